From an optimization exercise on the open Yosys and OpenROAD flow, aimed at small area and a short achievable clock period; shortcuts taken in it are not production practice.
Only simulation tests tie the RTL to the original design; equivalence was not proved.
Order is by start time. A run may have started before the one above it ended, and the first run may already hold edits.
The series may have gaps, and a smaller design here may also do less where the tests do not look.
Power figures rest on the tool's default switching activity, not on a simulated workload.

File: flow/run.sh
#!/bin/bash
# synth_recipe.tcl (not shown) runs the flow's synth.tcl, then flattens the netlist and writes it again
# the make line also repeats each setting of config.mk as NAME=value (left out here)
make -C /OpenROAD-flow-scripts/flow DESIGN_CONFIG=/design/flow/config.mk WORK_HOME=/design/flow/orfs CLKGATE_MAP_FILE= SYNTH_SCRIPT=/design/flow/synth_recipe.tcl finish
File: flow/config.mk
export PLATFORM = sky130hd
export DESIGN_NAME = Project
export DESIGN_NICKNAME = Project
export VERILOG_FILES = /design/flow/design.v
export SDC_FILE = /design/flow/constraint.sdc
export NUM_CORES = 4
export LEC_CHECK = 0
export CAP_MARGIN = 20
export CORE_MARGIN = 2
export CORE_UTILIZATION = 40
export SLEW_MARGIN = 20
File: flow/constraint.sdc
create_clock -name core_clock -period 8.0 [get_ports {clock}]
set_input_delay 1.6000 -clock core_clock [delete_from_list [all_inputs] [get_ports {clock}]]
set_output_delay 1.6000 -clock core_clock [all_outputs]
set_load 0.01 [all_outputs]
File: flow/design.v
module MUX2#(parameter SIZE = 4)(input SLCT,input[SIZE - 1:0] IN1, IN0, output[SIZE - 1:0] OT);
  assign OT = (SLCT)?IN1:IN0;  
endmodule
module MUX4#(parameter SIZE = 8)(input[1:0] SLCT, input [SIZE - 1:0] IN3, IN2, IN1, IN0, output [SIZE - 1 : 0] OT);
  assign OT = (SLCT[1] == 1'b1)? { (SLCT[0] == 1'b1)?IN3 : IN2 } :  {(SLCT[0] == 1'b1)?IN1 : IN0} ;
endmodule
module Add(input [7 : 0] a, b, output[7 : 0] out);
  assign out = a + b;
endmodule
module SixToEightExtend(input [5:0] In, output [7:0] Out);
  assign Out = { In[5], In[5], In};
endmodule
module SixToSixteen(input [5:0] In, output [15:0] Out);
  assign Out = { 10'b0, In};
endmodule
module PC(
  input clock,
  input reset,
  input PCEn,
  input [7:0] in, 
  output [7:0] out
);
  reg [7:0] Data;
  always@(posedge clock) begin
    if(reset)
      Data <= 8'b0;
    else if(PCEn)
      Data <= in;
  end
  assign out = Data;
endmodule  
module IF_STAGE(
  input         clk,
  input         rst,
  input         instr_fetch_enable,
  input [5:0]   imm_branch_offset,
  input         branch_enable,
  input         jump,
  input [15:0]  imem_data,
  output [7:0]  pc,
  output [15:0] instr
);
  wire[7:0] PCI;
  wire[7:0] PCO;
  wire[7:0] PCAdd1O;
  wire[7:0] PC1AddBr8;
  wire[7:0] Br8;
  wire[1:0] Mux4Select;
  assign Mux4Select = {jump, branch_enable};
  SixToEightExtend mySixToEight(
      .In(imm_branch_offset),
      .Out(Br8)
  );
  PC myPC(
      .clock(clk), 
      .reset(rst), 
      .PCEn(instr_fetch_enable),
      .in(PCI), 
      .out(PCO)
  );
  Add myPCByOne( 
    .a(PCO),
    .b(8'b00000001),
    .out(PCAdd1O)
  );
  Add myPC1ByBz( 
    .a(Br8),
    .b(PCAdd1O),
    .out(PC1AddBr8)
  );
  MUX4#(8) myIfMux4(
  .SLCT(Mux4Select), 
  .IN3(8'b0), 
  .IN2(Br8), 
  .IN1(PC1AddBr8), 
  .IN0(PCAdd1O), 
  .OT(PCI)
  );
  assign instr = imem_data;
  assign pc = PCO;
endmodule
module IF_ID(
  input clock,
  input reset,
  input [15:0] In,
  input InEnable,
  output [15:0] Out
);
  reg [15:0]myRegIFToID;
  always@(posedge clock) begin
    if(reset)
      myRegIFToID <= 0;
    else if(InEnable) myRegIFToID <= In; 
  end
  assign Out = myRegIFToID;
  endmodule
module  RegisterFile  (
  input         clk,
  input         rst,
  input         rg_wrt_enable,
  input [2:0]   rg_wrt_dest,
  input[15:0]   rg_wrt_data,
  input [2:0]   rg_rd_addr1,
  output [15:0] rg_rd_data1,
  input [2:0]   rg_rd_addr2,
  output [15:0] rg_rd_data2
);
reg [15:0] DataRegister [7:1];
  always@(posedge clk)begin
    if(rst)begin
       DataRegister[7][15:0] <= 16'b0;
       DataRegister[6][15:0] <= 16'b0;
       DataRegister[5][15:0] <= 16'b0;
       DataRegister[4][15:0] <= 16'b0;
       DataRegister[3][15:0] <= 16'b0;
       DataRegister[2][15:0] <= 16'b0;
       DataRegister[1][15:0] <= 16'b0;
    end
    else if(rg_wrt_enable && rg_wrt_dest != 0)
      DataRegister[rg_wrt_dest] <= rg_wrt_data;
    end
  assign rg_rd_data1 = (rg_rd_addr1 == 0) ? 16'b0 : DataRegister[rg_rd_addr1];
  assign rg_rd_data2 = (rg_rd_addr2 == 0) ? 16'b0 : DataRegister[rg_rd_addr2];
endmodule
module CONTROLLER(
  input             clock,
  input             reset,
  input             enable,
  input [15:0]      In,
  input             Zero,
  output reg [3:0]  alu_cmd,
  output reg        rf_write_back_en,
  output reg        write_back_result_mux,
  output reg        mem_write_en,
  output reg        rf_write_dest_mux,
  output reg        add_2_mux,
  output reg        data_2_mux,
  output reg        mem_write_mux,
  output reg        branchEn,
  output reg        jump
);
  wire [3:0] OP;
  assign OP = In[15:12];
  always@(posedge clock) begin
    if(reset) begin
    alu_cmd <= 0; rf_write_back_en <= 0; write_back_result_mux <= 0; mem_write_en <= 0; rf_write_dest_mux <= 0; add_2_mux <= 0; data_2_mux <= 0; mem_write_mux <= 0; branchEn <= 0; jump <= 0;
    end
    else if(enable) begin
    alu_cmd <= 0; rf_write_back_en <= 0; write_back_result_mux <= 0; mem_write_en <= 0; rf_write_dest_mux <= 0; add_2_mux <= 0; data_2_mux <= 0; mem_write_mux <= 0; branchEn <= 0; jump <= 0;
    case(OP) 
      0: begin if(OP == 0) begin alu_cmd <= 0; end end
      1: begin if(OP == 1) begin alu_cmd <= 1;  rf_write_back_en <= 1; rf_write_dest_mux <= 1; end end
      2: begin if(OP == 2) begin alu_cmd <= 2; rf_write_back_en <= 1; rf_write_dest_mux <= 1; end end
      3: begin if(OP == 3) begin alu_cmd <= 3; rf_write_back_en <= 1; rf_write_dest_mux <= 1; end end
      4: begin if(OP == 4) begin alu_cmd <= 4; rf_write_back_en <= 1; rf_write_dest_mux <= 1; end end
      5: begin if(OP == 5) begin alu_cmd <= 5; rf_write_back_en <= 1; rf_write_dest_mux <= 1; end end
      6: begin if(OP == 6) begin alu_cmd <= 6; rf_write_back_en <= 1; rf_write_dest_mux <= 1; end end
      7: begin if(OP == 7) begin alu_cmd <= 7; rf_write_back_en <= 1; rf_write_dest_mux <= 1; end end
      8: begin if(OP == 8) begin alu_cmd <= 8; rf_write_back_en <= 1; rf_write_dest_mux <= 1; end end
      9: begin if(OP == 9) begin alu_cmd <= 9; rf_write_back_en <= 1; rf_write_dest_mux <= 1; end end
      10: begin if(OP == 10) begin alu_cmd <= 1; rf_write_back_en <= 1;  data_2_mux <= 1; rf_write_dest_mux <= 1; end end
      11: begin if(OP == 11) begin alu_cmd <= 1; rf_write_back_en <= 1;  data_2_mux <= 1; rf_write_dest_mux <= 1; write_back_result_mux <= 1; end end
      12: begin if(OP == 12) begin alu_cmd <= 1; data_2_mux <= 1; add_2_mux <= 1; mem_write_mux <= 1; mem_write_en <= 1; end end
      13: begin if(OP == 13) begin branchEn <=(Zero)?1:0; end end
      14: begin if(OP == 14) begin jump <= 1; end end
    endcase
    end
  end
endmodule
module ID_STAGE (
input         clk,
input         rst,
input         ID_Enable,
input         ID_Zero,
input         ID_RegWriteEn,
input [2:0]   ID_RegWriteDest,
input [15:0]  ID_RegWriteData,
input [15:0]  ID_In,
input [15:0]  ID_Controller,
output [15:0] ID_AluSrc1,
output [15:0] ID_AluSrc2,
output [15:0] ID_MemWriteData,
output [2:0]  ID_RFWriteBackDest,
output        ID_MemWriteEn,
output        ID_WriteBackResultMux,
output        ID_RFWriteBackEn,
output [3:0]  ID_ALUCmd,
output        ID_jump,
output        ID_branch,
output  [2:0] ID_op1,
output  [2:0] ID_op2
);
wire [15:0] sixteenExtended;
wire RFWriteDestMux;
wire Add2Mux;
wire Data2Mux;
wire MemWriteDataMux;
wire [2:0] Add2MuxAddress;
wire [15:0] RegisterFileData2;
SixToSixteen mySixToSixteen(
 .In(ID_In[5:0]),
 .Out(sixteenExtended)
);
MUX2 #(16) myData2Mux2( 
  .SLCT(Data2Mux),
  .IN1(sixteenExtended),
  .IN0(RegisterFileData2), 
  .OT(ID_AluSrc2)
);
MUX2 #(3) myAdd2Mux2( 
  .SLCT(Add2Mux),
  .IN1(ID_In[11:9]),
  .IN0(ID_In[5:3]), 
  .OT(Add2MuxAddress)
);
assign ID_op1 = ID_In[8:6];
assign ID_op2 = Add2MuxAddress;
RegisterFile myRegisterFile(
  .clk(clk),
  .rst(rst),
  .rg_wrt_enable(ID_RegWriteEn),
  .rg_wrt_dest(ID_RegWriteDest),
  .rg_wrt_data(ID_RegWriteData),
  .rg_rd_addr1(ID_In[8:6]),
  .rg_rd_data1(ID_AluSrc1),
  .rg_rd_addr2(Add2MuxAddress),
  .rg_rd_data2(RegisterFileData2)
);
MUX2 #(16) myMemWriteDataMux2( 
  .SLCT(MemWriteDataMux),
  .IN1(RegisterFileData2),
  .IN0(16'b0), 
  .OT(ID_MemWriteData)
);
MUX2 #(3) myWriteDestMux2( 
  .SLCT(RFWriteDestMux),
  .IN1(ID_In[11:9]), 
  .IN0(3'b0),
  .OT(ID_RFWriteBackDest)
);
CONTROLLER  myController(
  .clock(clk),
  .reset(rst),
  .enable(ID_Enable),
  .In(ID_Controller),
  .Zero(ID_Zero),
  .alu_cmd(ID_ALUCmd),
  .rf_write_back_en(ID_RFWriteBackEn),
  .write_back_result_mux(ID_WriteBackResultMux),
  .mem_write_en(ID_MemWriteEn),
  .rf_write_dest_mux(RFWriteDestMux),
  .add_2_mux(Add2Mux),
  .data_2_mux(Data2Mux),
  .mem_write_mux(MemWriteDataMux),
  .branchEn(ID_branch),
  .jump(ID_jump)
);
endmodule
module ID_EX(
  input clock,
  input reset,
  input[3:0] ex_alu_cmd,
  input [15:0] ex_alu_src1,
  input[15:0] ex_alu_src2,
  input mem_write_en,
  input [15:0] mem_write_data,
  input write_back_en,
  input [2:0] write_back_dest,
  input write_back_result_mux,
  input stall,
  output [57:0] RegIDToExOut
);
  reg [57:0]myRegIDToEx;
  always@(posedge clock) begin
    if(reset)
      myRegIDToEx <= 0;
    else if(stall) begin 
      myRegIDToEx[57:54] <= ex_alu_cmd; 
      myRegIDToEx[53:38] <= ex_alu_src1;
      myRegIDToEx[37:22] <= ex_alu_src2;
      myRegIDToEx[21:21] <= mem_write_en;
      myRegIDToEx[20:5] <= mem_write_data;
      myRegIDToEx[4:4] <= write_back_en;
      myRegIDToEx[3:1] <= write_back_dest;
      myRegIDToEx[0:0] <= write_back_result_mux;
    end
    else
      myRegIDToEx <= 0;
   end
  assign RegIDToExOut = myRegIDToEx;
endmodule
module ALU (
  input      [15:0] a,
  input      [15:0] b,
  input      [3:0]  cmd,
  output reg [15:0] rLeft,
  output reg [15:0] rRight,
  output zero
);
  always@(a, b, cmd) begin
    rRight = 0;
    rLeft = 0;
    case(cmd) 
      1: rRight = a + b;
      2: rRight = a - b;
      3: rRight = a & b;
      4: rRight = a | b;
      5: rRight = a ^ b;
      6: begin rRight[15:1] = a[14:0]; rRight[0]=  a[0]; end
      7: begin rRight[14:0] = a[15:1]; rRight[15] = a[15]; end
      8: rRight = {1'b0, a[15:1] };
      9: begin {rLeft, rRight} = a * b; end
    endcase    
  end   
  assign zero = (rLeft == 0 && rRight == 0)?1:0;
endmodule
module EX_STAGE(
  input [3:0]       EX_AluCmd,
  input [15:0]      EX_AluSrc1,
  input [15:0]      EX_AluSrc2,
  output            zeroFlag,
  output  [15:0]    EX_LowResult
);
  ALU myAlu(
   .a(EX_AluSrc1),
   .b(EX_AluSrc2),
   .cmd(EX_AluCmd),
   .rLeft(),
   .rRight(EX_LowResult),
   .zero(zeroFlag)
  );
endmodule                
module EX_MEM(
  input clock,
  input reset,
  input [15:0] ex_alu_result,
  input mem_write_en,
  input[15:0] mem_write_data,
  input write_back_en,
  input [2:0] write_back_dest,
  input write_back_result_mux,
  output [37:0] RegExToMemOut
);
  reg [37:0]myRegExToMem;
  always@(posedge clock) begin
    if(reset) begin
      myRegExToMem <= 0;
    end
    else begin
      myRegExToMem[37:22] <= ex_alu_result; 
      myRegExToMem[21:21] <= mem_write_en;
      myRegExToMem[20:5] <= mem_write_data;
      myRegExToMem[4:4] <= write_back_en;
      myRegExToMem[3:1] <= write_back_dest;
      myRegExToMem[0:0] <= write_back_result_mux;
    end
  end
  assign RegExToMemOut = myRegExToMem;
endmodule
module MEM_WB(
  input clock,
  input reset,
  input [15:0] ex_alu_result,
  input [15:0] mem_read_data,
  input write_back_en,
  input [2:0] write_back_dest,
  input write_back_result_mux,
  output [36:0] RegMemToWBOut
);
  reg [36:0] RegMemToWB;
  always@(posedge clock) begin
    if(reset) begin
      RegMemToWB <= 0;
    end
    else begin
      RegMemToWB[36:21] <= ex_alu_result; 
      RegMemToWB[20:5] <= mem_read_data;
      RegMemToWB[4:4] <= write_back_en;
      RegMemToWB[3:1] <= write_back_dest;
      RegMemToWB[0:0] <= write_back_result_mux;
    end
  end
  assign RegMemToWBOut = RegMemToWB;
endmodule
module WB_STAGE(
  input [36:0]  pipeline_reg_in,
  output        Reg_write_en,
  output [2:0]  Reg_write_dest,
  output [15:0] Reg_write_data
);    
  MUX2 #(16) myWBRstMux2( 
    .SLCT(pipeline_reg_in[0:0]),
    .IN1(pipeline_reg_in[20:5]),
    .IN0(pipeline_reg_in[36:21]),
    .OT(Reg_write_data)
  );
  assign Reg_write_dest = pipeline_reg_in[3:1];
  assign Reg_write_en = pipeline_reg_in[4];
endmodule
module HAZARD
(
  input       clk,
  input       rst,
  input      [2:0] decoding_op_src1,
  input      [2:0] decoding_op_src2,
  input      [2:0] decoding_op_dest,
  input      [2:0] ex_op_dest,
  input      [2:0] mem_op_dest,
  input      [2:0] wb_op_dest,
  output reg   pipeline_stall_n
);
  always@(*) begin
      pipeline_stall_n = 1;
    if(rst) begin
      pipeline_stall_n = 0;
    end
    else if((decoding_op_src1 == wb_op_dest || decoding_op_src1 == mem_op_dest || decoding_op_src1 == ex_op_dest) && (decoding_op_src1 != 0) )
      pipeline_stall_n = 0;
    else if((decoding_op_src2 == wb_op_dest || decoding_op_src2 == mem_op_dest || decoding_op_src2 == ex_op_dest) && (decoding_op_src2 != 0) )
      pipeline_stall_n = 0;
    else if((decoding_op_dest == wb_op_dest || decoding_op_dest == mem_op_dest || decoding_op_dest == ex_op_dest) && (decoding_op_dest != 0) )
      pipeline_stall_n = 0;
  end
endmodule 
module Project(
      input clock,
      input reset,
      output [7:0]  imem_addr,
      input  [15:0] imem_data,
      output [15:0] dmem_addr,
      output [15:0] dmem_wdata,
      output        dmem_we,
      input  [15:0] dmem_rdata,
      output        wb_en,
      output [2:0]  wb_dest,
      output [15:0] wb_data
  );
  wire  [15:0] IF_Output;
  wire  [7:0]   PC_Out;
  wire  [15:0] ID_Input;
  wire  [15:0] ID_Alusrc1;
  wire  [15:0] ID_Alusrc2;
  wire  [15:0] ID_Memwritedata;
  wire  [3:0] ID_Alucmd;
  wire  [2:0] ID_Rfwritebackdest;
  wire IDJump;
  wire IDBranch;
  wire IDMemwriteenable;   
  wire IDWritebackenable;
  wire IDWritebackresultmux;  
  wire  [57:0]  EX_Input;
  wire  [37:0]  MEM_Input;  
  wire  [15:0]  EX_Lowresult;
  wire  [36:0]  WB_Input;
  wire  [15:0]  MEM_Memoryout;  
  wire  WBWriteenable;
  wire  [2:0] WBWritedest;
  wire  [15:0] WBWritedata;
  wire  stall;
  wire  [2:0] IDop1;
  wire  [2:0] IDop2;
  wire  zero;
  IF_STAGE Inst_Fetch(
    .clk(clock),
    .rst(reset),
    .instr_fetch_enable(stall),
    .imm_branch_offset(ID_Input[5:0]),
    .branch_enable(IDBranch),
    .jump(IDJump),
    .imem_data(imem_data),
    .pc(PC_Out),
    .instr(IF_Output)
    );
  IF_ID IF_ID_Register(
    .clock(clock),
    .reset(reset),
    .In(IF_Output),
    .InEnable(stall),
    .Out(ID_Input)
      );
  ID_STAGE Inst_Decode(
    .clk(clock),
    .rst(reset),
    .ID_Enable(stall),
    .ID_Zero(zero),
    .ID_RegWriteEn(WBWriteenable),
    .ID_RegWriteDest(WBWritedest),
    .ID_RegWriteData(WBWritedata),
    .ID_In(ID_Input),
    .ID_Controller(IF_Output),
    .ID_AluSrc1(ID_Alusrc1),
    .ID_AluSrc2(ID_Alusrc2),
    .ID_MemWriteData(ID_Memwritedata),
    .ID_RFWriteBackDest(ID_Rfwritebackdest),
    .ID_MemWriteEn(IDMemwriteenable),
    .ID_WriteBackResultMux(IDWritebackresultmux),
    .ID_RFWriteBackEn(IDWritebackenable),
    .ID_ALUCmd(ID_Alucmd),
    .ID_jump(IDJump),
    .ID_branch(IDBranch),
    .ID_op1(IDop1),
    .ID_op2(IDop2)
  );
  ID_EX   ID_EX_Register(
    .clock(clock),
    .reset(reset),
    .ex_alu_cmd(ID_Alucmd),
    .ex_alu_src1(ID_Alusrc1),
    .ex_alu_src2(ID_Alusrc2),
    .mem_write_en(IDMemwriteenable),
    .mem_write_data(ID_Memwritedata),
    .write_back_en(IDWritebackenable),
    .write_back_dest(ID_Rfwritebackdest),
    .write_back_result_mux(IDWritebackresultmux),
    .stall(stall),
    .RegIDToExOut(EX_Input)
  );
  EX_STAGE  Inst_Execute(
    .EX_AluCmd(EX_Input[57:54]),
    .EX_AluSrc1(EX_Input[53:38]),
    .EX_AluSrc2(EX_Input[37:22]),
    .zeroFlag(zero),
    .EX_LowResult(EX_Lowresult)
  );
  EX_MEM  EX_MEM_Register(
    .clock(clock),
    .reset(reset),
    .ex_alu_result(EX_Lowresult),
    .mem_write_en(EX_Input[21:21]),
    .mem_write_data(EX_Input[20:5]),
    .write_back_en(EX_Input[4:4]),
    .write_back_dest(EX_Input[3:1]),
    .write_back_result_mux(EX_Input[0:0]),
    .RegExToMemOut(MEM_Input)
  );
  assign dmem_addr = MEM_Input[37:22];
  assign dmem_wdata = MEM_Input[20:5];
  assign dmem_we = MEM_Input[21];
  assign MEM_Memoryout = dmem_rdata;
  MEM_WB MEM_WB_Register(
    .clock(clock),
    .reset(reset),
    .ex_alu_result(MEM_Input[37:22]),
    .mem_read_data(MEM_Memoryout),
    .write_back_en(MEM_Input[4:4]),
    .write_back_dest(MEM_Input[3:1]),
    .write_back_result_mux(MEM_Input[0:0]),
    .RegMemToWBOut(WB_Input)
  );
  WB_STAGE Inst_WriteBack(
    .pipeline_reg_in(WB_Input),
    .Reg_write_en(WBWriteenable),
    .Reg_write_dest(WBWritedest),
    .Reg_write_data(WBWritedata)
  );
  HAZARD myHazard(
  .clk(clock),
  .rst(reset),
  .decoding_op_src1(IDop1),
  .decoding_op_src2(IDop2),
  .decoding_op_dest(ID_Input[11:9]),
  .ex_op_dest(EX_Input[3:1]),
  .mem_op_dest(MEM_Input[3:1]),
  .wb_op_dest(WBWritedest),
  .pipeline_stall_n(stall)
);
  assign imem_addr = PC_Out;
  assign wb_en = WBWriteenable;
  assign wb_dest = WBWritedest;
  assign wb_data = WBWritedata;
endmodule
==> key figures, run 1 <==
Timing
  – Max Fclk: 130 MHz
  – Slew Viols, Final: 0
  – Post-layout min period: 7.71 ns
  – Max-slew headroom: 0.222
  – Clock Skew: 0.0295 ns
  – Endpoints failing setup: 0
  – Final hold vios: 0
  – Worst-margin pin slew: 1.17 ns
  – Period utilization: 0.964
  – RSZ-0062 raised after global routing: no

CTS
  – Clk latency of the worst-skew pair: 0.59 ns
  – Clock Tree Root: clkbuf_16
  – Hold_buf cts: 0
  – Worst-path clk slew: 0.08 ns
  – CTS tree: yes
  – Clock buffer depth: 3
  – Number of CTS-inserted buffers: 31
  – Clock sinks: 291
  – Postcts setup bufs: 0
  – H-tree depth: 1
  – # resized after CTS: 1

Logic synthesis
  – Sequential element share of the synthesized area: 0.295
  – Synth area leaders: fa_1 (17%), dfxtp_1 (15%), edfxtp_1 (14%)
  – Seq cells post-synth: 291
  – Post-synth cell types: 86
  – Post-synthesis cell area: 23500 µm²
  – Post-Syn Instances: 2586
  – Avg Cell Area, Syn: 9.09 µm²
  – Asr flop ratio synth: 0
  – Ys flop type: dfxtp_1
  – Top cell type's share of synthesized area: 0.168
  – Yosys top cell by area: fa_1
  – Syn. warnings: 9
  – EDFF count, synth: 112

Detailed routing
  – Per-cell routed wire length: 21.5 µm
  – Residual DRC: 0
  – Vias/cell: 5.48
  – Routed Antenna Nets: 0
  – Via count: 18600
  – Final WL: 72800 µm
  – DR iter-0 viols: 1577
  – First drt pass iteration count: 5

Worst setup path
  – Worst EP required: 8.53 ns
  – Startpoint types: flip-flop
  – Worst Path Max Fanout: 10
  – CP Class: flip-flop to flip-flop
  – CP arrival: 8.24 ns
  – Crit end category: flip-flop

Power and ir drop
  – Leakage: 10.0 nW
  – Peak supply drop: 171 µV
  – Power per Cell Area: 171 nW/µm²

Layout
  – Area growth syn-to-layout: 11.1%
  – Fin util: 0.451
  – Final instance area: 26100 µm²
  – Fin nets: 2983
  – Antenna diodes: 0
  – Layout cells sized above 1: 0.0596

Flow run
  – Max Cap Violations: 0

Global route
  – Vias in the first global route: 19000
  – Most Used Layer, Global Route: met2
  – Grt met2 use: 0.398
  – GRT Total Usage: 0.240
  – Initial antenna violation count: 1
  – Routing usage on met1: 0.328
  – First-pass GRT wire length: 113000 µm
  – M3 GR Usage: 0.0292
  – Largest net degree at the start of global routing: 68
  – Total gr overflow: 0

Floorplan
  – IO Pins: 95
  – Die H: 246 µm
  – Initial core utilization: 0.406
  – Core Area: 57900 µm²
  – Placement Rows: 88
  – Die X: 246 µm
  – Die ar.: 60800 µm²

Status
  – Outcome: finished clean

Place
  – Half-perimeter wire length after placement: 54500 µm
  – Cell area after placement: 25000 µm²
  – GPL Wtd Cong: 0.963
  – Port Buf Inserts: 94

Min path
  – Worst min path class: flip-flop to flip-flop
layer usage:
| layer | vias up | part of all wire |
|---|---|---|
| met1 | 9163 | 0.44 |
| met2 | 700 | 0.46 |
| li1 | 8564 | - |
| met5 | - | 0 |
| met3 | 127 | 0.067 |
| met4 | 0 | 0.028 |
metrics by stage:
stage / TNS [ns] / hold WS [ns] / std cells / worst slack, ns / power, mW
2_1_floorplan: 0 / 0.409 / 2601 / 1.94 / 2.55
3_3_place_gp: -0.439 / 0.420 / 3324 / -0.439 / 2.91
3_5_place_dp: -0.0178 / 0.425 / 3324 / -0.0178 / 2.93
4_1_cts: 0 / 0.436 / 3382 / 0.130 / 4.47
5_1_grt: 0 / 0.450 / 3383 / 0.116 / 4.64
6_report: 0 / 0.431 / 3383 / 0.290 / 4.46
cell type report:
| cell class | count | area [µm²] |
|---|---|---|
| clock buffers | 38 | 843 |
| clock inverters | 20 | 253 |
| fillers | 5749 | 31800 |
| inverters | 304 | 1140 |
| multi-input cells | 1830 | 14700 |
| flip-flops and latches | 291 | 6950 |
| well taps | 765 | 957 |
| repair buffers | 135 | 1250 |
registers in the layout, indices dropped and copies added, names as in the netlist:
register and cells:
Inst_Decode.myController.branchEn 1, MEM_WB_Register.RegMemToWB 37, Inst_Decode.myController.mem_write_en 1, Inst_Decode.myController.rf_write_dest_mux 1
Inst_Decode.myController.alu_cmd 4, Inst_Decode.myRegisterFile.DataRegister 128, ID_EX_Register.myRegIDToEx 58, Inst_Fetch.myPC.Data 8
IF_ID_Register.myRegIFToID 12, Inst_Decode.myController.write_back_result_mux 1, EX_MEM_Register.myRegExToMem 38, Inst_Decode.myController.data_2_mux 1
Inst_Decode.myController.jump 1
report_power, final:
group          total, mW  switching, mW  internal [mW]
registers           1.73          0.117           1.61
clock network       1.55          0.633          0.917
logic               1.18          0.738          0.440
placed cells by master, fill, tap and decap left out, types with 10 or more instances in the layout:
master / n
o21bai_1: 10
edfxtp_1: 112
o21ai_0: 67
and2_1: 27
a22oi_1: 14
conb_1: 16
clkinv_1: 21
inv_1: 286
ha_1: 159
a21o_1: 11
clkdlybuf4s50_1: 93
a311oi_1: 17
fa_1: 197
nor2b_1: 81
nor4_1: 11
a211oi_1: 51
buf_4: 41
mux2i_1: 58
nand3_1: 29
nand2b_1: 21
nor2_1: 355
nand2_1: 288
clkbuf_16: 32
nand3b_1: 17
nand4_1: 14
mux4_2: 33
nor3_1: 29
dfxtp_1: 177
xnor2_1: 39
a31oi_1: 17
xor2_1: 24
a21oi_1: 96
path summary, 6_finish.rpt:
kind,start,to,slack [ns],cells after the start
max reg2reg,ID_EX_Register.myRegIDToEx[26]$_SDFF_PP0_,Inst_Decode.myController.branchEn$_SDFFE_PP0P_,0.29,22
min reg2reg,Inst_Decode.myController.alu_cmd[0]$_SDFFE_PP0P_,ID_EX_Register.myRegIDToEx[54]$_SDFF_PP0_,0.43,2
max,ID_EX_Register.myRegIDToEx[26]$_SDFF_PP0_,Inst_Decode.myController.branchEn$_SDFFE_PP0P_,0.29,22
min,Inst_Decode.myController.alu_cmd[0]$_SDFFE_PP0P_,ID_EX_Register.myRegIDToEx[54]$_SDFF_PP0_,0.43,2
critical path: stages, from the launching register on:
cell and delay [ns]:
dfxtp_1 0.74, clkinvlp_4 0.53, nor2_1 0.27, fa_1 0.43, inv_1 0.08, fa_1 0.43
fa_1 0.51, inv_1 0.04, ha_1 0.29, fa_1 0.48, inv_1 0.05, fa_1 0.47
inv_1 0.04, ha_1 0.37, a21oi_1 0.24, nand2_1 0.13, o21ai_0 0.33, xor2_1 0.21
nor2_1 0.14, a2111oi_1 0.74, nor4bb_4 0.67, a31oi_1 0.23, a21bo_1 0.22
cell usage after synthesis, types with 33 or more instances:
master,number
nor2_1,355
nand2_1,288
inv_1,286
fa_1,197
dfxtp_1,179
ha_1,159
clkbuf_1,117
edfxtp_1,112
a21oi_1,96
nor2b_1,81
o21ai_0,67
mux2i_1,59
a211oi_1,51
xnor2_1,39
buf_4,34
mux4_2,33
cells by family (layout without fill, tap and decap cells):
| kind of cell | after synthesis | in the layout | share of synthesized area |
|---|---|---|---|
| and+or+nand+nor | 920 | 920 | 0.178 |
| buffers and inverters | 480 | 497 | 0.0832 |
| AOI/OAI and AO/OA | 375 | 375 | 0.107 |
| adders and majority gates | 356 | 356 | 0.252 |
| DFF | 291 | 291 | 0.295 |
| muxes | 100 | 100 | 0.0608 |
| xor gates and xnor gates | 63 | 63 | 0.0235 |
| other | 1 | 16 | 0.000159 |
==> inputs of run 2 (changes only) <==
==> flow/design.v (replaced) <==
module MULROWS(input [15:0] a, input [15:0] b, output [15:0] r0, output [15:0] r1, output [15:0] r2);
  wire one0 = b[0] ^ 1'b0;
  wire two0 = (b[1] & ~b[0] & ~1'b0) | (~b[1] & b[0] & 1'b0);
  wire neg0 = b[1];
  wire pp0_0 = (one0 & a[0]) ^ neg0;
  wire pp0_1 = ((one0 & a[1]) | (two0 & a[0])) ^ neg0;
  wire pp0_2 = ((one0 & a[2]) | (two0 & a[1])) ^ neg0;
  wire pp0_3 = ((one0 & a[3]) | (two0 & a[2])) ^ neg0;
  wire pp0_4 = ((one0 & a[4]) | (two0 & a[3])) ^ neg0;
  wire pp0_5 = ((one0 & a[5]) | (two0 & a[4])) ^ neg0;
  wire pp0_6 = ((one0 & a[6]) | (two0 & a[5])) ^ neg0;
  wire pp0_7 = ((one0 & a[7]) | (two0 & a[6])) ^ neg0;
  wire pp0_8 = ((one0 & a[8]) | (two0 & a[7])) ^ neg0;
  wire pp0_9 = ((one0 & a[9]) | (two0 & a[8])) ^ neg0;
  wire pp0_10 = ((one0 & a[10]) | (two0 & a[9])) ^ neg0;
  wire pp0_11 = ((one0 & a[11]) | (two0 & a[10])) ^ neg0;
  wire pp0_12 = ((one0 & a[12]) | (two0 & a[11])) ^ neg0;
  wire pp0_13 = ((one0 & a[13]) | (two0 & a[12])) ^ neg0;
  wire pp0_14 = ((one0 & a[14]) | (two0 & a[13])) ^ neg0;
  wire pp0_15 = ((one0 & a[15]) | (two0 & a[14])) ^ neg0;
  wire one1 = b[2] ^ b[1];
  wire two1 = (b[3] & ~b[2] & ~b[1]) | (~b[3] & b[2] & b[1]);
  wire neg1 = b[3];
  wire pp1_0 = (one1 & a[0]) ^ neg1;
  wire pp1_1 = ((one1 & a[1]) | (two1 & a[0])) ^ neg1;
  wire pp1_2 = ((one1 & a[2]) | (two1 & a[1])) ^ neg1;
  wire pp1_3 = ((one1 & a[3]) | (two1 & a[2])) ^ neg1;
  wire pp1_4 = ((one1 & a[4]) | (two1 & a[3])) ^ neg1;
  wire pp1_5 = ((one1 & a[5]) | (two1 & a[4])) ^ neg1;
  wire pp1_6 = ((one1 & a[6]) | (two1 & a[5])) ^ neg1;
  wire pp1_7 = ((one1 & a[7]) | (two1 & a[6])) ^ neg1;
  wire pp1_8 = ((one1 & a[8]) | (two1 & a[7])) ^ neg1;
  wire pp1_9 = ((one1 & a[9]) | (two1 & a[8])) ^ neg1;
  wire pp1_10 = ((one1 & a[10]) | (two1 & a[9])) ^ neg1;
  wire pp1_11 = ((one1 & a[11]) | (two1 & a[10])) ^ neg1;
  wire pp1_12 = ((one1 & a[12]) | (two1 & a[11])) ^ neg1;
  wire pp1_13 = ((one1 & a[13]) | (two1 & a[12])) ^ neg1;
  wire one2 = b[4] ^ b[3];
  wire two2 = (b[5] & ~b[4] & ~b[3]) | (~b[5] & b[4] & b[3]);
  wire neg2 = b[5];
  wire pp2_0 = (one2 & a[0]) ^ neg2;
  wire pp2_1 = ((one2 & a[1]) | (two2 & a[0])) ^ neg2;
  wire pp2_2 = ((one2 & a[2]) | (two2 & a[1])) ^ neg2;
  wire pp2_3 = ((one2 & a[3]) | (two2 & a[2])) ^ neg2;
  wire pp2_4 = ((one2 & a[4]) | (two2 & a[3])) ^ neg2;
  wire pp2_5 = ((one2 & a[5]) | (two2 & a[4])) ^ neg2;
  wire pp2_6 = ((one2 & a[6]) | (two2 & a[5])) ^ neg2;
  wire pp2_7 = ((one2 & a[7]) | (two2 & a[6])) ^ neg2;
  wire pp2_8 = ((one2 & a[8]) | (two2 & a[7])) ^ neg2;
  wire pp2_9 = ((one2 & a[9]) | (two2 & a[8])) ^ neg2;
  wire pp2_10 = ((one2 & a[10]) | (two2 & a[9])) ^ neg2;
  wire pp2_11 = ((one2 & a[11]) | (two2 & a[10])) ^ neg2;
  wire one3 = b[6] ^ b[5];
  wire two3 = (b[7] & ~b[6] & ~b[5]) | (~b[7] & b[6] & b[5]);
  wire neg3 = b[7];
  wire pp3_0 = (one3 & a[0]) ^ neg3;
  wire pp3_1 = ((one3 & a[1]) | (two3 & a[0])) ^ neg3;
  wire pp3_2 = ((one3 & a[2]) | (two3 & a[1])) ^ neg3;
  wire pp3_3 = ((one3 & a[3]) | (two3 & a[2])) ^ neg3;
  wire pp3_4 = ((one3 & a[4]) | (two3 & a[3])) ^ neg3;
  wire pp3_5 = ((one3 & a[5]) | (two3 & a[4])) ^ neg3;
  wire pp3_6 = ((one3 & a[6]) | (two3 & a[5])) ^ neg3;
  wire pp3_7 = ((one3 & a[7]) | (two3 & a[6])) ^ neg3;
  wire pp3_8 = ((one3 & a[8]) | (two3 & a[7])) ^ neg3;
  wire pp3_9 = ((one3 & a[9]) | (two3 & a[8])) ^ neg3;
  wire one4 = b[8] ^ b[7];
  wire two4 = (b[9] & ~b[8] & ~b[7]) | (~b[9] & b[8] & b[7]);
  wire neg4 = b[9];
  wire pp4_0 = (one4 & a[0]) ^ neg4;
  wire pp4_1 = ((one4 & a[1]) | (two4 & a[0])) ^ neg4;
  wire pp4_2 = ((one4 & a[2]) | (two4 & a[1])) ^ neg4;
  wire pp4_3 = ((one4 & a[3]) | (two4 & a[2])) ^ neg4;
  wire pp4_4 = ((one4 & a[4]) | (two4 & a[3])) ^ neg4;
  wire pp4_5 = ((one4 & a[5]) | (two4 & a[4])) ^ neg4;
  wire pp4_6 = ((one4 & a[6]) | (two4 & a[5])) ^ neg4;
  wire pp4_7 = ((one4 & a[7]) | (two4 & a[6])) ^ neg4;
  wire one5 = b[10] ^ b[9];
  wire two5 = (b[11] & ~b[10] & ~b[9]) | (~b[11] & b[10] & b[9]);
  wire neg5 = b[11];
  wire pp5_0 = (one5 & a[0]) ^ neg5;
  wire pp5_1 = ((one5 & a[1]) | (two5 & a[0])) ^ neg5;
  wire pp5_2 = ((one5 & a[2]) | (two5 & a[1])) ^ neg5;
  wire pp5_3 = ((one5 & a[3]) | (two5 & a[2])) ^ neg5;
  wire pp5_4 = ((one5 & a[4]) | (two5 & a[3])) ^ neg5;
  wire pp5_5 = ((one5 & a[5]) | (two5 & a[4])) ^ neg5;
  wire one6 = b[12] ^ b[11];
  wire two6 = (b[13] & ~b[12] & ~b[11]) | (~b[13] & b[12] & b[11]);
  wire neg6 = b[13];
  wire pp6_0 = (one6 & a[0]) ^ neg6;
  wire pp6_1 = ((one6 & a[1]) | (two6 & a[0])) ^ neg6;
  wire pp6_2 = ((one6 & a[2]) | (two6 & a[1])) ^ neg6;
  wire pp6_3 = ((one6 & a[3]) | (two6 & a[2])) ^ neg6;
  wire one7 = b[14] ^ b[13];
  wire two7 = (b[15] & ~b[14] & ~b[13]) | (~b[15] & b[14] & b[13]);
  wire neg7 = b[15];
  wire pp7_0 = (one7 & a[0]) ^ neg7;
  wire pp7_1 = ((one7 & a[1]) | (two7 & a[0])) ^ neg7;
  wire hs1 = neg2 ^ pp0_4;
  wire hc1 = neg2 & pp0_4;
  wire hs2 = pp0_5 ^ pp1_3;
  wire hc2 = pp0_5 & pp1_3;
  wire fs3 = neg3 ^ pp0_6 ^ pp1_4;
  wire fc3 = (neg3 & pp0_6) | (neg3 & pp1_4) | (pp0_6 & pp1_4);
  wire hs4 = pp2_2 ^ pp3_0;
  wire hc4 = pp2_2 & pp3_0;
  wire fs5 = pp0_7 ^ pp1_5 ^ pp2_3;
  wire fc5 = (pp0_7 & pp1_5) | (pp0_7 & pp2_3) | (pp1_5 & pp2_3);
  wire hs6 = pp3_1 ^ hc4;
  wire hc6 = pp3_1 & hc4;
  wire fs7 = neg4 ^ pp0_8 ^ pp1_6;
  wire fc7 = (neg4 & pp0_8) | (neg4 & pp1_6) | (pp0_8 & pp1_6);
  wire fs8 = pp2_4 ^ pp3_2 ^ pp4_0;
  wire fc8 = (pp2_4 & pp3_2) | (pp2_4 & pp4_0) | (pp3_2 & pp4_0);
  wire hs9 = fc5 ^ fs7;
  wire hc9 = fc5 & fs7;
  wire fs10 = pp0_9 ^ pp1_7 ^ pp2_5;
  wire fc10 = (pp0_9 & pp1_7) | (pp0_9 & pp2_5) | (pp1_7 & pp2_5);
  wire fs11 = pp3_3 ^ pp4_1 ^ fc7;
  wire fc11 = (pp3_3 & pp4_1) | (pp3_3 & fc7) | (pp4_1 & fc7);
  wire hs12 = fc8 ^ fs10;
  wire hc12 = fc8 & fs10;
  wire fs13 = neg5 ^ pp0_10 ^ pp1_8;
  wire fc13 = (neg5 & pp0_10) | (neg5 & pp1_8) | (pp0_10 & pp1_8);
  wire fs14 = pp2_6 ^ pp3_4 ^ pp4_2;
  wire fc14 = (pp2_6 & pp3_4) | (pp2_6 & pp4_2) | (pp3_4 & pp4_2);
  wire fs15 = pp5_0 ^ fc10 ^ fs13;
  wire fc15 = (pp5_0 & fc10) | (pp5_0 & fs13) | (fc10 & fs13);
  wire hs16 = fs14 ^ hc12;
  wire hc16 = fs14 & hc12;
  wire fs17 = pp0_11 ^ pp1_9 ^ pp2_7;
  wire fc17 = (pp0_11 & pp1_9) | (pp0_11 & pp2_7) | (pp1_9 & pp2_7);
  wire fs18 = pp3_5 ^ pp4_3 ^ pp5_1;
  wire fc18 = (pp3_5 & pp4_3) | (pp3_5 & pp5_1) | (pp4_3 & pp5_1);
  wire fs19 = fc13 ^ fc14 ^ fs17;
  wire fc19 = (fc13 & fc14) | (fc13 & fs17) | (fc14 & fs17);
  wire hs20 = fs18 ^ fc15;
  wire hc20 = fs18 & fc15;
  wire fs21 = neg6 ^ pp0_12 ^ pp1_10;
  wire fc21 = (neg6 & pp0_12) | (neg6 & pp1_10) | (pp0_12 & pp1_10);
  wire fs22 = pp2_8 ^ pp3_6 ^ pp4_4;
  wire fc22 = (pp2_8 & pp3_6) | (pp2_8 & pp4_4) | (pp3_6 & pp4_4);
  wire fs23 = pp5_2 ^ pp6_0 ^ fc17;
  wire fc23 = (pp5_2 & pp6_0) | (pp5_2 & fc17) | (pp6_0 & fc17);
  wire fs24 = fc18 ^ fs21 ^ fs22;
  wire fc24 = (fc18 & fs21) | (fc18 & fs22) | (fs21 & fs22);
  wire hs25 = fc19 ^ fs23;
  wire hc25 = fc19 & fs23;
  wire fs26 = pp0_13 ^ pp1_11 ^ pp2_9;
  wire fc26 = (pp0_13 & pp1_11) | (pp0_13 & pp2_9) | (pp1_11 & pp2_9);
  wire fs27 = pp3_7 ^ pp4_5 ^ pp5_3;
  wire fc27 = (pp3_7 & pp4_5) | (pp3_7 & pp5_3) | (pp4_5 & pp5_3);
  wire fs28 = pp6_1 ^ fc21 ^ fc22;
  wire fc28 = (pp6_1 & fc21) | (pp6_1 & fc22) | (fc21 & fc22);
  wire fs29 = fs26 ^ fs27 ^ fc23;
  wire fc29 = (fs26 & fs27) | (fs26 & fc23) | (fs27 & fc23);
  wire hs30 = fc24 ^ fs28;
  wire hc30 = fc24 & fs28;
  wire fs31 = neg7 ^ pp0_14 ^ pp1_12;
  wire fc31 = (neg7 & pp0_14) | (neg7 & pp1_12) | (pp0_14 & pp1_12);
  wire fs32 = pp2_10 ^ pp3_8 ^ pp4_6;
  wire fc32 = (pp2_10 & pp3_8) | (pp2_10 & pp4_6) | (pp3_8 & pp4_6);
  wire fs33 = pp5_4 ^ pp6_2 ^ pp7_0;
  wire fc33 = (pp5_4 & pp6_2) | (pp5_4 & pp7_0) | (pp6_2 & pp7_0);
  wire fs34 = fc26 ^ fc27 ^ fs31;
  wire fc34 = (fc26 & fc27) | (fc26 & fs31) | (fc27 & fs31);
  wire fs35 = fs32 ^ fs33 ^ fc28;
  wire fc35 = (fs32 & fs33) | (fs32 & fc28) | (fs33 & fc28);
  wire hs36 = fs34 ^ hc30;
  wire hc36 = fs34 & hc30;
  wire fs37 = pp0_15 ^ pp1_13 ^ pp2_11;
  wire fs38 = pp3_9 ^ pp4_7 ^ pp5_5;
  wire fs39 = pp6_3 ^ pp7_1 ^ fc31;
  wire fs40 = fc32 ^ fc33 ^ fs37;
  wire fs41 = fs38 ^ fc34 ^ fs39;
  wire hs42 = fs40 ^ fc35;
  assign r0 = {fs41, fc29, hc25, fs24, fs19, fc11, hc9, fs8, fc3, hc2, pp2_1, pp1_2, pp0_3, pp0_2, pp0_1, pp0_0};
  assign r1 = {hc36, fs35, fs29, hc20, hc16, fs15, fs11, hc6, fs5, fs3, hc1, pp2_0, pp1_1, pp1_0, 1'b0, neg0};
  assign r2 = {hs42, hs36, hs30, hs25, hs20, hs16, hs12, hs9, hs6, hs4, hs2, hs1, 1'b0, neg1, 1'b0, 1'b0};
endmodule
module Project(
      input clock,
      input reset,
      output [7:0]  imem_addr,
      input  [15:0] imem_data,
      output [15:0] dmem_addr,
      output [15:0] dmem_wdata,
      output        dmem_we,
      input  [15:0] dmem_rdata,
      output        wb_en,
      output [2:0]  wb_dest,
      output [15:0] wb_data
  );
  wire stall_n;
  wire zero;
  reg  [7:0]  pc;
  reg  [15:0] ir;         
  reg         id_jmp;     
  reg         id_st;      
  reg         id_br;      
  wire [3:0]  if_op = imem_data[15:12];
  wire [7:0]  br8 = {{2{ir[5]}}, ir[5:0]};
  wire [7:0]  pc_inc = pc + 8'd1;
  wire [7:0]  pc_next = id_jmp ? br8 : id_br ? pc_inc + br8 : pc_inc;
  always @(posedge clock) begin
    if (reset) begin
      pc <= 8'd0;
      ir[15:3] <= 13'd0;
      id_jmp <= 1'b0;
      id_st <= 1'b0;
      id_br <= 1'b0;
    end else if (stall_n) begin
      pc <= pc_next;
      ir[15:3] <= imem_data[15:3];
      id_jmp <= if_op == 4'd14;
      id_st <= if_op == 4'd12;
      id_br <= (if_op == 4'd13) & zero;
    end
  end
  always @(posedge clock)
    if (stall_n) ir[2:0] <= imem_data[2:0];
  wire [3:0] op = ir[15:12];
  wire [2:0] rd = ir[11:9];
  wire [2:0] rs = ir[8:6];
  wire [2:0] src2 = id_st ? rd : ir[5:3];
  reg        ex_wb, mem_wb, wb_wb;
  reg [2:0]  ex_rd, mem_rd, wb_rd;
  function hit(input [2:0] r, input e1, input [2:0] d1, input e2, input [2:0] d2, input e3, input [2:0] d3);
    hit = (r != 3'd0) & ((e1 & (r == d1)) | (e2 & (r == d2)) | (e3 & (r == d3)));
  endfunction
  assign stall_n = ~(hit(rs, ex_wb, ex_rd, mem_wb, mem_rd, wb_wb, wb_rd) |
                     hit(src2, ex_wb, ex_rd, mem_wb, mem_rd, wb_wb, wb_rd) |
                     hit(rd, ex_wb, ex_rd, mem_wb, mem_rd, wb_wb, wb_rd));
  reg [15:0] regs [1:7];
  reg [7:1]  valid;
  reg [15:0] wb_val;
  always @(posedge clock) begin
    if (reset)
      valid <= 7'd0;
    else if (wb_wb && wb_rd != 3'd0)
      valid[wb_rd] <= 1'b1;
  end
  always @(posedge clock)
    if (wb_wb && wb_rd != 3'd0)
      regs[wb_rd] <= wb_val;
  function [15:0] rdreg(input [2:0] r);
    integer k;
    begin
      rdreg = 16'd0;
      for (k = 1; k < 8; k = k + 1)
        rdreg = rdreg | ({16{r == k && valid[k]}} & regs[k]);
    end
  endfunction
  wire [15:0] rdata1 = rdreg(rs);
  wire [15:0] rdata2 = rdreg(src2);
  wire d_wb   = (op != 4'd0) & (op <= 4'd11);
  wire d_imm  = (op == 4'd10) | (op == 4'd11) | (op == 4'd12);
  wire d_ld   = op == 4'd11;
  wire d_st   = op == 4'd12;
  wire [3:0] d_cmd = (op <= 4'd9) ? op : (op <= 4'd12) ? 4'd1 : 4'd0;
  reg  [15:0] ex_a, ex_b;
  reg  [5:0]  ex_imm;
  reg         ex_useimm, ex_ld, ex_st;
  reg  [3:0]  ex_cmd;
  always @(posedge clock) begin
    ex_a <= rdata1;
    ex_b <= rdata2;
    ex_imm <= ir[5:0];
    ex_useimm <= d_imm;
    ex_ld <= d_ld;
    ex_rd <= rd;
    if (reset || !stall_n) begin
      ex_cmd <= 4'd0;
      ex_wb <= 1'b0;
      ex_st <= 1'b0;
    end else begin
      ex_cmd <= d_cmd;
      ex_wb <= d_wb;
      ex_st <= d_st;
    end
  end
  wire is_add = ex_cmd == 4'd1;
  wire is_sub = ex_cmd == 4'd2;
  wire is_mul = ex_cmd == 4'd9;
  wire [15:0] a = ex_a;
  wire [15:0] b = ex_b;
  wire [15:0] bsel = ex_useimm ? {10'd0, ex_imm} : b;
  wire [15:0] badd = bsel ^ {16{is_sub}};
  wire [16:0] sum17 = {a, 1'b1} + {badd, is_sub};
  wire [15:0] sum = sum17[16:1];
  wire [15:0] m0, m1, m2;
  MULROWS mul_rows(.a(a), .b(b), .r0(m0), .r1(m1), .r2(m2));
  reg [15:0] res;
  always @(*) begin
    case (ex_cmd)
      4'd3: res = a & b;
      4'd4: res = a | b;
      4'd5: res = a ^ b;
      4'd6: res = {a[14:0], a[0]};
      4'd7: res = {a[15], a[15:1]};
      4'd8: res = {1'b0, a[15:1]};
      4'd9: res = m0;
      default: res = sum;
    endcase
  end
  wire [15:0] ax = a ^ badd;
  wire [15:0] ao = a | badd;
  wire z_addsub = ~|(ax ^ {ao[14:0], is_sub});    
  wire z_a = ~|a;
  wire z_b = ~|b;
  reg zf;
  always @(*) begin
    case (ex_cmd)
      4'd1, 4'd2: zf = z_addsub;
      4'd3: zf = ~|(a & b);
      4'd4: zf = z_a & z_b;
      4'd5: zf = a == b;
      4'd6: zf = ~|a[14:0];
      4'd7: zf = z_a;
      4'd8: zf = ~|a[15:1];
      4'd9: zf = z_a | z_b;
      default: zf = 1'b1;
    endcase
  end
  assign zero = zf;
  reg  [15:0] mem_s, mem_c, mem_t;
  reg         mem_we, mem_ld, mem_mul;
  always @(posedge clock) begin
    mem_s <= res;
    mem_c <= is_mul ? m1 : b;
    mem_t <= m2;
    mem_ld <= ex_ld;
    mem_mul <= is_mul;
    mem_rd <= ex_rd;
    if (reset) begin
      mem_we <= 1'b0;
      mem_wb <= 1'b0;
    end else begin
      mem_we <= ex_st;
      mem_wb <= ex_wb;
    end
  end
  assign dmem_addr = mem_s;
  assign dmem_wdata = mem_c;
  assign dmem_we = mem_we;
  wire [15:0] fa_s = mem_s ^ mem_c ^ mem_t;
  wire [15:0] fa_c = (mem_s & mem_c) | (mem_s & mem_t) | (mem_c & mem_t);
  wire [15:0] product = fa_s + {fa_c[14:0], 1'b0};
  wire [15:0] mem_val = mem_ld ? dmem_rdata : mem_mul ? product : mem_s;
  always @(posedge clock) begin
    wb_val <= mem_val;
    wb_rd <= mem_rd;
    if (reset) wb_wb <= 1'b0;
    else wb_wb <= mem_wb;
  end
  assign imem_addr = pc;
  assign wb_en = wb_wb;
  assign wb_dest = wb_rd;
  assign wb_data = wb_val;
endmodule
==> run 2 against run 1 <==
Effect of this change:
- still clean
- clock skew down 0.017 ns
- sequential power up 9.8%
- power down 0.57%
- clock-buffer cell count unchanged
- wire length down 19%
- global-route usage up 2.3 points
- largest power group unchanged
==> key figures, run 2 <==
Status
  – Outcome: finished clean

Timing
  – Fin Setup TNS: 0 ns
  – Worst-margin pin slew: 0.974 ns
  – Setup WS post-layout: 3.55 ns
  – Slew Viols, Final: 0
  – Max Fclk: 225 MHz
  – Max-slew headroom: 0.351
  – Endpoints failing setup: 0
  – Post-layout min period: 4.45 ns
  – Final hold vios: 0
  – Period utilization: 0.557
  – RSZ-0062 raised after global routing: no
  – Clock Skew: 0.0121 ns

Place
  – Half-perimeter wire length after placement: 40100 µm
  – Cell area after placement: 18500 µm²
  – GPL Wtd Cong: 0.956
  – Pre-CTS WS: 3.67 ns
  – Port Buf Inserts: 94

Logic synthesis
  – Seq cells post-synth: 267
  – Top cell type's share of synthesized area: 0.203
  – EDFF count, synth: 115
  – Asr flop ratio synth: 0
  – Post-Syn Instances: 1823
  – Sequential element share of the synthesized area: 0.383
  – Post-synth cell types: 77
  – Most frequent cells after synthesis: a21oi_1 (158), dfxtp_1 (152), nand2_1 (127), nor2_1 (124), edfxtp_1 (115)
  – Yosys top cell by area: edfxtp_1
  – Syn. warnings: 1
  – Most frequent cell after synthesis: a21oi_1
  – Ys flop type: dfxtp_1
  – Avg Cell Area, Syn: 9.31 µm²
  – Post-synthesis cell area: 17000 µm²
  – Synth area leaders: edfxtp_1 (20%), dfxtp_1 (18%), ha_1 (7.7%)

Floorplan
  – Initial core utilization: 0.405
  – Core Area: 41900 µm²
  – Die H: 210 µm
  – Die ar.: 44100 µm²
  – Placement Rows: 75
  – Die X: 210 µm
  – IO Pins: 95

Detailed routing
  – First drt pass iteration count: 7
  – Per-cell routed wire length: 24.5 µm
  – Via count: 14900
  – Residual DRC: 0
  – Vias/cell: 6.19
  – Final WL: 59100 µm
  – DR iter-0 viols: 1700
  – Routed Antenna Nets: 0

CTS
  – Number of CTS-inserted buffers: 29
  – Clock buffer depth: 3
  – Worst-path clk slew: 0.07 ns
  – CTS tree: yes
  – Hold_buf cts: 0
  – # resized after CTS: 0
  – Clock sinks: 267
  – Postcts setup bufs: 0
  – Clk latency of the worst-skew pair: 0.58 ns
  – Clock Tree Root: clkbuf_16
  – H-tree depth: 1

Worst setup path
  – Critical Path, Cell by Cell: inv_1 > nor2_1 > a22oi_1 > o22ai_1 > a21oi_1 > fa_1 > inv_1 > fa_1 > inv_1 > fa_1 > xnor2_1 > xnor2_1 > xnor2_1 > xnor2_1 > xnor2_1
  – CP Class: flip-flop to flip-flop
  – Logic depth of the worst path, buffers included: 15
  – CP most frequent cell: xnor2_1
  – Worst Path Max Fanout: 21
  – Crit-path max cell delay: 0.85 ns
  – CP arrival: 4.91 ns
  – Buffer and inverter count on the worst path: 3
  – Register-to-Register Path Depth: 15
  – CP top delay family: adder cells
  – Crit end category: flip-flop
  – Worst EP required: 8.46 ns
  – Slowest CP cell: dfxtp_1
  – Startpoint types: flip-flop

Layout
  – Area growth syn-to-layout: 14.4%
  – Layout cells sized above 1: 0.0656
  – Fin nets: 2029
  – Number of flip-flops in the largest register: 112
  – Fin util: 0.463
  – Final instance area: 19400 µm²
  – Reg with most FFs: regs
  – Commonest cells after routing, fill and taps aside: a21oi_1 (158), dfxtp_1 (151), nand2_1 (127)
  – Commonest non-fill, non-tap cell in the layout: a21oi_1
  – Filler cells: 4011
  – Antenna diodes: 0

Global route
  – Largest net degree at the start of global routing: 64
  – Initial antenna violation count: 1
  – First-pass GRT wire length: 88400 µm
  – GRT Total Usage: 0.263
  – Vias in the first global route: 14300
  – Total gr overflow: 0

Min path
  – WHS Path Cells: 0
  – Worst min path class: flip-flop to flip-flop

Flow run
  – Max Cap Violations: 0

Power and ir drop
  – Peak supply drop: 144 µV
  – Leakage: 7.07 nW
  – Power per Cell Area: 228 nW/µm²
==> run 2: cell types whose count changed after synthesis, moves of 54 or more <==
cell,before,now
nor2_1,355,124
inv_1,286,84
nand2_1,288,127
fa_1,197,39
a22oi_1,14,90
nor2b_1,81,18
a21oi_1,96,158
xnor2_1,39,100
ha_1,159,105
==> run 2: metrics by stage <==
| stage | hold slack (ns) | total power, mW | cells |
|---|---|---|---|
| finish | 0.327 | 4.43 | 2413 |
| global route | 0.334 | 4.65 | 2413 |
| CTS | 0.329 | 4.44 | 2413 |
| detailed placement | 0.314 | 3.11 | 2359 |
| global placement | 0.311 | 3.09 | 2359 |
| floorplan | 0.310 | 2.62 | 1823 |
==> run 2: logic make-up after synthesis <==
family / after synthesis / share of synthesized area
buffers and inverters: 233 / 0.0528
DFF: 267 / 0.383
xor gates and xnor gates: 139 / 0.0717
and+or+nand+nor: 439 / 0.124
muxes: 32 / 0.0197
AOI/OAI and AO/OA: 569 / 0.226
adders and majority gates: 144 / 0.123
==> run 2: layer usage <==
metal	wire, µm	vias to the layer above	track usage
li1	-	6807	-
met4	2640	0	0.117
met2	26600	852	0.419
met1	24500	7112	0.352
met3	5310	155	0.0454
met5	0	-	0
==> run 2: report_power, final <==
part / total [mW] / leakage [nW] / switching [mW] / internal, mW
clock: 1.33 / 0.467 / 0.575 / 0.756
sequential: 1.90 / 2.28 / 0.286 / 1.61
combinational: 1.21 / 4.33 / 0.682 / 0.527
total: 4.43 / 7.07 / 1.54 / 2.89
==> run 2: layout make-up <==
| class | count | area (µm²) | share of cell area |
|---|---|---|---|
| inverters | 90 | 338 | 0.0174 |
| clock buffers | 38 | 811 | 0.0417 |
| clock inverters | 16 | 149 | 0.00766 |
| repair buffers | 140 | 1290 | 0.0662 |
| flip-flops and latches | 267 | 6500 | 0.334 |
| well taps | 539 | 674 | 0.0347 |
| multi-input cells | 1323 | 9670 | 0.498 |
==> run 2: path summary, 6_finish.rpt <==
path         slack [ns]             from                end
min                0.33    ex_ld$_DFF_P_     mem_ld$_DFF_P_
min reg2reg        0.33    ex_ld$_DFF_P_     mem_ld$_DFF_P_
max reg2reg        3.55  ex_b[2]$_DFF_P_  mem_t[15]$_DFF_P_
max                3.55  ex_b[2]$_DFF_P_  mem_t[15]$_DFF_P_
==> inputs of run 3 (changes only) <==
--- a/flow/design.v
+++ b/flow/design.v
@@ -1,99 +1,119 @@
-module MULROWS(input [15:0] a, input [15:0] b, output [15:0] r0, output [15:0] r1, output [15:0] r2);
-  wire one0 = b[0] ^ 1'b0;
-  wire two0 = (b[1] & ~b[0] & ~1'b0) | (~b[1] & b[0] & 1'b0);
+module KSADD16(input [15:0] x, input [15:0] y, input cin, output [15:0] s);
+  wire [15:0] p = x ^ y;
+  wire [15:0] g0 = (x & y) | {15'd0, p[0] & cin};
+  wire [15:0] g1, p1, g2, p2, g3, p3, g4;
+  genvar i;
+  generate
+    for (i = 0; i < 16; i = i + 1) begin : lvl
+      if (i >= 1) begin
+        assign g1[i] = g0[i] | (p[i] & g0[i-1]);
+        assign p1[i] = p[i] & p[i-1];
+      end else begin
+        assign g1[i] = g0[i];
+        assign p1[i] = p[i];
+      end
+      if (i >= 2) begin
+        assign g2[i] = g1[i] | (p1[i] & g1[i-2]);
+        assign p2[i] = p1[i] & p1[i-2];
+      end else begin
+        assign g2[i] = g1[i];
+        assign p2[i] = p1[i];
+      end
+      if (i >= 4) begin
+        assign g3[i] = g2[i] | (p2[i] & g2[i-4]);
+        assign p3[i] = p2[i] & p2[i-4];
+      end else begin
+        assign g3[i] = g2[i];
+        assign p3[i] = p2[i];
+      end
+      if (i >= 8)
+        assign g4[i] = g3[i] | (p3[i] & g3[i-8]);
+      else
+        assign g4[i] = g3[i];
+    end
+  endgenerate
+  assign s = p ^ {g4[14:0], cin};
+endmodule
+module MULROWS(input [15:0] a, input [15:0] b, input [7:0] one, input [7:0] two, output [15:0] r0, output [15:0] r1, output [15:0] r2);
   wire neg0 = b[1];
-  wire pp0_0 = (one0 & a[0]) ^ neg0;
-  wire pp0_1 = ((one0 & a[1]) | (two0 & a[0])) ^ neg0;
-  wire pp0_2 = ((one0 & a[2]) | (two0 & a[1])) ^ neg0;
-  wire pp0_3 = ((one0 & a[3]) | (two0 & a[2])) ^ neg0;
-  wire pp0_4 = ((one0 & a[4]) | (two0 & a[3])) ^ neg0;
-  wire pp0_5 = ((one0 & a[5]) | (two0 & a[4])) ^ neg0;
-  wire pp0_6 = ((one0 & a[6]) | (two0 & a[5])) ^ neg0;
-  wire pp0_7 = ((one0 & a[7]) | (two0 & a[6])) ^ neg0;
-  wire pp0_8 = ((one0 & a[8]) | (two0 & a[7])) ^ neg0;
-  wire pp0_9 = ((one0 & a[9]) | (two0 & a[8])) ^ neg0;
-  wire pp0_10 = ((one0 & a[10]) | (two0 & a[9])) ^ neg0;
-  wire pp0_11 = ((one0 & a[11]) | (two0 & a[10])) ^ neg0;
-  wire pp0_12 = ((one0 & a[12]) | (two0 & a[11])) ^ neg0;
-  wire pp0_13 = ((one0 & a[13]) | (two0 & a[12])) ^ neg0;
-  wire pp0_14 = ((one0 & a[14]) | (two0 & a[13])) ^ neg0;
-  wire pp0_15 = ((one0 & a[15]) | (two0 & a[14])) ^ neg0;
-  wire one1 = b[2] ^ b[1];
-  wire two1 = (b[3] & ~b[2] & ~b[1]) | (~b[3] & b[2] & b[1]);
+  wire pp0_0 = (one[0] & a[0]) ^ neg0;
+  wire pp0_1 = ((one[0] & a[1]) | (two[0] & a[0])) ^ neg0;
+  wire pp0_2 = ((one[0] & a[2]) | (two[0] & a[1])) ^ neg0;
+  wire pp0_3 = ((one[0] & a[3]) | (two[0] & a[2])) ^ neg0;
+  wire pp0_4 = ((one[0] & a[4]) | (two[0] & a[3])) ^ neg0;
+  wire pp0_5 = ((one[0] & a[5]) | (two[0] & a[4])) ^ neg0;
+  wire pp0_6 = ((one[0] & a[6]) | (two[0] & a[5])) ^ neg0;
+  wire pp0_7 = ((one[0] & a[7]) | (two[0] & a[6])) ^ neg0;
+  wire pp0_8 = ((one[0] & a[8]) | (two[0] & a[7])) ^ neg0;
+  wire pp0_9 = ((one[0] & a[9]) | (two[0] & a[8])) ^ neg0;
+  wire pp0_10 = ((one[0] & a[10]) | (two[0] & a[9])) ^ neg0;
+  wire pp0_11 = ((one[0] & a[11]) | (two[0] & a[10])) ^ neg0;
+  wire pp0_12 = ((one[0] & a[12]) | (two[0] & a[11])) ^ neg0;
+  wire pp0_13 = ((one[0] & a[13]) | (two[0] & a[12])) ^ neg0;
+  wire pp0_14 = ((one[0] & a[14]) | (two[0] & a[13])) ^ neg0;
+  wire pp0_15 = ((one[0] & a[15]) | (two[0] & a[14])) ^ neg0;
   wire neg1 = b[3];
-  wire pp1_0 = (one1 & a[0]) ^ neg1;
-  wire pp1_1 = ((one1 & a[1]) | (two1 & a[0])) ^ neg1;
-  wire pp1_2 = ((one1 & a[2]) | (two1 & a[1])) ^ neg1;
-  wire pp1_3 = ((one1 & a[3]) | (two1 & a[2])) ^ neg1;
-  wire pp1_4 = ((one1 & a[4]) | (two1 & a[3])) ^ neg1;
-  wire pp1_5 = ((one1 & a[5]) | (two1 & a[4])) ^ neg1;
-  wire pp1_6 = ((one1 & a[6]) | (two1 & a[5])) ^ neg1;
-  wire pp1_7 = ((one1 & a[7]) | (two1 & a[6])) ^ neg1;
-  wire pp1_8 = ((one1 & a[8]) | (two1 & a[7])) ^ neg1;
-  wire pp1_9 = ((one1 & a[9]) | (two1 & a[8])) ^ neg1;
-  wire pp1_10 = ((one1 & a[10]) | (two1 & a[9])) ^ neg1;
-  wire pp1_11 = ((one1 & a[11]) | (two1 & a[10])) ^ neg1;
-  wire pp1_12 = ((one1 & a[12]) | (two1 & a[11])) ^ neg1;
-  wire pp1_13 = ((one1 & a[13]) | (two1 & a[12])) ^ neg1;
-  wire one2 = b[4] ^ b[3];
-  wire two2 = (b[5] & ~b[4] & ~b[3]) | (~b[5] & b[4] & b[3]);
+  wire pp1_0 = (one[1] & a[0]) ^ neg1;
+  wire pp1_1 = ((one[1] & a[1]) | (two[1] & a[0])) ^ neg1;
+  wire pp1_2 = ((one[1] & a[2]) | (two[1] & a[1])) ^ neg1;
+  wire pp1_3 = ((one[1] & a[3]) | (two[1] & a[2])) ^ neg1;
+  wire pp1_4 = ((one[1] & a[4]) | (two[1] & a[3])) ^ neg1;
+  wire pp1_5 = ((one[1] & a[5]) | (two[1] & a[4])) ^ neg1;
+  wire pp1_6 = ((one[1] & a[6]) | (two[1] & a[5])) ^ neg1;
+  wire pp1_7 = ((one[1] & a[7]) | (two[1] & a[6])) ^ neg1;
+  wire pp1_8 = ((one[1] & a[8]) | (two[1] & a[7])) ^ neg1;
+  wire pp1_9 = ((one[1] & a[9]) | (two[1] & a[8])) ^ neg1;
+  wire pp1_10 = ((one[1] & a[10]) | (two[1] & a[9])) ^ neg1;
+  wire pp1_11 = ((one[1] & a[11]) | (two[1] & a[10])) ^ neg1;
+  wire pp1_12 = ((one[1] & a[12]) | (two[1] & a[11])) ^ neg1;
+  wire pp1_13 = ((one[1] & a[13]) | (two[1] & a[12])) ^ neg1;
   wire neg2 = b[5];
-  wire pp2_0 = (one2 & a[0]) ^ neg2;
-  wire pp2_1 = ((one2 & a[1]) | (two2 & a[0])) ^ neg2;
-  wire pp2_2 = ((one2 & a[2]) | (two2 & a[1])) ^ neg2;
-  wire pp2_3 = ((one2 & a[3]) | (two2 & a[2])) ^ neg2;
-  wire pp2_4 = ((one2 & a[4]) | (two2 & a[3])) ^ neg2;
-  wire pp2_5 = ((one2 & a[5]) | (two2 & a[4])) ^ neg2;
-  wire pp2_6 = ((one2 & a[6]) | (two2 & a[5])) ^ neg2;
-  wire pp2_7 = ((one2 & a[7]) | (two2 & a[6])) ^ neg2;
-  wire pp2_8 = ((one2 & a[8]) | (two2 & a[7])) ^ neg2;
-  wire pp2_9 = ((one2 & a[9]) | (two2 & a[8])) ^ neg2;
-  wire pp2_10 = ((one2 & a[10]) | (two2 & a[9])) ^ neg2;
-  wire pp2_11 = ((one2 & a[11]) | (two2 & a[10])) ^ neg2;
-  wire one3 = b[6] ^ b[5];
-  wire two3 = (b[7] & ~b[6] & ~b[5]) | (~b[7] & b[6] & b[5]);
+  wire pp2_0 = (one[2] & a[0]) ^ neg2;
+  wire pp2_1 = ((one[2] & a[1]) | (two[2] & a[0])) ^ neg2;
+  wire pp2_2 = ((one[2] & a[2]) | (two[2] & a[1])) ^ neg2;
+  wire pp2_3 = ((one[2] & a[3]) | (two[2] & a[2])) ^ neg2;
+  wire pp2_4 = ((one[2] & a[4]) | (two[2] & a[3])) ^ neg2;
+  wire pp2_5 = ((one[2] & a[5]) | (two[2] & a[4])) ^ neg2;
+  wire pp2_6 = ((one[2] & a[6]) | (two[2] & a[5])) ^ neg2;
+  wire pp2_7 = ((one[2] & a[7]) | (two[2] & a[6])) ^ neg2;
+  wire pp2_8 = ((one[2] & a[8]) | (two[2] & a[7])) ^ neg2;
+  wire pp2_9 = ((one[2] & a[9]) | (two[2] & a[8])) ^ neg2;
+  wire pp2_10 = ((one[2] & a[10]) | (two[2] & a[9])) ^ neg2;
+  wire pp2_11 = ((one[2] & a[11]) | (two[2] & a[10])) ^ neg2;
   wire neg3 = b[7];
-  wire pp3_0 = (one3 & a[0]) ^ neg3;
-  wire pp3_1 = ((one3 & a[1]) | (two3 & a[0])) ^ neg3;
-  wire pp3_2 = ((one3 & a[2]) | (two3 & a[1])) ^ neg3;
-  wire pp3_3 = ((one3 & a[3]) | (two3 & a[2])) ^ neg3;
-  wire pp3_4 = ((one3 & a[4]) | (two3 & a[3])) ^ neg3;
-  wire pp3_5 = ((one3 & a[5]) | (two3 & a[4])) ^ neg3;
-  wire pp3_6 = ((one3 & a[6]) | (two3 & a[5])) ^ neg3;
-  wire pp3_7 = ((one3 & a[7]) | (two3 & a[6])) ^ neg3;
-  wire pp3_8 = ((one3 & a[8]) | (two3 & a[7])) ^ neg3;
-  wire pp3_9 = ((one3 & a[9]) | (two3 & a[8])) ^ neg3;
-  wire one4 = b[8] ^ b[7];
-  wire two4 = (b[9] & ~b[8] & ~b[7]) | (~b[9] & b[8] & b[7]);
+  wire pp3_0 = (one[3] & a[0]) ^ neg3;
+  wire pp3_1 = ((one[3] & a[1]) | (two[3] & a[0])) ^ neg3;
+  wire pp3_2 = ((one[3] & a[2]) | (two[3] & a[1])) ^ neg3;
+  wire pp3_3 = ((one[3] & a[3]) | (two[3] & a[2])) ^ neg3;
+  wire pp3_4 = ((one[3] & a[4]) | (two[3] & a[3])) ^ neg3;
+  wire pp3_5 = ((one[3] & a[5]) | (two[3] & a[4])) ^ neg3;
+  wire pp3_6 = ((one[3] & a[6]) | (two[3] & a[5])) ^ neg3;
+  wire pp3_7 = ((one[3] & a[7]) | (two[3] & a[6])) ^ neg3;
+  wire pp3_8 = ((one[3] & a[8]) | (two[3] & a[7])) ^ neg3;
+  wire pp3_9 = ((one[3] & a[9]) | (two[3] & a[8])) ^ neg3;
   wire neg4 = b[9];
-  wire pp4_0 = (one4 & a[0]) ^ neg4;
-  wire pp4_1 = ((one4 & a[1]) | (two4 & a[0])) ^ neg4;
-  wire pp4_2 = ((one4 & a[2]) | (two4 & a[1])) ^ neg4;
-  wire pp4_3 = ((one4 & a[3]) | (two4 & a[2])) ^ neg4;
-  wire pp4_4 = ((one4 & a[4]) | (two4 & a[3])) ^ neg4;
-  wire pp4_5 = ((one4 & a[5]) | (two4 & a[4])) ^ neg4;
-  wire pp4_6 = ((one4 & a[6]) | (two4 & a[5])) ^ neg4;
-  wire pp4_7 = ((one4 & a[7]) | (two4 & a[6])) ^ neg4;
-  wire one5 = b[10] ^ b[9];
-  wire two5 = (b[11] & ~b[10] & ~b[9]) | (~b[11] & b[10] & b[9]);
+  wire pp4_0 = (one[4] & a[0]) ^ neg4;
+  wire pp4_1 = ((one[4] & a[1]) | (two[4] & a[0])) ^ neg4;
+  wire pp4_2 = ((one[4] & a[2]) | (two[4] & a[1])) ^ neg4;
+  wire pp4_3 = ((one[4] & a[3]) | (two[4] & a[2])) ^ neg4;
+  wire pp4_4 = ((one[4] & a[4]) | (two[4] & a[3])) ^ neg4;
+  wire pp4_5 = ((one[4] & a[5]) | (two[4] & a[4])) ^ neg4;
+  wire pp4_6 = ((one[4] & a[6]) | (two[4] & a[5])) ^ neg4;
+  wire pp4_7 = ((one[4] & a[7]) | (two[4] & a[6])) ^ neg4;
   wire neg5 = b[11];
-  wire pp5_0 = (one5 & a[0]) ^ neg5;
-  wire pp5_1 = ((one5 & a[1]) | (two5 & a[0])) ^ neg5;
-  wire pp5_2 = ((one5 & a[2]) | (two5 & a[1])) ^ neg5;
-  wire pp5_3 = ((one5 & a[3]) | (two5 & a[2])) ^ neg5;
-  wire pp5_4 = ((one5 & a[4]) | (two5 & a[3])) ^ neg5;
-  wire pp5_5 = ((one5 & a[5]) | (two5 & a[4])) ^ neg5;
-  wire one6 = b[12] ^ b[11];
-  wire two6 = (b[13] & ~b[12] & ~b[11]) | (~b[13] & b[12] & b[11]);
+  wire pp5_0 = (one[5] & a[0]) ^ neg5;
+  wire pp5_1 = ((one[5] & a[1]) | (two[5] & a[0])) ^ neg5;
+  wire pp5_2 = ((one[5] & a[2]) | (two[5] & a[1])) ^ neg5;
+  wire pp5_3 = ((one[5] & a[3]) | (two[5] & a[2])) ^ neg5;
+  wire pp5_4 = ((one[5] & a[4]) | (two[5] & a[3])) ^ neg5;
+  wire pp5_5 = ((one[5] & a[5]) | (two[5] & a[4])) ^ neg5;
   wire neg6 = b[13];
-  wire pp6_0 = (one6 & a[0]) ^ neg6;
-  wire pp6_1 = ((one6 & a[1]) | (two6 & a[0])) ^ neg6;
-  wire pp6_2 = ((one6 & a[2]) | (two6 & a[1])) ^ neg6;
-  wire pp6_3 = ((one6 & a[3]) | (two6 & a[2])) ^ neg6;
-  wire one7 = b[14] ^ b[13];
-  wire two7 = (b[15] & ~b[14] & ~b[13]) | (~b[15] & b[14] & b[13]);
+  wire pp6_0 = (one[6] & a[0]) ^ neg6;
+  wire pp6_1 = ((one[6] & a[1]) | (two[6] & a[0])) ^ neg6;
+  wire pp6_2 = ((one[6] & a[2]) | (two[6] & a[1])) ^ neg6;
+  wire pp6_3 = ((one[6] & a[3]) | (two[6] & a[2])) ^ neg6;
   wire neg7 = b[15];
-  wire pp7_0 = (one7 & a[0]) ^ neg7;
-  wire pp7_1 = ((one7 & a[1]) | (two7 & a[0])) ^ neg7;
+  wire pp7_0 = (one[7] & a[0]) ^ neg7;
+  wire pp7_1 = ((one[7] & a[1]) | (two[7] & a[0])) ^ neg7;
   wire hs1 = neg2 ^ pp0_4;
   wire hc1 = neg2 & pp0_4;
@@ -257,14 +277,28 @@
   wire d_ld   = op == 4'd11;
   wire d_st   = op == 4'd12;
+  wire d_sub  = op == 4'd2;
+  wire d_mul  = op == 4'd9;
   wire [3:0] d_cmd = (op <= 4'd9) ? op : (op <= 4'd12) ? 4'd1 : 4'd0;
-  reg  [15:0] ex_a, ex_b;
-  reg  [5:0]  ex_imm;
-  reg         ex_useimm, ex_ld, ex_st;
+  wire [15:0] d_bb = d_imm ? {10'd0, ir[5:0]} : d_sub ? ~rdata2 : rdata2;
+  wire [7:0] b_one, b_two;
+  genvar j;
+  generate
+    for (j = 0; j < 8; j = j + 1) begin : booth
+      wire hi = rdata2[2*j+1];
+      wire md = rdata2[2*j];
+      wire lo = (j == 0) ? 1'b0 : rdata2[(j == 0 ? 0 : 2*j-1)];
+      assign b_one[j] = md ^ lo;
+      assign b_two[j] = (hi & ~md & ~lo) | (~hi & md & lo);
+    end
+  endgenerate
+  wire [15:0] d_x = d_mul ? {b_two, b_one} : rdata2;
+  reg  [15:0] ex_a, ex_bb, ex_x;
+  reg         ex_cin, ex_ld, ex_st;
   reg  [3:0]  ex_cmd;
   always @(posedge clock) begin
     ex_a <= rdata1;
-    ex_b <= rdata2;
-    ex_imm <= ir[5:0];
-    ex_useimm <= d_imm;
+    ex_bb <= d_bb;
+    ex_x <= d_x;
+    ex_cin <= d_sub;
     ex_ld <= d_ld;
     ex_rd <= rd;
@@ -279,40 +313,37 @@
     end
   end
-  wire is_add = ex_cmd == 4'd1;
-  wire is_sub = ex_cmd == 4'd2;
   wire is_mul = ex_cmd == 4'd9;
   wire [15:0] a = ex_a;
-  wire [15:0] b = ex_b;
-  wire [15:0] bsel = ex_useimm ? {10'd0, ex_imm} : b;
-  wire [15:0] badd = bsel ^ {16{is_sub}};
-  wire [16:0] sum17 = {a, 1'b1} + {badd, is_sub};
-  wire [15:0] sum = sum17[16:1];
+  wire [15:0] bb = ex_bb;
+  wire [15:0] sum;
+  KSADD16 alu_add(.x(a), .y(bb), .cin(ex_cin), .s(sum));
   wire [15:0] m0, m1, m2;
-  MULROWS mul_rows(.a(a), .b(b), .r0(m0), .r1(m1), .r2(m2));
-  reg [15:0] res;
+  MULROWS mul_rows(.a(a), .b(bb), .one(ex_x[7:0]), .two(ex_x[15:8]), .r0(m0), .r1(m1), .r2(m2));
+  reg [15:0] res_o;
   always @(*) begin
     case (ex_cmd)
-      4'd3: res = a & b;
-      4'd4: res = a | b;
-      4'd5: res = a ^ b;
-      4'd6: res = {a[14:0], a[0]};
-      4'd7: res = {a[15], a[15:1]};
-      4'd8: res = {1'b0, a[15:1]};
-      4'd9: res = m0;
-      default: res = sum;
+      4'd3: res_o = a & bb;
+      4'd4: res_o = a | bb;
+      4'd5: res_o = a ^ bb;
+      4'd6: res_o = {a[14:0], a[0]};
+      4'd7: res_o = {a[15], a[15:1]};
+      4'd8: res_o = {1'b0, a[15:1]};
+      default: res_o = m0;
     endcase
   end
-  wire [15:0] ax = a ^ badd;
-  wire [15:0] ao = a | badd;
-  wire z_addsub = ~|(ax ^ {ao[14:0], is_sub});    
+  wire use_sum = (ex_cmd < 4'd3) | (ex_cmd > 4'd9);
+  wire [15:0] res = use_sum ? sum : res_o;
+  wire [15:0] ax = a ^ bb;
+  wire [15:0] ao = a | bb;
+  wire z_addsub = ~|(ax ^ {ao[14:0], ex_cin});    
   wire z_a = ~|a;
-  wire z_b = ~|b;
+  wire z_b = ~|bb;
   reg zf;
   always @(*) begin
     case (ex_cmd)
       4'd1, 4'd2: zf = z_addsub;
-      4'd3: zf = ~|(a & b);
+      4'd3: zf = ~|(a & bb);
       4'd4: zf = z_a & z_b;
-      4'd5: zf = a == b;
+      4'd5: zf = ~|ax;
       4'd6: zf = ~|a[14:0];
       4'd7: zf = z_a;
@@ -327,5 +358,5 @@
   always @(posedge clock) begin
     mem_s <= res;
-    mem_c <= is_mul ? m1 : b;
+    mem_c <= is_mul ? m1 : ex_x;
     mem_t <= m2;
     mem_ld <= ex_ld;
@@ -345,6 +376,7 @@
   wire [15:0] fa_s = mem_s ^ mem_c ^ mem_t;
   wire [15:0] fa_c = (mem_s & mem_c) | (mem_s & mem_t) | (mem_c & mem_t);
-  wire [15:0] product = fa_s + {fa_c[14:0], 1'b0};
-  wire [15:0] mem_val = mem_ld ? dmem_rdata : mem_mul ? product : mem_s;
+  wire [15:0] product;
+  KSADD16 mul_add(.x(fa_s), .y({fa_c[14:0], 1'b0}), .cin(1'b0), .s(product));
+  wire [15:0] mem_val = mem_mul ? product : mem_ld ? dmem_rdata : mem_s;
   always @(posedge clock) begin
     wb_val <= mem_val;
--- a/flow/config.mk
+++ b/flow/config.mk
@@ -8,4 +8,5 @@
 export CAP_MARGIN = 20
 export CORE_MARGIN = 2
-export CORE_UTILIZATION = 40
+export CORE_UTILIZATION = 50
+export SETUP_SLACK_MARGIN = 5
 export SLEW_MARGIN = 20
==> run 3 against run 2 <==
Effect of this change:
- power is 32% higher
- setup slack better by 1.5 ns
- synthesized cell count down 8.1%
- utilization up 12 points
- synthesized area is 1.3% lower
- global-route usage up 4.0 points
- sequential power rose by 14%
- highest routed layer unchanged
==> key figures, run 3 <==
Power and ir drop
  – Power per Cell Area: 302 nW/µm²
  – Peak supply drop: 204 µV
  – Leakage: 7.23 nW

Logic synthesis
  – Synth area leaders: edfxtp_1 (21%), dfxtp_1 (19%), xnor2_1 (7.2%)
  – EDFF count, synth: 115
  – Most frequent cells after synthesis: dfxtp_1 (162), xnor2_1 (137), edfxtp_1 (115), clkbuf_1 (109), a22oi_1 (106)
  – Avg Cell Area, Syn: 10.0 µm²
  – Top cell type's share of synthesized area: 0.206
  – Asr flop ratio synth: 0
  – Ys flop type: dfxtp_1
  – Syn. warnings: 1
  – Post-synth cell types: 80
  – Seq cells post-synth: 277
  – Yosys top cell by area: edfxtp_1
  – Post-Syn Instances: 1676
  – Sequential element share of the synthesized area: 0.400
  – Most frequent cell after synthesis: dfxtp_1
  – Post-synthesis cell area: 16800 µm²

Place
  – GPL Wtd Cong: 0.962
  – Cell area after placement: 18000 µm²
  – Half-perimeter wire length after placement: 37500 µm
  – Port Buf Inserts: 94
  – Dpl cells: 2114

Layout
  – Commonest non-fill, non-tap cell in the layout: xnor2_1
  – Commonest cells after routing, fill and taps aside: xnor2_1 (137), edfxtp_1 (115), a22oi_1 (106)
  – Fin nets: 1874
  – Final instance area: 19400 µm²
  – Area growth syn-to-layout: 15.8%
  – Layout cells sized above 1: 0.126
  – Antenna diodes: 0
  – Reg with most FFs: regs
  – Number of flip-flops in the largest register: 112
  – Final std cells w/o fill: 2194
  – Fin util: 0.583

CTS
  – Clk latency of the worst-skew pair: 0.60 ns
  – Clock buffer depth: 3
  – CTS tree: yes
  – H-tree depth: 1
  – Clock Tree Root: clkbuf_16
  – Worst-path clk slew: 0.06 ns
  – Number of CTS-inserted buffers: 30
  – Hold_buf cts: 0
  – Clock sinks: 277

Floorplan
  – Die X: 187 µm
  – IO Pins: 95
  – Core Area: 33300 µm²
  – Die ar.: 35000 µm²
  – Initial core utilization: 0.503
  – Die H: 187 µm
  – Placement Rows: 67

Worst setup path
  – Slowest CP cell: dfxtp_4
  – CP arrival: 1.39 ns
  – CP top delay family: buffers and inverters
  – FF-to-FF Start: ir[4]$_SDFFE_PP0N_
  – CP Class: flip-flop to primary output
  – Flop2flop setup slack: 5.09 ns
  – Critical Path, Cell by Cell: buf_4 > dlygate4sd2_1
  – Critical Path End: wb_dest[0]
  – Buffer and inverter count on the worst path: 2
  – Startpoint types: flip-flop
  – Crit-path max cell delay: 0.37 ns
  – Register-to-Register Path Depth: 8
  – Crit path from: wb_rd[0]$_DFF_P_
  – Worst EP required: 6.40 ns
  – Crit end category: primary output
  – RR Endpoint: ex_x[10]$_DFF_P_
  – Logic depth of the worst path, buffers included: 2
  – Worst Path Max Fanout: 6

Global route
  – GRT Total Usage: 0.303
  – First-pass GRT wire length: 81900 µm
  – Vias in the first global route: 13500
  – Total gr overflow: 0
  – Initial antenna violation count: 1
  – Largest net degree at the start of global routing: 41

Detailed routing
  – Routed Antenna Nets: 0
  – First drt pass iteration count: 6
  – DR iter-0 viols: 1463
  – Final WL: 54100 µm
  – Via count: 13800
  – Per-cell routed wire length: 24.7 µm
  – Vias/cell: 6.27
  – Residual DRC: 0

Timing
  – Hold_ws: 0.335 ns
  – Max Fclk: 334 MHz
  – Final hold vios: 0
  – RSZ-0062 raised after global routing: yes
  – Clock Skew: 0.0342 ns
  – Endpoints failing setup: 0
  – Post-layout min period: 2.99 ns
  – Fin Setup TNS: 0 ns
  – Slew Viols, Final: 0
  – Period utilization: 0.374
  – Max-slew headroom: 0.263
  – Worst-margin pin slew: 1.08 ns

Min path
  – Worst min path class: flip-flop to flip-flop

Flow run
  – Max Cap Violations: 0

Status
  – Outcome: finished clean
run 3: worst min path at each step:
| stage | start | endpoint | slack (ns) | depth (start not counted) |
|---|---|---|---|---|
| after floorplan | ex_ld$_DFF_P_ | mem_ld$_DFF_P_ | 0.31 | 0 |
| after global placement | ex_ld$_DFF_P_ | mem_ld$_DFF_P_ | 0.31 | 0 |
| after detailed placement | ex_ld$_DFF_P_ | mem_ld$_DFF_P_ | 0.32 | 0 |
| after CTS | ex_ld$_DFF_P_ | mem_ld$_DFF_P_ | 0.33 | 0 |
| after global routing | ex_ld$_DFF_P_ | mem_ld$_DFF_P_ | 0.36 | 0 |
| final | ex_ld$_DFF_P_ | mem_ld$_DFF_P_ | 0.34 | 0 |
run 3: where the power goes:
part           leakage (nW)  switching [mW]  total (mW)  internal [mW]
Sequential             2.41           0.404        2.17           1.77
Clock                 0.545           0.613        1.49          0.873
Combinational          4.27            1.23        2.21          0.983
run 3: routing by layer:
layer  up-vias  GRT usage  wire length (µm)
met2       688      0.494             25300
met5         -          0                 0
met1      6684      0.403             22300
li1       6253          -                 -
met3       136     0.0497              4240
met4         0      0.125              2340
run 3: cell type report:
type	count	area, µm²
clock buffers	39	902
flip-flops and latches	277	6820
inverters	75	289
well taps	448	561
clock inverters	17	188
multi-input cells	1191	9350
fillers	2958	13900
repair buffers	147	1290
run 3: timing repair:
action,CTS,global route
gates resized for setup,124,33
endpoints found under the setup margin,125,46
buffers inserted,1,22
pin swaps,1,5
cloned,1,0
run 3: cell families after synthesis:
| family | share of synthesized area |
|---|---|
| compound gates | 0.182 |
| buf+inv | 0.0503 |
| fa+ha+maj | 0.106 |
| mux | 0.0386 |
| simple gates | 0.128 |
| xor+xnor | 0.0946 |
| flops | 0.400 |
run 3: per-stage QoR:
step | setup WS, ns | total power [mW]
3_3_place_gp | 4.29 | 4.26
4_1_cts | 4.84 | 5.78
3_5_place_dp | 4.54 | 4.30
6_report | 5.01 | 5.87
2_1_floorplan | 5.06 | 3.49
5_1_grt | 4.87 | 6.20
run 3: worst register-to-register path, stage by stage (launching register included):
cell and delay (ns):
dfxtp_1 0.55, mux2i_2 0.12, buf_4 0.26, and2_1 0.36, a32o_1 0.35, a2111oi_4 0.68, and3b_1 0.26, nor3_1 0.13
a21oi_1 0.06
==> inputs of run 4 (changes only) <==
==> flow/flow/run.sh (new file) <==
#!/bin/bash
set -euo pipefail
export SETUP_SLACK_MARGIN=5.6
export BUFFER_PORTS_ARGS="-buffer_cell sky130_fd_sc_hd__buf_2"
bash standard.sh > standard.log 2>&1
==> flow/standard.sh (new file) <==
#!/bin/bash
# synth_recipe.tcl (not shown) runs the flow's synth.tcl, then flattens the netlist and writes it again
# the make line also repeats each setting of config.mk as NAME=value (left out here)
make -C /OpenROAD-flow-scripts/flow DESIGN_CONFIG=/design/flow/config.mk WORK_HOME=/design/flow/orfs CLKGATE_MAP_FILE= SYNTH_SCRIPT=/design/flow/synth_recipe.tcl "${@:-finish}"
--- a/flow/config.mk
+++ b/flow/config.mk
@@ -9,4 +9,3 @@
 export CORE_MARGIN = 2
 export CORE_UTILIZATION = 50
-export SETUP_SLACK_MARGIN = 5
 export SLEW_MARGIN = 20
removed: flow/run.sh
==> run 4 against run 3 <==
Effect of this change:
- synthesized area unchanged
- sequential share of layout area down 3.4 points
- setup slack better by 0.29 ns
- wire length up 9.1%
- clock-buffer cell count up 1
- global-route usage up 2.2 points
- synthesized cell count unchanged
- final area up 14%
- clock skew down 0.012 ns
- largest cell class unchanged
- highest routed layer is now met5
==> key figures, run 4 <==
Status
  – Outcome: finished clean

Global route
  – Total gr overflow: 0
  – Initial antenna violation count: 4
  – Vias in the first global route: 14400
  – First-pass GRT wire length: 88100 µm
  – GRT Total Usage: 0.326
  – Largest net degree at the start of global routing: 41

Detailed routing
  – DR iter-0 viols: 1638
  – Routed Antenna Nets: 0
  – Per-cell routed wire length: 25.0 µm
  – Final WL: 59100 µm
  – Vias/cell: 6.31
  – First drt pass iteration count: 10
  – Via count: 14900
  – Residual DRC: 0

Logic synthesis
  – Post-synth cell types: 80
  – Most frequent cell after synthesis: dfxtp_1
  – Synth area leaders: edfxtp_1 (21%), dfxtp_1 (19%), xnor2_1 (7.2%)
  – Asr flop ratio synth: 0
  – Post-synthesis cell area: 16800 µm²
  – Post-Syn Instances: 1676
  – Ys flop type: dfxtp_1
  – Most frequent cells after synthesis: dfxtp_1 (162), xnor2_1 (137), edfxtp_1 (115), clkbuf_1 (109), a22oi_1 (106)
  – Syn. warnings: 1
  – Sequential element share of the synthesized area: 0.400
  – Top cell type's share of synthesized area: 0.206
  – EDFF count, synth: 115
  – Yosys top cell by area: edfxtp_1
  – Seq cells post-synth: 277
  – Avg Cell Area, Syn: 10.0 µm²

Min path
  – Worst min path class: flip-flop to flip-flop

Floorplan
  – Die ar.: 35000 µm²
  – Die H: 187 µm
  – Core Area: 33300 µm²
  – Initial core utilization: 0.503
  – Placement Rows: 67
  – Die X: 187 µm
  – IO Pins: 95

Layout
  – Reg with most FFs: regs
  – Layout cells sized above 1: 0.359
  – Number of flip-flops in the largest register: 112
  – Fin nets: 2044
  – Filler cells: 2563
  – Fin util: 0.663
  – FF/Latch Area: 7000 µm²
  – Commonest cells after routing, fill and taps aside: buf_4 (181), xnor2_1 (120), edfxtp_1 (115)
  – Multi-input logic area: 10400 µm²
  – Area growth syn-to-layout: 31.7%
  – Final std cells w/o fill: 2364
  – Commonest non-fill, non-tap cell in the layout: buf_4

Place
  – Half-perimeter wire length after placement: 37100 µm
  – GPL Wtd Cong: 0.970
  – Dpl cells: 2111
  – Port Buf Inserts: 94

Worst setup path
  – Worst Path Max Fanout: 2
  – Crit-path max cell delay: 0.42 ns
  – Critical Path, Cell by Cell: buf_6
  – CP top delay family: flip-flops
  – CP arrival: 1.11 ns
  – Worst EP required: 6.40 ns
  – Slowest CP cell: dfxtp_4
  – Crit end category: primary output
  – Startpoint types: flip-flop
  – CP Class: flip-flop to primary output
  – Buffer and inverter count on the worst path: 1

Power and ir drop
  – Power per Cell Area: 292 nW/µm²
  – Peak supply drop: 191 µV
  – Leakage: 8.18 nW
  – Power Total: 6.43 mW

CTS
  – Number of CTS-inserted buffers: 29
  – Hold_buf cts: 0
  – CTS tree: yes
  – Clk latency of the worst-skew pair: 0.58 ns
  – Worst-path clk slew: 0.06 ns
  – Clock sinks: 277
  – Clock Tree Root: clkbuf_16
  – Clock buffer depth: 3
  – H-tree depth: 1

Timing
  – Slew Viols, Final: 0
  – Final hold vios: 0
  – Max Fclk: 369 MHz
  – Post-layout min period: 2.71 ns
  – RSZ-0062 raised after global routing: yes
  – Period utilization: 0.338
  – Fin Setup TNS: 0 ns
  – Max-slew headroom: 0.395
  – Clock Skew: 0.0218 ns
  – Worst-margin pin slew: 0.907 ns
  – Endpoints failing setup: 0

Flow run
  – Max Cap Violations: 0
## run 4: changes by cell type in the layout (fill, tap and decap cells not counted), sizes merged, moves of 2 or more
cell           previous run  this run
clkinvlp                  2         7
dlygate4sd2              60         0
inv                      77        73
clkdlybuf4s50            33         0
clkinv                   11         8
buf                      53       313
mux2                     13        15
clkbuf                   39        41
## run 4: path summary, 6_finish.rpt
check	startpoint	endpoint	slack [ns]	cells past startpoint
max	wb_val[10]$_DFF_P_	wb_data[10]	5.29	1
min	ex_ld$_DFF_P_	mem_ld$_DFF_P_	0.33	0
max reg2reg	mem_c[5]$_DFF_P_	wb_val[13]$_DFF_P_	5.36	10
min reg2reg	ex_ld$_DFF_P_	mem_ld$_DFF_P_	0.33	0
## run 4: where the power goes
| part | internal (mW) | switching (mW) | leakage, nW | total [mW] |
|---|---|---|---|---|
| registers | 1.78 | 0.315 | 2.45 | 2.09 |
| clock network | 0.762 | 0.578 | 0.461 | 1.34 |
| logic | 1.40 | 1.60 | 5.27 | 3.00 |
| total | 3.94 | 2.49 | 8.18 | 6.43 |
## run 4: area by class of cell
cell class | count | share of cell area
Clock inverter | 14 | 0.00595
Inverter | 75 | 0.0146
Antenna cell | 1 | 0.000113
Tap cell | 448 | 0.0254
Sequential cell | 277 | 0.317
Clock buffer | 40 | 0.0375
Multi-Input combinational cell | 1194 | 0.473
Timing Repair Buffer | 315 | 0.126
## run 4: routing by layer
layer	vias to the layer above	routed length (µm)	track usage
met5	-	13	0
li1	6611	-	-
met4	2	3350	0.147
met2	886	27100	0.531
met1	7193	23300	0.425
met3	226	5330	0.0578
## run 4: per-stage QoR
| stage | area [µm²] | setup WS [ns] | hold slack (ns) |
|---|---|---|---|
| floorplan | 17100 | 5.50 | 0.310 |
| global placement | 17600 | 4.34 | 0.310 |
| detailed placement | 17600 | 4.26 | 0.318 |
| CTS | 21000 | 5.27 | 0.331 |
| global route | 22100 | 5.26 | 0.340 |
| finish | 22100 | 5.29 | 0.329 |
## run 4: cell families (layout without fill, tap and decap cells)
| family | count (synthesis) | in the layout | synth area share |
|---|---|---|---|
| adders and majority gates | 118 | 118 | 0.106 |
| and+or+nand+nor | 413 | 413 | 0.128 |
| other | 0 | 1 | 0 |
| xor gates and xnor gates | 181 | 181 | 0.0946 |
| AOI/OAI and AO/OA | 417 | 418 | 0.182 |
| DFF | 277 | 277 | 0.400 |
| buffers and inverters | 209 | 444 | 0.0503 |
| muxes | 61 | 64 | 0.0386 |
## run 4: repair_timing
action                                  CTS  global route
pin swaps                                72            87
setup buffers                           137            55
gates resized for setup                 338           140
gates cloned                              5             1
endpoints found under the setup margin  219           135
==> inputs of run 5 (changes only) <==
==> flow/flow/run.sh (replaced) <==
#!/bin/bash
set -euo pipefail
export SETUP_SLACK_MARGIN=5.0
export BUFFER_PORTS_ARGS="-buffer_cell sky130_fd_sc_hd__buf_1"
bash standard.sh > standard.log 2>&1
--- a/flow/config.mk
+++ b/flow/config.mk
@@ -8,4 +8,4 @@
 export CAP_MARGIN = 20
 export CORE_MARGIN = 2
-export CORE_UTILIZATION = 50
+export CORE_UTILIZATION = 60
 export SLEW_MARGIN = 20
==> run 5 against run 4 <==
Effect of this change:
- wire length fell by 11%
- cell count fell by 11%
- die area fell by 16%
- hold slack improved by 0.091 ns
- register-to-register slack got worse by 0.33 ns
- still clean
- clock power rose by about 10%
- final area fell by 15%
- clock skew rose by 0.0068 ns
- synthesized area did not move
- largest cell class unchanged
- largest power group is now registers
==> key figures, run 5 <==
Status
  – Outcome: finished clean

Place
  – Dpl cells: 2037
  – GPL Wtd Cong: 0.931
  – Pre-CTS WS: 4.28 ns
  – Cell area after placement: 17200 µm²
  – Port Buf Inserts: 94
  – Half-perimeter wire length after placement: 35800 µm

Power and ir drop
  – Power Total: 5.76 mW
  – Power per Cell Area: 309 nW/µm²
  – Leakage: 6.65 nW
  – Peak supply drop: 250 µV

Layout
  – Area growth syn-to-layout: 11.3%
  – FF/Latch Area: 6750 µm²
  – Number of flip-flops in the largest register: 112
  – Filler cells: 2250
  – Commonest cells after routing, fill and taps aside: xnor2_1 (137), dfxtp_1 (130), edfxtp_1 (115)
  – Final std cells w/o fill: 2108
  – Commonest non-fill, non-tap cell in the layout: xnor2_1
  – Multi-input logic area: 9420 µm²
  – Final instance area: 18600 µm²
  – Reg with most FFs: regs
  – Fin nets: 1858
  – Layout cells sized above 1: 0.105
  – Antenna diodes: 0

Timing
  – Clock Skew: 0.0286 ns
  – Max Fclk: 337 MHz
  – Endpoints failing setup: 0
  – Worst-margin pin slew: 1.06 ns
  – Post-layout min period: 2.97 ns
  – Slew Viols, Final: 0
  – Period utilization: 0.371
  – Max-slew headroom: 0.282
  – RSZ-0062 raised after global routing: no
  – Setup WS post-layout: 5.03 ns
  – Fin Setup TNS: 0 ns
  – Final hold vios: 0

Worst setup path
  – FF-to-FF Start: ex_bb[11]$_SDFF_PP0_
  – CP arrival: 3.45 ns
  – Crit path from: ex_bb[11]$_SDFF_PP0_
  – Crit end category: flip-flop
  – Worst Path Max Fanout: 8
  – Worst EP required: 8.48 ns
  – Startpoint types: flip-flop
  – CP Class: flip-flop to flip-flop

Global route
  – Vias in the first global route: 12900
  – Initial antenna violation count: 0
  – Largest net degree at the start of global routing: 41
  – Total gr overflow: 0
  – First-pass GRT wire length: 78000 µm
  – GRT Total Usage: 0.354

Logic synthesis
  – Post-synth cell types: 80
  – Yosys top cell by area: edfxtp_1
  – EDFF count, synth: 115
  – Most frequent cell after synthesis: dfxtp_1
  – Most frequent cells after synthesis: dfxtp_1 (162), xnor2_1 (137), edfxtp_1 (115), clkbuf_1 (109), a22oi_1 (106)
  – Ys flop type: dfxtp_1
  – Asr flop ratio synth: 0
  – Post-synthesis cell area: 16800 µm²
  – Synth area leaders: edfxtp_1 (21%), dfxtp_1 (19%), xnor2_1 (7.2%)
  – Sequential element share of the synthesized area: 0.400
  – Avg Cell Area, Syn: 10.0 µm²
  – Seq cells post-synth: 277
  – Syn. warnings: 1
  – Top cell type's share of synthesized area: 0.206
  – Post-Syn Instances: 1676

CTS
  – Hold_buf cts: 0
  – Worst-path clk slew: 0.06 ns
  – Clock sinks: 277
  – Number of CTS-inserted buffers: 30
  – CTS tree: yes
  – Clock Tree Root: clkbuf_16
  – Clk latency of the worst-skew pair: 0.59 ns
  – H-tree depth: 1
  – Clock buffer depth: 3

Detailed routing
  – DR iter-0 viols: 1531
  – First drt pass iteration count: 6
  – Vias/cell: 6.59
  – Residual DRC: 0
  – Final WL: 52700 µm
  – Via count: 13900
  – Routed Antenna Nets: 0
  – Per-cell routed wire length: 25.0 µm

Min path
  – Min-delay src: ex_ld$_DFF_P_
  – Worst min path class: flip-flop to flip-flop

Floorplan
  – Die ar.: 29300 µm²
  – Initial core utilization: 0.606
  – IO Pins: 95
  – Die X: 171 µm
  – Placement Rows: 61
  – Die H: 171 µm
  – Core Area: 27600 µm²

Flow run
  – Max Cap Violations: 0
[run 5: critical path: stages, from the launching register on]
cell	delay (ns)
dfxtp_1	0.59
inv_1	0.27
ha_1	0.46
xnor2_1	0.19
nor4_1	0.38
nand3_1	0.13
nor4_1	0.38
a211oi_1	0.15
o41ai_1	0.34
[run 5: cells by family (layout without fill, tap and decap cells)]
kind of cell               count (synthesis)  in the layout  share of synthesized area
AOI/OAI and AO/OA                        417            418                      0.182
xor gates and xnor gates                 181            181                     0.0946
adders and majority gates                118            118                      0.106
buffers and inverters                    209            261                     0.0503
DFF                                      277            277                      0.400
muxes                                     61             62                     0.0386
and+or+nand+nor                          413            413                      0.128
[run 5: repair_timing]
| action | CTS | global route |
|---|---|---|
| resized for setup | 24 | 38 |
| setup endpoints to repair | 63 | 33 |
| cloned | 2 | 0 |
| pin swaps | 2 | 3 |
| buffers inserted | 2 | 11 |
[run 5: power by group]
part,switching [mW],internal (mW)
sequential,0.407,1.74
clock,0.592,0.887
combinational,1.24,0.891
total,2.23,3.52
[run 5: final cells by class]
| class | count | share of cell area |
|---|---|---|
| Multi-Input combinational cell | 1192 | 0.505 |
| Inverter | 75 | 0.0155 |
| Clock inverter | 19 | 0.0144 |
| Sequential cell | 277 | 0.362 |
| Timing Repair Buffer | 130 | 0.0342 |
| Tap cell | 378 | 0.0254 |
| Clock buffer | 37 | 0.0433 |
[run 5: final timing paths]
check / slack, ns / end / cells past startpoint
worst min register to register: 0.42 / mem_ld$_DFF_P_ / 0
worst max-delay path: 5.03 / id_br$_SDFFE_PP0N_ / 8
worst min-delay path: 0.42 / mem_ld$_DFF_P_ / 0
worst max register to register: 5.03 / id_br$_SDFFE_PP0N_ / 8
[run 5: per-stage QoR]
| stage | util | hold WS, ns |
|---|---|---|
| 3_5_place_dp | 0.624 | 0.411 |
| 6_report | 0.675 | 0.420 |
| 3_3_place_gp | 0.624 | 0.412 |
| 4_1_cts | 0.667 | 0.425 |
| 2_1_floorplan | - | 0.310 |
| 5_1_grt | 0.675 | 0.433 |
[run 5: per-layer routing]
metal,up-vias,part of all wire,track usage,wire (µm)
met2,845,0.45,0.561,23700
met3,187,0.097,0.0622,5120
met4,0,0.060,0.185,3180
met1,6627,0.39,0.465,20700
met5,-,0,0,0
li1,6223,-,-,-
==> inputs of run 6 (changes only) <==
==> flow/flow/run.sh (replaced) <==
#!/bin/bash
set -euo pipefail
export SETUP_SLACK_MARGIN=5.3
export BUFFER_PORTS_ARGS="-buffer_cell sky130_fd_sc_hd__buf_1"
bash standard.sh > standard.log 2>&1
==> run 6 against run 5 <==
Effect of this change:
- cell count rose by 3.3%
- sequential share of layout area fell by 1.1 points
- final area rose by 6.4%
- combinational power rose by about 20%
- wire length rose by 5.8%
- flip-flop and latch count did not move
- synthesized cell count did not move
- register-to-register slack improved by 0.27 ns
==> key figures, run 6 <==
Place
  – Dpl cells: 2045
  – Port Buf Inserts: 94
  – Pre-CTS WS: 4.30 ns
  – GPL Wtd Cong: 0.961
  – Half-perimeter wire length after placement: 36600 µm
  – Cell area after placement: 17300 µm²

Layout
  – Commonest non-fill, non-tap cell in the layout: xnor2_1
  – Number of flip-flops in the largest register: 112
  – Layout cells sized above 1: 0.233
  – Final std cells w/o fill: 2177
  – Fin nets: 1926
  – Fin util: 0.718
  – Area growth syn-to-layout: 18.4%
  – Commonest cells after routing, fill and taps aside: xnor2_1 (133), edfxtp_1 (115), a22oi_1 (100)
  – Reg with most FFs: regs
  – Final instance area: 19800 µm²

Logic synthesis
  – Sequential element share of the synthesized area: 0.400
  – Post-Syn Instances: 1676
  – Post-synth cell types: 80
  – Seq cells post-synth: 277
  – Most frequent cells after synthesis: dfxtp_1 (162), xnor2_1 (137), edfxtp_1 (115), clkbuf_1 (109), a22oi_1 (106)
  – Most frequent cell after synthesis: dfxtp_1
  – Yosys top cell by area: edfxtp_1
  – Avg Cell Area, Syn: 10.0 µm²
  – Top cell type's share of synthesized area: 0.206
  – Syn. warnings: 1
  – EDFF count, synth: 115
  – Ys flop type: dfxtp_1
  – Asr flop ratio synth: 0
  – Synth area leaders: edfxtp_1 (21%), dfxtp_1 (19%), xnor2_1 (7.2%)
  – Post-synthesis cell area: 16800 µm²

Worst setup path
  – Worst Path Max Fanout: 3
  – FF-to-FF Start: wb_rd[0]$_DFF_P_
  – RR Endpoint: valid[5]$_SDFFE_PP0P_
  – Register-to-Register Path Depth: 12
  – Crit end category: primary output
  – Startpoint types: flip-flop
  – CP Class: flip-flop to primary output
  – Worst EP required: 6.40 ns
  – Flop2flop setup slack: 5.30 ns
  – CP arrival: 1.16 ns

CTS
  – CTS tree: yes
  – Worst-path clk slew: 0.06 ns
  – Clock Tree Root: clkbuf_16
  – Clock sinks: 277
  – Clk latency of the worst-skew pair: 0.58 ns
  – Number of CTS-inserted buffers: 29
  – Clock buffer depth: 3
  – H-tree depth: 1

Timing
  – Fin Setup TNS: 0 ns
  – Post-layout min period: 2.76 ns
  – Final hold vios: 0
  – Setup WS post-layout: 5.24 ns
  – Max-slew headroom: 0.342
  – Clock Skew: 0.0305 ns
  – Slew Viols, Final: 0
  – Hold_ws: 0.395 ns
  – RSZ-0062 raised after global routing: yes
  – Endpoints failing setup: 0
  – Period utilization: 0.345
  – Max Fclk: 362 MHz
  – Worst-margin pin slew: 0.987 ns

Detailed routing
  – Final WL: 55800 µm
  – Via count: 14500
  – DR iter-0 viols: 1803
  – Routed Antenna Nets: 0
  – Per-cell routed wire length: 25.6 µm
  – First drt pass iteration count: 9
  – Residual DRC: 0
  – Vias/cell: 6.68

Global route
  – Initial antenna violation count: 0
  – First-pass GRT wire length: 82500 µm
  – Total gr overflow: 0
  – Vias in the first global route: 13800
  – Largest net degree at the start of global routing: 41
  – GRT Total Usage: 0.373

Power and ir drop
  – Peak supply drop: 266 µV
  – Power Total: 6.04 mW
  – Leakage: 7.28 nW
  – Power per Cell Area: 304 nW/µm²

Status
  – Outcome: finished clean

Floorplan
  – Placement Rows: 61
  – Die H: 171 µm
  – Core Area: 27600 µm²
  – IO Pins: 95
  – Initial core utilization: 0.606
  – Die ar.: 29300 µm²
  – Die X: 171 µm

Min path
  – Worst min path class: flip-flop to flip-flop
  – WHS Path Cells: 0
  – Hold EP: mem_ld$_DFF_P_
  – Min-delay src: ex_ld$_DFF_P_

Flow run
  – Max Cap Violations: 0
## run 6: where the power goes
group / total, mW / leakage, nW / internal (mW) / switching (mW)
Sequential: 2.11 / 2.44 / 1.78 / 0.335
Clock: 1.38 / 0.482 / 0.782 / 0.593
Combinational: 2.55 / 4.36 / 1.12 / 1.43
## run 6: logic make-up after synthesis
kind of cell,count (synthesis),share of synthesized area
AO/OA/AOI/OAI,417,0.182
XOR/XNOR,181,0.0946
flip-flops,277,0.400
buffers and inverters,209,0.0503
AND/OR/NAND/NOR,413,0.128
multiplexers,61,0.0386
adder cells (fa/ha/maj),118,0.106
## run 6: worst max-delay path by stage
stage,start,end,slack (ns),depth (start not counted)
after floorplan,ex_bb[7]$_SDFF_PP0_,mem_c[15]$_DFF_P_,5.32,9
after global placement,id_st$_SDFFE_PP0N_,ir[0]$_DFFE_PN_,4.35,5
after detailed placement,id_st$_SDFFE_PP0N_,ir[1]$_DFFE_PN_,4.30,5
after CTS,wb_rd[0]$_DFF_P_,valid[5]$_SDFFE_PP0P_,5.30,12
after global routing,wb_rd[0]$_DFF_P_,wb_dest[0],5.21,2
final,wb_rd[0]$_DFF_P_,wb_dest[0],5.24,2
## run 6: repair_timing
action,CTS,global route
pin swaps,16,36
hold buffers,0,0
hold endpoints to repair,0,0
setup buffers,35,37
gates resized for setup,197,127
gates cloned,3,1
setup endpoints to repair,157,108
## run 6: cell type report
cell class | instances | area, µm²
flip-flops and latches | 277 | 6950
diodes | 2 | 5.00
clock inverters | 15 | 131
multi-input cells | 1194 | 9800
repair buffers | 197 | 1340
well taps | 378 | 473
fillers | 2039 | 7790
clock buffers | 39 | 846
inverters | 75 | 293
## run 6: worst max-delay path: stages (launching register included)
cell and delay [ns]:
dfxtp_4 0.37, buf_6 0.13, buf_6 0.11
## run 6: metal layers
| layer | global-route usage | part of all wire |
|---|---|---|
| met5 | 0 | 0 |
| met4 | 0.194 | 0.057 |
| met3 | 0.0703 | 0.10 |
| met2 | 0.597 | 0.46 |
| met1 | 0.484 | 0.38 |
==> inputs of run 7 (changes only) <==
--- a/flow/config.mk
+++ b/flow/config.mk
@@ -9,3 +9,5 @@
 export CORE_MARGIN = 2
 export CORE_UTILIZATION = 60
+export CTS_BUF_LIST = sky130_fd_sc_hd__clkbuf_8
+export CTS_CLUSTER_SIZE = 20
 export SLEW_MARGIN = 20
==> run 7 against run 6 <==
Effect of this change:
- largest power group unchanged
- setup slack better by 0.070 ns
- cell count up 1.6%
- global-route usage about the same
- clock power down 9%
- largest cell class unchanged
- final area down 0.25%
==> key figures, run 7 <==
Status
  – Outcome: finished clean

Logic synthesis
  – Synth area leaders: edfxtp_1 (21%), dfxtp_1 (19%), xnor2_1 (7.2%)
  – Asr flop ratio synth: 0
  – Post-synth cell types: 80
  – Ys flop type: dfxtp_1
  – Most frequent cell after synthesis: dfxtp_1
  – Syn. warnings: 1
  – Avg Cell Area, Syn: 10.0 µm²
  – EDFF count, synth: 115
  – Post-synthesis cell area: 16800 µm²
  – Most frequent cells after synthesis: dfxtp_1 (162), xnor2_1 (137), edfxtp_1 (115), clkbuf_1 (109), a22oi_1 (106)
  – Top cell type's share of synthesized area: 0.206
  – Sequential element share of the synthesized area: 0.400
  – Post-Syn Instances: 1676
  – Seq cells post-synth: 277
  – Yosys top cell by area: edfxtp_1

Power and ir drop
  – Peak supply drop: 250 µV
  – Power Total: 5.89 mW
  – Leakage: 7.34 nW
  – Power per Cell Area: 298 nW/µm²

Global route
  – First-pass GRT wire length: 82400 µm
  – Initial antenna violation count: 3
  – Total gr overflow: 0
  – Largest net degree at the start of global routing: 41
  – GRT Total Usage: 0.374
  – Vias in the first global route: 13900

Floorplan
  – Placement Rows: 61
  – Die H: 171 µm
  – Die X: 171 µm
  – Initial core utilization: 0.606
  – Core Area: 27600 µm²
  – IO Pins: 95
  – Die ar.: 29300 µm²

Timing
  – Slew Viols, Final: 0
  – RSZ-0062 raised after global routing: yes
  – Clock Skew: 0.0444 ns
  – Period utilization: 0.336
  – Max-slew headroom: 0.339
  – Worst-margin pin slew: 0.990 ns
  – Max Fclk: 372 MHz
  – Fin Setup TNS: 0 ns
  – Endpoints failing setup: 0
  – Final hold vios: 0
  – Post-layout min period: 2.69 ns

Worst setup path
  – Startpoint types: flip-flop
  – CP top delay family: flip-flops
  – Buffer and inverter count on the worst path: 1
  – Critical Path, Cell by Cell: buf_6
  – Worst Path Max Fanout: 5
  – Worst EP required: 6.40 ns
  – Crit-path max cell delay: 0.40 ns
  – CP arrival: 1.09 ns
  – Crit end category: primary output
  – Slowest CP cell: dfxtp_4
  – CP Class: flip-flop to primary output

CTS
  – H-tree depth: 2
  – Clk latency of the worst-skew pair: 0.59 ns
  – CTS tree: yes
  – Clock Tree Root: clkbuf_8
  – Clock sinks: 277
  – Number of CTS-inserted buffers: 44
  – Worst-path clk slew: 0.06 ns
  – Hold_buf cts: 0
  – Clock buffer depth: 3

Detailed routing
  – Final WL: 55500 µm
  – Via count: 14500
  – DR iter-0 viols: 1677
  – First drt pass iteration count: 10
  – Per-cell routed wire length: 25.1 µm
  – Vias/cell: 6.57
  – Residual DRC: 0
  – Routed Antenna Nets: 0

Layout
  – Number of flip-flops in the largest register: 112
  – Fin nets: 1948
  – Layout cells sized above 1: 0.236
  – Commonest non-fill, non-tap cell in the layout: xnor2_1
  – Commonest cells after routing, fill and taps aside: xnor2_1 (135), edfxtp_1 (115), buf_4 (102)
  – Area growth syn-to-layout: 18.1%
  – Reg with most FFs: regs

Flow run
  – Max Cap Violations: 0

Min path
  – Worst min path class: flip-flop to flip-flop

Place
  – Half-perimeter wire length after placement: 36600 µm
  – GPL Wtd Cong: 0.961
  – Port Buf Inserts: 94
[run 7: final cells by class]
cell class                 count  area, µm²
fill                        2079       7840
timing repair buffer         204       1420
antenna                        1       2.50
multi-input combinational   1194       9730
tap                          378        473
clock inverter                30        205
sequential                   277       6950
inverter                      75        295
clock buffer                  52        716
[run 7: logic make-up (layout without fill, tap and decap cells)]
logic type / after synthesis / count (layout) / share of synthesized area
compound gates: 417 / 418 / 0.182
mux: 61 / 64 / 0.0386
fa+ha+maj: 118 / 118 / 0.106
other cells: 0 / 1 / 0
xor+xnor: 181 / 181 / 0.0946
buf+inv: 209 / 361 / 0.0503
flops: 277 / 277 / 0.400
simple gates: 413 / 413 / 0.128
[run 7: through the flow]
stage               area, µm²  hold WS [ns]  std cells   util  worst slack [ns]
floorplan               16800         0.310       1676      -              5.32
global placement        17300         0.412       2045  0.626              4.35
detailed placement      17300         0.410       2045  0.626              4.30
CTS                     19100         0.422       2173  0.691              5.29
global route            19800         0.429       2210  0.716              5.21
finish                  19800         0.421       2211  0.716              5.31
[run 7: path summary, 6_finish.rpt]
kind | start | endpoint | slack (ns) | cells past startpoint
max | wb_rd[0]$_DFF_P_ | wb_dest[0] | 5.31 | 1
min | mem_rd[0]$_DFF_P_ | wb_rd[0]$_DFF_P_ | 0.42 | 0
max reg2reg | ir[9]$_SDFFE_PP0N_ | ex_x[15]$_DFF_P_ | 5.32 | 7
min reg2reg | mem_rd[0]$_DFF_P_ | wb_rd[0]$_DFF_P_ | 0.42 | 0
[run 7: routing by layer]
metal	wire length, µm	GRT usage
met5	16	0
met2	25300	0.597
met4	3130	0.190
met3	5530	0.0756
met1	21500	0.482
[run 7: worst register-to-register path: stages, from the launching register on]
cell and delay, ns:
dfxtp_2 0.57, mux2_4 0.39, o2111a_4 0.54, a32o_1 0.28, a2111oi_4 0.06, buf_4 0.19
or3_1 0.40, a21oi_1 0.17
[run 7: what timing repair did]
action	4_1_cts	5_1_grt
pin swaps	18	32
cloned	3	2
endpoints found under the setup margin	158	98
setup buffers	43	35
resized for setup	205	109
[run 7: where the power goes]
part | internal (mW) | total, mW | switching [mW]
registers | 1.78 | 2.11 | 0.330
clock network | 0.668 | 1.26 | 0.591
logic | 1.12 | 2.53 | 1.41
total | 3.56 | 5.89 | 2.33
==> inputs of run 8 (changes only) <==
--- a/flow/config.mk
+++ b/flow/config.mk
@@ -8,6 +8,7 @@
 export CAP_MARGIN = 20
 export CORE_MARGIN = 2
-export CORE_UTILIZATION = 60
+export CORE_UTILIZATION = 70
 export CTS_BUF_LIST = sky130_fd_sc_hd__clkbuf_8
 export CTS_CLUSTER_SIZE = 20
+export PLACE_DENSITY = 0.75
 export SLEW_MARGIN = 20
==> run 8 against run 7 <==
Effect of this change:
- hold slack got worse by 0.032 ns
- sequential power barely moved
- combinational power grew 2%
- final area decreased by 1.2%
- flip-flop and latch count stayed put
- fmax shrank 4.2%
- die area decreased by 14%
- non-clock buffer count decreased by 12
- setup slack got worse by 0.12 ns
- cell count decreased by 3.4%
- critical endpoint is now valid[5]$_SDFFE_PP0P_
- highest routed layer is now met4
==> key figures, run 8 <==
Status
  – Outcome: finished clean

Logic synthesis
  – Top cell type's share of synthesized area: 0.206
  – Avg Cell Area, Syn: 10.0 µm²
  – Yosys top cell by area: edfxtp_1
  – Ys flop type: dfxtp_1
  – Asr flop ratio synth: 0
  – Synth area leaders: edfxtp_1 (21%), dfxtp_1 (19%), xnor2_1 (7.2%)
  – Sequential element share of the synthesized area: 0.400
  – Syn. warnings: 1
  – Most frequent cell after synthesis: dfxtp_1
  – Post-synth cell types: 80
  – Post-synthesis cell area: 16800 µm²
  – Most frequent cells after synthesis: dfxtp_1 (162), xnor2_1 (137), edfxtp_1 (115), clkbuf_1 (109), a22oi_1 (106)
  – EDFF count, synth: 115
  – Post-Syn Instances: 1676
  – Seq cells post-synth: 277

Detailed routing
  – Via count: 15000
  – Per-cell routed wire length: 26.3 µm
  – Final WL: 56100 µm
  – First drt pass iteration count: 10
  – DR iter-0 viols: 2693
  – Residual DRC: 0
  – Vias/cell: 7.04
  – Routed Antenna Nets: 0

Global route
  – Vias in the first global route: 14500
  – Total gr overflow: 0
  – First-pass GRT wire length: 83100 µm
  – Initial antenna violation count: 0
  – Largest net degree at the start of global routing: 41
  – GRT Total Usage: 0.422

Timing
  – Period utilization: 0.351
  – Hold_ws: 0.389 ns
  – Max-slew headroom: 0.344
  – Endpoints failing setup: 0
  – Worst-margin pin slew: 0.984 ns
  – Clock Skew: 0.0499 ns
  – Slew Viols, Final: 0
  – Final hold vios: 0
  – RSZ-0062 raised after global routing: yes
  – Max Fclk: 356 MHz
  – Fin Setup TNS: 0 ns
  – Post-layout min period: 2.81 ns
  – Setup WS post-layout: 5.19 ns

Layout
  – Reg with most FFs: regs
  – Commonest cells after routing, fill and taps aside: xnor2_1 (135), edfxtp_1 (115), a22oi_1 (101)
  – Antenna diodes: 0
  – Area growth syn-to-layout: 16.7%
  – Layout cells sized above 1: 0.231
  – Commonest non-fill, non-tap cell in the layout: xnor2_1
  – Fin util: 0.833
  – Fin nets: 1935
  – Number of flip-flops in the largest register: 112

Place
  – GPL Wtd Cong: 0.991
  – Pre-CTS WS: 4.57 ns
  – Half-perimeter wire length after placement: 35600 µm
  – Port Buf Inserts: 94

Floorplan
  – Die ar.: 25200 µm²
  – Core Area: 23500 µm²
  – Die X: 159 µm
  – Initial core utilization: 0.714
  – Placement Rows: 56
  – Die H: 159 µm
  – IO Pins: 95

Flow run
  – Max Cap Violations: 0

Worst setup path
  – FF-to-FF Start: wb_rd[1]$_DFF_P_
  – Worst EP required: 8.52 ns
  – CP Class: flip-flop to flip-flop
  – Worst Path Max Fanout: 5
  – Crit path from: wb_rd[1]$_DFF_P_
  – CP arrival: 3.32 ns
  – Startpoint types: flip-flop
  – Crit end category: flip-flop

CTS
  – Worst-path clk slew: 0.07 ns
  – Number of CTS-inserted buffers: 45
  – Clk latency of the worst-skew pair: 0.60 ns
  – H-tree depth: 2
  – CTS tree: yes
  – Clock buffer depth: 3
  – Hold_buf cts: 0
  – Clock Tree Root: clkbuf_8
  – Clock sinks: 277

Min path
  – Min-delay src: ex_ld$_DFF_P_
  – Worst min path class: flip-flop to flip-flop

Power and ir drop
  – Power Total: 5.93 mW
  – Leakage: 7.32 nW
  – Peak supply drop: 230 µV
  – Power per Cell Area: 303 nW/µm²
[run 8: through the flow]
step                      cells  instance area [µm²]
after floorplan            1676                16800
after global placement     1985                17200
after detailed placement   1985                17200
after CTS                  2108                19000
after global routing       2136                19600
final                      2136                19600
[run 8: final timing paths]
check	to	slack (ns)	depth (start not counted)
max	valid[5]$_SDFFE_PP0P_	5.19	12
max reg2reg	valid[5]$_SDFFE_PP0P_	5.19	12
min	mem_ld$_DFF_P_	0.39	0
min reg2reg	mem_ld$_DFF_P_	0.39	0
[run 8: report_power, final]
part | internal (mW) | switching [mW]
clock network | 0.674 | 0.588
logic | 1.10 | 1.48
registers | 1.77 | 0.317
total | 3.54 | 2.39
[run 8: layout make-up]
cell class / instances / area (µm²)
multi-input combinational: 1192 / 9710
inverter: 75 / 293
sequential: 277 / 6920
clock buffer: 53 / 729
clock inverter: 28 / 191
timing repair buffer: 192 / 1310
fill: 1334 / 3910
tap: 319 / 399
[run 8: logic make-up (layout without fill, tap and decap cells)]
logic type | Yosys count | after routing | synth area share
fa+ha+maj | 118 | 118 | 0.106
xor+xnor | 181 | 181 | 0.0946
simple gates | 413 | 413 | 0.128
flops | 277 | 277 | 0.400
compound gates | 417 | 418 | 0.182
mux | 61 | 62 | 0.0386
buf+inv | 209 | 348 | 0.0503
[run 8: routing by layer]
layer / track usage / up-vias / wire length, µm
met1: 0.527 / 7118 / 19400
met2: 0.656 / 1210 / 25100
li1: - / 6374 / -
met3: 0.112 / 338 / 7190
met4: 0.259 / 0 / 4430
met5: 0 / - / 0
[run 8: critical path, cell delays in order, from the launching register on]
cell        delay, ns
dfxtp_4          0.37
clkinvlp_4       0.16
ha_4             0.22
ha_4             0.28
and3_4           0.20
inv_1            0.08
ha_4             0.18
nor4b_4          0.26
a31oi_1          0.12
or3_4            0.41
nor3b_4          0.23
a21oi_1          0.11
nor2_1           0.12
[run 8: what timing repair did]
item / 4_1_cts / 5_1_grt
gates resized for setup: 198 / 104
setup buffers: 40 / 27
pin swaps: 10 / 25
setup endpoints to repair: 149 / 83
gates cloned: 2 / 1
==> inputs of run 9 (changes only) <==
--- a/flow/design.v
+++ b/flow/design.v
@@ -251,16 +251,22 @@
                      hit(src2, ex_wb, ex_rd, mem_wb, mem_rd, wb_wb, wb_rd) |
                      hit(rd, ex_wb, ex_rd, mem_wb, mem_rd, wb_wb, wb_rd));
-  reg [15:0] regs [1:7];
+  reg [127:16] regs;    
   reg [7:1]  valid;
   reg [15:0] wb_val;
-  always @(posedge clock) begin
-    if (reset)
-      valid <= 7'd0;
-    else if (wb_wb && wb_rd != 3'd0)
-      valid[wb_rd] <= 1'b1;
-  end
-  always @(posedge clock)
-    if (wb_wb && wb_rd != 3'd0)
-      regs[wb_rd] <= wb_val;
+  wire [7:1] wen;
+  genvar k;
+  generate
+    for (k = 1; k < 8; k = k + 1) begin : rf
+      assign wen[k] = wb_wb & (wb_rd == k);
+      always @(posedge clock) begin
+        if (reset)
+          valid[k] <= 1'b0;
+        else if (wen[k])
+          valid[k] <= 1'b1;
+        if (wen[k])
+          regs[16*k +: 16] <= wb_val;
+      end
+    end
+  endgenerate
   function [15:0] rdreg(input [2:0] r);
     integer k;
@@ -268,5 +274,5 @@
       rdreg = 16'd0;
       for (k = 1; k < 8; k = k + 1)
-        rdreg = rdreg | ({16{r == k && valid[k]}} & regs[k]);
+        rdreg = rdreg | ({16{r == k && valid[k]}} & regs[16*k +: 16]);
     end
   endfunction
--- a/flow/config.mk
+++ b/flow/config.mk
@@ -8,7 +8,6 @@
 export CAP_MARGIN = 20
 export CORE_MARGIN = 2
-export CORE_UTILIZATION = 70
+export CORE_UTILIZATION = 60
 export CTS_BUF_LIST = sky130_fd_sc_hd__clkbuf_8
 export CTS_CLUSTER_SIZE = 20
-export PLACE_DENSITY = 0.75
 export SLEW_MARGIN = 20
==> run 9 against run 8 <==
Effect of this change:
- still clean on timing, DRC and antenna
- synthesized area grew 0.37%
- sequential share of layout area shrank 1.5 points
- power up 4.5%
- utilization down 9.0 points
- clock-buffer cell count unchanged
==> key figures, run 9 <==
Status
  – Outcome: finished clean

Global route
  – Largest net degree at the start of global routing: 31
  – GRT Total Usage: 0.398
  – Vias in the first global route: 14100
  – Initial antenna violation count: 1
  – Total gr overflow: 0
  – First-pass GRT wire length: 86700 µm

Worst setup path
  – RR Endpoint: mem_s[15]$_DFF_P_
  – Worst EP required: 8.47 ns
  – CP most frequent cell: xnor2_1
  – Crit-path max cell delay: 0.47 ns
  – Flop2flop setup slack: 5.24 ns
  – Slowest CP cell: dfxtp_2
  – Worst Path Max Fanout: 8
  – Startpoint types: flip-flop
  – Register-to-Register Path Depth: 9
  – CP Class: flip-flop to flip-flop
  – CP arrival: 3.23 ns
  – Critical Path, Cell by Cell: a22oi_2 > xnor2_1 > fa_1 > fa_1 > xnor2_2 > xnor2_1 > xnor2_1 > o21a_1 > a21oi_4
  – Crit end category: flip-flop
  – FF-to-FF Start: ex_a[13]$_DFF_P_

Timing
  – Fin Setup TNS: 0 ns
  – RSZ-0062 raised after global routing: yes
  – Clock Skew: 0.0400 ns
  – Max Fclk: 363 MHz
  – Period utilization: 0.345
  – Slew Viols, Final: 0
  – Endpoints failing setup: 0
  – Max-slew headroom: 0.397
  – Worst-margin pin slew: 0.904 ns
  – Post-layout min period: 2.76 ns
  – Final hold vios: 0

Layout
  – Reg with most FFs: regs
  – Fin nets: 1988
  – Layout cells sized above 1: 0.278
  – Final instance area: 20600 µm²
  – Commonest cells after routing, fill and taps aside: buf_4 (132), xnor2_1 (125), edfxtp_1 (115)
  – Fin util: 0.743
  – Number of flip-flops in the largest register: 112
  – Area growth syn-to-layout: 22.4%
  – Final std cells w/o fill: 2262
  – Commonest non-fill, non-tap cell in the layout: buf_4

Place
  – GPL Wtd Cong: 0.999
  – Half-perimeter wire length after placement: 37700 µm
  – Cell area after placement: 17300 µm²
  – Port Buf Inserts: 94
  – Dpl cells: 2058

Power and ir drop
  – Leakage: 7.59 nW
  – Power Total: 6.19 mW
  – Peak supply drop: 281 µV
  – Power per Cell Area: 301 nW/µm²

Detailed routing
  – Vias/cell: 6.69
  – Via count: 15100
  – First drt pass iteration count: 6
  – Per-cell routed wire length: 26.5 µm
  – Final WL: 60000 µm
  – Routed Antenna Nets: 0
  – Residual DRC: 0
  – DR iter-0 viols: 2154

CTS
  – Worst-path clk slew: 0.07 ns
  – Clock sinks: 277
  – CTS tree: yes
  – Number of CTS-inserted buffers: 46
  – Clk latency of the worst-skew pair: 0.61 ns
  – H-tree depth: 2
  – Clock Tree Root: clkbuf_8
  – Clock buffer depth: 3
  – Hold_buf cts: 0

Floorplan
  – Die X: 171 µm
  – Core Area: 27700 µm²
  – Die H: 171 µm
  – IO Pins: 95
  – Initial core utilization: 0.607
  – Placement Rows: 61
  – Die ar.: 29400 µm²

Min path
  – WHS Path Cells: 0
  – Hold EP: mem_ld$_DFF_P_
  – Min-delay src: ex_ld$_DFF_P_
  – Worst min path class: flip-flop to flip-flop

Logic synthesis
  – Yosys top cell by area: edfxtp_1
  – Ys flop type: dfxtp_1
  – Synth area leaders: edfxtp_1 (21%), dfxtp_1 (19%), xnor2_1 (6.8%)
  – Asr flop ratio synth: 0
  – Avg Cell Area, Syn: 9.94 µm²
  – Most frequent cell after synthesis: dfxtp_1
  – Seq cells post-synth: 277
  – Post-Syn Instances: 1692
  – Syn. warnings: 1
  – EDFF count, synth: 115
  – Sequential element share of the synthesized area: 0.398
  – Most frequent cells after synthesis: dfxtp_1 (162), xnor2_1 (131), a21oi_1 (116), clkbuf_1 (115), edfxtp_1 (115)
  – Post-synth cell types: 84
  – Top cell type's share of synthesized area: 0.205
  – Post-synthesis cell area: 16800 µm²

Flow run
  – Max Cap Violations: 0
## run 9: changes by cell type after synthesis, moves of 11 or more
cell / previous run / this run
a21oi_1: 97 / 116
and3_1: 15 / 4
mux2_2: 11 / 22
mux2i_1: 47 / 27
nand3_1: 88 / 64
nor2_1: 88 / 108
o211ai_1: 12 / 58
## run 9: critical path, delay by kind of cell, from the launching register on
kind | cells | cell delay (ns)
xor gates and xnor gates | 4 | 0.67
DFF | 1 | 0.47
adders and majority gates | 2 | 0.94
AOI/OAI and AO/OA | 3 | 0.55
## run 9: logic make-up (layout without fill, tap and decap cells)
group,Yosys count,after routing,synth area share
AOI/OAI and AO/OA,464,465,0.202
xor gates and xnor gates,179,179,0.0932
adders and majority gates,109,109,0.0994
buffers and inverters,221,409,0.0530
DFF,277,277,0.398
muxes,51,53,0.0330
other,0,1,0
and+or+nand+nor,391,391,0.121
## run 9: final cells by class
type	instances	area (µm²)
diodes	1	2.50
clock buffers	53	729
clock inverters	33	358
fillers	2036	7120
inverters	81	322
multi-input cells	1197	9810
flip-flops and latches	277	6980
well taps	378	473
repair buffers	242	1910
## run 9: layer usage
metal	vias to the layer above	routed length, µm	GRT usage
met5	-	17	0
met4	2	4500	0.245
met3	267	6550	0.0867
met2	1090	27400	0.631
met1	7241	21500	0.497
li1	6529	-	-
## run 9: worst max path at each step
| stage | endpoint | start | cells after the start |
|---|---|---|---|
| 2_1_floorplan | mem_c[15]$_DFF_P_ | ex_bb[7]$_SDFF_PP0_ | 9 |
| 3_3_place_gp | ex_cmd[3]$_SDFF_PP0_ | id_st$_SDFFE_PP0N_ | 7 |
| 3_5_place_dp | ex_cmd[3]$_SDFF_PP0_ | id_st$_SDFFE_PP0N_ | 7 |
| 4_1_cts | wb_data[1] | wb_val[1]$_DFF_P_ | 1 |
| 5_1_grt | wb_val[13]$_DFF_P_ | mem_c[2]$_DFF_P_ | 11 |
| 6_report | mem_s[15]$_DFF_P_ | ex_a[13]$_DFF_P_ | 9 |
## run 9: where the power goes
part / switching [mW] / internal, mW / total, mW
logic: 1.47 / 1.12 / 2.59
clock network: 0.630 / 0.845 / 1.47
registers: 0.356 / 1.77 / 2.13
## run 9: metrics by stage
stage                     hold WS, ns  worst slack (ns)
after detailed placement        0.322              4.04
after global routing            0.353              5.17
final                           0.336              5.24
after floorplan                 0.310              5.30
after global placement          0.312              4.17
after CTS                       0.337              5.25
## run 9: what timing repair did
item,CTS,global route
gates cloned,3,2
endpoints found under the hold margin,0,0
endpoints found under the setup margin,144,92
gates resized for setup,259,124
setup buffers,55,57
pin swaps,19,50
==> inputs of run 10 (changes only) <==
--- a/flow/config.mk
+++ b/flow/config.mk
@@ -12,2 +12,3 @@
 export CTS_CLUSTER_SIZE = 20
 export SLEW_MARGIN = 20
+export TNS_END_PERCENT = 0
==> run 10 against run 9 <==
Effect of this change:
- first-iteration DRC count down 5.8%
- sequential power about the same
- critical path type is now flip-flop to primary output
- power down 5.9%
- setup slack better by 0.018 ns
- critical endpoint is now dmem_wdata[12]
- highest routed layer is now met4
- clock power down 9%
- hold slack worse by 0.011 ns
- combinational power down 9.3%
==> key figures, run 10 <==
Worst setup path
  – CP arrival: 1.14 ns
  – CP top delay family: flip-flops
  – Worst Path Max Fanout: 2
  – Critical Path, Cell by Cell: buf_2
  – Slowest CP cell: dfxtp_4
  – Crit-path max cell delay: 0.41 ns
  – Startpoint types: flip-flop
  – Crit end category: primary output
  – Buffer and inverter count on the worst path: 1
  – Worst EP required: 6.40 ns
  – CP Class: flip-flop to primary output

Timing
  – Period utilization: 0.343
  – Final hold vios: 0
  – Post-layout min period: 2.74 ns
  – Endpoints failing setup: 0
  – Slew Viols, Final: 0
  – Fin Setup TNS: 0 ns
  – Worst-margin pin slew: 1.12 ns
  – Max Fclk: 365 MHz
  – Clock Skew: 0.0215 ns
  – RSZ-0062 raised after global routing: yes
  – Setup WS post-layout: 5.26 ns
  – Max-slew headroom: 0.252

Power and ir drop
  – Power per Cell Area: 301 nW/µm²
  – Power Total: 5.83 mW
  – Leakage: 6.96 nW
  – Peak supply drop: 291 µV

Detailed routing
  – Vias/cell: 6.64
  – Final WL: 57000 µm
  – First drt pass iteration count: 9
  – DR iter-0 viols: 2029
  – Via count: 14600
  – Residual DRC: 0
  – Per-cell routed wire length: 26.0 µm
  – Routed Antenna Nets: 0

Global route
  – Initial antenna violation count: 2
  – GRT Total Usage: 0.386
  – First-pass GRT wire length: 84100 µm
  – Total gr overflow: 0
  – Vias in the first global route: 13700
  – Largest net degree at the start of global routing: 31

Floorplan
  – Die ar.: 29400 µm²
  – IO Pins: 95
  – Die H: 171 µm
  – Die X: 171 µm
  – Initial core utilization: 0.607
  – Core Area: 27700 µm²
  – Placement Rows: 61

Layout
  – Layout cells sized above 1: 0.203
  – FF/Latch Area: 6880 µm²
  – Reg with most FFs: regs
  – Antenna diodes: 0
  – Number of flip-flops in the largest register: 112
  – Commonest non-fill, non-tap cell in the layout: xnor2_1
  – Filler cells: 2165
  – Commonest cells after routing, fill and taps aside: xnor2_1 (127), edfxtp_1 (115), nor2_1 (108), a21oi_1 (108), a22oi_1 (107)
  – Multi-input logic area: 9620 µm²
  – Fin nets: 1922
  – Area growth syn-to-layout: 15.3%

Logic synthesis
  – Most frequent cell after synthesis: dfxtp_1
  – Ys flop type: dfxtp_1
  – Syn. warnings: 1
  – Post-Syn Instances: 1692
  – Seq cells post-synth: 277
  – Most frequent cells after synthesis: dfxtp_1 (162), xnor2_1 (131), a21oi_1 (116), clkbuf_1 (115), edfxtp_1 (115)
  – EDFF count, synth: 115
  – Sequential element share of the synthesized area: 0.398
  – Post-synth cell types: 84
  – Asr flop ratio synth: 0
  – Top cell type's share of synthesized area: 0.205
  – Synth area leaders: edfxtp_1 (21%), dfxtp_1 (19%), xnor2_1 (6.8%)
  – Yosys top cell by area: edfxtp_1
  – Avg Cell Area, Syn: 9.94 µm²
  – Post-synthesis cell area: 16800 µm²

CTS
  – CTS tree: yes
  – Clk latency of the worst-skew pair: 0.58 ns
  – H-tree depth: 2
  – Hold_buf cts: 0
  – Clock sinks: 277
  – Clock buffer depth: 3
  – Number of CTS-inserted buffers: 48
  – Worst-path clk slew: 0.06 ns
  – Clock Tree Root: clkbuf_8

Min path
  – Worst min path class: flip-flop to flip-flop

Flow run
  – Max Cap Violations: 0

Place
  – Port Buf Inserts: 94
  – GPL Wtd Cong: 0.960
  – Half-perimeter wire length after placement: 37400 µm
  – Pre-CTS WS: 4.55 ns

Status
  – Outcome: finished clean
==> run 10: metrics by stage <==
stage	util	hold slack (ns)	instances	instance area (µm²)
detailed placement	0.626	0.312	2058	17300
CTS	0.680	0.329	2172	18800
global route	0.700	0.354	2196	19400
floorplan	-	0.310	1692	16800
finish	0.700	0.325	2196	19400
global placement	0.626	0.311	2058	17300
==> run 10: logic make-up after synthesis <==
family                   share of synthesized area
XOR/XNOR                                    0.0932
AND/OR/NAND/NOR                              0.121
flip-flops                                   0.398
buffers and inverters                       0.0530
multiplexers                                0.0330
AO/OA/AOI/OAI                                0.202
adder cells (fa/ha/maj)                     0.0994
==> run 10: worst paths after layout <==
path,depth (start not counted),slack [ns],from,to
min,0,0.33,ex_ld$_DFF_P_,mem_ld$_DFF_P_
max reg2reg,9,5.27,ex_bb[15]$_SDFF_PP0_,id_br$_SDFFE_PP0N_
max,1,5.26,mem_c[12]$_DFF_P_,dmem_wdata[12]
min reg2reg,0,0.33,ex_ld$_DFF_P_,mem_ld$_DFF_P_
==> run 10: worst reg2reg max path: stages (launching register included) <==
cell and delay, ns:
dfxtp_1 0.48, inv_1 0.17, ha_1 0.38, xnor2_1 0.16, nor4_1 0.40, nand3_1 0.16, nor4_2 0.34, a21oi_1 0.14
a211oi_1 0.31, a31o_1 0.12
==> run 10: timing repair <==
item	4_1_cts	5_1_grt
setup buffers	23	23
pin swaps	4	23
setup endpoints to repair	130	127
cloned	2	1
gates resized for setup	121	102
==> run 10: layer usage <==
layer / global-route usage / vias up / share of wire
li1: - / 6410 / -
met1: 0.491 / 6966 / 0.37
met2: 0.602 / 955 / 0.45
met3: 0.0778 / 240 / 0.10
met4: 0.246 / 0 / 0.071
met5: 0 / - / 0
==> run 10: final cells by class <==
type | instances | share of cell area
Timing Repair Buffer | 174 | 0.0565
Clock buffer | 58 | 0.0412
Clock inverter | 31 | 0.0108
Inverter | 81 | 0.0162
Sequential cell | 277 | 0.355
Tap cell | 378 | 0.0244
Multi-Input combinational cell | 1197 | 0.496
==> run 10: where the power goes <==
part / total, mW / leakage [nW] / switching [mW] / internal, mW
Sequential: 2.14 / 2.43 / 0.375 / 1.76
Clock: 1.34 / 0.548 / 0.610 / 0.729
Combinational: 2.35 / 3.99 / 1.37 / 0.981
==> inputs of run 11 (changes only) <==
==> flow/flow/run.sh (replaced) <==
#!/bin/bash
set -euo pipefail
export SETUP_SLACK_MARGIN=5.2
export BUFFER_PORTS_ARGS="-buffer_cell sky130_fd_sc_hd__buf_1"
bash standard.sh > standard.log 2>&1
==> run 11 against run 10 <==
Effect of this change:
- flip-flop and latch count stayed put
- critical path depth stayed put
- highest routed layer is now met5
- die area stayed put
- largest power group unchanged
- sequential share of layout area is 0.79 points higher
- register-to-register slack worse by 0.19 ns
- first-iteration DRC count is 12% lower
- hold slack better by 0.0033 ns
- sequential power hardly changed
- synthesized area stayed put
- power is 3.4% lower
- still clean on timing, DRC and antenna
==> key figures, run 11 <==
Power and ir drop
  – Power Internal: 3.36 mW
  – Comb power frac: 0.383
  – Switching share of power: 0.403
  – Peak supply drop: 266 µV
  – Sequential Power Share: 0.380
  – Clk pwr share: 0.236
  – Sw Pwr: 2.27 mW
  – Leakage: 6.57 nW
  – Power per Cell Area: 303 nW/µm²

Logic synthesis
  – Sequential element share of the synthesized area: 0.398
  – Most frequent cell after synthesis: dfxtp_1
  – Post-synthesis cell area: 16800 µm²
  – Most frequent cells after synthesis: dfxtp_1 (162), xnor2_1 (131), a21oi_1 (116), clkbuf_1 (115), edfxtp_1 (115)
  – EDFF count, synth: 115
  – Post-synth cell types: 84
  – Post-Syn Instances: 1692
  – Avg Cell Area, Syn: 9.94 µm²
  – Asr flop ratio synth: 0
  – Syn. warnings: 1
  – Post-synthesis mux area share: 0.0330
  – Area share of and/or/nand/nor cells after synthesis: 0.121
  – Synth Area in Compound Gates: 0.202
  – Post-Synth Adder-Cell Area: 0.0994
  – Xor and xnor area share after synthesis: 0.0932
  – Synth area leaders: edfxtp_1 (21%), dfxtp_1 (19%), xnor2_1 (6.8%)
  – Yosys top cell by area: edfxtp_1
  – Top cell type's share of synthesized area: 0.205
  – Ys flop type: dfxtp_1
  – Largest family of logic cells by synthesized area: compound AO/OA/AOI/OAI gates
  – Seq cells post-synth: 277

CTS
  – CTS tree: yes
  – Number of CTS-inserted buffers: 47
  – Clock sinks: 277
  – Clock buffer depth: 3
  – Hold_buf cts: 0
  – Clk latency of the worst-skew pair: 0.58 ns
  – Clock Tree Root: clkbuf_8
  – Worst-path clk slew: 0.06 ns
  – H-tree depth: 2

Global route
  – Total gr overflow: 0
  – Initial antenna violation count: 1
  – Largest net degree at the start of global routing: 31
  – Vias in the first global route: 13700
  – GRT Total Usage: 0.380
  – First-pass GRT wire length: 82900 µm

Flow run
  – Max Cap Violations: 0

Detailed routing
  – Vias/cell: 6.58
  – Final WL: 55800 µm
  – Residual DRC: 0
  – Via count: 14200
  – DR iter-0 viols: 1777
  – First drt pass iteration count: 10
  – Per-cell routed wire length: 25.9 µm
  – Routed Antenna Nets: 0

Timing
  – Max Fclk: 341 MHz
  – Endpoints failing setup: 0
  – Slew Viols, Final: 0
  – RSZ-0062 raised after global routing: yes
  – Hold_ws: 0.329 ns
  – Max-slew headroom: 0.304
  – Post-layout min period: 2.94 ns
  – Period utilization: 0.367
  – Final hold vios: 0
  – Clock Skew: 0.0330 ns
  – Worst-margin pin slew: 1.04 ns
  – Fin Setup TNS: 0 ns

Floorplan
  – Die ar.: 29400 µm²
  – Initial core utilization: 0.607
  – Placement Rows: 61
  – Die X: 171 µm
  – Core Area: 27700 µm²
  – Die H: 171 µm
  – IO Pins: 95

Layout
  – Filler cells: 2268
  – Commonest cells after routing, fill and taps aside: xnor2_1 (131), dfxtp_1 (126), edfxtp_1 (115)
  – Number of flip-flops in the largest register: 112
  – Layout cells sized above 1: 0.132
  – Commonest non-fill, non-tap cell in the layout: xnor2_1
  – Area growth syn-to-layout: 10.6%
  – Fin nets: 1881
  – Reg with most FFs: regs

Worst setup path
  – Startpoint types: flip-flop
  – RR Endpoint: mem_s[15]$_DFF_P_
  – Crit path from: mem_c[12]$_DFF_P_
  – Flop2flop setup slack: 5.08 ns
  – CP top delay family: flip-flops
  – Critical Path End: dmem_wdata[12]
  – FF-to-FF Start: ex_x[5]$_DFF_P_
  – Crit-path max cell delay: 0.59 ns
  – Register-to-Register Path Depth: 9
  – Critical Path, Cell by Cell: buf_1
  – Worst Path Max Fanout: 2
  – Crit end category: primary output
  – Buffer and inverter count on the worst path: 1
  – Worst EP required: 6.40 ns
  – CP arrival: 1.34 ns
  – Slowest CP cell: dfxtp_1
  – Logic depth of the worst path, buffers included: 1
  – CP Class: flip-flop to primary output

Place
  – GPL Wtd Cong: 0.983
  – Half-perimeter wire length after placement: 37800 µm
  – Port Buf Inserts: 94

Status
  – Outcome: finished clean

Min path
  – Worst min path class: flip-flop to flip-flop
[run 11: cell count changes in the layout (fill, tap and decap cells not counted), sizes merged, moves of 2 or more]
| cell | delta |
|---|---|
| bufinv | +2 |
| clkinvlp | -2 |
| clkbuf | -21 |
| buf | -21 |
[run 11: final cells by class]
type	count	area (µm²)	area share
multi-input combinational	1195	9390	0.505
sequential	277	6740	0.363
clock buffer	54	743	0.0400
timing repair buffer	136	684	0.0368
tap	378	473	0.0254
inverter	81	307	0.0165
clock inverter	32	253	0.0136
antenna	1	2.50	0.000135
[run 11: per-stage QoR]
step | power, mW | cell area [µm²] | utilization | setup WS, ns | std cells
3_5_place_dp | 4.19 | 17300 | 0.626 | 4.38 | 2056
5_1_grt | 5.90 | 18600 | 0.671 | 5.02 | 2153
2_1_floorplan | 3.48 | 16800 | - | 5.19 | 1692
6_report | 5.63 | 18600 | 0.671 | 5.06 | 2154
3_3_place_gp | 4.16 | 17300 | 0.626 | 4.50 | 2056
4_1_cts | 5.57 | 18500 | 0.667 | 5.09 | 2146
[run 11: what timing repair did]
item                                    CTS  global route
gates resized for setup                  49            19
gates cloned                              1             0
pin swaps                                 4             4
buffers inserted                          3             7
endpoints found under the setup margin  112           100
[run 11: routing by layer]
metal | GRT usage | routed length, µm | vias up
met3 | 0.0874 | 5590 | 187
li1 | - | - | 6305
met2 | 0.605 | 25600 | 885
met1 | 0.469 | 21000 | 6793
met5 | 0 | 10 | -
met4 | 0.230 | 3530 | 2
[run 11: worst min-delay path by stage]
stage | start | slack, ns | cells past startpoint | to
floorplan | ex_ld$_DFF_P_ | 0.31 | 0 | mem_ld$_DFF_P_
global placement | ex_ld$_DFF_P_ | 0.31 | 0 | mem_ld$_DFF_P_
detailed placement | ex_ld$_DFF_P_ | 0.31 | 0 | mem_ld$_DFF_P_
CTS | ex_ld$_DFF_P_ | 0.33 | 0 | mem_ld$_DFF_P_
global route | ex_ld$_DFF_P_ | 0.35 | 0 | mem_ld$_DFF_P_
finish | ex_ld$_DFF_P_ | 0.33 | 0 | mem_ld$_DFF_P_
[run 11: kinds of logic (layout without fill, tap and decap cells)]
family	Yosys count	in the layout
other cells	0	1
simple gates	391	391
compound gates	464	465
xor+xnor	179	179
flops	277	277
mux	51	51
buf+inv	221	303
fa+ha+maj	109	109
[run 11: power by group through the flow]
| stage | combinational, mW | clock (mW) | sequential (mW) |
|---|---|---|---|
| 2_1_floorplan | 1.54 | 0 | 1.95 |
| 3_3_place_gp | 2.02 | 0 | 2.14 |
| 3_5_place_dp | 2.05 | 0 | 2.14 |
| 4_1_cts | 2.10 | 1.35 | 2.12 |
| 5_1_grt | 2.33 | 1.41 | 2.16 |
| 6_report | 2.16 | 1.33 | 2.14 |
==> inputs of run 12 (changes only) <==
--- a/flow/design.v
+++ b/flow/design.v
@@ -216,5 +216,5 @@
   reg  [15:0] ir;         
   reg         id_jmp;     
-  reg         id_st;      
+  reg  [2:0]  id_src2;    
   reg         id_br;      
   wire [3:0]  if_op = imem_data[15:12];
@@ -227,5 +227,5 @@
       ir[15:3] <= 13'd0;
       id_jmp <= 1'b0;
-      id_st <= 1'b0;
+      id_src2 <= 3'd0;
       id_br <= 1'b0;
     end else if (stall_n) begin
@@ -233,5 +233,5 @@
       ir[15:3] <= imem_data[15:3];
       id_jmp <= if_op == 4'd14;
-      id_st <= if_op == 4'd12;
+      id_src2 <= (if_op == 4'd12) ? imem_data[11:9] : imem_data[5:3];
       id_br <= (if_op == 4'd13) & zero;
     end
@@ -242,5 +242,5 @@
   wire [2:0] rd = ir[11:9];
   wire [2:0] rs = ir[8:6];
-  wire [2:0] src2 = id_st ? rd : ir[5:3];
+  wire [2:0] src2 = id_src2;
   reg        ex_wb, mem_wb, wb_wb;
   reg [2:0]  ex_rd, mem_rd, wb_rd;
@@ -334,26 +334,16 @@
       4'd6: res_o = {a[14:0], a[0]};
       4'd7: res_o = {a[15], a[15:1]};
-      4'd8: res_o = {1'b0, a[15:1]};
-      default: res_o = m0;
+      default: res_o = {1'b0, a[15:1]};
     endcase
   end
   wire use_sum = (ex_cmd < 4'd3) | (ex_cmd > 4'd9);
-  wire [15:0] res = use_sum ? sum : res_o;
-  wire [15:0] ax = a ^ bb;
-  wire [15:0] ao = a | bb;
-  wire z_addsub = ~|(ax ^ {ao[14:0], ex_cin});    
-  wire z_a = ~|a;
-  wire z_b = ~|bb;
+  wire [15:0] res = is_mul ? m0 : use_sum ? sum : res_o;
+  wire z_addsub = ~|((a ^ bb) ^ {(a[14:0] | bb[14:0]), ex_cin});    
   reg zf;
   always @(*) begin
     case (ex_cmd)
       4'd1, 4'd2: zf = z_addsub;
-      4'd3: zf = ~|(a & bb);
-      4'd4: zf = z_a & z_b;
-      4'd5: zf = ~|ax;
-      4'd6: zf = ~|a[14:0];
-      4'd7: zf = z_a;
-      4'd8: zf = ~|a[15:1];
-      4'd9: zf = z_a | z_b;
+      4'd3, 4'd4, 4'd5, 4'd6, 4'd7, 4'd8: zf = ~|res_o;
+      4'd9: zf = ~|a | ~|bb;
       default: zf = 1'b1;
     endcase
==> flow/flow/run.sh (replaced) <==
#!/bin/bash
set -euo pipefail
export SETUP_SLACK_MARGIN=5.45
export BUFFER_PORTS_ARGS="-buffer_cell sky130_fd_sc_hd__buf_1"
bash standard.sh > standard.log 2>&1
==> run 12 against run 11 <==
Effect of this change:
- sequential share of layout area increased by 1.8 points
- sequential power increased by 2%
- flip-flop and latch count increased by 2
- largest power group unchanged
- power increased by 2.3%
- global-route usage decreased by 3.2 points
- critical endpoint is now dmem_addr[3]
==> key figures, run 12 <==
Worst setup path
  – CP Class: flip-flop to primary output
  – Flop2flop setup slack: 5.29 ns
  – Register-to-Register Path Depth: 11
  – Worst EP required: 6.40 ns
  – Slowest CP cell: dfxtp_2
  – CP arrival: 1.12 ns
  – Buffer and inverter count on the worst path: 1
  – CP top delay family: flip-flops
  – RR Endpoint: mem_s[15]$_DFF_P_
  – Critical Path, Cell by Cell: buf_2
  – Startpoint types: flip-flop
  – Crit end category: primary output
  – FF-to-FF Start: ex_x[8]$_DFF_P_
  – Crit-path max cell delay: 0.39 ns
  – Worst Path Max Fanout: 3

Logic synthesis
  – Post-synth cell types: 74
  – Seq cells post-synth: 279
  – Asr flop ratio synth: 0
  – EDFF count, synth: 115
  – Post-synthesis cell area: 16000 µm²
  – Synth area leaders: edfxtp_1 (22%), dfxtp_1 (21%), xnor2_1 (8.1%)
  – Yosys top cell by area: edfxtp_1
  – Post-Syn Instances: 1608
  – Most frequent cell after synthesis: dfxtp_1
  – Ys flop type: dfxtp_1
  – Top cell type's share of synthesized area: 0.216
  – Sequential element share of the synthesized area: 0.422
  – Avg Cell Area, Syn: 9.93 µm²
  – Most frequent cells after synthesis: dfxtp_1 (164), xnor2_1 (148), a22oi_1 (134), nand2_1 (119), nor2_1 (116)
  – Syn. warnings: 1

Global route
  – Initial antenna violation count: 3
  – Largest net degree at the start of global routing: 39
  – Vias in the first global route: 12700
  – Total gr overflow: 0
  – First-pass GRT wire length: 75100 µm
  – GRT Total Usage: 0.348

Place
  – Pre-CTS WS: 4.67 ns
  – Port Buf Inserts: 94
  – Dpl cells: 1944
  – GPL Wtd Cong: 0.979
  – Half-perimeter wire length after placement: 33400 µm

Power and ir drop
  – Clk pwr share: 0.224
  – Comb power frac: 0.397
  – Sequential Power Share: 0.379
  – Sw Pwr: 2.26 mW
  – Power per Cell Area: 316 nW/µm²
  – Switching share of power: 0.392
  – Peak supply drop: 227 µV
  – Leakage: 6.93 nW
  – Power Total: 5.76 mW
  – Power Internal: 3.50 mW

Timing
  – Post-layout min period: 2.72 ns
  – Final hold vios: 0
  – Worst-margin pin slew: 1.03 ns
  – Slew Viols, Final: 0
  – Fin Setup TNS: 0 ns
  – Setup WS post-layout: 5.28 ns
  – Endpoints failing setup: 0
  – RSZ-0062 raised after global routing: yes
  – Max-slew headroom: 0.312
  – Period utilization: 0.339
  – Clock Skew: 0.0332 ns
  – Max Fclk: 368 MHz

CTS
  – H-tree depth: 2
  – Clock Tree Root: clkbuf_8
  – Clock sinks: 279
  – Hold_buf cts: 0
  – Clock buffer depth: 3
  – Clk latency of the worst-skew pair: 0.58 ns
  – CTS tree: yes
  – Worst-path clk slew: 0.06 ns
  – Number of CTS-inserted buffers: 48

Min path
  – WHS Path Cells: 0
  – Worst min path class: flip-flop to flip-flop
  – Hold EP: mem_ld$_DFF_P_
  – Min-delay src: ex_ld$_DFF_P_

Floorplan
  – Die ar.: 27900 µm²
  – Die X: 167 µm
  – Placement Rows: 59
  – Initial core utilization: 0.611
  – Die H: 167 µm
  – IO Pins: 95
  – Core Area: 26100 µm²

Detailed routing
  – Per-cell routed wire length: 23.9 µm
  – Final WL: 49700 µm
  – Residual DRC: 0
  – Vias/cell: 6.50
  – Routed Antenna Nets: 0
  – Via count: 13500
  – DR iter-0 viols: 1836
  – First drt pass iteration count: 26

Layout
  – Fin nets: 1848
  – Layout cells sized above 1: 0.184
  – Multi-input logic area: 8610 µm²
  – Reg with most FFs: regs
  – Final std cells w/o fill: 2077
  – Antenna diodes: 0
  – Area growth syn-to-layout: 14.2%
  – Filler cells: 2051
  – Number of flip-flops in the largest register: 112
  – Fin util: 0.698
  – Commonest non-fill, non-tap cell in the layout: xnor2_1
  – FF/Latch Area: 6940 µm²
  – Commonest cells after routing, fill and taps aside: xnor2_1 (144), a22oi_1 (132), nand2_1 (119)

Status
  – Outcome: finished clean

Flow run
  – Max Cap Violations: 0
-- run 12: cell types whose count changed in the layout (fill, tap and decap cells not counted), sizes merged, moves of 12 or more --
cell	before	now
o22ai	3	16
o21a	15	3
a22oi	109	134
nand2	60	120
nand3	64	47
xor2	48	31
o211ai	58	9
nand4	26	14
a21oi	116	64
buf	136	170
mux2	23	1
a222oi	16	42
xnor2	131	148
nand2b	11	23
-- run 12: metrics by stage --
stage	hold WS [ns]	cell area [µm²]
final	0.389	18200
after global routing	0.409	18200
after CTS	0.416	17900
after detailed placement	0.408	16500
after global placement	0.407	16500
after floorplan	0.310	16100
-- run 12: routing by layer --
layer | vias up | track usage | routed length (µm)
met2 | 856 | 0.552 | 22900
li1 | 6063 | - | -
met1 | 6418 | 0.474 | 19600
met4 | 2 | 0.137 | 2000
met5 | - | 0 | 13
met3 | 156 | 0.0671 | 5050
-- run 12: area by class of cell --
class / instances / share of cell area
multi-input combinational: 1133 / 0.472
sequential: 279 / 0.380
timing repair buffer: 170 / 0.0568
clock buffer: 54 / 0.0407
tap: 335 / 0.0230
inverter: 73 / 0.0153
clock inverter: 33 / 0.0121
-- run 12: worst max path at each step --
| stage | end | cells past startpoint | start |
|---|---|---|---|
| after floorplan | mem_s[15]$_DFF_P_ | 13 | ex_x[8]$_DFF_P_ |
| after global placement | mem_s[2]$_DFF_P_ | 6 | ex_cmd[0]$_SDFF_PP0_ |
| after detailed placement | mem_s[2]$_DFF_P_ | 6 | ex_cmd[0]$_SDFF_PP0_ |
| after CTS | imem_addr[7] | 1 | pc[7]$_SDFFE_PP0N_ |
| after global routing | wb_val[11]$_DFF_P_ | 11 | mem_s[1]$_DFF_P_ |
| final | dmem_addr[3] | 1 | mem_s[3]$_DFF_P_ |
-- run 12: kinds of logic after synthesis --
kind of cell | Yosys count | share of synthesized area
fa+ha+maj | 109 | 0.105
xor+xnor | 179 | 0.0982
simple gates | 422 | 0.128
buf+inv | 196 | 0.0517
mux | 34 | 0.0222
flops | 279 | 0.422
compound gates | 389 | 0.174
-- run 12: repair_timing --
action	4_1_cts	5_1_grt
endpoints found under the setup margin	120	115
buffers inserted	22	24
pin swaps	4	20
cloned	0	0
gates resized for setup	176	37
-- run 12: power by group through the flow --
stage               Clock, mW  Sequential, mW  Combinational (mW)
finish                   1.29            2.18                2.29
global route             1.37            2.21                2.51
CTS                      1.30            2.18                2.21
detailed placement          0            2.21                2.05
global placement            0            2.20                2.04
floorplan                   0            2.00                1.61
==> inputs of run 13 (changes only) <==
--- a/flow/design.v
+++ b/flow/design.v
@@ -269,14 +269,14 @@
     end
   endgenerate
-  function [15:0] rdreg(input [2:0] r);
-    integer k;
-    begin
-      rdreg = 16'd0;
-      for (k = 1; k < 8; k = k + 1)
-        rdreg = rdreg | ({16{r == k && valid[k]}} & regs[16*k +: 16]);
+  reg [15:0] rdata1, rdata2;
+  integer n;
+  always @(*) begin
+    rdata1 = 16'd0;
+    rdata2 = 16'd0;
+    for (n = 1; n < 8; n = n + 1) begin
+      rdata1 = rdata1 | ({16{rs == n && valid[n]}} & regs[16*n +: 16]);
+      rdata2 = rdata2 | ({16{src2 == n && valid[n]}} & regs[16*n +: 16]);
     end
-  endfunction
-  wire [15:0] rdata1 = rdreg(rs);
-  wire [15:0] rdata2 = rdreg(src2);
+  end
   wire d_wb   = (op != 4'd0) & (op <= 4'd11);
   wire d_imm  = (op == 4'd10) | (op == 4'd11) | (op == 4'd12);
==> run 13 against run 12 <==
Effect of this change:
- utilization decreased by 0.97 points
- final area decreased by 1.7%
- setup slack got worse by 0.0076 ns
- first-iteration DRC count decreased by 5.5%
- hold slack improved by 0.032 ns
- register-to-register slack about the same
- combinational power decreased by 3%
- critical endpoint is now imem_addr[2]
- highest routed layer is now met4
==> key figures, run 13 <==
Detailed routing
  – Final WL: 49300 µm
  – DR iter-0 viols: 1735
  – Vias/cell: 6.42
  – Via count: 13100
  – First drt pass iteration count: 7
  – Per-cell routed wire length: 24.1 µm
  – Routed Antenna Nets: 0
  – Residual DRC: 0

Timing
  – Clock Skew: 0.0412 ns
  – Max-slew headroom: 0.278
  – Worst-margin pin slew: 1.07 ns
  – Fin Setup TNS: 0 ns
  – Hold_ws: 0.422 ns
  – Max Fclk: 367 MHz
  – RSZ-0062 raised after global routing: yes
  – Final hold vios: 0
  – Endpoints failing setup: 0
  – Slew Viols, Final: 0
  – Period utilization: 0.340
  – Post-layout min period: 2.72 ns

Power and ir drop
  – Power Internal: 3.60 mW
  – Sw Pwr: 2.30 mW
  – Power Total: 5.90 mW
  – Peak supply drop: 258 µV
  – Comb power frac: 0.378
  – Sequential Power Share: 0.387
  – Power per Cell Area: 329 nW/µm²
  – Switching share of power: 0.389
  – Leakage: 6.73 nW
  – Clk pwr share: 0.235

Logic synthesis
  – Post-synthesis cell area: 16000 µm²
  – Sequential element share of the synthesized area: 0.422
  – Yosys top cell by area: edfxtp_1
  – EDFF count, synth: 115
  – Post-Syn Instances: 1614
  – Top cell type's share of synthesized area: 0.216
  – Post-synth cell types: 73
  – Most frequent cells after synthesis: dfxtp_1 (164), xnor2_1 (140), a22oi_1 (139), nor2_1 (118), nand2_1 (117)
  – Avg Cell Area, Syn: 9.88 µm²
  – Asr flop ratio synth: 0
  – Most frequent cell after synthesis: dfxtp_1
  – Ys flop type: dfxtp_1
  – Syn. warnings: 1
  – Seq cells post-synth: 279
  – Synth area leaders: edfxtp_1 (22%), dfxtp_1 (21%), xnor2_1 (7.7%)

Worst setup path
  – CP Class: flip-flop to primary output
  – CP top delay family: flip-flops
  – Crit end category: primary output
  – Crit-path max cell delay: 0.40 ns
  – Buffer and inverter count on the worst path: 1
  – CP arrival: 1.12 ns
  – Worst EP required: 6.40 ns
  – Slowest CP cell: dfxtp_2
  – Startpoint types: flip-flop
  – Critical Path, Cell by Cell: buf_2
  – Worst Path Max Fanout: 6

Floorplan
  – Die X: 167 µm
  – Placement Rows: 59
  – Die ar.: 27900 µm²
  – IO Pins: 95
  – Core Area: 26100 µm²
  – Die H: 167 µm
  – Initial core utilization: 0.612

CTS
  – Worst-path clk slew: 0.07 ns
  – Clock buffer depth: 3
  – Clock Tree Root: clkbuf_8
  – Clock sinks: 279
  – H-tree depth: 2
  – Number of CTS-inserted buffers: 46
  – CTS tree: yes
  – Clk latency of the worst-skew pair: 0.59 ns
  – Hold_buf cts: 0

Global route
  – First-pass GRT wire length: 74100 µm
  – Initial antenna violation count: 1
  – Vias in the first global route: 12700
  – GRT Total Usage: 0.345
  – Total gr overflow: 0
  – Largest net degree at the start of global routing: 40

Status
  – Outcome: finished clean

Place
  – Half-perimeter wire length after placement: 33600 µm
  – Port Buf Inserts: 94
  – GPL Wtd Cong: 1.02

Min path
  – Worst min path class: flip-flop to flip-flop

Layout
  – Antenna diodes: 0
  – Commonest cells after routing, fill and taps aside: xnor2_1 (140), a22oi_1 (139), nor2_1 (118)
  – Number of flip-flops in the largest register: 112
  – Fin nets: 1818
  – Filler cells: 2044
  – Layout cells sized above 1: 0.164
  – Commonest non-fill, non-tap cell in the layout: xnor2_1
  – Reg with most FFs: regs
  – Area growth syn-to-layout: 12.5%

Flow run
  – Max Cap Violations: 0
==> run 13: cell types whose count changed in the layout (fill, tap and decap cells not counted), moves of 8 or more <==
cell,delta
nor3_1,-12
inv_1,-14
nand3_1,-9
a21oi_1,+34
nor2b_1,+8
buf_4,-30
dfxtp_4,-12
a222oi_1,-10
==> run 13: what timing repair did <==
action | in CTS | in global routing
gates resized for setup | 158 | 25
pin swaps | 8 | 14
setup endpoints to repair | 133 | 148
buffers inserted | 19 | 2
hold endpoints to repair | 0 | 0
cloned | 1 | 1
==> run 13: path summary, 6_finish.rpt <==
path | slack [ns] | from | cells past startpoint | to
hold / removal | 0.42 | ex_ld$_DFF_P_ | 0 | mem_ld$_DFF_P_
setup / recovery | 5.28 | pc[2]$_SDFFE_PP0N_ | 1 | imem_addr[2]
setup reg to reg | 5.29 | mem_t[9]$_DFF_P_ | 10 | wb_val[15]$_DFF_P_
hold reg to reg | 0.42 | ex_ld$_DFF_P_ | 0 | mem_ld$_DFF_P_
==> run 13: cell type report <==
type / instances / area [µm²] / area share
Clock buffer: 55 / 757 / 0.0422
Multi-Input combinational cell: 1141 / 8530 / 0.476
Timing Repair Buffer: 138 / 790 / 0.0440
Clock inverter: 28 / 277 / 0.0154
Sequential cell: 279 / 6900 / 0.385
Inverter: 68 / 262 / 0.0146
Tap cell: 335 / 419 / 0.0234
Timing Repair inverter: 1 / 5.00 / 0.000279
==> run 13: power groups by stage <==
stage / registers [mW] / clock network, mW / logic (mW)
6_report: 2.28 / 1.39 / 2.23
5_1_grt: 2.31 / 1.47 / 2.46
4_1_cts: 2.27 / 1.40 / 2.18
3_5_place_dp: 2.30 / 0 / 2.02
3_3_place_gp: 2.29 / 0 / 2.00
2_1_floorplan: 2.06 / 0 / 1.61
==> run 13: cell families (layout without fill, tap and decap cells) <==
logic type	count (synthesis)	count (layout)	synth area share
simple gates	408	408	0.125
buf+inv	194	290	0.0527
flops	279	279	0.422
compound gates	421	421	0.182
fa+ha+maj	109	109	0.105
mux	28	28	0.0176
xor+xnor	175	175	0.0961
==> run 13: metrics by stage <==
| step | cell area, µm² | cells | util | worst slack [ns] |
|---|---|---|---|---|
| finish | 17900 | 2045 | 0.689 | 5.28 |
| global placement | 16400 | 1939 | 0.628 | 4.78 |
| CTS | 17800 | 2042 | 0.684 | 5.28 |
| floorplan | 16000 | 1614 | - | 5.40 |
| global route | 17900 | 2045 | 0.689 | 5.20 |
| detailed placement | 16400 | 1939 | 0.628 | 4.81 |
==> run 13: routing by layer <==
layer  track usage  routed length (µm)  vias up
met2         0.564               23200      744
met5             0                   0        -
li1              -                   -     5967
met1         0.456               19300     6282
met3        0.0594                4600      144
met4         0.146                2130        0
==> inputs of run 14 (changes only) <==
==> flow/flow/run.sh (replaced) <==
#!/bin/bash
set -euo pipefail
export SETUP_SLACK_MARGIN=5.6
export BUFFER_PORTS_ARGS="-buffer_cell sky130_fd_sc_hd__buf_1"
bash standard.sh > standard.log 2>&1
==> run 14 against run 13 <==
Effect of this change:
- die area is the same
- critical path depth did not move
- still clean
- largest power group unchanged
- wire length is essentially flat
- largest cell class unchanged
- final area is 0.79% lower
- utilization shrank 0.54 points
- via count fell by 0.61%
- clock skew fell by 0.0087 ns
- synthesized cell count did not move
- cell count is 0.20% lower
- hold slack worse by 0.021 ns
==> key figures, run 14 <==
Global route
  – First-pass GRT wire length: 75100 µm
  – Total gr overflow: 0
  – Largest net degree at the start of global routing: 40
  – Initial antenna violation count: 1
  – GRT Total Usage: 0.348
  – Vias in the first global route: 12800

Power and ir drop
  – Power Internal: 3.50 mW
  – Peak supply drop: 228 µV
  – Sequential Power Share: 0.394
  – Power per Cell Area: 326 nW/µm²
  – Leakage: 6.64 nW
  – Switching share of power: 0.397
  – Comb power frac: 0.377
  – Clk pwr share: 0.229
  – Sw Pwr: 2.30 mW

Floorplan
  – Core Area: 26100 µm²
  – Initial core utilization: 0.612
  – Die X: 167 µm
  – IO Pins: 95
  – Die ar.: 27900 µm²
  – Placement Rows: 59
  – Die H: 167 µm

Timing
  – Clock Skew: 0.0325 ns
  – Final hold vios: 0
  – Max Fclk: 364 MHz
  – Slew Viols, Final: 0
  – Worst-margin pin slew: 0.909 ns
  – Period utilization: 0.344
  – Endpoints failing setup: 0
  – Fin Setup TNS: 0 ns
  – Post-layout min period: 2.75 ns
  – Max-slew headroom: 0.394
  – RSZ-0062 raised after global routing: yes

Detailed routing
  – First drt pass iteration count: 8
  – Routed Antenna Nets: 0
  – Final WL: 49300 µm
  – Via count: 13100
  – Vias/cell: 6.40
  – DR iter-0 viols: 1533
  – Per-cell routed wire length: 24.1 µm
  – Residual DRC: 0

Logic synthesis
  – Most frequent cell after synthesis: dfxtp_1
  – Syn. warnings: 1
  – Sequential element share of the synthesized area: 0.422
  – Seq cells post-synth: 279
  – Post-synthesis cell area: 16000 µm²
  – Post-Syn Instances: 1614
  – Yosys top cell by area: edfxtp_1
  – Ys flop type: dfxtp_1
  – Avg Cell Area, Syn: 9.88 µm²
  – Most frequent cells after synthesis: dfxtp_1 (164), xnor2_1 (140), a22oi_1 (139), nor2_1 (118), nand2_1 (117)
  – Asr flop ratio synth: 0
  – Post-synth cell types: 73
  – Top cell type's share of synthesized area: 0.216
  – Synth area leaders: edfxtp_1 (22%), dfxtp_1 (21%), xnor2_1 (7.7%)
  – EDFF count, synth: 115

Status
  – Outcome: finished clean

Flow run
  – Max Cap Violations: 0

CTS
  – Clk latency of the worst-skew pair: 0.59 ns
  – Clock buffer depth: 3
  – CTS tree: yes
  – H-tree depth: 2
  – Clock sinks: 279
  – Number of CTS-inserted buffers: 48
  – Hold_buf cts: 0
  – Worst-path clk slew: 0.06 ns
  – Clock Tree Root: clkbuf_8

Layout
  – Final std cells w/o fill: 2041
  – Reg with most FFs: regs
  – Fin nets: 1811
  – Filler cells: 2059
  – Area growth syn-to-layout: 11.6%
  – Commonest cells after routing, fill and taps aside: xnor2_1 (140), a22oi_1 (139), nor2_1 (118)
  – Number of flip-flops in the largest register: 112
  – Commonest non-fill, non-tap cell in the layout: xnor2_1
  – Layout cells sized above 1: 0.146

Worst setup path
  – Critical Path, Cell by Cell: buf_1
  – Buffer and inverter count on the worst path: 1
  – Worst Path Max Fanout: 6
  – Worst EP required: 6.40 ns
  – Crit-path max cell delay: 0.40 ns
  – CP arrival: 1.15 ns
  – CP Class: flip-flop to primary output
  – Slowest CP cell: dfxtp_2
  – Startpoint types: flip-flop
  – CP top delay family: flip-flops
  – Crit end category: primary output

Min path
  – Worst min path class: flip-flop to flip-flop

Place
  – Port Buf Inserts: 94
  – Half-perimeter wire length after placement: 34000 µm
  – Dpl cells: 1939
  – GPL Wtd Cong: 0.991
-- run 14: cell families (layout without fill, tap and decap cells) --
logic type      count (synthesis)  in the layout  synth area share
compound gates                421            421             0.182
simple gates                  408            408             0.125
flops                         279            279             0.422
buf+inv                       194            285            0.0527
xor+xnor                      175            175            0.0961
fa+ha+maj                     109            109             0.105
mux                            28             28            0.0176
other cells                     0              1                 0
-- run 14: routing by layer --
layer,global-route usage,share of wire
met5,0,0
met2,0.551,0.46
met3,0.0635,0.096
met4,0.173,0.050
met1,0.460,0.39
-- run 14: worst paths after layout --
check / start / to / slack (ns) / cells past startpoint
worst min-delay path: ex_ld$_DFF_P_ / mem_ld$_DFF_P_ / 0.40 / 0
worst max register to register: mem_t[2]$_DFF_P_ / wb_val[15]$_DFF_P_ / 5.26 / 10
worst min register to register: ex_ld$_DFF_P_ / mem_ld$_DFF_P_ / 0.40 / 0
worst max-delay path: pc[2]$_SDFFE_PP0N_ / imem_addr[2] / 5.25 / 1
-- run 14: power by group through the flow --
stage / logic [mW] / clock network, mW / registers (mW)
2_1_floorplan: 1.62 / 0 / 2.06
3_3_place_gp: 2.03 / 0 / 2.29
3_5_place_dp: 2.04 / 0 / 2.29
4_1_cts: 2.15 / 1.34 / 2.27
5_1_grt: 2.41 / 1.41 / 2.32
6_report: 2.19 / 1.33 / 2.29
-- run 14: layout make-up --
cell class	instances	area [µm²]	area share
well taps	335	419	0.0235
flip-flops and latches	279	6880	0.387
multi-input cells	1141	8530	0.479
inverters	68	258	0.0145
repair buffers	130	701	0.0394
diodes	1	2.50	0.000141
clock buffers	59	812	0.0456
clock inverters	28	193	0.0108
-- run 14: timing repair --
item	4_1_cts	5_1_grt
pin swaps	5	13
gates resized for setup	108	32
endpoints found under the setup margin	141	158
buffers inserted	12	1
gates cloned	0	1
-- run 14: per-stage QoR --
step	setup WS, ns	util	hold slack, ns	power [mW]	area, µm²
3_5_place_dp	4.78	0.629	0.410	4.33	16400
4_1_cts	5.24	0.678	0.409	5.76	17700
5_1_grt	5.14	0.683	0.392	6.13	17800
6_report	5.25	0.683	0.401	5.80	17800
2_1_floorplan	5.49	-	0.310	3.68	16100
3_3_place_gp	4.88	0.629	0.414	4.32	16400
==> inputs of run 15 (changes only) <==
==> flow/flow/run.sh (replaced) <==
#!/bin/bash
set -euo pipefail
export SETUP_SLACK_MARGIN=5.45
export BUFFER_PORTS_ARGS="-buffer_cell sky130_fd_sc_hd__buf_1"
bash standard.sh > standard.log 2>&1
--- a/flow/config.mk
+++ b/flow/config.mk
@@ -10,5 +10,6 @@
 export CORE_UTILIZATION = 60
 export CTS_BUF_LIST = sky130_fd_sc_hd__clkbuf_8
-export CTS_CLUSTER_SIZE = 20
+export CTS_CLUSTER_DIAMETER = 100
+export CTS_CLUSTER_SIZE = 14
 export SLEW_MARGIN = 20
 export TNS_END_PERCENT = 0
==> run 15 against run 14 <==
Effect of this change:
- die area is the same
- critical path type unchanged
- clock-buffer cell count down 36
- fmax down 0.60%
- final area is 3.5% lower
- synthesized cell count stayed put
==> key figures, run 15 <==
Min path
  – Hold EP: mem_rd[1]$_DFF_P_
  – Min-delay src: ex_rd[1]$_DFF_P_
  – WHS Path Cells: 0
  – Worst min path class: flip-flop to flip-flop

Worst setup path
  – Flop2flop setup slack: 5.25 ns
  – Register-to-Register Path Depth: 10
  – Buffer and inverter count on the worst path: 1
  – FF-to-FF Start: mem_t[9]$_DFF_P_
  – Startpoint types: flip-flop
  – CP top delay family: flip-flops
  – CP Class: flip-flop to primary output
  – Critical Path, Cell by Cell: buf_6
  – Worst EP required: 6.40 ns
  – Slowest CP cell: dfxtp_4
  – Worst Path Max Fanout: 2
  – CP arrival: 1.17 ns
  – RR Endpoint: wb_val[15]$_DFF_P_
  – Crit end category: primary output
  – Crit-path max cell delay: 0.44 ns

Place
  – Port Buf Inserts: 94
  – Half-perimeter wire length after placement: 33600 µm
  – Pre-CTS WS: 4.81 ns
  – Cell area after placement: 16400 µm²
  – GPL Wtd Cong: 1.02
  – Dpl cells: 1939

Logic synthesis
  – Sequential element share of the synthesized area: 0.422
  – Avg Cell Area, Syn: 9.88 µm²
  – Synth area leaders: edfxtp_1 (22%), dfxtp_1 (21%), xnor2_1 (7.7%)
  – Asr flop ratio synth: 0
  – Post-synthesis mux area share: 0.0176
  – Seq cells post-synth: 279
  – Xor and xnor area share after synthesis: 0.0961
  – Top cell type's share of synthesized area: 0.216
  – Post-synth cell types: 73
  – EDFF count, synth: 115
  – Largest family of logic cells by synthesized area: compound AO/OA/AOI/OAI gates
  – Post-synthesis cell area: 16000 µm²
  – Ys flop type: dfxtp_1
  – Post-Syn Instances: 1614
  – Synth Area in Compound Gates: 0.182
  – Post-Synth Adder-Cell Area: 0.105
  – Most frequent cell after synthesis: dfxtp_1
  – Most frequent cells after synthesis: dfxtp_1 (164), xnor2_1 (140), a22oi_1 (139), nor2_1 (118), nand2_1 (117)
  – Area share of and/or/nand/nor cells after synthesis: 0.125
  – Yosys top cell by area: edfxtp_1
  – Syn. warnings: 1

CTS
  – Clk latency of the worst-skew pair: 0.60 ns
  – CTS tree: yes
  – Clock Tree Root: clkbuf_8
  – H-tree depth: 1
  – Clock buffer depth: 3
  – Worst-path clk slew: 0.11 ns
  – Clock sinks: 279
  – Hold_buf cts: 0
  – Number of CTS-inserted buffers: 23

Timing
  – Worst-margin pin slew: 1.07 ns
  – Post-layout min period: 2.77 ns
  – Setup WS post-layout: 5.23 ns
  – Clock Skew: 0.0327 ns
  – Final hold vios: 0
  – Endpoints failing setup: 0
  – Slew Viols, Final: 0
  – Period utilization: 0.346
  – Max-slew headroom: 0.279
  – Fin Setup TNS: 0 ns
  – RSZ-0062 raised after global routing: yes
  – Max Fclk: 361 MHz

Flow run
  – Max Cap Violations: 0

Detailed routing
  – Vias/cell: 6.52
  – DR iter-0 viols: 1624
  – First drt pass iteration count: 7
  – Via count: 13000
  – Per-cell routed wire length: 24.5 µm
  – Routed Antenna Nets: 0
  – Residual DRC: 0
  – Final WL: 48900 µm

Layout
  – Layout cells sized above 1: 0.118
  – Antenna diodes: 0
  – Number of flip-flops in the largest register: 112
  – FF/Latch Area: 6910 µm²
  – Multi-input logic area: 8520 µm²
  – Commonest cells after routing, fill and taps aside: xnor2_1 (140), a22oi_1 (139), nor2_1 (118)
  – Final std cells w/o fill: 1991
  – Fin nets: 1786
  – Commonest non-fill, non-tap cell in the layout: xnor2_1
  – Area growth syn-to-layout: 7.73%
  – Reg with most FFs: regs
  – Filler cells: 2131
  – Final instance area: 17200 µm²

Global route
  – Total gr overflow: 0
  – First-pass GRT wire length: 73400 µm
  – Vias in the first global route: 12300
  – Largest net degree at the start of global routing: 40
  – GRT Total Usage: 0.341
  – Initial antenna violation count: 1

Floorplan
  – Die ar.: 27900 µm²
  – Placement Rows: 59
  – Initial core utilization: 0.612
  – IO Pins: 95
  – Die X: 167 µm
  – Core Area: 26100 µm²
  – Die H: 167 µm

Status
  – Outcome: finished clean

Power and ir drop
  – Peak supply drop: 262 µV
  – Power per Cell Area: 303 nW/µm²
  – Leakage: 6.28 nW
==> run 15: cell types whose count changed in the layout (fill, tap and decap cells not counted), moves of 3 or more <==
| cell | before | now |
|---|---|---|
| o21ai_1 | 6 | 10 |
| clkbuf_8 | 59 | 23 |
| clkinv_2 | 5 | 0 |
| dfxtp_2 | 36 | 32 |
| ha_2 | 3 | 0 |
| inv_1 | 80 | 76 |
| dfxtp_1 | 101 | 96 |
| dfxtp_4 | 27 | 36 |
| buf_2 | 23 | 19 |
| buf_1 | 69 | 74 |
==> run 15: cell families (layout without fill, tap and decap cells) <==
family / count (synthesis) / in the layout
xor+xnor: 175 / 175
compound gates: 421 / 421
buf+inv: 194 / 236
fa+ha+maj: 109 / 109
simple gates: 408 / 408
mux: 28 / 28
flops: 279 / 279
==> run 15: how the worst max path moves through the flow <==
stage,startpoint,endpoint,slack [ns],cells past startpoint
final,wb_val[13]$_DFF_P_,wb_data[13],5.23,1
after floorplan,ex_a[4]$_DFF_P_,mem_t[14]$_DFF_P_,5.40,9
after global placement,ex_cmd[0]$_SDFF_PP0_,mem_s[2]$_DFF_P_,4.78,6
after global routing,mem_t[9]$_DFF_P_,wb_val[15]$_DFF_P_,5.17,10
after detailed placement,ex_cmd[0]$_SDFF_PP0_,mem_s[2]$_DFF_P_,4.81,6
after CTS,wb_val[13]$_DFF_P_,wb_data[13],5.23,1
==> run 15: per-stage QoR <==
stage               total power [mW]  hold slack [ns]  utilization
finish                          5.21            0.431        0.660
global placement                4.29            0.419        0.628
detailed placement              4.32            0.425        0.628
CTS                             5.15            0.430        0.654
global route                    5.52            0.446        0.660
floorplan                       3.67            0.310            -
==> run 15: layer usage <==
metal	GRT usage	wire length, µm	vias to the layer above
met4	0.141	2310	0
met1	0.460	19100	6243
met2	0.553	23000	716
met5	0	0	-
met3	0.0530	4550	153
li1	-	-	5867
==> run 15: what timing repair did <==
action / 4_1_cts / 5_1_grt
pin swaps: 3 / 11
setup buffers: 10 / 2
endpoints found under the setup margin: 136 / 152
gates resized for setup: 122 / 37
cloned: 1 / 1
==> run 15: area by class of cell <==
class,count,share of cell area
Multi-Input combinational cell,1141,0.496
Sequential cell,279,0.402
Timing Repair Buffer,129,0.0398
Tap cell,335,0.0244
Clock buffer,23,0.0184
Inverter,68,0.0152
Clock inverter,15,0.00371
Timing Repair inverter,1,0.000291
==> run 15: power by group <==
| group | total [mW] | internal (mW) | switching [mW] |
|---|---|---|---|
| Sequential | 2.30 | 1.84 | 0.459 |
| Clock | 0.741 | 0.269 | 0.471 |
| Combinational | 2.17 | 0.927 | 1.24 |
| Total | 5.21 | 3.04 | 2.18 |
==> inputs of run 16 (changes only) <==
--- a/flow/config.mk
+++ b/flow/config.mk
@@ -8,5 +8,5 @@
 export CAP_MARGIN = 20
 export CORE_MARGIN = 2
-export CORE_UTILIZATION = 60
+export CORE_UTILIZATION = 55
 export CTS_BUF_LIST = sky130_fd_sc_hd__clkbuf_8
 export CTS_CLUSTER_DIAMETER = 100
==> run 16 against run 15 <==
Effect of this change:
- combinational power rose by 5%
- critical path type unchanged
- still clean on timing, DRC and antenna
- clock-buffer cell count is 1 higher
- die area up 8.9%
- fmax is 1.5% lower
- power rose by 2.7%
- wire length rose by 3.9%
- sequential share of layout area down 0.66 points
- flip-flop and latch count stayed put
- cell count up 3.4%
==> key figures, run 16 <==
Global route
  – Largest net degree at the start of global routing: 40
  – First-pass GRT wire length: 75600 µm
  – GRT Total Usage: 0.328
  – Initial antenna violation count: 1
  – Vias in the first global route: 12400
  – Total gr overflow: 0

Layout
  – Fin nets: 1803
  – Area growth syn-to-layout: 9.60%
  – Number of flip-flops in the largest register: 112
  – Layout cells sized above 1: 0.142
  – Fin util: 0.611
  – Reg with most FFs: regs
  – Commonest cells after routing, fill and taps aside: xnor2_1 (139), a22oi_1 (139), nor2_1 (118)
  – Filler cells: 2442
  – Antenna diodes: 0

Power and ir drop
  – Peak supply drop: 168 µV
  – Power per Cell Area: 306 nW/µm²
  – Leakage: 6.46 nW

Timing
  – Post-layout min period: 2.81 ns
  – Endpoints failing setup: 0
  – Period utilization: 0.351
  – Fin Setup TNS: 0 ns
  – RSZ-0062 raised after global routing: yes
  – Worst-margin pin slew: 1.02 ns
  – Slew Viols, Final: 0
  – Final hold vios: 0
  – Clock Skew: 0.0445 ns
  – Max Fclk: 356 MHz
  – Max-slew headroom: 0.319

CTS
  – Clock buffer depth: 3
  – Clock Tree Root: clkbuf_8
  – CTS tree: yes
  – H-tree depth: 1
  – Clk latency of the worst-skew pair: 0.61 ns
  – Clock sinks: 279
  – Worst-path clk slew: 0.09 ns
  – Hold_buf cts: 0
  – Number of CTS-inserted buffers: 24

Detailed routing
  – Final WL: 50800 µm
  – Residual DRC: 0
  – DR iter-0 viols: 1472
  – Routed Antenna Nets: 0
  – First drt pass iteration count: 7
  – Via count: 12900
  – Per-cell routed wire length: 24.7 µm
  – Vias/cell: 6.25

Place
  – Port Buf Inserts: 94
  – Half-perimeter wire length after placement: 34800 µm
  – GPL Wtd Cong: 0.942

Status
  – Outcome: finished clean

Logic synthesis
  – Most frequent cells after synthesis: dfxtp_1 (164), xnor2_1 (140), a22oi_1 (139), nor2_1 (118), nand2_1 (117)
  – Post-synthesis cell area: 16000 µm²
  – Ys flop type: dfxtp_1
  – EDFF count, synth: 115
  – Avg Cell Area, Syn: 9.88 µm²
  – Post-synth cell types: 73
  – Syn. warnings: 1
  – Post-Syn Instances: 1614
  – Synth area leaders: edfxtp_1 (22%), dfxtp_1 (21%), xnor2_1 (7.7%)
  – Seq cells post-synth: 279
  – Most frequent cell after synthesis: dfxtp_1
  – Yosys top cell by area: edfxtp_1
  – Asr flop ratio synth: 0
  – Top cell type's share of synthesized area: 0.216
  – Sequential element share of the synthesized area: 0.422

Worst setup path
  – Worst EP required: 6.40 ns
  – Startpoint types: flip-flop
  – Worst Path Max Fanout: 2
  – CP Class: flip-flop to primary output
  – CP arrival: 1.21 ns
  – Crit end category: primary output

Floorplan
  – Die X: 174 µm
  – Die H: 174 µm
  – Die ar.: 30400 µm²
  – Core Area: 28600 µm²
  – IO Pins: 95
  – Placement Rows: 62
  – Initial core utilization: 0.557

Min path
  – Worst min path class: flip-flop to flip-flop

Flow run
  – Max Cap Violations: 0
[run 16: cell counts after synthesis]
Identical to the previous run, type by type.
[run 16: through the flow]
stage | area, µm² | instances | total power, mW | hold WS, ns | setup slack (ns)
after global routing | 17500 | 2059 | 5.69 | 0.400 | 5.12
after floorplan | 16000 | 1614 | 3.67 | 0.310 | 5.40
after global placement | 16400 | 1988 | 4.34 | 0.402 | 4.82
final | 17500 | 2059 | 5.35 | 0.390 | 5.19
after CTS | 17400 | 2053 | 5.30 | 0.412 | 5.25
after detailed placement | 16400 | 1988 | 4.35 | 0.402 | 4.80
[run 16: worst paths after layout]
check / startpoint / end / slack (ns) / cells past startpoint
hold / removal: ex_ld$_DFF_P_ / mem_ld$_DFF_P_ / 0.39 / 0
setup reg to reg: id_src2[1]$_SDFFE_PP0N_ / ex_x[10]$_DFF_P_ / 5.23 / 5
setup / recovery: mem_s[9]$_DFF_P_ / dmem_addr[9] / 5.19 / 2
hold reg to reg: ex_ld$_DFF_P_ / mem_ld$_DFF_P_ / 0.39 / 0
[run 16: cell type report]
| cell class | count | area, µm² | share of cell area |
|---|---|---|---|
| well taps | 384 | 480 | 0.0275 |
| multi-input cells | 1141 | 8530 | 0.488 |
| repair buffers | 145 | 847 | 0.0484 |
| clock buffers | 24 | 330 | 0.0189 |
| flip-flops and latches | 279 | 6920 | 0.396 |
| clock inverters | 17 | 111 | 0.00637 |
| inverters | 68 | 262 | 0.0150 |
| repair inverters | 1 | 5.00 | 0.000286 |
[run 16: timing repair]
item,4_1_cts,5_1_grt
setup endpoints to repair,137,149
setup buffers,22,6
resized for setup,156,23
cloned,2,0
pin swaps,5,16
[run 16: cells by family after synthesis]
kind of cell,share of synthesized area
compound gates,0.182
xor+xnor,0.0961
fa+ha+maj,0.105
buf+inv,0.0527
flops,0.422
mux,0.0176
simple gates,0.125
[run 16: per-layer routing]
layer	vias to the layer above	GRT usage	share of wire
met4	2	0.144	0.047
met1	6159	0.425	0.40
li1	5912	-	-
met2	649	0.538	0.46
met3	142	0.0621	0.093
met5	-	0	0.00030
[run 16: critical path: stages, from the launching register on]
cell     delay (ns)
dfxtp_4        0.38
buf_4          0.15
buf_6          0.11
[run 16: report_power, final]
group          internal (mW)  leakage [nW]  switching, mW  total, mW
sequential              1.84          2.44          0.423       2.26
clock                  0.317         0.267          0.491      0.808
combinational          0.975          3.75           1.31       2.28
total                   3.13          6.46           2.22       5.35
==> inputs of run 17 (changes only) <==
--- a/flow/config.mk
+++ b/flow/config.mk
@@ -8,8 +8,8 @@
 export CAP_MARGIN = 20
 export CORE_MARGIN = 2
-export CORE_UTILIZATION = 55
+export CORE_UTILIZATION = 60
 export CTS_BUF_LIST = sky130_fd_sc_hd__clkbuf_8
 export CTS_CLUSTER_DIAMETER = 100
-export CTS_CLUSTER_SIZE = 14
+export CTS_CLUSTER_SIZE = 17
 export SLEW_MARGIN = 20
 export TNS_END_PERCENT = 0
==> run 17 against run 16 <==
Effect of this change:
- non-clock buffer count increased by 3
- combinational power barely moved
- sequential share of layout area rose by 0.33 points
- largest power group unchanged
- utilization up 5.6 points
- register-to-register slack improved by 0.07 ns
- first-iteration DRC count grew 24%
==> key figures, run 17 <==
Place
  – Port Buf Inserts: 94
  – Pre-CTS WS: 4.81 ns
  – Half-perimeter wire length after placement: 33600 µm
  – GPL Wtd Cong: 1.02

Logic synthesis
  – EDFF count, synth: 115
  – Seq cells post-synth: 279
  – Sequential element share of the synthesized area: 0.422
  – Top cell type's share of synthesized area: 0.216
  – Post-Synth Adder-Cell Area: 0.105
  – Avg Cell Area, Syn: 9.88 µm²
  – Syn. warnings: 1
  – Ys flop type: dfxtp_1
  – Most frequent cell after synthesis: dfxtp_1
  – Post-Syn Instances: 1614
  – Post-synthesis mux area share: 0.0176
  – Yosys top cell by area: edfxtp_1
  – Post-synth cell types: 73
  – Largest family of logic cells by synthesized area: compound AO/OA/AOI/OAI gates
  – Xor and xnor area share after synthesis: 0.0961
  – Area share of and/or/nand/nor cells after synthesis: 0.125
  – Post-synthesis cell area: 16000 µm²
  – Synth Area in Compound Gates: 0.182
  – Asr flop ratio synth: 0
  – Synth area leaders: edfxtp_1 (22%), dfxtp_1 (21%), xnor2_1 (7.7%)
  – Most frequent cells after synthesis: dfxtp_1 (164), xnor2_1 (140), a22oi_1 (139), nor2_1 (118), nand2_1 (117)

Global route
  – Largest net degree at the start of global routing: 40
  – Total gr overflow: 0
  – Vias in the first global route: 12600
  – GRT Total Usage: 0.343
  – Initial antenna violation count: 0
  – First-pass GRT wire length: 74000 µm

Timing
  – Worst-margin pin slew: 1.03 ns
  – Final hold vios: 0
  – RSZ-0062 raised after global routing: yes
  – Fin Setup TNS: 0 ns
  – Endpoints failing setup: 0
  – Max-slew headroom: 0.302
  – Slew Viols, Final: 0
  – Setup WS post-layout: 5.28 ns
  – Post-layout min period: 2.72 ns
  – Clock Skew: 0.0572 ns
  – Period utilization: 0.340
  – Hold_ws: 0.423 ns
  – Max Fclk: 367 MHz

Power and ir drop
  – Leakage: 6.43 nW
  – Power per Cell Area: 302 nW/µm²
  – Sequential Power Share: 0.432
  – Power Internal: 3.07 mW
  – Switching share of power: 0.415
  – Comb power frac: 0.434
  – Peak supply drop: 316 µV
  – Sw Pwr: 2.18 mW
  – Clk pwr share: 0.133

Layout
  – Commonest cells after routing, fill and taps aside: xnor2_1 (140), a22oi_1 (139), nor2_1 (118)
  – Antenna diodes: 0
  – Area growth syn-to-layout: 9.00%
  – Commonest non-fill, non-tap cell in the layout: xnor2_1
  – Layout cells sized above 1: 0.148
  – Fin util: 0.667
  – Number of flip-flops in the largest register: 112
  – Reg with most FFs: regs
  – Fin nets: 1802

Detailed routing
  – Routed Antenna Nets: 0
  – Vias/cell: 6.51
  – Final WL: 49100 µm
  – First drt pass iteration count: 6
  – Per-cell routed wire length: 24.5 µm
  – Via count: 13100
  – DR iter-0 viols: 1822
  – Residual DRC: 0

Flow run
  – Max Cap Violations: 0

CTS
  – Clock Tree Root: clkbuf_8
  – Worst-path clk slew: 0.11 ns
  – Clock buffer depth: 3
  – CTS tree: yes
  – Clk latency of the worst-skew pair: 0.59 ns
  – Clock sinks: 279
  – H-tree depth: 1
  – Number of CTS-inserted buffers: 20
  – Hold_buf cts: 0

Floorplan
  – IO Pins: 95
  – Die ar.: 27900 µm²
  – Initial core utilization: 0.612
  – Die X: 167 µm
  – Core Area: 26100 µm²
  – Placement Rows: 59
  – Die H: 167 µm

Worst setup path
  – CP top delay family: flip-flops
  – Critical Path, Cell by Cell: buf_2
  – Buffer and inverter count on the worst path: 1
  – Worst EP required: 6.40 ns
  – CP arrival: 1.12 ns
  – Worst Path Max Fanout: 5
  – Slowest CP cell: dfxtp_4
  – Startpoint types: flip-flop
  – CP Class: flip-flop to primary output
  – Crit end category: primary output
  – Crit-path max cell delay: 0.42 ns

Min path
  – Worst min path class: flip-flop to flip-flop

Status
  – Outcome: finished clean
-- run 17: cell counts after synthesis --
No cell type changed its count.
-- run 17: per-stage QoR --
stage	area, µm²	std cells	total power [mW]
6_report	17400	2006	5.26
5_1_grt	17400	2006	5.57
4_1_cts	17200	2001	5.18
3_5_place_dp	16400	1939	4.32
3_3_place_gp	16400	1939	4.29
2_1_floorplan	16000	1614	3.67
-- run 17: what timing repair did --
action	CTS	global route
endpoints found under the setup margin	135	151
gates cloned	1	1
gates resized for setup	160	40
hold endpoints to repair	0	0
buffers inserted	27	4
pin swaps	7	22
-- run 17: cell type report --
type	instances	area [µm²]
multi-input cells	1141	8560
repair inverters	1	5.00
clock inverters	14	71.3
fillers	2102	8670
inverters	68	262
repair buffers	148	862
well taps	335	419
flip-flops and latches	279	6930
clock buffers	20	275
-- run 17: path summary, 6_finish.rpt --
path / startpoint / endpoint / slack (ns) / cells after the start
setup reg to reg: ex_a[0]$_DFF_P_ / mem_s[8]$_DFF_P_ / 5.30 / 12
hold reg to reg: ex_ld$_DFF_P_ / mem_ld$_DFF_P_ / 0.42 / 0
hold / removal: ex_ld$_DFF_P_ / mem_ld$_DFF_P_ / 0.42 / 0
setup / recovery: wb_val[7]$_DFF_P_ / wb_data[7] / 5.28 / 1
-- run 17: layer usage --
metal  share of wire  GRT usage  wire length (µm)
met5               0          0                 0
met4           0.041      0.137              2040
met3           0.086     0.0468              4230
met2            0.48      0.563             23400
met1            0.40      0.460             19500
-- run 17: power by group through the flow --
stage / Combinational, mW / Sequential [mW] / Clock, mW
floorplan: 1.61 / 2.06 / 0
CTS: 2.21 / 2.25 / 0.711
global placement: 2.00 / 2.29 / 0
detailed placement: 2.02 / 2.30 / 0
finish: 2.28 / 2.27 / 0.701
global route: 2.51 / 2.30 / 0.758
-- run 17: kinds of logic (layout without fill, tap and decap cells) --
group,after synthesis,after routing
adders and majority gates,109,109
and+or+nand+nor,408,408
buffers and inverters,194,251
AOI/OAI and AO/OA,421,421
xor gates and xnor gates,175,175
muxes,28,28
DFF,279,279
==> inputs of run 18 (changes only) <==
==> flow/flow/run.sh (replaced) <==
#!/bin/bash
set -euo pipefail
export SETUP_SLACK_MARGIN=5.35
export BUFFER_PORTS_ARGS="-buffer_cell sky130_fd_sc_hd__buf_1"
bash standard.sh > standard.log 2>&1
--- a/flow/config.mk
+++ b/flow/config.mk
@@ -11,5 +11,5 @@
 export CTS_BUF_LIST = sky130_fd_sc_hd__clkbuf_8
 export CTS_CLUSTER_DIAMETER = 100
-export CTS_CLUSTER_SIZE = 17
+export CTS_CLUSTER_SIZE = 14
 export SLEW_MARGIN = 20
 export TNS_END_PERCENT = 0
==> run 18 against run 17 <==
Effect of this change:
- die area stayed put
- fmax fell by 0.27%
- flip-flop and latch count stayed put
- final area grew 0.63%
- critical path depth is 8 higher
- cell count fell by 0.25%
- clock skew decreased by 0.010 ns
- largest cell class unchanged
- register-to-register slack got worse by 0.03 ns
- critical endpoint is now id_br$_SDFFE_PP0N_
- wire length decreased by 0.97%
- clock power increased by 13%
- critical path type is now flip-flop to flip-flop
- still clean on timing, DRC and antenna
- combinational power about the same
==> key figures, run 18 <==
Status
  – Outcome: finished clean

Logic synthesis
  – Synth area leaders: edfxtp_1 (22%), dfxtp_1 (21%), xnor2_1 (7.7%)
  – Yosys top cell by area: edfxtp_1
  – Most frequent cells after synthesis: dfxtp_1 (164), xnor2_1 (140), a22oi_1 (139), nor2_1 (118), nand2_1 (117)
  – EDFF count, synth: 115
  – Post-synthesis cell area: 16000 µm²
  – Ys flop type: dfxtp_1
  – Most frequent cell after synthesis: dfxtp_1
  – Post-Syn Instances: 1614
  – Post-synth cell types: 73
  – Seq cells post-synth: 279
  – Sequential element share of the synthesized area: 0.422
  – Top cell type's share of synthesized area: 0.216
  – Avg Cell Area, Syn: 9.88 µm²
  – Asr flop ratio synth: 0
  – Syn. warnings: 1

Timing
  – Clock Skew: 0.0468 ns
  – Endpoints failing setup: 0
  – Fin Setup TNS: 0 ns
  – Worst-margin pin slew: 1.03 ns
  – Setup WS post-layout: 5.27 ns
  – RSZ-0062 raised after global routing: yes
  – Max-slew headroom: 0.315
  – Slew Viols, Final: 0
  – Period utilization: 0.341
  – Post-layout min period: 2.73 ns
  – Final hold vios: 0
  – Max Fclk: 366 MHz

Floorplan
  – Placement Rows: 59
  – Die H: 167 µm
  – Core Area: 26100 µm²
  – IO Pins: 95
  – Die X: 167 µm
  – Initial core utilization: 0.612
  – Die ar.: 27900 µm²

Layout
  – Final std cells w/o fill: 2001
  – Number of flip-flops in the largest register: 112
  – Reg with most FFs: regs
  – Antenna diodes: 0
  – Fin nets: 1795
  – Layout cells sized above 1: 0.164
  – Area growth syn-to-layout: 9.68%
  – Commonest cells after routing, fill and taps aside: xnor2_1 (139), a22oi_1 (139), nor2_1 (118)
  – Final instance area: 17500 µm²

Detailed routing
  – DR iter-0 viols: 1525
  – M1 WL: 19200 µm
  – Vias/cell: 6.49
  – Via count: 13000
  – First drt pass iteration count: 9
  – Per-cell routed wire length: 24.3 µm
  – Residual DRC: 0
  – Routed Antenna Nets: 0
  – Max layer used: met4
  – Final WL: 48600 µm
  – Total length of routed met3 wires: 4380 µm
  – Met2 wire len: 22900 µm

Power and ir drop
  – Power per Cell Area: 306 nW/µm²
  – Sw Pwr: 2.19 mW
  – Peak supply drop: 198 µV
  – Switching share of power: 0.410
  – Comb power frac: 0.428
  – Sequential Power Share: 0.424
  – Leakage: 6.49 nW
  – Power Internal: 3.15 mW
  – Clk pwr share: 0.148

Worst setup path
  – CP arrival: 3.15 ns
  – Startpoint types: flip-flop
  – Register-to-Register Path Depth: 9
  – Worst Path Max Fanout: 7
  – Worst EP required: 8.42 ns
  – Crit end category: flip-flop
  – CP Class: flip-flop to flip-flop

CTS
  – Clock sinks: 279
  – CTS tree: yes
  – Clock buffer depth: 3
  – Worst-path clk slew: 0.09 ns
  – Clock Tree Root: clkbuf_8
  – Hold_buf cts: 0
  – Clk latency of the worst-skew pair: 0.59 ns
  – H-tree depth: 1
  – Number of CTS-inserted buffers: 24

Min path
  – WHS Path Cells: 0
  – Worst min path class: flip-flop to flip-flop

Global route
  – Total gr overflow: 0
  – Vias in the first global route: 12600
  – Initial antenna violation count: 1
  – Largest net degree at the start of global routing: 40
  – First-pass GRT wire length: 73700 µm
  – GRT Total Usage: 0.340

Place
  – Cell area after placement: 16300 µm²
  – Pre-CTS WS: 4.66 ns
  – Dpl cells: 1938
  – Half-perimeter wire length after placement: 33500 µm
  – Port Buf Inserts: 94
  – GPL Wtd Cong: 0.983

Flow run
  – Max Cap Violations: 0
## run 18: cell counts after synthesis
Identical to the previous run, type by type.
## run 18: area by class of cell
class | instances | area [µm²]
clock buffers | 24 | 330
clock inverters | 16 | 104
fillers | 2138 | 8560
inverters | 68 | 258
multi-input cells | 1141 | 8620
flip-flops and latches | 279 | 6930
well taps | 335 | 419
repair buffers | 138 | 833
## run 18: metrics by stage
stage | hold WS, ns | utilization | total power [mW]
CTS | 0.418 | 0.660 | 5.25
global placement | 0.418 | 0.626 | 4.26
finish | 0.431 | 0.671 | 5.35
floorplan | 0.310 | - | 3.65
detailed placement | 0.418 | 0.626 | 4.29
global route | 0.407 | 0.671 | 5.69
## run 18: timing repair
| item | in CTS | in global routing |
|---|---|---|
| setup endpoints to repair | 114 | 124 |
| gates cloned | 0 | 1 |
| gates resized for setup | 165 | 77 |
| pin swaps | 4 | 23 |
| buffers inserted | 17 | 5 |
## run 18: worst paths after layout
path	startpoint	end	slack, ns
setup / recovery	ex_bb[13]$_SDFF_PP0_	id_br$_SDFFE_PP0N_	5.27
hold / removal	ex_rd[2]$_DFF_P_	mem_rd[2]$_DFF_P_	0.43
setup reg to reg	ex_bb[13]$_SDFF_PP0_	id_br$_SDFFE_PP0N_	5.27
hold reg to reg	ex_rd[2]$_DFF_P_	mem_rd[2]$_DFF_P_	0.43
## run 18: worst max-delay path, cell delays in order (launching register included)
cell	delay (ns)
dfxtp_1	0.55
inv_1	0.23
ha_1	0.47
nand2_1	0.08
o21ai_0	0.08
o221ai_1	0.12
a21oi_1	0.42
and4b_1	0.26
a41oi_1	0.25
a211oi_1	0.11
## run 18: routing by layer
layer / global-route usage / vias to the layer above
li1: - / 5892
met1: 0.454 / 6271
met2: 0.557 / 698
met3: 0.0537 / 131
met4: 0.138 / 0
met5: 0 / -
## run 18: cells by family (layout without fill, tap and decap cells)
logic type | after synthesis | after routing | share of synthesized area
buf+inv | 194 | 246 | 0.0527
fa+ha+maj | 109 | 109 | 0.105
xor+xnor | 175 | 175 | 0.0961
flops | 279 | 279 | 0.422
simple gates | 408 | 408 | 0.125
compound gates | 421 | 421 | 0.182
mux | 28 | 28 | 0.0176
## run 18: power by group through the flow
stage | combinational (mW) | clock [mW] | sequential (mW)
2_1_floorplan | 1.59 | 0 | 2.06
3_3_place_gp | 1.98 | 0 | 2.29
3_5_place_dp | 1.99 | 0 | 2.29
4_1_cts | 2.19 | 0.809 | 2.25
5_1_grt | 2.52 | 0.862 | 2.31
6_report | 2.29 | 0.791 | 2.27
==> inputs of run 19 (changes only) <==
==> flow/flow/run.sh (replaced) <==
#!/bin/bash
set -euo pipefail
export SETUP_SLACK_MARGIN=5.55
export BUFFER_PORTS_ARGS="-buffer_cell sky130_fd_sc_hd__buf_1"
bash standard.sh > standard.log 2>&1
==> run 19 against run 18 <==
Effect of this change:
- still clean
- sequential power is essentially flat
- first-iteration DRC count is 23% higher
- power is 2.0% lower
- clock power fell by 3.3%
- utilization fell by 0.88 points
- critical path type is now flip-flop to primary output
==> key figures, run 19 <==
Logic synthesis
  – EDFF count, synth: 115
  – Yosys top cell by area: edfxtp_1
  – Post-synthesis cell area: 16000 µm²
  – Seq cells post-synth: 279
  – Ys flop type: dfxtp_1
  – Avg Cell Area, Syn: 9.88 µm²
  – Most frequent cell after synthesis: dfxtp_1
  – Post-synthesis mux area share: 0.0176
  – Largest family of logic cells by synthesized area: compound AO/OA/AOI/OAI gates
  – Synth area leaders: edfxtp_1 (22%), dfxtp_1 (21%), xnor2_1 (7.7%)
  – Top cell type's share of synthesized area: 0.216
  – Syn. warnings: 1
  – Most frequent cells after synthesis: dfxtp_1 (164), xnor2_1 (140), a22oi_1 (139), nor2_1 (118), nand2_1 (117)
  – Asr flop ratio synth: 0
  – Sequential element share of the synthesized area: 0.422
  – Post-synth cell types: 73
  – Xor and xnor area share after synthesis: 0.0961
  – Post-Synth Adder-Cell Area: 0.105
  – Area share of and/or/nand/nor cells after synthesis: 0.125
  – Synth Area in Compound Gates: 0.182
  – Post-Syn Instances: 1614

Worst setup path
  – Crit end category: primary output
  – CP top delay family: flip-flops
  – Flop2flop setup slack: 5.28 ns
  – Buffer and inverter count on the worst path: 1
  – Crit-path max cell delay: 0.43 ns
  – Critical Path End: wb_data[4]
  – Worst EP required: 6.40 ns
  – Startpoint types: flip-flop
  – CP Class: flip-flop to primary output
  – RR Endpoint: wb_val[10]$_DFF_P_
  – FF-to-FF Start: mem_t[2]$_DFF_P_
  – CP arrival: 1.16 ns
  – Logic depth of the worst path, buffers included: 1
  – Crit path from: wb_val[4]$_DFF_P_
  – Slowest CP cell: dfxtp_4
  – Worst Path Max Fanout: 8
  – Critical Path, Cell by Cell: buf_6
  – Register-to-Register Path Depth: 10

Layout
  – Final instance area: 17300 µm²
  – Fin util: 0.663
  – Reg with most FFs: regs
  – Number of flip-flops in the largest register: 112
  – Fin nets: 1790
  – Layout cells sized above 1: 0.128
  – Commonest non-fill, non-tap cell in the layout: xnor2_1
  – Area growth syn-to-layout: 8.24%
  – Commonest cells after routing, fill and taps aside: xnor2_1 (140), a22oi_1 (139), nor2_1 (118)

Floorplan
  – Die ar.: 27900 µm²
  – Placement Rows: 59
  – Die H: 167 µm
  – Initial core utilization: 0.612
  – Core Area: 26100 µm²
  – Die X: 167 µm
  – IO Pins: 95

Power and ir drop
  – Peak supply drop: 226 µV
  – Comb power frac: 0.419
  – Power per Cell Area: 304 nW/µm²
  – Switching share of power: 0.417
  – Sw Pwr: 2.18 mW
  – Sequential Power Share: 0.435
  – Clk pwr share: 0.146
  – Leakage: 6.34 nW
  – Power Internal: 3.06 mW

Timing
  – Period utilization: 0.345
  – Endpoints failing setup: 0
  – Max-slew headroom: 0.365
  – Max Fclk: 362 MHz
  – Clock Skew: 0.0566 ns
  – Slew Viols, Final: 0
  – Post-layout min period: 2.76 ns
  – RSZ-0062 raised after global routing: yes
  – Setup WS post-layout: 5.24 ns
  – Worst-margin pin slew: 0.953 ns
  – Final hold vios: 0
  – Fin Setup TNS: 0 ns
  – Hold_ws: 0.385 ns

Status
  – Outcome: finished clean

Detailed routing
  – Routed Antenna Nets: 0
  – Final WL: 48900 µm
  – DR iter-0 viols: 1870
  – Via count: 12900
  – First drt pass iteration count: 9
  – Residual DRC: 0
  – Per-cell routed wire length: 24.5 µm
  – Vias/cell: 6.48

Global route
  – Vias in the first global route: 12500
  – First-pass GRT wire length: 74400 µm
  – Largest net degree at the start of global routing: 40
  – GRT Total Usage: 0.344
  – Total gr overflow: 0
  – Initial antenna violation count: 1

CTS
  – H-tree depth: 1
  – CTS tree: yes
  – Clock buffer depth: 3
  – Clock sinks: 279
  – Worst-path clk slew: 0.10 ns
  – Number of CTS-inserted buffers: 24
  – Clock Tree Root: clkbuf_8
  – Clk latency of the worst-skew pair: 0.62 ns

Place
  – Port Buf Inserts: 94
  – GPL Wtd Cong: 0.991
  – Pre-CTS WS: 4.78 ns
  – Half-perimeter wire length after placement: 34000 µm
  – Cell area after placement: 16400 µm²

Flow run
  – Max Cap Violations: 0

Min path
  – Worst min path class: flip-flop to flip-flop
==> run 19: cell counts after synthesis <==
Identical to the previous run, type by type.
==> run 19: cells by family (layout without fill, tap and decap cells) <==
| kind of cell | after synthesis | count (layout) |
|---|---|---|
| mux | 28 | 28 |
| other cells | 0 | 1 |
| simple gates | 408 | 408 |
| compound gates | 421 | 421 |
| buf+inv | 194 | 238 |
| flops | 279 | 279 |
| xor+xnor | 175 | 175 |
| fa+ha+maj | 109 | 109 |
==> run 19: metal layers <==
layer / track usage / part of all wire / up-vias
met5: 0 / 0 / -
met4: 0.149 / 0.043 / 0
met3: 0.0573 / 0.092 / 133
met2: 0.554 / 0.47 / 695
met1: 0.461 / 0.40 / 6220
li1: - / - / 5876
==> run 19: power by group through the flow <==
stage,sequential (mW),combinational (mW),clock [mW]
floorplan,2.06,1.62,0
global placement,2.29,2.03,0
detailed placement,2.29,2.04,0
CTS,2.27,2.16,0.773
global route,2.31,2.42,0.831
finish,2.28,2.20,0.765
==> run 19: how the worst min path moves through the flow <==
stage                       start             end  cells after the start
finish              ex_ld$_DFF_P_  mem_ld$_DFF_P_                      0
CTS                 ex_ld$_DFF_P_  mem_ld$_DFF_P_                      0
global placement    ex_ld$_DFF_P_  mem_ld$_DFF_P_                      0
global route        ex_ld$_DFF_P_  mem_ld$_DFF_P_                      0
floorplan           ex_ld$_DFF_P_  mem_ld$_DFF_P_                      0
detailed placement  ex_ld$_DFF_P_  mem_ld$_DFF_P_                      0
==> run 19: area by class of cell <==
cell class | count | area (µm²)
clock inverters | 13 | 75.1
flip-flops and latches | 279 | 6910
fillers | 2122 | 8790
clock buffers | 24 | 330
repair buffers | 133 | 747
diodes | 1 | 2.50
inverters | 68 | 258
multi-input cells | 1141 | 8530
well taps | 335 | 419
==> run 19: repair_timing <==
item	in CTS	in global routing
setup endpoints to repair	135	154
gates cloned	0	1
pin swaps	4	10
setup buffers	13	2
gates resized for setup	124	31
hold buffers	0	0
==> run 19: metrics by stage <==
stage,std cells,total power [mW]
final,1994,5.24
after global routing,1993,5.56
after CTS,1989,5.20
after detailed placement,1939,4.33
after global placement,1939,4.32
after floorplan,1614,3.68
==> inputs of run 20 (changes only) <==
==> flow/flow/run.sh (replaced) <==
#!/bin/bash
set -euo pipefail
export SETUP_SLACK_MARGIN=5.45
export BUFFER_PORTS_ARGS="-buffer_cell sky130_fd_sc_hd__buf_1"
bash standard.sh > standard.log 2>&1
--- a/flow/config.mk
+++ b/flow/config.mk
@@ -12,4 +12,5 @@
 export CTS_CLUSTER_DIAMETER = 100
 export CTS_CLUSTER_SIZE = 14
+export GPL_TIMING_DRIVEN = 0
 export SLEW_MARGIN = 20
 export TNS_END_PERCENT = 0
==> run 20 against run 19 <==
Effect of this change:
- cell count up 6.0%
- first-iteration DRC count up 0.16%
- global-route usage up 1.2 points
- setup slack worse by 0.025 ns
- register-to-register slack worse by 0.07 ns
- fmax down 0.90%
- power up 3.5%
- synthesized area unchanged
- sequential share of layout area down 2.0 points
- via count up 6.1%
- final area up 4.3%
- combinational power up 15%
- critical path type is now flip-flop to flip-flop
- highest routed layer unchanged
==> key figures, run 20 <==
CTS
  – H-tree depth: 1
  – Clk latency of the worst-skew pair: 0.60 ns
  – Number of CTS-inserted buffers: 24
  – Clock Tree Root: clkbuf_8
  – Clock sinks: 279
  – Clock buffer depth: 3
  – Worst-path clk slew: 0.09 ns
  – CTS tree: yes

Timing
  – Hold_ws: 0.334 ns
  – Max Fclk: 359 MHz
  – Worst-margin pin slew: 0.764 ns
  – Post-layout min period: 2.79 ns
  – Period utilization: 0.348
  – Final hold vios: 0
  – Clock Skew: 0.0732 ns
  – Slew Viols, Final: 0
  – RSZ-0062 raised after global routing: yes
  – Max-slew headroom: 0.491
  – Fin Setup TNS: 0 ns
  – Endpoints failing setup: 0

Worst setup path
  – Crit end category: flip-flop
  – CP arrival: 3.25 ns
  – Startpoint types: flip-flop
  – Worst Path Max Fanout: 10
  – Worst EP required: 8.46 ns
  – CP Class: flip-flop to flip-flop

Logic synthesis
  – Synth area leaders: edfxtp_1 (22%), dfxtp_1 (21%), xnor2_1 (7.7%)
  – Post-synthesis cell area: 16000 µm²
  – Post-Synth Adder-Cell Area: 0.105
  – Synth Area in Compound Gates: 0.182
  – Syn. warnings: 1
  – Xor and xnor area share after synthesis: 0.0961
  – EDFF count, synth: 115
  – Yosys top cell by area: edfxtp_1
  – Post-synthesis mux area share: 0.0176
  – Asr flop ratio synth: 0
  – Most frequent cell after synthesis: dfxtp_1
  – Ys flop type: dfxtp_1
  – Sequential element share of the synthesized area: 0.422
  – Seq cells post-synth: 279
  – Largest family of logic cells by synthesized area: compound AO/OA/AOI/OAI gates
  – Post-Syn Instances: 1614
  – Most frequent cells after synthesis: dfxtp_1 (164), xnor2_1 (140), a22oi_1 (139), nor2_1 (118), nand2_1 (117)
  – Post-synth cell types: 73
  – Area share of and/or/nand/nor cells after synthesis: 0.125
  – Top cell type's share of synthesized area: 0.216
  – Avg Cell Area, Syn: 9.88 µm²

Detailed routing
  – Per-cell routed wire length: 24.3 µm
  – Vias/cell: 6.49
  – Routed Antenna Nets: 0
  – First drt pass iteration count: 10
  – Via count: 13700
  – Residual DRC: 0
  – Final WL: 51400 µm
  – DR iter-0 viols: 1873

Power and ir drop
  – Comb power frac: 0.465
  – Clk pwr share: 0.146
  – Power Total: 5.42 mW
  – Power Internal: 3.17 mW
  – Peak supply drop: 361 µV
  – Sequential Power Share: 0.389
  – Switching share of power: 0.416
  – Power per Cell Area: 301 nW/µm²
  – Leakage: 6.81 nW
  – Sw Pwr: 2.26 mW

Global route
  – GRT Total Usage: 0.356
  – Vias in the first global route: 13000
  – Total gr overflow: 0
  – First-pass GRT wire length: 76300 µm
  – Initial antenna violation count: 2
  – Largest net degree at the start of global routing: 16

Floorplan
  – Core Area: 26100 µm²
  – Die ar.: 27900 µm²
  – Initial core utilization: 0.612
  – Placement Rows: 59
  – Die H: 167 µm
  – IO Pins: 95
  – Die X: 167 µm

Place
  – Port Buf Inserts: 94
  – Dpl cells: 2051
  – Cell area after placement: 16900 µm²
  – GPL Wtd Cong: 0.983
  – Half-perimeter wire length after placement: 38000 µm

Status
  – Outcome: finished clean

Flow run
  – Max Cap Violations: 0

Layout
  – Layout cells sized above 1: 0.165
  – Area growth syn-to-layout: 12.8%
  – Reg with most FFs: regs
  – Filler cells: 2087
  – Final instance area: 18000 µm²
  – Commonest non-fill, non-tap cell in the layout: xnor2_1
  – Fin nets: 1904
  – Final std cells w/o fill: 2113
  – Number of flip-flops in the largest register: 112
  – Commonest cells after routing, fill and taps aside: xnor2_1 (140), a22oi_1 (139), nand2_1 (117)

Min path
  – Worst min path class: flip-flop to flip-flop
## run 20: changes by cell type in the layout (fill, tap and decap cells not counted), sizes merged
cell,before,now
inv,78,83
buf,132,165
clkbuf,25,106
bufinv,0,1
clkinv,3,2
## run 20: final cells by class
cell class                 instances  area (µm²)  area share
antenna                            1        2.50    0.000139
buffer                           126         757      0.0420
inverter                          68         255      0.0142
clock inverter                    18         113     0.00626
multi-input combinational       1141        8640       0.480
timing repair buffer             121         639      0.0355
clock buffer                      24         330      0.0183
tap                              335         419      0.0233
sequential                       279        6850       0.381
## run 20: power by group through the flow
stage | sequential (mW) | combinational, mW | clock, mW
floorplan | 2.06 | 1.61 | 0
global placement | 2.13 | 2.25 | 0
detailed placement | 2.13 | 2.28 | 0
CTS | 2.10 | 2.43 | 0.806
global route | 2.13 | 2.74 | 0.861
finish | 2.11 | 2.52 | 0.793
## run 20: repair_timing
item	in CTS	in global routing
hold buffers	0	0
endpoints found under the setup margin	99	110
resized for setup	187	52
buffers inserted	14	5
pin swaps	8	16
## run 20: through the flow
stage	setup slack (ns)	util
CTS	5.25	0.684
global route	5.15	0.691
detailed placement	4.57	0.648
floorplan	5.40	-
global placement	4.51	0.644
finish	5.21	0.691
## run 20: worst max-delay path, stage by stage (launching register included)
cell,delay [ns]
dfxtp_1,0.38
clkbuf_4,0.24
buf_4,0.22
inv_1,0.12
ha_4,0.34
o21ai_1,0.10
o21ai_2,0.22
nand4_1,0.16
a21boi_2,0.23
o21ai_0,0.12
nor3b_1,0.16
a211oi_1,0.28
o21ai_2,0.13
## run 20: final timing paths
kind	start	to	slack [ns]	cells past startpoint
max reg2reg	ex_a[2]$_DFF_P_	mem_s[13]$_DFF_P_	5.21	12
min reg2reg	ex_ld$_DFF_P_	mem_ld$_DFF_P_	0.33	0
max	ex_a[2]$_DFF_P_	mem_s[13]$_DFF_P_	5.21	12
min	ex_ld$_DFF_P_	mem_ld$_DFF_P_	0.33	0
## run 20: cells by family (layout without fill, tap and decap cells)
family,Yosys count,count (layout)
AO/OA/AOI/OAI,421,421
AND/OR/NAND/NOR,408,408
flip-flops,279,279
buffers and inverters,194,357
XOR/XNOR,175,175
adder cells (fa/ha/maj),109,109
multiplexers,28,28
other,0,1
## run 20: metal layers
| layer | up-vias | track usage | part of all wire |
|---|---|---|---|
| met3 | 177 | 0.0520 | 0.099 |
| li1 | 6127 | - | - |
| met5 | - | 0 | 0 |
| met2 | 840 | 0.571 | 0.45 |
| met4 | 0 | 0.168 | 0.055 |
| met1 | 6569 | 0.478 | 0.39 |
==> inputs of run 21 (changes only) <==
--- a/flow/config.mk
+++ b/flow/config.mk
@@ -12,5 +12,5 @@
 export CTS_CLUSTER_DIAMETER = 100
 export CTS_CLUSTER_SIZE = 14
-export GPL_TIMING_DRIVEN = 0
+export PLACE_DENSITY = 0.7
 export SLEW_MARGIN = 20
 export TNS_END_PERCENT = 0
==> run 21 against run 20 <==
Effect of this change:
- still clean on timing, DRC and antenna
- cell count is 5.3% lower
- hold slack gained 0.0051 ns
- flip-flop and latch count is the same
- via count decreased by 4.8%
- setup slack better by 0.020 ns
- synthesized area is the same
- fmax grew 0.74%
- first-iteration DRC count stayed put
- sequential share of layout area grew 1.8 points
- critical endpoint is now wb_data[7]
- largest cell class unchanged
- largest power group is now registers
==> key figures, run 21 <==
Timing
  – Worst-margin pin slew: 1.02 ns
  – Post-layout min period: 2.77 ns
  – Period utilization: 0.346
  – Endpoints failing setup: 0
  – Fin Setup TNS: 0 ns
  – RSZ-0062 raised after global routing: yes
  – Final hold vios: 0
  – Slew Viols, Final: 0
  – Clock Skew: 0.0754 ns
  – Max-slew headroom: 0.320
  – Hold_ws: 0.339 ns
  – Max Fclk: 361 MHz

Layout
  – Commonest cells after routing, fill and taps aside: xnor2_1 (140), a22oi_1 (139), nor2_1 (118)
  – Reg with most FFs: regs
  – Area growth syn-to-layout: 8.82%
  – Antenna diodes: 0
  – Final instance area: 17400 µm²
  – Number of flip-flops in the largest register: 112
  – Layout cells sized above 1: 0.132
  – Fin nets: 1796
  – Commonest non-fill, non-tap cell in the layout: xnor2_1

Place
  – Half-perimeter wire length after placement: 33800 µm
  – GPL Wtd Cong: 0.978
  – Port Buf Inserts: 94
  – Cell area after placement: 16400 µm²

Detailed routing
  – DR iter-0 viols: 1873
  – First drt pass iteration count: 7
  – Vias/cell: 6.53
  – Residual DRC: 0
  – Routed Antenna Nets: 0
  – Via count: 13100
  – Final WL: 49000 µm
  – Per-cell routed wire length: 24.5 µm

CTS
  – CTS tree: yes
  – Number of CTS-inserted buffers: 24
  – Worst-path clk slew: 0.09 ns
  – H-tree depth: 1
  – Clk latency of the worst-skew pair: 0.62 ns
  – Clock buffer depth: 3
  – Hold_buf cts: 0
  – Clock sinks: 279
  – Clock Tree Root: clkbuf_8

Worst setup path
  – Register-to-Register Path Depth: 5
  – Slowest CP cell: dfxtp_4
  – FF-to-FF Start: id_src2[2]$_SDFFE_PP0N_
  – CP Class: flip-flop to primary output
  – CP arrival: 1.17 ns
  – Buffer and inverter count on the worst path: 1
  – Crit-path max cell delay: 0.42 ns
  – CP top delay family: flip-flops
  – Worst Path Max Fanout: 2
  – Critical Path, Cell by Cell: buf_6
  – Logic depth of the worst path, buffers included: 1
  – Worst EP required: 6.40 ns
  – Crit end category: primary output
  – Crit path from: wb_val[7]$_DFF_P_
  – Startpoint types: flip-flop

Floorplan
  – Placement Rows: 59
  – IO Pins: 95
  – Die H: 167 µm
  – Die ar.: 27900 µm²
  – Initial core utilization: 0.612
  – Die X: 167 µm
  – Core Area: 26100 µm²

Min path
  – Worst min path class: flip-flop to flip-flop
  – Min-delay src: ex_ld$_DFF_P_
  – WHS Path Cells: 0

Global route
  – Total gr overflow: 0
  – GRT Total Usage: 0.341
  – Initial antenna violation count: 1
  – First-pass GRT wire length: 73600 µm
  – Largest net degree at the start of global routing: 40
  – Vias in the first global route: 12400

Power and ir drop
  – Power per Cell Area: 305 nW/µm²
  – Peak supply drop: 232 µV
  – Leakage: 6.39 nW

Logic synthesis
  – Post-Syn Instances: 1614
  – Most frequent cells after synthesis: dfxtp_1 (164), xnor2_1 (140), a22oi_1 (139), nor2_1 (118), nand2_1 (117)
  – Ys flop type: dfxtp_1
  – Avg Cell Area, Syn: 9.88 µm²
  – Post-synthesis cell area: 16000 µm²
  – Asr flop ratio synth: 0
  – Yosys top cell by area: edfxtp_1
  – Most frequent cell after synthesis: dfxtp_1
  – Post-synth cell types: 73
  – Syn. warnings: 1
  – EDFF count, synth: 115
  – Synth area leaders: edfxtp_1 (22%), dfxtp_1 (21%), xnor2_1 (7.7%)
  – Seq cells post-synth: 279
  – Sequential element share of the synthesized area: 0.422
  – Top cell type's share of synthesized area: 0.216

Status
  – Outcome: finished clean

Flow run
  – Max Cap Violations: 0
## run 21: cell type report
type | instances | area (µm²)
Multi-Input combinational cell | 1141 | 8550
Fill cell | 2091 | 8700
Inverter | 68 | 260
Sequential cell | 279 | 6910
Clock buffer | 24 | 330
Timing Repair Buffer | 139 | 808
Tap cell | 335 | 419
Clock inverter | 14 | 75.1
## run 21: final timing paths
kind	end	slack, ns
max	wb_data[7]	5.23
min	mem_ld$_DFF_P_	0.34
max reg2reg	ex_x[10]$_DFF_P_	5.24
min reg2reg	mem_ld$_DFF_P_	0.34
## run 21: metrics by stage
stage	power [mW]	std cells	utilization	worst slack [ns]
2_1_floorplan	3.67	1614	-	5.40
3_3_place_gp	4.31	1938	0.627	4.81
3_5_place_dp	4.33	1939	0.628	4.72
4_1_cts	5.22	1995	0.659	5.25
5_1_grt	5.61	2000	0.666	5.18
6_report	5.30	2000	0.666	5.23
## run 21: what timing repair did
item / in CTS / in global routing
pin swaps: 4 / 16
gates cloned: 1 / 0
setup endpoints to repair: 120 / 135
resized for setup: 135 / 41
buffers inserted: 17 / 5
## run 21: cells by family (layout without fill, tap and decap cells)
| kind of cell | Yosys count | after routing | share of synthesized area |
|---|---|---|---|
| AO/OA/AOI/OAI | 421 | 421 | 0.182 |
| XOR/XNOR | 175 | 175 | 0.0961 |
| adder cells (fa/ha/maj) | 109 | 109 | 0.105 |
| buffers and inverters | 194 | 245 | 0.0527 |
| flip-flops | 279 | 279 | 0.422 |
| multiplexers | 28 | 28 | 0.0176 |
| AND/OR/NAND/NOR | 408 | 408 | 0.125 |
## run 21: where the power goes
group	internal [mW]	leakage [nW]	switching, mW
Sequential	1.84	2.44	0.434
Clock	0.284	0.247	0.477
Combinational	0.979	3.70	1.29
## run 21: metal layers
metal / up-vias / track usage / share of wire
li1: 5903 / - / -
met1: 6253 / 0.457 / 0.40
met2: 751 / 0.546 / 0.46
met3: 154 / 0.0518 / 0.092
met4: 0 / 0.160 / 0.047
met5: - / 0 / 0

## re-timing with driven ports
In the flow no input, the clock included, has a driving cell. The finished layouts below were timed again as built, in two steps.
Step 1 sets driving cells, clkbuf_16 on the clock port and buf_2 on the other inputs (assumed; they add their load-dependent delay and slew).
Step 2 times the ports against the registers' clock, not the clock port: input delays grow and output delays shrink by t, the midpoint of the rising clock arrivals with the driver on.
Three values: ideal ports, drivers, drivers and shift; two values: the first two.
run	shift t [ns]	setup WS [ns]	worst setup path after step 2	slew at the worst register clock pin (ns)	worst data-port slew with drivers (ns)
run 1	0.628	0.290 / 0.290 / 0.290	register to register	0.08 / 0.08	0.05
run 2	0.629	3.547 / 3.547 / 3.547	register to register	0.07 / 0.07	0.04
run 3	0.637	5.006 / 4.950 / 5.033	input to register	0.07 / 0.07	0.04
run 4	0.625	5.293 / 5.237 / 5.263	input to register	0.08 / 0.08	0.03
run 5	0.623	5.032 / 4.991 / 5.032	register to register	0.07 / 0.07	0.03
run 6	0.621	5.240 / 5.185 / 5.036	input to register	0.07 / 0.07	0.04
run 7	0.621	5.310 / 5.261 / 5.078	input to register	0.07 / 0.07	0.04
run 8	0.621	5.193 / 5.143 / 4.971	input to register	0.07 / 0.07	0.04
run 9	0.635	5.242 / 5.216 / 5.034	input to register	0.08 / 0.08	0.04
run 10	0.614	5.260 / 5.215 / 4.819	input to register	0.07 / 0.07	0.03
run 11	0.607	5.064 / 5.018 / 4.768	input to register	0.07 / 0.07	0.04
run 12	0.611	5.285 / 5.239 / 5.096	input to register	0.08 / 0.08	0.03
run 13	0.614	5.277 / 5.227 / 4.900	input to register	0.07 / 0.07	0.03
run 14	0.620	5.249 / 5.201 / 4.984	input to register	0.06 / 0.06	0.03
run 15	0.635	5.232 / 5.186 / 4.896	input to register	0.11 / 0.11	0.04
run 16	0.635	5.191 / 5.142 / 4.930	input to register	0.10 / 0.10	0.04
run 17	0.611	5.279 / 5.230 / 4.906	input to register	0.12 / 0.12	0.04
run 18	0.613	5.271 / 5.236 / 5.031	input to register	0.11 / 0.11	0.03
run 19	0.633	5.238 / 5.192 / 4.953	input to register	0.11 / 0.11	0.03
run 20	0.615	5.213 / 5.197 / 4.845	input to register	0.12 / 0.12	0.04
run 21	0.631	5.233 / 5.186 / 4.893	input to register	0.10 / 0.10	0.04
After both steps setup and hold are still met in every run listed. The setup slack of run 10, which loses most, moves by -0.045 ns with the drivers and by -0.441 ns with both steps.
